This design comes from an exercise in tuning for small area on the open sky130 flow, not from production work.
In this exercise RTL edits were held to simulation tests only and were not proved equivalent to the original.
Order is by start time. A run may have started before the one above it ended, and the first run may already hold edits.
Some runs may be left out. An edit can pass the tests and still lose a function that they never use.
The clock port is modelled as an ideal driver; clocking choices that lean on that would not hold on a real chip.
Power and IR drop assume default switching activity.

--- design/flow/run.sh ---
#!/bin/bash
# synth_recipe.tcl (not shown) runs the flow's synth.tcl, then flattens the netlist and writes it again
# the make line also repeats each setting of config.mk as NAME=value (left out here)
make -C /OpenROAD-flow-scripts/flow DESIGN_CONFIG=/design/flow/config.mk WORK_HOME=/design/flow/orfs CLKGATE_MAP_FILE= SYNTH_SCRIPT=/design/flow/synth_recipe.tcl finish
--- design/flow/config.mk ---
export PLATFORM = sky130hd
export DESIGN_NAME = conv2d_3x3_fifo_full
export DESIGN_NICKNAME = conv2d_3x3_fifo_full
export VERILOG_FILES = /design/flow/design.v
export SDC_FILE = /design/flow/constraint.sdc
export NUM_CORES = 4
export LEC_CHECK = 0
export CAP_MARGIN = 20
export CORE_MARGIN = 2
export CORE_UTILIZATION = 40
export SLEW_MARGIN = 20
--- design/flow/constraint.sdc ---
create_clock -name core_clock -period 10.0 [get_ports {clk}]
set_input_delay 2.0000 -clock core_clock [delete_from_list [all_inputs] [get_ports {clk}]]
set_output_delay 2.0000 -clock core_clock [all_outputs]
set_load 0.01 [all_outputs]
--- design/flow/design.v ---
`timescale 1ns/1ps
module fifo #(parameter DATA_WIDTH=8, parameter DEPTH=128)(
    input clk,
    input rst_n,
    input wr_en,
    input rd_en,
    input [DATA_WIDTH-1:0] din,
    output reg [DATA_WIDTH-1:0] dout,
    output full,
    output empty
);
    reg [DATA_WIDTH-1:0] mem [0:DEPTH-1];
    reg [$clog2(DEPTH)-1:0] wr_ptr;
    reg [$clog2(DEPTH)-1:0] rd_ptr;
    reg [$clog2(DEPTH+1)-1:0] count;
    wire do_rd = rd_en && !empty;
    wire do_wr = wr_en && (!full || do_rd);
    assign full = (count == DEPTH);
    assign empty = (count == 0);
    always @(posedge clk or negedge rst_n) begin
        if (!rst_n) begin
            wr_ptr <= 0; rd_ptr <= 0; count <= 0; dout <= 0;
        end else begin
            if (do_wr) begin
                wr_ptr <= (wr_ptr == DEPTH-1) ? 0 : wr_ptr + 1;
            end
            if (do_rd) begin
                dout <= mem[rd_ptr];
                rd_ptr <= (rd_ptr == DEPTH-1) ? 0 : rd_ptr + 1;
            end
            if (do_wr && !do_rd)
                count <= count + 1;
            else if (do_rd && !do_wr)
                count <= count - 1;
        end
    end
    always @(posedge clk) begin
        if (do_wr)
            mem[wr_ptr] <= din;
    end
endmodule
module conv2d_3x3_fifo_full #(
    parameter IMG_W = 128,
    parameter PIXEL_BITS = 8,
    parameter K00=1, K01=0, K02=-1,
    parameter K10=2, K11=0, K12=-2,
    parameter K20=1, K21=0, K22=-1
)(
    input clk,
    input rst_n,
    input [PIXEL_BITS-1:0] pixel_in,
    input pixel_valid,
    output reg [PIXEL_BITS-1:0] out_pixel,
    output reg out_valid
);
    wire [PIXEL_BITS-1:0] fifo_out1, fifo_out2;
    wire full1, full2;
    fifo #(PIXEL_BITS, IMG_W-1) linebuf1 (
        .clk(clk), .rst_n(rst_n),
        .wr_en(pixel_valid), .rd_en(pixel_valid && full1),
        .din(pixel_in), .dout(fifo_out1),
        .full(full1), .empty()
    );
    fifo #(PIXEL_BITS, IMG_W-1) linebuf2 (
        .clk(clk), .rst_n(rst_n),
        .wr_en(pixel_valid), .rd_en(pixel_valid && full2),
        .din(fifo_out1), .dout(fifo_out2),
        .full(full2), .empty()
    );
    reg [PIXEL_BITS-1:0] w00, w01, w02;
    reg [PIXEL_BITS-1:0] w10, w11, w12;
    reg [PIXEL_BITS-1:0] w20, w21, w22;
    always @(posedge clk or negedge rst_n) begin
        if (!rst_n) begin
            w00<=0; w01<=0; w02<=0;
            w10<=0; w11<=0; w12<=0;
            w20<=0; w21<=0; w22<=0;
            out_pixel<=0; out_valid<=0;
        end else if (pixel_valid) begin
            w00<=w01; w01<=w02; w02<=fifo_out2;
            w10<=w11; w11<=w12; w12<=fifo_out1;
            w20<=w21; w21<=w22; w22<=pixel_in;
            out_pixel <= (w00*K00 + w01*K01 + w02*K02
                        + w10*K10 + w11*K11 + w12*K12
                        + w20*K20 + w21*K21 + w22*K22) >>> 4;
            out_valid <= 1;
        end else begin
            out_valid <= 0;
        end
    end
endmodule
==> results of run 1 <==
critical path, cell delays in order, from the launching register on:
cell and delay, ns:
dfrtp_1 0.44, fa_1 0.46, fa_1 0.62, inv_1 0.13, fa_1 0.49, inv_1 0.05, fa_1 0.45, ha_1 0.33
xnor2_1 0.15, fa_1 0.48, inv_1 0.05, fa_1 0.52, fa_1 0.44, fa_1 0.51, fa_1 0.54, inv_1 0.05
fa_1 0.47, inv_1 0.05, fa_1 0.47, inv_1 0.04, ha_1 0.32, and4_1 0.17, a2111oi_0 0.77, o21bai_1 0.15
xor2_1 0.17, mux2_2 0.26
metrics by stage:
step | setup WS [ns] | std cells
after floorplan | 1.76 | 4556
after global placement | 1.24 | 7374
after detailed placement | 1.21 | 7374
after CTS | 1.21 | 7774
after global routing | 0.830 | 7776
final | 1.30 | 7778
flip-flops by register name (all words and copies together), names as in the netlist:
register	count
w11	8
linebuf1.dout	8
linebuf1.rd_ptr	7
out_pixel	8
w22	8
linebuf2.count	7
w21	8
linebuf2.wr_ptr	7
linebuf1.mem	1016
linebuf1.wr_ptr	7
out_valid	1
w20	8
w02	8
linebuf2.rd_ptr	7
w10	8
w12	8
w01	8
linebuf2.dout	8
w00	8
linebuf1.count	7
linebuf2.mem	1016
cells by family (layout without fill, tap and decap cells):
kind of cell / after synthesis / after routing / share of synthesized area, %
AOI/OAI and AO/OA: 453 / 453 / 3.47
xor gates and xnor gates: 46 / 46 / 0.455
adders and majority gates: 180 / 180 / 3.42
buffers and inverters: 390 / 651 / 2.16
DFF: 2171 / 2171 / 72.8
muxes: 685 / 685 / 14.6
other: 0 / 3 / 0
and+or+nand+nor: 631 / 631 / 3.08
synthesized netlist by cell type, types with 7 or more instances:
| library cell | count |
|---|---|
| a31oi_1 | 12 |
| inv_1 | 153 |
| nand4_1 | 11 |
| buf_6 | 21 |
| mux4_2 | 445 |
| nand3_1 | 33 |
| buf_2 | 65 |
| buf_4 | 27 |
| edfxtp_1 | 2032 |
| a22oi_1 | 54 |
| and3_1 | 9 |
| a221oi_1 | 27 |
| nor3_1 | 20 |
| clkbuf_1 | 96 |
| a21oi_1 | 75 |
| xor2_1 | 14 |
| ha_1 | 77 |
| nor2_1 | 323 |
| a22o_1 | 23 |
| xnor2_1 | 32 |
| o221ai_1 | 17 |
| nand2_1 | 147 |
| nor2b_1 | 39 |
| o211ai_1 | 7 |
| buf_8 | 7 |
| fa_1 | 103 |
| mux2i_1 | 124 |
| o31ai_1 | 11 |
| nand2b_1 | 15 |
| mux4_1 | 24 |
| buf_1 | 15 |
| o21ai_0 | 95 |
| mux2_2 | 92 |
| a211oi_1 | 43 |
| a21o_1 | 12 |
| a2111oi_0 | 13 |
| and2_1 | 11 |
| dfrtp_1 | 139 |
| o22ai_1 | 26 |
cell type report:
| class | instances | area [um2] | area share [%] |
|---|---|---|---|
| diodes | 3 | 7.51 | 0.00761 |
| flip-flops and latches | 2171 | 64500 | 65.4 |
| clock buffers | 287 | 5820 | 5.89 |
| clock inverters | 113 | 1040 | 1.05 |
| repair buffers | 94 | 796 | 0.806 |
| inverters | 157 | 589 | 0.597 |
| well taps | 2958 | 3700 | 3.75 |
| multi-input cells | 1995 | 22200 | 22.5 |
path summary, 6_finish.rpt:
path | start | to | slack [ns] | depth (start not counted)
worst max-delay path | w12[2] | out_pixel[6] | 1.30 | 25
worst min-delay path | w11[1] | w10[1] | 0.46 | 2
worst max register to register | w12[2] | out_pixel[6] | 1.30 | 25
worst min register to register | w11[1] | w10[1] | 0.46 | 2
max in group asynchronous | rst_n | w10[6] | 7.44 | 2
min in group asynchronous | rst_n | linebuf2.rd_ptr[2] | 1.26 | 1
where the power goes:
part           internal [W]  switching [W]  total (W)
sequential           0.0107       0.000460     0.0111
clock               0.00432        0.00350    0.00782
combinational       0.00787        0.00855     0.0164
total                0.0229         0.0125     0.0354
per-layer routing:
| metal | vias up | routed length (um) | global-route usage [%] |
|---|---|---|---|
| met5 | - | 109 | 0.324 |
| met4 | 4 | 7150 | 6.72 |
| met3 | 365 | 15100 | 3.93 |
| met2 | 1565 | 99000 | 29.1 |
| met1 | 23200 | 90000 | 26.3 |
| li1 | 18500 | - | - |
==> flow_summary_export.csv, run 1 <==
group,metric,value,unit
status,status,"no timing/DRC/antenna violations",
layout,drive_gt1_share,19.8,%
timing,fin_setup_tns,0,ns
clock_tree,cts_resized,0,
timing,min_period,8.70,ns
worst_hold_path,hp-class,"reg -> reg",
clock_tree,cts_buffer_depth,3,
clock_tree,cts-root-buf,"clkbuf_16",
power,ir_drop,1530,uV
synth,yosysTopAreaCell,"edfxtp_1",
floorplan,die_w,475,um
routing,vias,43600,
timing,finalCritPeriodShare,87.0,%
synth,syn_area_per_cell,19.4,um2
power,p_leak,32.1,nW
power,total_power,0.0354,W
place,io_buffers,19,
clock_tree,path_clk_slew,0.06,ns
clock_tree,numCtsBuffers,219,
timing,fin_skew,0.0711,ns
floorplan,start_util,40.3,%
clock_tree,cts.sinks,2171,
layout,mostFrequentLayoutCell,"edfxtp_1",
synth,ys.flop_type,"edfxtp_1",
layout,fin_util,44.9,%
global_route,grt_max_degree,111,
floorplan,io_pins,20,
synth,synth_warnings,2,
layout,area_growth,11.5,%
clock_tree,cts_tree,"done",
layout,mostFrequentLayoutCells,"2032 x edfxtp_1, 445 x mux4_2, 320 x nor2_1",
clock_tree,h-tree-depth,4,
synth,synth_nets,4747,
timing,tightestPinTransition,1.11,ns
routing,wl,211000,um
synth,netlist.area_leader.share,68.9,%
critical_path,worstSetupEndpointType,"flop",
floorplan,core_area,220000,um2
flow_run,timing.max_cap.violations,0,
global_route,grt_first_pass_wirelength,310000,um
critical_path,cp-start-kind,"flop",
timing,setup-violations-final,0,
global_route,antenna_found_initial,4,
synth,synth_edf_count,2032,
routing,antenna_left,0,
synth,netlist_instances,4556,
synth,syn_area,88600,um2
global_route,track_usage,18.8,%
clock_tree,ctsHoldBuffers,0,
synth,ys_top_cells_by_area,"edfxtp_1 69%, mux4_2 11%, dfrtp_1 3.9%",
layout,nFillCells,18800,
synth,async_flop_share,6.40,%
floorplan,die_height,475,um
timing,finalHoldViolCount,0,
floorplan,placementRows,172,
routing,drcViolationCount,0,
place,placed_cell_area,91800,um2
floorplan,dieArea,225000,um2
layout,final_nets,4829,
timing,holdWs,0.459,ns
synth,synth-seq-area-share,72.8,%
timing,drv_slew,0,
critical_path,crit_type,"reg -> reg",
place,dp_hpwl,128000,um
synth,ys_ff_latch,2171,
synth,ys_types,68,
global_route,overflow,0,
critical_path,cp_data_arrival_time,9.42,ns
layout,fin_area,98700,um2
critical_path,crit_required,10.73,ns
routing,drtIter0Drc,4544,
place,gp_congestion,0.802,
timing,fmax,115,MHz
clock_tree,clk_latency,0.89,ns
timing,rsz0062_at_grt,"false",
global_route,grt_pass1_vias,44500,
power,p_per_area,358,nW/um2
timing,maxSlewHeadroom,26.1,%
critical_path,crit_fanout,5,
routing,drtPass1Iterations,5,
clock_tree,cts_setup_buffers,0,
routing,viasPerCell,5.60,
routing,routedWlPerCell,27.2,um
==> run 2, diff against run 1 <==
==> design/flow/design.v (replaced) <==
`timescale 1ns/1ps
module conv2d_3x3_fifo_full #(
    parameter IMG_W = 128,
    parameter PIXEL_BITS = 8
)(
    input clk,
    input rst_n,
    input [PIXEL_BITS-1:0] pixel_in,
    input pixel_valid,
    output reg [PIXEL_BITS-1:0] out_pixel,
    output reg out_valid
);
    localparam N = 2*IMG_W + 3;
    reg [PIXEL_BITS-1:0] sr [1:N];
    integer k;
    always @(posedge clk) begin
        if (pixel_valid) begin
            sr[1] <= pixel_in;
            for (k = 2; k <= N; k = k + 1)
                sr[k] <= sr[k-1];
        end
    end
    reg [$clog2(N+1)-1:0] cnt;
    always @(posedge clk or negedge rst_n) begin
        if (!rst_n)
            cnt <= 0;
        else if (pixel_valid && cnt != N)
            cnt <= cnt + 1'b1;
    end
    wire [PIXEL_BITS-1:0] t1 = (cnt >= 1)         ? sr[1]         : 0;
    wire [PIXEL_BITS-1:0] t3 = (cnt >= 3)         ? sr[3]         : 0;
    wire [PIXEL_BITS-1:0] m1 = (cnt >= IMG_W+1)   ? sr[IMG_W+1]   : 0;
    wire [PIXEL_BITS-1:0] m3 = (cnt >= IMG_W+3)   ? sr[IMG_W+3]   : 0;
    wire [PIXEL_BITS-1:0] b1 = (cnt >= 2*IMG_W+1) ? sr[2*IMG_W+1] : 0;
    wire [PIXEL_BITS-1:0] b3 = (cnt >= 2*IMG_W+3) ? sr[2*IMG_W+3] : 0;
    wire [11:0] s = {4'd0, b3} - {4'd0, b1}
                  + {3'd0, m3, 1'b0} - {3'd0, m1, 1'b0}
                  + {4'd0, t3} - {4'd0, t1};
    always @(posedge clk or negedge rst_n) begin
        if (!rst_n) begin
            out_pixel <= 0;
            out_valid <= 0;
        end else begin
            out_valid <= pixel_valid;
            if (pixel_valid)
                out_pixel <= s[11:4];
        end
    end
endmodule
==> run 2 against run 1 <==
First-iteration DRC count decreased by 51%. Clock-buffer cell count decreased by 40. Core utilization increased by 0.94 points. Routed wire length decreased by 62%. Register-to-register slack improved by 3.5 ns. Via count decreased by 50%. Non-clock buffer count decreased by 55. Highest routed layer is now met4. Sequential share of layout area increased by 20 points. Hold slack got worse by 0.073 ns. Die area decreased by 27%. Synthesized area decreased by 27%.
==> flow_summary_export.csv, run 2 <==
group,metric,value,unit
synth,syn_area_per_cell,27.6,um2
synth,async_flop_share,0.861,%
layout,area_growth,13.8,%
synth,ys_top_cells_by_count,"2072 x edfxtp_1, 39 x inv_1, 35 x nand2_1",
critical_path,cp_data_arrival_time,5.87,ns
routing,dr_wl_met2,32000,um
power,pwr-share-comb,3.6,%
critical_path,setup.worst_path.start,"cnt[7]",
place,gp_congestion,0.769,
clock_tree,cts_setup_buffers,0,
floorplan,die_w,406,um
timing,maxSlewHeadroom,23.8,%
power,p_sw,0.00357,W
synth,syn_area,64700,um2
place,io_buffers,19,
synth,ys_ff_latch,2090,
synth,synth_edf_count,2072,
floorplan,placementRows,147,
clock_tree,cts_buffer_depth,3,
layout,largest-register,"sr",
power,p_leak,24.5,nW
global_route,grt_max_degree,217,
synth,ys_top_cells_by_area,"edfxtp_1 96%, fa_1 0.71%, dfrtp_1 0.70%",
layout,final_nets,2635,
global_route,overflow,0,
floorplan,dieArea,165000,um2
synth,netlist_instances,2345,
synth,ys.flop_type,"edfxtp_1",
power,p_per_area,241,nW/um2
synth,synth-seq-area-share,96.9,%
clock_tree,path_clk_slew,0.07,ns
critical_path,crit_type,"reg -> reg",
clock_tree,cts.sinks,2090,
critical_path,max_stage_delay,0.53,ns
power,ir_drop,179,uV
routing,drtIter0Drc,2224,
layout,top_regs,"sr x2072, cnt x9, out_pixel x8",
critical_path,worstSetupEndpointType,"flop",
global_route,antenna_found_initial,0,
routing,drcViolationCount,0,
critical_path,crit_chain,"nor3_2 -> a41oi_1 -> and2_1 -> ha_1 -> nor2b_1 -> o31a_1 -> o311ai_2 -> nand2b_1 -> a21oi_1 -> fa_1 -> ha_1 -> ha_1 -> o21a_1 -> nor2_1 -> or4_4 -> o211ai_2",
clock_tree,h-tree-depth,4,
floorplan,io_pins,20,
floorplan,die_height,406,um
power,internal_power,0.0141,W
clock_tree,cts_tree,"done",
synth,yosysMostFrequentCell,"edfxtp_1",
layout,drive_gt1_share,10.3,%
critical_path,slowest_stage,"or4_4",
timing,holdWs,0.387,ns
routing,antenna_left,0,
place,placed_cell_area,67800,um2
clock_tree,clk_latency,0.80,ns
synth,ys_types,44,
layout,mostFrequentLayoutCell,"edfxtp_1",
routing,top_layer_used,"met4",
global_route,grt_first_pass_wirelength,125000,um
routing,routedWlPerCell,16.3,um
timing,fmax,194,MHz
power,sw_frac_of_total,20.2,%
critical_path,crit_required,10.72,ns
critical_path,cp-start-kind,"flop",
global_route,track_usage,9.59,%
synth,synth_warnings,2,
power,p_seq_share,58.7,%
clock_tree,cts-root-buf,"clkbuf_16",
synth,netlist.area_leader.share,96.2,%
timing,fin_setup_tns,0,ns
routing,wl,79400,um
timing,fin_skew,0.0299,ns
critical_path,reg2reg_from,"cnt[7]",
clock_tree,ctsHoldBuffers,0,
layout,num_antenna_cells,0,
flow_run,timing.max_cap.violations,0,
routing,drtPass1Iterations,4,
layout,largest_reg_flops,2072,
worst_hold_path,min_from,"sr[28][1]",
critical_path,crit_fanout,8,
timing,drv_slew,0,
clock_tree,cts_resized,0,
global_route,grt_pass1_vias,21800,
synth,synth_nets,2405,
layout,fin_area,73600,um2
routing,route.met3.wl,3070,um
power,p_clk_share,37.8,%
place,dp_hpwl,34200,um
floorplan,core_area,161000,um2
clock_tree,numCtsBuffers,191,
status,status,"no timing/DRC/antenna violations",
timing,finalHoldViolCount,0,
routing,vias,21800,
layout,mostFrequentLayoutCells,"2072 x edfxtp_1, 195 x clkbuf_16, 52 x clkbuf_1",
timing,setup-violations-final,0,
routing,viasPerCell,4.46,
floorplan,start_util,40.3,%
timing,rsz0062_at_grt,"false",
worst_hold_path,hp-class,"reg -> reg",
critical_path,crit_top_cell,"ha_1",
synth,yosysTopAreaCell,"edfxtp_1",
timing,min_period,5.15,ns
routing,drt-met1-wl,41500,um
timing,tightestPinTransition,1.14,ns
timing,finalCritPeriodShare,51.5,%
-- run 2: cell count changes after synthesis, moves of 67 or more --
cell | previous run | this run
nand2_1 | 147 | 35
clkbuf_1 | 96 | 2
mux2i_1 | 124 | 0
a21oi_1 | 75 | 8
dfrtp_1 | 139 | 18
nor2_1 | 323 | 16
mux4_2 | 445 | 0
inv_1 | 153 | 39
fa_1 | 103 | 23
mux2_2 | 92 | 4
o21ai_0 | 95 | 7
-- run 2: final timing paths --
kind	endpoint	cells past startpoint	slack, ns
worst max register to register	out_pixel[7]	16	4.85
min in group asynchronous	out_pixel[7]	1	1.71
worst max-delay path	out_pixel[7]	16	4.85
max in group asynchronous	out_pixel[0]	1	7.73
worst min register to register	sr[29][1]	0	0.39
worst min-delay path	sr[29][1]	0	0.39
-- run 2: power groups by stage --
stage          clock network (W)  registers, W  logic (W)
2_1_floorplan                  0        0.0105   0.000339
3_3_place_gp                   0        0.0106   0.000623
3_5_place_dp                   0        0.0106   0.000646
4_1_cts                  0.00696        0.0104   0.000643
5_1_grt                  0.00731        0.0104   0.000716
6_report                 0.00669        0.0104   0.000629
-- run 2: stage by stage --
step | power, W | setup WS, ns | utilization, % | cells
global placement | 0.0112 | 5.03 | 42.2 | 4541
global route | 0.0185 | 4.43 | 45.8 | 4885
detailed placement | 0.0112 | 4.89 | 42.2 | 4541
finish | 0.0177 | 4.85 | 45.8 | 4885
floorplan | 0.0108 | 5.53 | - | 2345
CTS | 0.0180 | 4.87 | 45.8 | 4884
-- run 2: per-layer routing --
| layer | up-vias | GRT usage [%] |
|---|---|---|
| li1 | 9877 | - |
| met1 | 11400 | 15.2 |
| met2 | 352 | 12.1 |
| met3 | 181 | 2.26 |
| met4 | 0 | 5.09 |
| met5 | - | 0 |
-- run 2: cell families after synthesis --
| group | Yosys count | share of synthesized area, % |
|---|---|---|
| compound gates | 36 | 0.401 |
| fa+ha+maj | 49 | 1.22 |
| flops | 2090 | 96.9 |
| mux | 5 | 0.0929 |
| simple gates | 108 | 0.904 |
| xor+xnor | 16 | 0.217 |
| buf+inv | 41 | 0.238 |
-- run 2: worst max-delay path: cells and delay by family (launching register included) --
family | cells | cell delay (ns)
simple gates | 6 | 1.55
flops | 1 | 0.45
fa+ha+maj | 4 | 1.44
compound gates | 6 | 1.65
-- run 2: final cells by class --
| type | instances | area, um2 |
|---|---|---|
| clock buffer | 247 | 5070 |
| clock inverter | 96 | 674 |
| fill | 12900 | 87000 |
| inverter | 39 | 146 |
| multi-input combinational | 214 | 1830 |
| sequential | 2090 | 62700 |
| tap | 2160 | 2700 |
| timing repair buffer | 39 | 469 |
==> run 3, diff against run 2 <==
==> design/flow/design.v (replaced) <==
`timescale 1ns/1ps
module conv2d_3x3_fifo_full #(
    parameter IMG_W = 128,
    parameter PIXEL_BITS = 8
)(
    input clk,
    input rst_n,
    input [PIXEL_BITS-1:0] pixel_in,
    input pixel_valid,
    output reg [PIXEL_BITS-1:0] out_pixel,
    output reg out_valid
);
    localparam N = 2*IMG_W;
    reg [PIXEL_BITS-1:0] sr [1:N];
    integer k;
    always @(posedge clk) begin
        if (pixel_valid) begin
            sr[1] <= pixel_in;
            for (k = 2; k <= N; k = k + 1)
                sr[k] <= sr[k-1];
        end
    end
    reg [$clog2(N+1)-1:0] cnt;
    always @(posedge clk or negedge rst_n) begin
        if (!rst_n)
            cnt <= 0;
        else if (pixel_valid && cnt != N)
            cnt <= cnt + 1'b1;
    end
    wire [PIXEL_BITS-1:0] mid = (cnt >= IMG_W) ? sr[IMG_W] : 0;
    wire [PIXEL_BITS-1:0] bot = (cnt >= N)     ? sr[N]     : 0;
    wire [PIXEL_BITS+1:0] v0 = pixel_in + {mid, 1'b0} + bot;
    reg  [PIXEL_BITS+1:0] v1, v2;
    wire [PIXEL_BITS+3:0] s = {2'b00, v2} - {2'b00, v0};
    reg  [PIXEL_BITS-1:0] nxt;
    always @(posedge clk or negedge rst_n) begin
        if (!rst_n) begin
            v1 <= 0; v2 <= 0; nxt <= 0;
            out_pixel <= 0;
            out_valid <= 0;
        end else begin
            out_valid <= pixel_valid;
            if (pixel_valid) begin
                v1 <= v0;
                v2 <= v1;
                nxt <= s[PIXEL_BITS+3:4];
                out_pixel <= nxt;
            end
        end
    end
endmodule
--- a/design/flow/config.mk
+++ b/design/flow/config.mk
@@ -7,5 +7,8 @@
 export LEC_CHECK = 0
 export CAP_MARGIN = 20
 export CORE_MARGIN = 2
-export CORE_UTILIZATION = 40
+export CORE_UTILIZATION = 60
+export CTS_BUF_LIST = sky130_fd_sc_hd__clkbuf_8
+export CTS_CLUSTER_DIAMETER = 60
+export CTS_CLUSTER_SIZE = 22
 export SLEW_MARGIN = 20
==> run 3 against run 2 <==
Die area fell by 34%. Combinational power fell by 38%. Non-clock buffer count fell by 7. Sequential share of layout area rose by 5.3 points. Critical path depth fell by 1. Power fell by 15%. Critical endpoint is now nxt[4]. Clock skew fell by 0.0064 ns. Largest power group unchanged. Flip-flop and latch count rose by 2. Highest routed layer unchanged.
==> flow_summary_export.csv, run 3 <==
group,metric,value,unit
status,status,"no timing/DRC/antenna violations",
layout,largest-register,"sr",
synth,yosysTopAreaCell,"edfxtp_1",
layout,drive_gt1_share,10.4,%
clock_tree,path_clk_slew,0.12,ns
critical_path,crit_type,"in -> reg",
routing,drcViolationCount,0,
power,sw_frac_of_total,19.9,%
global_route,track_usage,13.2,%
timing,fmax,188,MHz
synth,synth_edf_count,2048,
place,io_buffers,19,
global_route,grt_pass1_vias,19900,
synth,synth-seq-area-share,97.7,%
critical_path,max_stage_delay,0.57,ns
synth,async_flop_share,2.10,%
power,pwr-share-comb,2.6,%
power,p_per_area,219,nW/um2
clock_tree,h-tree-depth,4,
place,dp_slack,3.82,ns
synth,ys_top_cells_by_area,"edfxtp_1 96%, dfrtp_1 1.7%, mux2_2 0.42%",
timing,fin_skew,0.0236,ns
routing,vias,20700,
layout,final_nets,2481,
routing,antenna_left,0,
clock_tree,cts-root-buf,"clkbuf_8",
layout,nFillCells,6613,
timing,maxSlewHeadroom,29.0,%
synth,syn_area,64100,um2
synth,netlist_instances,2278,
floorplan,die_height,331,um
synth,synth_nets,2315,
timing,fin_ws,4.67,ns
layout,area_growth,8.00,%
layout,top_regs,"sr x2048, v1 x10, v2 x10",
clock_tree,ctsHoldBuffers,0,
synth,ys.flop_type,"edfxtp_1",
critical_path,crit_chain,"clkdlybuf4s50_1 -> fa_1 -> ha_1 -> inv_1 -> fa_1 -> nor2b_1 -> o21ai_0 -> a21o_1 -> ha_1 -> and3_2 -> a221o_1 -> maj3_2 -> a21o_1 -> xor2_1 -> mux2_4",
timing,rsz0062_at_grt,"false",
layout,largest_reg_flops,2048,
floorplan,core_area,106000,um2
synth,syn_area_per_cell,28.1,um2
routing,drtPass1Iterations,5,
clock_tree,cts_buffer_depth,3,
clock_tree,cts.sinks,2092,
routing,drtIter0Drc,2158,
timing,finalHoldViolCount,0,
power,p_leak,23.0,nW
synth,yosysMostFrequentCell,"edfxtp_1",
synth,synth_top_family_by_area,"adder cells",
critical_path,crit_fanout,3,
floorplan,io_pins,20,
critical_path,cp_data_arrival_time,6.05,ns
layout,mostFrequentLayoutCells,"2048 x edfxtp_1, 146 x clkbuf_8, 44 x dfrtp_1",
synth,ys_types,43,
clock_tree,numCtsBuffers,139,
clock_tree,cts_setup_buffers,0,
clock_tree,cts_resized,0,
power,p_clk_share,28.7,%
synth,synth-simple-area-share,0.469,%
floorplan,die_w,331,um
place,gp_congestion,0.740,
flow_run,timing.max_cap.violations,0,
place,dp_hpwl,30400,um
critical_path,worstSetupEndpointType,"flop",
power,p_sw,0.00301,W
timing,drv_slew,0,
global_route,grt_max_degree,227,
global_route,overflow,0,
timing,finalCritPeriodShare,53.3,%
routing,viasPerCell,5.25,
floorplan,start_util,60.7,%
timing,fin_setup_tns,0,ns
synth,netlist.area_leader.share,96.0,%
floorplan,placementRows,119,
global_route,antenna_found_initial,3,
synth,synth_mux_area_share,0.461,%
synth,synth_xor_area_share,0.232,%
power,p_seq_share,68.7,%
synth,synth_warnings,2,
worst_hold_path,hp-class,"reg -> reg",
routing,routedWlPerCell,18.3,um
timing,setup-violations-final,0,
synth,ys_top_cells_by_count,"2048 x edfxtp_1, 44 x dfrtp_1, 24 x mux2_2",
critical_path,crit_required,10.73,ns
critical_path,cp-start-kind,"input pin",
synth,ys_ff_latch,2092,
global_route,grt_first_pass_wirelength,112000,um
synth,yosys.area_share.adder,0.619,%
power,ir_drop,173,uV
timing,min_period,5.33,ns
layout,mostFrequentLayoutCell,"edfxtp_1",
power,internal_power,0.0121,W
timing,tightestPinTransition,1.06,ns
floorplan,dieArea,109000,um2
synth,synth_compound_area_share,0.426,%
critical_path,slowest_stage,"fa_1",
clock_tree,cts_tree,"done",
clock_tree,clk_latency,0.83,ns
routing,wl,72300,um
## run 3: cell count changes in the layout (fill, tap and decap cells not counted), moves of 24 or more
cell,previous run,this run
dfrtp_1,18,44
clkbuf_8,0,146
clkbuf_1,52,0
edfxtp_1,2072,2048
clkinv_1,44,13
clkbuf_16,195,0
## run 3: routing by layer
metal | wire, um | track usage (%) | vias to the layer above
li1 | - | - | 9471
met1 | 40100 | 23.3 | 10800
met2 | 27900 | 15.8 | 245
met3 | 2340 | 2.77 | 139
met4 | 1900 | 5.10 | 0
met5 | 0 | 0 | -
## run 3: worst paths after layout
| kind | from | end | slack [ns] | depth (start not counted) |
|---|---|---|---|---|
| max in group asynchronous | rst_n | v2[2] | 8.43 | 1 |
| min | sr[130][5] | sr[131][5] | 0.40 | 0 |
| min reg2reg | sr[130][5] | sr[131][5] | 0.40 | 0 |
| min in group asynchronous | rst_n | nxt[5] | 1.16 | 1 |
| max reg2reg | cnt[8] | nxt[4] | 5.25 | 16 |
| max | pixel_in[1] | nxt[4] | 4.67 | 15 |
## run 3: logic make-up (layout without fill, tap and decap cells)
| family | Yosys count | count (layout) |
|---|---|---|
| buf+inv | 19 | 286 |
| flops | 2092 | 2092 |
| compound gates | 40 | 40 |
| mux | 26 | 26 |
| other cells | 0 | 4 |
| fa+ha+maj | 27 | 27 |
| xor+xnor | 17 | 17 |
| simple gates | 57 | 57 |
## run 3: final cells by class
cell class,count,area (um2),share of cell area (%)
multi-input combinational,167,1410,2.04
sequential,2092,62600,90.4
antenna,4,10.0,0.0145
clock buffer,146,2010,2.90
tap,1391,1740,2.51
clock inverter,96,948,1.37
timing repair buffer,32,448,0.647
inverter,12,45.0,0.0651
## run 3: through the flow
step / hold WS (ns) / power, W / std cells / instance area [um2] / util [%]
after floorplan: 0.400 / 0.0107 / 2278 / 64100 / -
after global placement: 0.400 / 0.0110 / 3693 / 66200 / 62.7
after detailed placement: 0.405 / 0.0110 / 3693 / 66200 / 62.7
after CTS: 0.399 / 0.0154 / 3935 / 69200 / 65.5
after global routing: 0.397 / 0.0158 / 3937 / 69200 / 65.6
final: 0.399 / 0.0151 / 3940 / 69200 / 65.6
## run 3: power groups by stage
stage / registers (W) / clock network, W / logic (W)
floorplan: 0.0105 / 0 / 0.000161
global placement: 0.0106 / 0 / 0.000380
detailed placement: 0.0106 / 0 / 0.000400
CTS: 0.0104 / 0.00457 / 0.000398
global route: 0.0105 / 0.00488 / 0.000439
finish: 0.0104 / 0.00434 / 0.000392
## run 3: critical path, delay by kind of cell
kind / cells / cell delay (ns)
AND/OR/NAND/NOR: 2 / 0.39
AO/OA/AOI/OAI: 4 / 0.85
XOR/XNOR: 1 / 0.14
buffers and inverters: 2 / 0.55
multiplexers: 1 / 0.25
adder cells (fa/ha/maj): 5 / 1.86
==> run 4, diff against run 3 <==
--- a/design/flow/config.mk
+++ b/design/flow/config.mk
@@ -8,7 +8,7 @@
 export CAP_MARGIN = 20
 export CORE_MARGIN = 2
 export CORE_UTILIZATION = 60
-export CTS_BUF_LIST = sky130_fd_sc_hd__clkbuf_8
-export CTS_CLUSTER_DIAMETER = 60
-export CTS_CLUSTER_SIZE = 22
+export CTS_BUF_LIST = sky130_fd_sc_hd__clkbuf_16
+export CTS_CLUSTER_DIAMETER = 70
+export CTS_CLUSTER_SIZE = 34
 export SLEW_MARGIN = 20
==> run 4 against run 3 <==
Die area did not move. Critical path type unchanged. Synthesized cell count did not move. Still clean. Global-route usage fell by 0.35 points. Critical endpoint unchanged. Final cell count fell by 2.0%.
==> flow_summary_export.csv, run 4 <==
group,metric,value,unit
status,status,"no timing/DRC/antenna violations",
routing,antenna_left,0,
clock_tree,cts_buffer_depth,3,
power,p_leak,23.0,nW
synth,ys_ff_latch,2092,
critical_path,crit_required,10.59,ns
synth,ys_types,43,
critical_path,reg2reg_from,"cnt[8]",
layout,multi_input_area,1410,um2
synth,synth_nets,2315,
floorplan,placementRows,119,
worst_hold_path,hold_depth,0,
clock_tree,clk_latency,0.69,ns
layout,top_regs,"sr x2048, v1 x10, v2 x10",
critical_path,max_stage_delay,0.57,ns
floorplan,die_height,331,um
floorplan,core_area,106000,um2
layout,nFillCells,6526,
global_route,grt_first_pass_wirelength,110000,um
routing,routedWlPerCell,18.3,um
timing,rsz0062_at_grt,"false",
worst_hold_path,hp-class,"reg -> reg",
synth,ys_top_cells_by_count,"2048 x edfxtp_1, 44 x dfrtp_1, 24 x mux2_2",
global_route,track_usage,12.8,%
timing,drv_slew,0,
layout,num_antenna_cells,0,
power,ir_drop,147,uV
timing,min_period,5.46,ns
routing,drcViolationCount,0,
place,io_buffers,19,
power,p_sw,0.00316,W
timing,fmax,183,MHz
global_route,grt_max_degree,227,
layout,register_area,62600,um2
place,placed_cell_area,66200,um2
worst_hold_path,min_from,"sr[81][5]",
power,p_clk_share,30.4,%
critical_path,crit_fanout,3,
timing,maxSlewHeadroom,21.6,%
worst_hold_path,hold_end,"sr[82][5]",
layout,area_growth,8.54,%
layout,largest_reg_flops,2048,
synth,yosysMostFrequentCell,"edfxtp_1",
critical_path,cp_data_arrival_time,6.05,ns
clock_tree,cts-root-buf,"clkbuf_16",
routing,drtPass1Iterations,4,
synth,syn_area_per_cell,28.1,um2
layout,mostFrequentLayoutCell,"edfxtp_1",
floorplan,dieArea,109000,um2
synth,netlist_instances,2278,
clock_tree,h-tree-depth,3,
routing,vias,20400,
global_route,antenna_found_initial,2,
critical_path,timing.reg2reg.setup_slack,5.22,ns
critical_path,setup.worst_path.start,"pixel_in[1]",
critical_path,timing.rr.end,"nxt[4]",
synth,synth_warnings,2,
clock_tree,cts_tree,"done",
timing,setup-violations-final,0,
power,pwr-share-comb,2.5,%
power,internal_power,0.0123,W
routing,drtIter0Drc,2223,
synth,ys_top_cells_by_area,"edfxtp_1 96%, dfrtp_1 1.7%, mux2_2 0.42%",
synth,synth_edf_count,2048,
clock_tree,numCtsBuffers,91,
floorplan,io_pins,20,
critical_path,worstSetupEndpointType,"flop",
global_route,overflow,0,
power,sw_frac_of_total,20.4,%
timing,holdWs,0.405,ns
synth,async_flop_share,2.10,%
critical_path,cp-start-kind,"input pin",
timing,fin_skew,0.0226,ns
power,p_seq_share,67.1,%
place,gp_congestion,0.740,
clock_tree,cts_setup_buffers,0,
synth,synth-seq-area-share,97.7,%
synth,syn_area,64100,um2
layout,drive_gt1_share,8.34,%
synth,netlist.area_leader.share,96.0,%
place,dp_hpwl,30400,um
timing,fin_setup_tns,0,ns
power,total_power,0.0155,W
critical_path,rr_worst_depth,16,
layout,largest-register,"sr",
power,p_per_area,223,nW/um2
critical_path,crit_type,"in -> reg",
synth,yosysTopAreaCell,"edfxtp_1",
synth,ys.flop_type,"edfxtp_1",
clock_tree,path_clk_slew,0.11,ns
clock_tree,cts_resized,0,
clock_tree,cts.sinks,2092,
layout,mostFrequentLayoutCells,"2048 x edfxtp_1, 93 x clkbuf_16, 44 x dfrtp_1",
layout,fin_util,65.9,%
timing,finalHoldViolCount,0,
global_route,grt_pass1_vias,19300,
routing,viasPerCell,5.28,
timing,tightestPinTransition,1.18,ns
layout,fin_area,69600,um2
timing,finalCritPeriodShare,54.6,%
critical_path,crit_chain,"clkdlybuf4s50_1 -> fa_1 -> ha_1 -> inv_1 -> fa_1 -> nor2b_1 -> o21ai_0 -> a21o_1 -> ha_1 -> and3_2 -> a221o_1 -> maj3_2 -> a21o_1 -> xor2_1 -> mux2_4",
layout,final_nets,2433,
floorplan,start_util,60.7,%
routing,wl,70600,um
critical_path,slowest_stage,"fa_1",
flow_run,timing.max_cap.violations,0,
floorplan,die_w,331,um
clock_tree,ctsHoldBuffers,0,
run 4: cell counts after synthesis:
Identical to the previous run, type by type.
run 4: routing by layer:
| layer | track usage, % | routed length, um | share of wire [%] | vias to the layer above |
|---|---|---|---|---|
| li1 | - | - | - | 9376 |
| met1 | 23.1 | 39300 | 56 | 10700 |
| met2 | 15.7 | 27600 | 39 | 204 |
| met3 | 2.58 | 2220 | 3.1 | 97 |
| met4 | 3.63 | 1600 | 2.3 | 0 |
| met5 | 0 | 0 | 0 | - |
run 4: worst max-delay path by stage:
stage	end	slack [ns]	cells after the start
2_1_floorplan	nxt[4]	4.57	14
3_3_place_gp	nxt[4]	3.87	15
3_5_place_dp	nxt[4]	3.82	15
4_1_cts	nxt[4]	4.59	15
5_1_grt	nxt[4]	4.43	15
6_report	nxt[4]	4.54	15
run 4: cell type report:
type                       count  area share [%]
sequential                  2092            90.0
clock buffer                  93            3.35
tap                         1391            2.50
multi-input combinational    167            2.03
clock inverter                73            1.42
timing repair buffer          32           0.644
inverter                      12          0.0648
run 4: logic make-up (layout without fill, tap and decap cells):
logic type                 after synthesis  after routing  share of synthesized area, %
adders and majority gates               27             27                         0.619
and+or+nand+nor                         57             57                         0.469
DFF                                   2092           2092                          97.7
xor gates and xnor gates                17             17                         0.232
muxes                                   26             26                         0.461
AOI/OAI and AO/OA                       40             40                         0.426
buffers and inverters                   19            210                         0.117
run 4: power groups by stage:
| stage | combinational (W) | sequential (W) | clock (W) |
|---|---|---|---|
| 2_1_floorplan | 0.000161 | 0.0105 | 0 |
| 3_3_place_gp | 0.000380 | 0.0106 | 0 |
| 3_5_place_dp | 0.000400 | 0.0106 | 0 |
| 4_1_cts | 0.000399 | 0.0104 | 0.00493 |
| 5_1_grt | 0.000438 | 0.0105 | 0.00524 |
| 6_report | 0.000392 | 0.0104 | 0.00471 |
run 4: critical path: cells and delay by family:
family                   cells  cell delay [ns]
adder cells (fa/ha/maj)      5             1.86
AO/OA/AOI/OAI                4             0.85
buffers and inverters        2             0.55
AND/OR/NAND/NOR              2             0.39
multiplexers                 1             0.25
XOR/XNOR                     1             0.14
run 4: per-stage QoR:
step                      setup slack [ns]  std cells
after floorplan                       4.57       2278
after global placement                3.87       3693
after detailed placement              3.82       3693
after CTS                             4.59       3859
after global routing                  4.43       3860
final                                 4.54       3860
==> run 5, diff against run 4 <==
--- a/design/flow/config.mk
+++ b/design/flow/config.mk
@@ -7,8 +7,8 @@
 export LEC_CHECK = 0
 export CAP_MARGIN = 20
 export CORE_MARGIN = 2
-export CORE_UTILIZATION = 60
+export CORE_UTILIZATION = 70
 export CTS_BUF_LIST = sky130_fd_sc_hd__clkbuf_16
-export CTS_CLUSTER_DIAMETER = 70
-export CTS_CLUSTER_SIZE = 34
+export CTS_CLUSTER_DIAMETER = 60
+export CTS_CLUSTER_SIZE = 30
 export SLEW_MARGIN = 20
==> run 5 against run 4 <==
Synthesized cell count unchanged. Register-to-register slack improved by 0.06 ns. Critical endpoint unchanged. Critical path type unchanged. Via count increased by 1.1%. Global-route usage increased by 2.4 points.
==> flow_summary_export.csv, run 5 <==
group,metric,value,unit
synth,async_flop_share,2.10,%
place,gp_congestion,0.750,
layout,area_growth,9.44,%
critical_path,rr_worst_depth,16,
timing,fin_setup_tns,0,ns
power,ir_drop,180,uV
synth,synth-seq-area-share,97.7,%
layout,top_regs,"sr x2048, v1 x10, v2 x10",
status,status,"no timing/DRC/antenna violations",
synth,netlist_instances,2278,
global_route,grt_pass1_vias,19600,
clock_tree,numCtsBuffers,112,
critical_path,crit_required,10.59,ns
critical_path,cp-start-kind,"input pin",
synth,syn_area,64100,um2
clock_tree,cts.sinks,2092,
clock_tree,cts_buffer_depth,3,
layout,num_antenna_cells,0,
critical_path,cp_data_arrival_time,6.10,ns
floorplan,placementRows,110,
floorplan,start_util,70.9,%
timing,rsz0062_at_grt,"false",
routing,drtPass1Iterations,5,
synth,yosysMostFrequentCell,"edfxtp_1",
synth,synth_warnings,2,
clock_tree,cts_resized,0,
floorplan,dieArea,94000,um2
layout,mostFrequentLayoutCells,"2048 x edfxtp_1, 117 x clkbuf_16, 44 x dfrtp_1",
power,p_leak,23.5,nW
critical_path,worstSetupEndpointType,"flop",
power,p_per_area,230,nW/um2
timing,fmax,182,MHz
floorplan,die_height,307,um
global_route,grt_max_degree,201,
critical_path,crit_type,"in -> reg",
worst_hold_path,hp-class,"reg -> reg",
timing,setup-violations-final,0,
clock_tree,cts-root-buf,"clkbuf_16",
global_route,antenna_found_initial,1,
timing,min_period,5.50,ns
layout,nFillCells,4399,
place,dp_slack,3.79,ns
layout,drive_gt1_share,10.1,%
global_route,grt_first_pass_wirelength,111000,um
synth,synth_edf_count,2048,
routing,drcViolationCount,0,
synth,yosysTopAreaCell,"edfxtp_1",
synth,ys_types,43,
critical_path,crit_fanout,3,
timing,fin_ws,4.50,ns
routing,vias,20600,
clock_tree,h-tree-depth,3,
clock_tree,ctsHoldBuffers,0,
place,io_buffers,19,
flow_run,timing.max_cap.violations,0,
timing,fin_skew,0.0336,ns
timing,maxSlewHeadroom,29.7,%
timing,drv_slew,0,
synth,netlist.area_leader.share,96.0,%
clock_tree,cts_tree,"done",
global_route,track_usage,15.2,%
floorplan,io_pins,20,
routing,drtIter0Drc,2115,
synth,syn_area_per_cell,28.1,um2
layout,largest-register,"sr",
routing,antenna_left,0,
synth,ys.flop_type,"edfxtp_1",
place,dp_hpwl,31000,um
timing,finalCritPeriodShare,55.0,%
synth,synth_nets,2315,
layout,final_nets,2457,
routing,viasPerCell,5.59,
floorplan,core_area,90400,um2
routing,wl,71200,um
worst_hold_path,hold_depth,0,
global_route,overflow,0,
synth,ys_top_cells_by_area,"edfxtp_1 96%, dfrtp_1 1.7%, mux2_2 0.42%",
clock_tree,cts_setup_buffers,0,
layout,largest_reg_flops,2048,
timing,finalHoldViolCount,0,
layout,mostFrequentLayoutCell,"edfxtp_1",
clock_tree,clk_latency,0.72,ns
timing,tightestPinTransition,1.06,ns
routing,routedWlPerCell,19.3,um
clock_tree,path_clk_slew,0.09,ns
synth,ys_ff_latch,2092,
floorplan,die_w,307,um
synth,ys_top_cells_by_count,"2048 x edfxtp_1, 44 x dfrtp_1, 24 x mux2_2",
==> run 5: cell counts after synthesis <==
No cell type changed its count.
==> run 5: routing by layer <==
| metal | GRT usage [%] | routed length, um | share of wire (%) |
|---|---|---|---|
| met5 | 0 | 0 | 0 |
| met4 | 4.66 | 1790 | 2.5 |
| met3 | 2.69 | 2470 | 3.5 |
| met2 | 19.9 | 29600 | 42 |
| met1 | 26.8 | 37300 | 52 |
==> run 5: cell type report <==
type                    instances  area [um2]  share of cell area (%)
flip-flops and latches       2092       62600                    89.3
well taps                    1176        1470                    2.10
inverters                      12        45.0                  0.0642
clock buffers                 117        2930                    4.17
clock inverters                92        1250                    1.78
multi-input cells             167        1410                    2.02
repair buffers                 35         429                   0.612
==> run 5: kinds of logic (layout without fill, tap and decap cells) <==
kind of cell,count (synthesis),count (layout),share of synthesized area (%)
compound gates,40,40,0.426
xor+xnor,17,17,0.232
fa+ha+maj,27,27,0.619
buf+inv,19,256,0.117
flops,2092,2092,97.7
mux,26,26,0.461
simple gates,57,57,0.469
==> run 5: power breakdown <==
group | internal, W | leakage (nW) | total (W) | switching (W)
clock | 0.00240 | 2.02 | 0.00535 | 0.00296
sequential | 0.0102 | 20.6 | 0.0104 | 0.000194
combinational | 0.000140 | 0.869 | 0.000396 | 0.000255
total | 0.0128 | 23.5 | 0.0162 | 0.00340
==> run 5: worst max-delay path: stages <==
cell and delay [ns]:
clkdlybuf4s50_1 0.48, fa_1 0.57, ha_1 0.21, inv_1 0.07, fa_1 0.41, nor2b_1 0.17, o21ai_0 0.11, a21o_1 0.18
ha_1 0.33, and3_2 0.22, a221o_1 0.37, maj3_2 0.36, a21o_1 0.19, xor2_1 0.15, mux2_4 0.26
==> run 5: stage by stage <==
stage          hold slack, ns  area [um2]  total power (W)  utilization (%)  cells
4_1_cts                 0.401       70100           0.0164             77.6   3691
5_1_grt                 0.405       70100           0.0167             77.6   3691
3_5_place_dp            0.405       66000           0.0110             72.9   3482
6_report                0.403       70100           0.0162             77.6   3691
3_3_place_gp            0.401       66000           0.0110             72.9   3482
2_1_floorplan           0.400       64100           0.0107                -   2278
==> run 5: worst paths after layout <==
kind,from,endpoint,slack [ns]
worst min-delay path,sr[54][6],sr[55][6],0.40
worst max register to register,cnt[8],nxt[4],5.28
worst min register to register,sr[54][6],sr[55][6],0.40
min in group asynchronous,rst_n,v2[1],1.29
max in group asynchronous,rst_n,v2[2],8.30
worst max-delay path,pixel_in[1],nxt[4],4.50
==> run 6, diff against run 5 <==
==> design/flow/flow/run.sh (new file) <==
#!/bin/bash
# The standard layout, with clock tree synthesis told to add no dummy loads
# and to cluster the flip-flops into larger groups per leaf buffer.
set -euo pipefail
export CTS_ARGS="-sink_clustering_enable -repair_clock_nets -dont_use_dummy_load -sink_clustering_size 28 -sink_clustering_max_diameter 100 -buf_list sky130_fd_sc_hd__clkbuf_16"
bash standard.sh > standard.log 2>&1
==> design/flow/standard.sh (new file) <==
#!/bin/bash
# synth_recipe.tcl (not shown) runs the flow's synth.tcl, then flattens the netlist and writes it again
# the make line also repeats each setting of config.mk as NAME=value (left out here)
make -C /OpenROAD-flow-scripts/flow DESIGN_CONFIG=/design/flow/config.mk WORK_HOME=/design/flow/orfs CLKGATE_MAP_FILE= SYNTH_SCRIPT=/design/flow/synth_recipe.tcl "${@:-finish}"
--- a/design/flow/config.mk
+++ b/design/flow/config.mk
@@ -7,8 +7,5 @@
 export LEC_CHECK = 0
 export CAP_MARGIN = 20
 export CORE_MARGIN = 2
-export CORE_UTILIZATION = 70
-export CTS_BUF_LIST = sky130_fd_sc_hd__clkbuf_16
-export CTS_CLUSTER_DIAMETER = 60
-export CTS_CLUSTER_SIZE = 30
+export CORE_UTILIZATION = 60
 export SLEW_MARGIN = 20
removed: design/flow/run.sh
==> run 6 against run 5 <==
Setup slack worse by 0.016 ns. Synthesized cell count unchanged. Largest power group unchanged. Combinational power is 1% lower. Maximum frequency down 0.28%. Routed wire length fell by 0.73%. Critical path depth did not move. Synthesized area stayed put. Highest routed layer unchanged. Critical path type unchanged. Core utilization shrank 13 points. Power down 9.8%.
==> flow_summary_export.csv, run 6 <==
group,metric,value,unit
layout,mostFrequentLayoutCell,"edfxtp_1",
synth,ys_ff_latch,2092,
clock_tree,ctsHoldBuffers,0,
critical_path,rr_worst_depth,16,
critical_path,crit_type,"in -> reg",
power,total_power,0.0146,W
timing,fin_skew,0.0288,ns
clock_tree,h-tree-depth,3,
routing,viasPerCell,5.39,
synth,ys_top_cells_by_count,"2048 x edfxtp_1, 44 x dfrtp_1, 24 x mux2_2",
clock_tree,clk_latency,0.67,ns
routing,drtIter0Drc,2103,
routing,wl,70600,um
clock_tree,cts.sinks,2092,
layout,largest-register,"sr",
synth,yosysTopAreaCell,"edfxtp_1",
layout,mostFrequentLayoutCells,"2048 x edfxtp_1, 84 x clkbuf_16, 44 x dfrtp_1",
routing,drtPass1Iterations,5,
timing,drv_slew,0,
synth,ys.flop_type,"edfxtp_1",
place,io_buffers,19,
routing,vias,20300,
clock_tree,cts-root-buf,"clkbuf_16",
routing,antenna_left,0,
global_route,overflow,0,
timing,rsz0062_at_grt,"false",
synth,netlist_instances,2278,
floorplan,core_area,106000,um2
power,p_per_area,213,nW/um2
floorplan,dieArea,109000,um2
critical_path,timing.rr.end,"nxt[4]",
global_route,grt_max_degree,227,
synth,syn_area_per_cell,28.1,um2
routing,routedWlPerCell,18.7,um
floorplan,placementRows,119,
floorplan,die_height,331,um
worst_hold_path,hold_end,"sr[103][0]",
clock_tree,numCtsBuffers,84,
global_route,antenna_found_initial,2,
routing,drt-met1-wl,39300,um
worst_hold_path,min_from,"sr[102][0]",
critical_path,cp-start-kind,"input pin",
layout,largest_reg_flops,2048,
layout,fin_area,68300,um2
global_route,track_usage,12.8,%
timing,finalCritPeriodShare,55.2,%
layout,num_antenna_cells,0,
clock_tree,cts_buffer_depth,3,
layout,final_nets,2426,
worst_hold_path,hold_depth,0,
synth,synth_edf_count,2048,
power,p_leak,22.5,nW
place,gp_congestion,0.740,
critical_path,cp_data_arrival_time,6.06,ns
timing,min_period,5.52,ns
synth,async_flop_share,2.10,%
worst_hold_path,hp-class,"reg -> reg",
status,status,"no timing/DRC/antenna violations",
synth,syn_area,64100,um2
routing,dr_wl_met2,27500,um
critical_path,crit_required,10.54,ns
floorplan,die_w,331,um
layout,drive_gt1_share,5.49,%
critical_path,worstSetupEndpointType,"flop",
routing,drcViolationCount,0,
layout,fin_util,64.7,%
floorplan,start_util,60.7,%
critical_path,crit_fanout,3,
timing,maxSlewHeadroom,28.8,%
clock_tree,cts_resized,0,
layout,top_regs,"sr x2048, v1 x10, v2 x10",
power,ir_drop,141,uV
place,dp_hpwl,30400,um
clock_tree,cts_setup_buffers,0,
flow_run,timing.max_cap.violations,0,
timing,tightestPinTransition,1.07,ns
synth,synth-seq-area-share,97.7,%
routing,top_layer_used,"met4",
timing,finalHoldViolCount,0,
timing,setup-violations-final,0,
synth,ys_types,43,
synth,yosysMostFrequentCell,"edfxtp_1",
critical_path,reg2reg_from,"cnt[8]",
synth,netlist.area_leader.share,96.0,%
synth,ys_top_cells_by_area,"edfxtp_1 96%, dfrtp_1 1.7%, mux2_2 0.42%",
synth,synth_warnings,2,
floorplan,io_pins,20,
layout,area_growth,6.65,%
critical_path,timing.reg2reg.setup_slack,5.22,ns
clock_tree,path_clk_slew,0.10,ns
global_route,grt_pass1_vias,19200,
routing,route.met3.wl,2000,um
timing,fin_setup_tns,0,ns
place,placed_cell_area,66200,um2
clock_tree,cts_tree,"done",
global_route,grt_first_pass_wirelength,110000,um
synth,synth_nets,2315,
timing,fmax,181,MHz
-- run 6: layout make-up --
type | instances | area (um2)
clock buffers | 84 | 2100
fillers | 6642 | 37200
inverters | 12 | 45.0
multi-input cells | 167 | 1410
flip-flops and latches | 2092 | 62600
well taps | 1391 | 1740
repair buffers | 32 | 448
-- run 6: cells by family (layout without fill, tap and decap cells) --
group	after synthesis	count (layout)	share of synthesized area, %
fa+ha+maj	27	27	0.619
xor+xnor	17	17	0.232
simple gates	57	57	0.469
compound gates	40	40	0.426
flops	2092	2092	97.7
mux	26	26	0.461
buf+inv	19	128	0.117
-- run 6: metrics by stage --
stage / instances / worst slack, ns / hold WS [ns]
detailed placement: 3693 / 3.82 / 0.405
finish: 3778 / 4.48 / 0.401
CTS: 3777 / 4.54 / 0.396
global placement: 3693 / 3.87 / 0.400
floorplan: 2278 / 4.57 / 0.400
global route: 3778 / 4.39 / 0.409
-- run 6: worst max-delay path, stage by stage --
cell and delay (ns):
clkdlybuf4s50_1 0.48, fa_1 0.57, ha_1 0.20, inv_1 0.07, fa_1 0.40, nor2b_1 0.18, o21ai_0 0.10, a21o_1 0.18
ha_1 0.33, and3_2 0.22, a221o_1 0.37, maj3_2 0.36, a21o_1 0.20, xor2_1 0.14, mux2_4 0.25
-- run 6: worst max path at each step --
stage                start     end  depth (start not counted)
3_3_place_gp   pixel_in[1]  nxt[4]                         15
4_1_cts        pixel_in[1]  nxt[4]                         15
6_report       pixel_in[1]  nxt[4]                         15
2_1_floorplan  pixel_in[1]  nxt[4]                         14
5_1_grt        pixel_in[1]  nxt[4]                         15
3_5_place_dp   pixel_in[1]  nxt[4]                         15
-- run 6: power by group --
group | total (W) | internal [W] | leakage (nW) | switching, W
clock network | 0.00378 | 0.00151 | 1.04 | 0.00226
logic | 0.000392 | 0.000141 | 0.870 | 0.000251
registers | 0.0104 | 0.0102 | 20.6 | 0.000189
total | 0.0146 | 0.0119 | 22.5 | 0.00270
-- run 6: per-layer routing --
metal,track usage [%],up-vias
li1,-,9262
met4,3.92,0
met1,23.2,10800
met2,15.7,213
met5,0,-
met3,2.28,109
==> run 7, diff against run 6 <==
==> design/flow/flow/run.sh (replaced) <==
#!/bin/bash
# The standard layout, with clock tree synthesis told to add no dummy loads
# and to cluster the flip-flops into larger groups per leaf buffer.
set -euo pipefail
export CTS_ARGS="-sink_clustering_enable -repair_clock_nets -dont_use_dummy_load -sink_clustering_size 36 -sink_clustering_max_diameter 100 -buf_list sky130_fd_sc_hd__clkbuf_16"
bash standard.sh > standard.log 2>&1
==> run 7 against run 6 <==
Largest cell class unchanged. Largest power group unchanged. Global-route usage decreased by 0.13 points. Power down 2.3%. Routed wire length down 0.91%. Critical path depth did not move. Still clean. Maximum frequency rose by 0.40%. Synthesized area stayed put.
==> flow_summary_export.csv, run 7 <==
group,metric,value,unit
critical_path,slowest_stage,"fa_1",
routing,antenna_left,0,
global_route,antenna_found_initial,2,
critical_path,reg2reg_from,"cnt[8]",
critical_path,cp-endpoint,"nxt[4]",
layout,largest_reg_flops,2048,
status,status,"no timing/DRC/antenna violations",
synth,ys_ff_latch,2092,
global_route,grt_max_degree,227,
synth,yosysTopAreaCell,"edfxtp_1",
critical_path,crit_type,"in -> reg",
floorplan,die_w,331,um
clock_tree,h-tree-depth,3,
floorplan,dieArea,109000,um2
routing,drtPass1Iterations,5,
layout,fin_cells,3762,
power,p_leak,22.3,nW
timing,fin_skew,0.0415,ns
clock_tree,cts-root-buf,"clkbuf_16",
place,dp_hpwl,30400,um
routing,wl,70000,um
layout,nFillCells,6693,
place,dp_slack,3.82,ns
synth,synth_nets,2315,
layout,register_area,62600,um2
clock_tree,clk_latency,0.66,ns
critical_path,setup.worst_path.start,"pixel_in[1]",
timing,min_period,5.50,ns
clock_tree,ctsHoldBuffers,0,
worst_hold_path,min_from,"sr[45][0]",
timing,fin_ws,4.50,ns
routing,drcViolationCount,0,
synth,ys.flop_type,"edfxtp_1",
layout,top_regs,"sr x2048, v1 x10, v2 x10",
layout,drive_gt1_share,4.85,%
timing,finalCritPeriodShare,55.0,%
critical_path,crit_chain,"clkdlybuf4s50_1 -> fa_1 -> ha_1 -> inv_1 -> fa_1 -> nor2b_1 -> o21ai_0 -> a21o_1 -> ha_1 -> and3_2 -> a221o_1 -> maj3_2 -> a21o_1 -> xor2_1 -> mux2_4",
routing,vias,20100,
clock_tree,path_clk_slew,0.12,ns
synth,ys_types,43,
timing,fin_setup_tns,0,ns
synth,yosys.area_share.adder,0.619,%
layout,multi_input_area,1410,um2
critical_path,worstSetupPathDepth,15,
timing,drv_slew,0,
critical_path,max_stage_delay,0.57,ns
synth,synth_xor_area_share,0.232,%
flow_run,timing.max_cap.violations,0,
critical_path,worstSetupEndpointType,"flop",
synth,synth_compound_area_share,0.426,%
synth,synth-seq-area-share,97.7,%
global_route,grt_first_pass_wirelength,109000,um
clock_tree,cts.sinks,2092,
synth,synth_top_family_by_area,"adder cells",
place,dp.cells,3693,
timing,tightestPinTransition,1.11,ns
clock_tree,numCtsBuffers,68,
synth,synth_mux_area_share,0.461,%
synth,syn_area,64100,um2
routing,drtIter0Drc,2201,
routing,routedWlPerCell,18.6,um
synth,synth_warnings,2,
clock_tree,cts_buffer_depth,3,
floorplan,start_util,60.7,%
timing,setup-violations-final,0,
floorplan,die_height,331,um
synth,synth-simple-area-share,0.469,%
synth,netlist.area_leader.share,96.0,%
layout,area_growth,6.02,%
critical_path,cp_data_arrival_time,6.05,ns
synth,syn_area_per_cell,28.1,um2
critical_path,path_delay_family,"adder cells",
synth,async_flop_share,2.10,%
power,p_per_area,210,nW/um2
layout,final_nets,2410,
timing,fmax,182,MHz
critical_path,rr_worst_depth,16,
critical_path,critPathBufInv,2,
timing,maxSlewHeadroom,26.3,%
clock_tree,cts_setup_buffers,0,
critical_path,crit_required,10.55,ns
clock_tree,cts_tree,"done",
clock_tree,cts_resized,0,
floorplan,core_area,106000,um2
place,io_buffers,19,
global_route,track_usage,12.6,%
place,gp_congestion,0.740,
critical_path,timing.reg2reg.setup_slack,5.23,ns
floorplan,placementRows,119,
power,ir_drop,156,uV
synth,ys_top_cells_by_count,"2048 x edfxtp_1, 44 x dfrtp_1, 24 x mux2_2",
synth,synth_edf_count,2048,
critical_path,crit_fanout,3,
global_route,overflow,0,
routing,viasPerCell,5.35,
synth,netlist_instances,2278,
synth,ys_top_cells_by_area,"edfxtp_1 96%, dfrtp_1 1.7%, mux2_2 0.42%",
critical_path,cp-start-kind,"input pin",
layout,mostFrequentLayoutCell,"edfxtp_1",
critical_path,timing.rr.end,"nxt[4]",
synth,yosysMostFrequentCell,"edfxtp_1",
layout,num_antenna_cells,0,
worst_hold_path,hp-class,"reg -> reg",
global_route,grt_pass1_vias,19000,
layout,largest-register,"sr",
timing,finalHoldViolCount,0,
layout,mostFrequentLayoutCells,"2048 x edfxtp_1, 68 x clkbuf_16, 44 x dfrtp_1",
timing,rsz0062_at_grt,"false",
floorplan,io_pins,20,
## run 7: cell counts after synthesis
No cell type changed its count.
## run 7: how the worst min path moves through the flow
stage | cells past startpoint | to | slack [ns]
6_report | 0 | sr[46][0] | 0.37
5_1_grt | 0 | sr[46][0] | 0.38
4_1_cts | 0 | sr[46][0] | 0.37
3_5_place_dp | 0 | sr[103][1] | 0.40
3_3_place_gp | 0 | sr[131][3] | 0.40
2_1_floorplan | 0 | sr[100][0] | 0.40
## run 7: metrics by stage
step | area (um2) | hold WS (ns) | utilization [%] | total power, W
floorplan | 64100 | 0.400 | - | 0.0107
CTS | 67900 | 0.373 | 64.3 | 0.0145
detailed placement | 66200 | 0.405 | 62.7 | 0.0110
global route | 67900 | 0.382 | 64.4 | 0.0148
global placement | 66200 | 0.400 | 62.7 | 0.0110
finish | 67900 | 0.373 | 64.4 | 0.0142
## run 7: report_power, final
| part | switching (W) | leakage (nW) | total [W] | internal (W) |
|---|---|---|---|---|
| logic | 0.000250 | 0.870 | 0.000391 | 0.000141 |
| registers | 0.000189 | 20.6 | 0.0104 | 0.0102 |
| clock network | 0.00220 | 0.838 | 0.00345 | 0.00125 |
## run 7: routing by layer
metal  vias to the layer above  share of wire (%)  global-route usage (%)  routed length (um)
met3                        97                2.9                    2.35                2000
met2                       171                 39                    15.6               27200
met4                         0                2.4                    3.57                1660
li1                       9221                  -                       -                   -
met5                         -                  0                       0                   0
met1                     10600                 56                    22.9               39100
## run 7: area by class of cell
class                      instances  area share, %
inverter                          12         0.0663
sequential                      2092           92.1
tap                             1391           2.56
timing repair buffer              32          0.659
multi-input combinational        167           2.08
clock buffer                      68           2.50
## run 7: cell families (layout without fill, tap and decap cells)
logic type | after synthesis | in the layout
AO/OA/AOI/OAI | 40 | 40
XOR/XNOR | 17 | 17
adder cells (fa/ha/maj) | 27 | 27
flip-flops | 2092 | 2092
AND/OR/NAND/NOR | 57 | 57
multiplexers | 26 | 26
buffers and inverters | 19 | 112
==> run 8, diff against run 7 <==
--- a/design/flow/design.v
+++ b/design/flow/design.v
@@ -24,11 +24,11 @@
     always @(posedge clk or negedge rst_n) begin
         if (!rst_n)
             cnt <= 0;
-        else if (pixel_valid && cnt != N)
+        else if (pixel_valid && !cnt[$clog2(N)])
             cnt <= cnt + 1'b1;
     end
-    wire [PIXEL_BITS-1:0] mid = (cnt >= IMG_W) ? sr[IMG_W] : 0;
-    wire [PIXEL_BITS-1:0] bot = (cnt >= N)     ? sr[N]     : 0;
+    wire [PIXEL_BITS-1:0] mid = (cnt[$clog2(N)] | cnt[$clog2(N)-1]) ? sr[IMG_W] : 0;
+    wire [PIXEL_BITS-1:0] bot = cnt[$clog2(N)] ? sr[N] : 0;
     wire [PIXEL_BITS+1:0] v0 = pixel_in + {mid, 1'b0} + bot;
     reg  [PIXEL_BITS+1:0] v1, v2;
     wire [PIXEL_BITS+3:0] s = {2'b00, v2} - {2'b00, v0};
==> design/flow/flow/run.sh (replaced) <==
#!/bin/bash
# The standard layout, with clock tree synthesis told to add no dummy loads
# and to cluster the flip-flops into larger groups per leaf buffer.
set -euo pipefail
export BUFFER_PORTS_ARGS="-buffer_cell sky130_fd_sc_hd__buf_1"
export CTS_ARGS="-sink_clustering_enable -repair_clock_nets -dont_use_dummy_load -sink_clustering_size 36 -sink_clustering_max_diameter 100 -buf_list sky130_fd_sc_hd__clkbuf_16"
bash standard.sh > standard.log 2>&1
==> run 8 against run 7 <==
Final cell count is essentially flat. Still clean. Critical path type unchanged. Synthesized cell count shrank 0.35%. Largest power group unchanged. Synthesized area is essentially flat. Critical endpoint unchanged.
==> flow_summary_export.csv, run 8 <==
group,metric,value,unit
status,status,"no timing/DRC/antenna violations",
synth,ys_types,44,
critical_path,crit_required,10.55,ns
global_route,grt_max_degree,211,
critical_path,path_delay_family,"adder cells",
critical_path,max_stage_delay,0.46,ns
global_route,grt_pass1_vias,19000,
layout,final_nets,2406,
clock_tree,ctsHoldBuffers,0,
floorplan,start_util,60.7,%
clock_tree,cts.sinks,2092,
power,p_leak,22.2,nW
critical_path,critPathBufInv,4,
clock_tree,clk_latency,0.67,ns
synth,async_flop_share,2.10,%
routing,drtPass1Iterations,5,
worst_hold_path,hp-class,"reg -> reg",
global_route,overflow,0,
routing,vias,20300,
place,gp_congestion,0.744,
place,io_buffers,19,
timing,finalHoldViolCount,0,
routing,wl,70200,um
synth,syn_area_per_cell,28.2,um2
layout,top_regs,"sr x2048, v1 x10, v2 x10",
synth,netlist.area_leader.share,96.0,%
routing,routedWlPerCell,18.7,um
critical_path,crit_chain,"buf_1 -> inv_1 -> fa_1 -> inv_1 -> ha_1 -> inv_1 -> fa_1 -> nor2b_1 -> o21ai_0 -> a21o_1 -> ha_1 -> and3_2 -> a221o_1 -> maj3_2 -> a21o_1 -> xor2_1 -> mux2_4",
synth,synth_warnings,2,
power,ir_drop,150,uV
synth,synth_edf_count,2048,
power,total_power,0.0141,W
layout,area_growth,5.85,%
synth,ys_ff_latch,2092,
critical_path,cp_data_arrival_time,5.71,ns
flow_run,timing.max_cap.violations,0,
synth,netlist_instances,2270,
critical_path,crit_top_cell,"inv_1",
synth,yosysTopAreaCell,"edfxtp_1",
floorplan,die_height,331,um
layout,mostFrequentLayoutCells,"2048 x edfxtp_1, 68 x clkbuf_16, 44 x dfrtp_1",
synth,ys.flop_type,"edfxtp_1",
worst_hold_path,min_from,"sr[129][3]",
timing,tightestPinTransition,1.08,ns
timing,fin_skew,0.0452,ns
layout,drive_gt1_share,4.94,%
critical_path,reg2reg_from,"cnt[8]",
global_route,track_usage,12.7,%
place,dp_hpwl,30800,um
layout,largest_reg_flops,2048,
floorplan,core_area,106000,um2
routing,drcViolationCount,0,
synth,yosysMostFrequentCell,"edfxtp_1",
clock_tree,cts_tree,"done",
critical_path,setup.worst_path.start,"pixel_in[1]",
timing,maxSlewHeadroom,28.2,%
timing,finalCritPeriodShare,51.7,%
critical_path,slowest_stage,"fa_1",
floorplan,io_pins,20,
routing,drtIter0Drc,2205,
global_route,antenna_found_initial,2,
timing,fmax,194,MHz
critical_path,crit_type,"in -> reg",
clock_tree,cts-root-buf,"clkbuf_16",
critical_path,cp-start-kind,"input pin",
floorplan,dieArea,109000,um2
critical_path,crit_fanout,3,
clock_tree,h-tree-depth,3,
routing,viasPerCell,5.39,
layout,nFillCells,6640,
synth,synth-seq-area-share,97.8,%
clock_tree,cts_buffer_depth,3,
synth,ys_top_cells_by_count,"2048 x edfxtp_1, 44 x dfrtp_1, 24 x mux2_2",
floorplan,placementRows,119,
layout,mostFrequentLayoutCell,"edfxtp_1",
synth,syn_area,64000,um2
clock_tree,path_clk_slew,0.12,ns
timing,min_period,5.17,ns
critical_path,worstSetupEndpointType,"flop",
synth,synth_nets,2306,
global_route,grt_first_pass_wirelength,109000,um
clock_tree,cts_resized,0,
timing,setup-violations-final,0,
clock_tree,cts_setup_buffers,0,
timing,rsz0062_at_grt,"false",
timing,drv_slew,0,
clock_tree,numCtsBuffers,68,
layout,largest-register,"sr",
timing,fin_setup_tns,0,ns
floorplan,die_w,331,um
synth,ys_top_cells_by_area,"edfxtp_1 96%, dfrtp_1 1.7%, mux2_2 0.42%",
routing,antenna_left,0,
power,p_per_area,208,nW/um2
-- run 8: cell families after synthesis --
family                     count (synthesis)  share of synthesized area (%)
AOI/OAI and AO/OA                         43                          0.453
xor gates and xnor gates                  16                          0.219
buffers and inverters                     17                          0.106
and+or+nand+nor                           50                          0.406
DFF                                     2092                           97.8
muxes                                     26                          0.461
adders and majority gates                 26                          0.600
-- run 8: cell type report --
type,instances,area [um2],share of cell area [%]
tap,1391,1740,2.57
multi-input combinational,161,1370,2.02
inverter,11,41.3,0.0609
timing repair buffer,36,329,0.485
sequential,2092,62600,92.4
antenna,1,2.50,0.00369
clock buffer,68,1700,2.51
-- run 8: through the flow --
step / setup slack [ns] / cells / cell area [um2] / util, % / hold slack (ns)
5_1_grt: 4.74 / 3759 / 67800 / 64.2 / 0.404
3_5_place_dp: 4.16 / 3690 / 66100 / 62.6 / 0.405
2_1_floorplan: 4.55 / 2270 / 64000 / - / 0.400
6_report: 4.83 / 3760 / 67800 / 64.2 / 0.389
4_1_cts: 4.90 / 3758 / 67800 / 64.2 / 0.389
3_3_place_gp: 4.20 / 3690 / 66100 / 62.6 / 0.400
-- run 8: final timing paths --
| path | to | slack [ns] | cells past startpoint |
|---|---|---|---|
| max in group asynchronous | v1[5] | 8.17 | 2 |
| max | nxt[4] | 4.83 | 17 |
| min | sr[130][3] | 0.39 | 0 |
| max reg2reg | nxt[4] | 5.41 | 15 |
| min reg2reg | sr[130][3] | 0.39 | 0 |
| min in group asynchronous | cnt[5] | 1.42 | 2 |
-- run 8: routing by layer --
layer	GRT usage, %	up-vias	wire length (um)
met1	23.0	10800	38600
li1	-	9208	-
met3	2.23	94	2080
met5	0	-	0
met4	3.59	0	1560
met2	15.8	202	28000
-- run 8: power breakdown --
group	leakage [nW]	switching, W	total, W	internal [W]
combinational	0.802	0.000207	0.000279	0.0000719
clock	0.838	0.00220	0.00344	0.00125
sequential	20.6	0.000178	0.0104	0.0102
==> run 9, diff against run 8 <==
==> design/flow/flow/run.sh (replaced) <==
#!/bin/bash
# The standard layout, with clock tree synthesis told to add no dummy loads
# and to cluster the flip-flops into larger groups per leaf buffer.
set -euo pipefail
export BUFFER_PORTS_ARGS="-buffer_cell sky130_fd_sc_hd__buf_1"
export CTS_ARGS="-sink_clustering_enable -repair_clock_nets -dont_use_dummy_load -sink_clustering_size 40 -sink_clustering_max_diameter 60 -buf_list sky130_fd_sc_hd__clkbuf_16"
bash standard.sh > standard.log 2>&1
--- a/design/flow/config.mk
+++ b/design/flow/config.mk
@@ -5,7 +5,7 @@
 export SDC_FILE = /design/flow/constraint.sdc
 export NUM_CORES = 4
 export LEC_CHECK = 0
-export CAP_MARGIN = 20
+export CAP_MARGIN = 0
 export CORE_MARGIN = 2
 export CORE_UTILIZATION = 60
-export SLEW_MARGIN = 20
+export SLEW_MARGIN = 0
==> run 9 against run 8 <==
Still clean. Register-to-register slack better by 0.04 ns. Core utilization up 1.4 points. Power up 9.2%. Maximum frequency up 1.6%. Clock skew down 0.0040 ns. Synthesized area unchanged. Non-clock buffer count down 1. Synthesized cell count unchanged. First-iteration DRC count down 0.45%. Critical path type unchanged.
==> flow_summary_export.csv, run 9 <==
group,metric,value,unit
critical_path,cp-start-kind,"input pin",
power,p_seq_share,67.4,%
power,p_leak,23.0,nW
synth,ys_top_cells_by_count,"2048 x edfxtp_1, 44 x dfrtp_1, 24 x mux2_2",
worst_hold_path,hp-class,"reg -> reg",
clock_tree,cts.sinks,2092,
critical_path,max_stage_delay,0.46,ns
synth,ys_top_cells_by_area,"edfxtp_1 96%, dfrtp_1 1.7%, mux2_2 0.42%",
clock_tree,path_clk_slew,0.09,ns
layout,drive_gt1_share,7.33,%
synth,ys_ff_latch,2092,
layout,top_regs,"sr x2048, v1 x10, v2 x10",
routing,vias,20600,
routing,wl,72100,um
floorplan,core_area,106000,um2
global_route,grtUsageMet2,16.0,%
timing,fin_skew,0.0412,ns
global_route,track_usage,13.2,%
synth,yosysMostFrequentCell,"edfxtp_1",
global_route,busiest_layer,"met1",
layout,largest_reg_flops,2048,
critical_path,crit_top_cell,"inv_1",
global_route,use_met3,2.53,%
synth,synth_warnings,2,
layout,area_growth,8.24,%
power,pwr-share-comb,1.8,%
clock_tree,cts-root-buf,"clkbuf_16",
critical_path,critPathBufInv,4,
power,p_clk_share,30.8,%
critical_path,crit_type,"in -> reg",
place,io_buffers,19,
timing,drv_slew,0,
synth,netlist_instances,2270,
clock_tree,cts_resized,0,
critical_path,crit_chain,"buf_1 -> inv_1 -> fa_1 -> inv_1 -> ha_1 -> inv_1 -> fa_1 -> nor2b_1 -> o21ai_0 -> a21o_1 -> ha_1 -> and3_2 -> a221o_1 -> maj3_2 -> a21o_1 -> xor2_1 -> mux2_4",
clock_tree,cts_buffer_depth,3,
layout,register_area,62600,um2
routing,antenna_left,0,
power,p_per_area,222,nW/um2
layout,mostFrequentLayoutCell,"edfxtp_1",
clock_tree,h-tree-depth,4,
synth,synth_nets,2306,
critical_path,slowest_stage,"fa_1",
clock_tree,cts_tree,"done",
place,dp_hpwl,30800,um
layout,final_nets,2467,
place,gp_congestion,0.744,
timing,finalHoldViolCount,0,
global_route,grt_pass1_vias,19700,
timing,tightestPinTransition,1.10,ns
synth,yosysTopAreaCell,"edfxtp_1",
status,status,"no timing/DRC/antenna violations",
routing,drtPass1Iterations,5,
synth,syn_area,64000,um2
timing,fin_setup_tns,0,ns
critical_path,worstSetupEndpointType,"flop",
floorplan,dieArea,109000,um2
clock_tree,cts_setup_buffers,0,
power,p_sw,0.00282,W
timing,rsz0062_at_grt,"false",
synth,async_flop_share,2.10,%
timing,finalCritPeriodShare,50.8,%
timing,setup-violations-final,0,
synth,syn_area_per_cell,28.2,um2
layout,mostFrequentLayoutCells,"2048 x edfxtp_1, 130 x clkbuf_16, 44 x dfrtp_1",
routing,routedWlPerCell,18.9,um
clock_tree,ctsHoldBuffers,0,
clock_tree,numCtsBuffers,130,
layout,largest-register,"sr",
global_route,antenna_found_initial,2,
clock_tree,clk_latency,0.73,ns
timing,min_period,5.08,ns
global_route,overflow,0,
floorplan,start_util,60.7,%
layout,multi_input_area,1370,um2
critical_path,crit_required,10.62,ns
synth,ys_types,44,
routing,drtIter0Drc,2195,
floorplan,die_height,331,um
flow_run,timing.max_cap.violations,0,
synth,netlist.area_leader.share,96.0,%
floorplan,io_pins,20,
power,total_power,0.0154,W
global_route,grt_first_pass_wirelength,112000,um
floorplan,placementRows,119,
global_route,grt_max_degree,211,
critical_path,path_delay_family,"adder cells",
layout,nFillCells,6502,
power,sw_frac_of_total,18.3,%
critical_path,crit_fanout,3,
critical_path,cp_data_arrival_time,5.70,ns
synth,synth_edf_count,2048,
layout,num_antenna_cells,0,
routing,viasPerCell,5.39,
timing,fmax,197,MHz
power,internal_power,0.0126,W
synth,ys.flop_type,"edfxtp_1",
synth,synth-seq-area-share,97.8,%
power,ir_drop,150,uV
routing,drcViolationCount,0,
timing,maxSlewHeadroom,26.6,%
global_route,grtUsageMet1,23.4,%
floorplan,die_w,331,um
timing,holdWs,0.381,ns
-- run 9: cell counts after synthesis --
Identical to the previous run, type by type.
-- run 9: layer usage --
layer / vias to the layer above / wire, um
li1: 9359 / -
met3: 142 / 2600
met5: - / 0
met2: 270 / 28100
met1: 10800 / 39400
met4: 0 / 1980
-- run 9: final timing paths --
path                       slack, ns         from         to  cells past startpoint
max in group asynchronous       8.20        rst_n      v2[6]                      2
min in group asynchronous       1.36        rst_n     nxt[5]                      2
setup / recovery                4.92  pixel_in[1]     nxt[4]                     17
hold / removal                  0.38    sr[21][5]  sr[22][5]                      0
setup reg to reg                5.45       cnt[8]     nxt[4]                     15
hold reg to reg                 0.38    sr[21][5]  sr[22][5]                      0
-- run 9: cell families after synthesis --
| family | synth area share [%] |
|---|---|
| flip-flops | 97.8 |
| AND/OR/NAND/NOR | 0.406 |
| AO/OA/AOI/OAI | 0.453 |
| multiplexers | 0.461 |
| adder cells (fa/ha/maj) | 0.600 |
| buffers and inverters | 0.106 |
| XOR/XNOR | 0.219 |
-- run 9: metrics by stage --
stage               instance area [um2]  setup WS, ns  utilization (%)  instances
floorplan                         64000          4.55                -       2270
global placement                  66100          4.20             62.6       3690
detailed placement                66100          4.16             62.6       3690
CTS                               69300          4.97             65.7       3820
global route                      69300          4.81             65.7       3820
finish                            69300          4.92             65.7       3820
-- run 9: layout make-up --
type                            count  share of cell area (%)
Inverter                           11                  0.0596
Sequential cell                  2092                    90.3
Tap cell                         1391                    2.51
Clock buffer                      130                    4.69
Multi-Input combinational cell    161                    1.98
Timing Repair Buffer               35                   0.446
-- run 9: power groups by stage --
stage / logic, W / registers [W] / clock network [W]
2_1_floorplan: 0.0000862 / 0.0105 / 0
3_3_place_gp: 0.000272 / 0.0106 / 0
3_5_place_dp: 0.000289 / 0.0106 / 0
4_1_cts: 0.000286 / 0.0104 / 0.00497
5_1_grt: 0.000314 / 0.0104 / 0.00525
6_report: 0.000278 / 0.0104 / 0.00473
==> run 10, diff against run 9 <==
==> design/flow/flow/run.sh (replaced) <==
#!/bin/bash
# The standard layout, with clock tree synthesis told to add no dummy loads
# and to cluster the flip-flops into larger groups per leaf buffer.
set -euo pipefail
export BUFFER_PORTS_ARGS="-buffer_cell sky130_fd_sc_hd__buf_1"
export CTS_ARGS="-sink_clustering_enable -repair_clock_nets -dont_use_dummy_load -sink_clustering_size 44 -sink_clustering_max_diameter 45 -buf_list sky130_fd_sc_hd__clkbuf_16"
bash standard.sh > standard.log 2>&1
==> run 10 against run 9 <==
Still clean. Die area stayed put. Maximum frequency decreased by 0.45%. Hold slack improved by 0.0065 ns. Core utilization rose by 0.73 points. Design area up 1.1%. Largest power group unchanged.
==> flow_summary_export.csv, run 10 <==
group,metric,value,unit
status,status,"no timing/DRC/antenna violations",
timing,min_period,5.11,ns
critical_path,timing.rr.end,"nxt[4]",
global_route,grtUsageMet2,15.9,%
synth,syn_area_per_cell,28.2,um2
floorplan,start_util,60.7,%
routing,drtPass1Iterations,5,
timing,finalCritPeriodShare,51.1,%
floorplan,die_w,331,um
floorplan,placementRows,119,
global_route,antenna_found_initial,2,
synth,yosysTopAreaCell,"edfxtp_1",
routing,wl,72400,um
timing,fmax,196,MHz
global_route,busiest_layer,"met1",
layout,final_nets,2498,
synth,ys_top_cells_by_count,"2048 x edfxtp_1, 44 x dfrtp_1, 24 x mux2_2",
synth,synth_nets,2306,
routing,viasPerCell,5.37,
synth,syn_area,64000,um2
critical_path,timing.reg2reg.setup_slack,5.42,ns
synth,ys_ff_latch,2092,
clock_tree,cts_setup_buffers,0,
synth,yosys.area_share.adder,0.600,%
worst_hold_path,hp-class,"reg -> reg",
layout,top_regs,"sr x2048, v1 x10, v2 x10",
clock_tree,h-tree-depth,4,
layout,mostFrequentLayoutCells,"2048 x edfxtp_1, 161 x clkbuf_16, 44 x dfrtp_1",
synth,netlist_instances,2270,
clock_tree,cts.sinks,2092,
clock_tree,numCtsBuffers,161,
synth,yosysMostFrequentCell,"edfxtp_1",
critical_path,cp_data_arrival_time,5.70,ns
critical_path,cp-start-kind,"input pin",
synth,ys_top_cells_by_area,"edfxtp_1 96%, dfrtp_1 1.7%, mux2_2 0.42%",
critical_path,crit_fanout,3,
global_route,grt_first_pass_wirelength,113000,um
timing,fin_skew,0.0338,ns
clock_tree,cts_buffer_depth,3,
layout,drive_gt1_share,8.50,%
routing,drtIter0Drc,2144,
global_route,overflow,0,
place,io_buffers,19,
routing,vias,20700,
layout,num_antenna_cells,0,
synth,synth_mux_area_share,0.461,%
global_route,use_met3,3.26,%
synth,ys_types,44,
synth,synth_warnings,2,
synth,synth-seq-area-share,97.8,%
layout,nFillCells,6425,
timing,finalHoldViolCount,0,
critical_path,crit_type,"in -> reg",
synth,synth_top_family_by_area,"adder cells",
layout,largest_reg_flops,2048,
worst_hold_path,hold_depth,0,
layout,mostFrequentLayoutCell,"edfxtp_1",
global_route,track_usage,13.3,%
clock_tree,clk_latency,0.73,ns
floorplan,dieArea,109000,um2
timing,fin_setup_tns,0,ns
flow_run,timing.max_cap.violations,0,
global_route,grt_max_degree,211,
critical_path,worstSetupEndpointType,"flop",
clock_tree,ctsHoldBuffers,0,
critical_path,crit_required,10.60,ns
timing,fin_ws,4.89,ns
timing,rsz0062_at_grt,"false",
worst_hold_path,hold_end,"sr[200][6]",
routing,antenna_left,0,
global_route,grtUsageMet1,23.4,%
synth,synth-simple-area-share,0.406,%
clock_tree,cts-root-buf,"clkbuf_16",
synth,netlist.area_leader.share,96.0,%
routing,drcViolationCount,0,
floorplan,io_pins,20,
power,ir_drop,150,uV
timing,drv_slew,0,
synth,synth_xor_area_share,0.219,%
power,p_per_area,229,nW/um2
critical_path,rr_worst_depth,15,
timing,tightestPinTransition,1.10,ns
power,p_leak,23.4,nW
synth,synth_compound_area_share,0.453,%
synth,async_flop_share,2.10,%
place,dp_slack,4.16,ns
clock_tree,cts_resized,0,
timing,setup-violations-final,0,
worst_hold_path,min_from,"sr[199][6]",
place,dp_hpwl,30800,um
synth,ys.flop_type,"edfxtp_1",
clock_tree,cts_tree,"done",
layout,largest-register,"sr",
place,gp_congestion,0.744,
synth,synth_edf_count,2048,
critical_path,reg2reg_from,"cnt[8]",
floorplan,die_height,331,um
floorplan,core_area,106000,um2
layout,area_growth,9.45,%
timing,maxSlewHeadroom,26.6,%
clock_tree,path_clk_slew,0.07,ns
global_route,grt_pass1_vias,19900,
routing,routedWlPerCell,18.8,um
## run 10: cell families after synthesis
group | after synthesis
adder cells (fa/ha/maj) | 26
flip-flops | 2092
AND/OR/NAND/NOR | 50
multiplexers | 26
AO/OA/AOI/OAI | 43
XOR/XNOR | 16
buffers and inverters | 17
## run 10: layout make-up
class	count	area (um2)	area share [%]
multi-input combinational	161	1370	1.95
sequential	2092	62600	89.3
clock buffer	161	4030	5.75
inverter	11	41.3	0.0589
tap	1391	1740	2.48
timing repair buffer	35	309	0.441
## run 10: how the worst max path moves through the flow
stage	start	end	slack, ns	cells past startpoint
floorplan	pixel_in[1]	nxt[4]	4.55	16
global placement	pixel_in[1]	nxt[4]	4.20	17
detailed placement	pixel_in[1]	nxt[4]	4.16	17
CTS	pixel_in[1]	nxt[4]	4.96	17
global route	pixel_in[1]	nxt[4]	4.80	17
finish	pixel_in[1]	nxt[4]	4.89	17
## run 10: where the power goes
part	internal (W)	switching (W)
logic	0.0000711	0.000207
registers	0.0102	0.000179
clock network	0.00283	0.00254
## run 10: metal layers
metal  part of all wire, %  vias to the layer above
met5                     0                        -
li1                      -                     9408
met1                    55                    10800
met3                   3.9                      153
met2                    39                      281
met4                   2.6                        0
## run 10: critical path: stages
cell and delay [ns]:
buf_1 0.11, inv_1 0.07, fa_1 0.46, inv_1 0.07, ha_1 0.20, inv_1 0.07, fa_1 0.41, nor2b_1 0.17
o21ai_0 0.10, a21o_1 0.19, ha_1 0.33, and3_2 0.22, a221o_1 0.36, maj3_2 0.36, a21o_1 0.20, xor2_1 0.14
mux2_4 0.25
## run 10: through the flow
| step | area, um2 | utilization [%] | power (W) | cells | hold WS [ns] |
|---|---|---|---|---|---|
| after global placement | 66100 | 62.6 | 0.0108 | 3690 | 0.400 |
| after floorplan | 64000 | - | 0.0106 | 2270 | 0.400 |
| after detailed placement | 66100 | 62.6 | 0.0109 | 3690 | 0.405 |
| after CTS | 70100 | 66.4 | 0.0163 | 3851 | 0.385 |
| after global routing | 70100 | 66.4 | 0.0167 | 3851 | 0.394 |
| final | 70100 | 66.4 | 0.0160 | 3851 | 0.388 |
==> run 11, diff against run 10 <==
==> design/flow/flow/run.sh (replaced) <==
#!/bin/bash
# The standard layout, with clock tree synthesis told to add no dummy loads
# and to cluster the flip-flops into larger groups per leaf buffer.
set -euo pipefail
export BUFFER_PORTS_ARGS="-buffer_cell sky130_fd_sc_hd__buf_1"
export CTS_ARGS="-sink_clustering_enable -repair_clock_nets -dont_use_dummy_load -sink_clustering_size 36 -sink_clustering_max_diameter 100 -buf_list sky130_fd_sc_hd__clkbuf_16 -tree_buf sky130_fd_sc_hd__clkbuf_8"
bash standard.sh > standard.log 2>&1
==> run 11 against run 10 <==
Sequential power barely moved. Largest power group unchanged. Register-to-register slack barely moved. Design area fell by 3.3%. Critical endpoint unchanged. Still clean.
==> flow_summary_export.csv, run 11 <==
group,metric,value,unit
critical_path,reg2reg_from,"cnt[8]",
synth,ys_types,44,
clock_tree,cts_buffer_depth,3,
place,io_buffers,19,
routing,drcViolationCount,0,
routing,wl,70300,um
critical_path,path_delay_family,"adder cells",
worst_hold_path,hp-class,"reg -> reg",
critical_path,timing.rr.end,"nxt[4]",
synth,ys_ff_latch,2092,
status,status,"no timing/DRC/antenna violations",
synth,netlist.area_leader.share,96.0,%
clock_tree,cts-root-buf,"clkbuf_16",
global_route,overflow,0,
synth,ys.flop_type,"edfxtp_1",
routing,vias,20200,
clock_tree,cts_resized,0,
synth,synth_nets,2306,
power,p_leak,22.2,nW
routing,drtPass1Iterations,5,
place,gp_congestion,0.744,
layout,final_nets,2405,
clock_tree,cts_tree,"done",
critical_path,crit_type,"in -> reg",
floorplan,dieArea,109000,um2
timing,fmax,194,MHz
routing,drtIter0Drc,2257,
timing,fin_skew,0.0460,ns
critical_path,cp-start-kind,"input pin",
layout,mostFrequentLayoutCell,"edfxtp_1",
layout,largest-register,"sr",
clock_tree,cts.sinks,2092,
synth,ys_top_cells_by_area,"edfxtp_1 96%, dfrtp_1 1.7%, mux2_2 0.42%",
timing,rsz0062_at_grt,"false",
synth,yosysMostFrequentCell,"edfxtp_1",
critical_path,crit_fanout,3,
critical_path,max_stage_delay,0.46,ns
clock_tree,cts_setup_buffers,0,
global_route,track_usage,12.7,%
critical_path,worstSetupEndpointType,"flop",
critical_path,critPathBufInv,4,
critical_path,cp_data_arrival_time,5.71,ns
routing,routedWlPerCell,18.7,um
layout,largest_reg_flops,2048,
critical_path,rr_worst_depth,15,
clock_tree,path_clk_slew,0.12,ns
synth,syn_area,64000,um2
worst_hold_path,hold_end,"sr[130][3]",
flow_run,timing.max_cap.violations,0,
timing,finalCritPeriodShare,51.6,%
floorplan,core_area,106000,um2
critical_path,timing.reg2reg.setup_slack,5.42,ns
floorplan,die_w,331,um
floorplan,io_pins,20,
worst_hold_path,min_from,"sr[129][3]",
layout,mostFrequentLayoutCells,"2048 x edfxtp_1, 68 x clkbuf_16, 44 x dfrtp_1",
synth,async_flop_share,2.10,%
clock_tree,clk_latency,0.67,ns
synth,synth-seq-area-share,97.8,%
timing,drv_slew,0,
place,dp.cells,3690,
power,p_per_area,208,nW/um2
layout,top_regs,"sr x2048, v1 x10, v2 x10",
timing,fin_setup_tns,0,ns
timing,tightestPinTransition,1.09,ns
layout,fin_cells,3759,
global_route,antenna_found_initial,2,
power,ir_drop,150,uV
floorplan,placementRows,119,
layout,fin_util,64.2,%
synth,netlist_instances,2270,
timing,finalHoldViolCount,0,
clock_tree,ctsHoldBuffers,0,
timing,maxSlewHeadroom,27.2,%
clock_tree,h-tree-depth,3,
worst_hold_path,hold_depth,0,
global_route,grt_first_pass_wirelength,109000,um
routing,antenna_left,0,
global_route,grt_pass1_vias,19000,
layout,area_growth,5.82,%
synth,synth_edf_count,2048,
critical_path,crit_required,10.55,ns
synth,ys_top_cells_by_count,"2048 x edfxtp_1, 44 x dfrtp_1, 24 x mux2_2",
timing,setup-violations-final,0,
routing,viasPerCell,5.37,
place,dp_hpwl,30800,um
floorplan,die_height,331,um
synth,syn_area_per_cell,28.2,um2
global_route,grt_max_degree,211,
critical_path,crit_top_cell,"inv_1",
timing,fin_ws,4.84,ns
synth,yosysTopAreaCell,"edfxtp_1",
critical_path,crit_chain,"buf_1 -> inv_1 -> fa_1 -> inv_1 -> ha_1 -> inv_1 -> fa_1 -> nor2b_1 -> o21ai_0 -> a21o_1 -> ha_1 -> and3_2 -> a221o_1 -> maj3_2 -> a21o_1 -> xor2_1 -> mux2_4",
critical_path,slowest_stage,"fa_1",
timing,min_period,5.16,ns
clock_tree,numCtsBuffers,68,
floorplan,start_util,60.7,%
layout,drive_gt1_share,4.90,%
synth,synth_warnings,2,
place,dp_slack,4.16,ns
## run 11: cell counts after synthesis
No cell type changed its count.
## run 11: worst max-delay path by stage
| stage | endpoint | cells past startpoint | slack, ns | startpoint |
|---|---|---|---|---|
| 4_1_cts | nxt[4] | 17 | 4.90 | pixel_in[1] |
| 5_1_grt | nxt[4] | 17 | 4.74 | pixel_in[1] |
| 3_5_place_dp | nxt[4] | 17 | 4.16 | pixel_in[1] |
| 6_report | nxt[4] | 17 | 4.84 | pixel_in[1] |
| 2_1_floorplan | nxt[4] | 16 | 4.55 | pixel_in[1] |
| 3_3_place_gp | nxt[4] | 17 | 4.20 | pixel_in[1] |
## run 11: layer usage
metal | GRT usage, % | routed length, um | vias up
met5 | 0 | 0 | -
met4 | 3.59 | 1530 | 0
met3 | 2.23 | 1880 | 95
met2 | 15.8 | 27800 | 182
met1 | 23.0 | 39100 | 10700
li1 | - | - | 9206
## run 11: area by class of cell
class	count	area (um2)
Inverter	11	41.3
Sequential cell	2092	62600
Fill cell	6641	37800
Antenna cell	1	2.50
Clock buffer	68	1700
Timing Repair Buffer	35	309
Multi-Input combinational cell	161	1370
Tap cell	1391	1740
## run 11: logic make-up after synthesis
family / Yosys count / synth area share, %
flops: 2092 / 97.8
simple gates: 50 / 0.406
compound gates: 43 / 0.453
mux: 26 / 0.461
fa+ha+maj: 26 / 0.600
buf+inv: 17 / 0.106
xor+xnor: 16 / 0.219
## run 11: where the power goes
part,internal [W],switching (W),leakage (nW)
clock,0.00125,0.00220,0.838
sequential,0.0102,0.000178,20.6
combinational,0.0000711,0.000207,0.793
## run 11: stage by stage
step / hold WS, ns / area (um2) / power [W]
5_1_grt: 0.404 / 67800 / 0.0146
3_5_place_dp: 0.405 / 66100 / 0.0109
6_report: 0.386 / 67800 / 0.0141
4_1_cts: 0.389 / 67800 / 0.0143
2_1_floorplan: 0.400 / 64000 / 0.0106
3_3_place_gp: 0.400 / 66100 / 0.0108
==> run 12, diff against run 11 <==
==> design/flow/flow/run.sh (replaced) <==
#!/bin/bash
# The standard layout, with clock tree synthesis told to add no dummy loads
# and to cluster the flip-flops into larger groups per leaf buffer.
set -euo pipefail
export BUFFER_PORTS_ARGS="-buffer_cell sky130_fd_sc_hd__buf_1"
export CTS_ARGS="-sink_clustering_enable -repair_clock_nets -dont_use_dummy_load -sink_clustering_size 36 -sink_clustering_max_diameter 100 -buf_list sky130_fd_sc_hd__clkbuf_16"
bash standard.sh > standard.log 2>&1
==> run 12 against run 11 <==
Maximum frequency unchanged. Clock power is essentially flat. Flip-flop and latch count unchanged. Largest cell class unchanged. Setup slack unchanged. Final cell count unchanged. Clock-buffer cell count unchanged. Highest routed layer unchanged. Critical path type unchanged. Still clean on timing, DRC and antenna. Power did not move.
==> flow_summary_export.csv, run 12 <==
group,metric,value,unit
timing,tightestPinTransition,1.09,ns
clock_tree,numCtsBuffers,68,
layout,multi_input_area,1370,um2
critical_path,max_stage_delay,0.46,ns
timing,drv_slew,0,
routing,drtPass1Iterations,5,
clock_tree,cts_resized,0,
synth,ys_ff_latch,2092,
timing,finalCritPeriodShare,51.6,%
clock_tree,cts-root-buf,"clkbuf_16",
floorplan,die_w,331,um
critical_path,crit_fanout,3,
synth,syn_area_per_cell,28.2,um2
synth,netlist.area_leader.share,96.0,%
floorplan,io_pins,20,
synth,yosysMostFrequentCell,"edfxtp_1",
timing,setup-violations-final,0,
clock_tree,cts_tree,"done",
critical_path,critPathBufInv,4,
power,p_leak,22.2,nW
synth,ys.flop_type,"edfxtp_1",
synth,ys_types,44,
timing,fin_setup_tns,0,ns
global_route,grt_max_degree,211,
timing,maxSlewHeadroom,27.2,%
synth,netlist_instances,2270,
timing,fin_skew,0.0460,ns
layout,final_nets,2405,
critical_path,crit_top_cell,"inv_1",
layout,largest_reg_flops,2048,
synth,synth_nets,2306,
synth,synth-seq-area-share,97.8,%
power,p_per_area,208,nW/um2
critical_path,path_delay_family,"adder cells",
flow_run,timing.max_cap.violations,0,
layout,fin_cells,3759,
critical_path,crit_required,10.55,ns
place,dp_hpwl,30800,um
synth,syn_area,64000,um2
critical_path,crit_type,"in -> reg",
floorplan,placementRows,119,
clock_tree,clk_latency,0.67,ns
routing,drtIter0Drc,2257,
floorplan,die_height,331,um
synth,ys_top_cells_by_count,"2048 x edfxtp_1, 44 x dfrtp_1, 24 x mux2_2",
global_route,grt_pass1_vias,19000,
global_route,grt_first_pass_wirelength,109000,um
floorplan,start_util,60.7,%
critical_path,crit_chain,"buf_1 -> inv_1 -> fa_1 -> inv_1 -> ha_1 -> inv_1 -> fa_1 -> nor2b_1 -> o21ai_0 -> a21o_1 -> ha_1 -> and3_2 -> a221o_1 -> maj3_2 -> a21o_1 -> xor2_1 -> mux2_4",
place,io_buffers,19,
layout,area_growth,5.82,%
layout,drive_gt1_share,4.90,%
synth,yosysTopAreaCell,"edfxtp_1",
synth,async_flop_share,2.10,%
clock_tree,cts.sinks,2092,
timing,finalHoldViolCount,0,
floorplan,core_area,106000,um2
layout,register_area,62600,um2
clock_tree,h-tree-depth,3,
synth,synth_edf_count,2048,
worst_hold_path,hp-class,"reg -> reg",
routing,wl,70300,um
global_route,track_usage,12.7,%
clock_tree,ctsHoldBuffers,0,
place,dp.cells,3690,
layout,fin_util,64.2,%
timing,min_period,5.16,ns
critical_path,slowest_stage,"fa_1",
layout,top_regs,"sr x2048, v1 x10, v2 x10",
critical_path,worstSetupEndpointType,"flop",
routing,viasPerCell,5.37,
timing,fmax,194,MHz
critical_path,cp-start-kind,"input pin",
clock_tree,path_clk_slew,0.12,ns
synth,synth_warnings,2,
global_route,overflow,0,
routing,routedWlPerCell,18.7,um
clock_tree,cts_buffer_depth,3,
critical_path,cp_data_arrival_time,5.71,ns
synth,ys_top_cells_by_area,"edfxtp_1 96%, dfrtp_1 1.7%, mux2_2 0.42%",
timing,rsz0062_at_grt,"false",
routing,antenna_left,0,
routing,vias,20200,
clock_tree,cts_setup_buffers,0,
power,ir_drop,150,uV
layout,largest-register,"sr",
status,status,"no timing/DRC/antenna violations",
routing,drcViolationCount,0,
layout,mostFrequentLayoutCells,"2048 x edfxtp_1, 68 x clkbuf_16, 44 x dfrtp_1",
timing,fin_ws,4.84,ns
floorplan,dieArea,109000,um2
place,gp_congestion,0.744,
layout,mostFrequentLayoutCell,"edfxtp_1",
global_route,antenna_found_initial,2,
layout,nFillCells,6641,
place,dp_slack,4.16,ns
[run 12: cell counts after synthesis]
Identical to the previous run, type by type.
[run 12: logic make-up after synthesis]
family / after synthesis / synth area share, %
AND/OR/NAND/NOR: 50 / 0.406
multiplexers: 26 / 0.461
adder cells (fa/ha/maj): 26 / 0.600
buffers and inverters: 17 / 0.106
XOR/XNOR: 16 / 0.219
flip-flops: 2092 / 97.8
AO/OA/AOI/OAI: 43 / 0.453
[run 12: metrics by stage]
step	power (W)	cell area, um2	hold slack, ns
2_1_floorplan	0.0106	64000	0.400
3_3_place_gp	0.0108	66100	0.400
3_5_place_dp	0.0109	66100	0.405
4_1_cts	0.0143	67800	0.389
5_1_grt	0.0146	67800	0.404
6_report	0.0141	67800	0.386
[run 12: final timing paths]
kind | depth (start not counted) | start | end | slack [ns]
hold reg to reg | 0 | sr[129][3] | sr[130][3] | 0.39
setup reg to reg | 15 | cnt[8] | nxt[4] | 5.42
min in group asynchronous | 2 | rst_n | cnt[5] | 1.42
setup / recovery | 17 | pixel_in[1] | nxt[4] | 4.84
hold / removal | 0 | sr[129][3] | sr[130][3] | 0.39
max in group asynchronous | 2 | rst_n | v1[5] | 8.16
[run 12: worst register-to-register path, stage by stage, from the launching register on]
cell,delay [ns]
dfrtp_1,0.55
nor2_1,0.41
nor2b_1,0.12
fa_1,0.54
inv_1,0.06
fa_1,0.47
nor2b_1,0.17
o21ai_0,0.11
a21o_1,0.19
ha_1,0.33
and3_2,0.22
a221o_1,0.36
maj3_2,0.36
a21o_1,0.20
xor2_1,0.14
mux2_4,0.25
[run 12: layer usage]
metal  global-route usage, %  vias to the layer above  wire (um)
met2                    15.8                      182      27800
li1                        -                     9206          -
met3                    2.23                       95       1880
met1                    23.0                    10700      39100
met5                       0                        -          0
met4                    3.59                        0       1530
[run 12: area by class of cell]
class	count	area share, %
flip-flops and latches	2092	92.4
repair buffers	35	0.456
inverters	11	0.0609
multi-input cells	161	2.02
clock buffers	68	2.51
diodes	1	0.00369
well taps	1391	2.57
[run 12: power by group]
group	switching, W	leakage, nW	internal, W
clock network	0.00220	0.838	0.00125
registers	0.000178	20.6	0.0102
logic	0.000207	0.793	0.0000711
total	0.00259	22.2	0.0115
==> run 13, diff against run 12 <==
--- a/design/flow/config.mk
+++ b/design/flow/config.mk
@@ -7,5 +7,5 @@
 export LEC_CHECK = 0
 export CAP_MARGIN = 0
 export CORE_MARGIN = 2
-export CORE_UTILIZATION = 60
+export CORE_UTILIZATION = 80
 export SLEW_MARGIN = 0
==> run 13 against run 12 <==
The run now fails in 3_5_place_dp. Synthesized cell count stayed put. Synthesized area stayed put.
==> flow_summary_export.csv, run 13 <==
group,metric,value,unit
synth,netlist_instances,2270,
synth,async_flop_share,2.10,%
synth,yosysMostFrequentCell,"edfxtp_1",
synth,ys_top_cells_by_count,"2048 x edfxtp_1, 44 x dfrtp_1, 24 x mux2_2",
synth,synth_edf_count,2048,
status,error_line,"[ERROR DPL-0033] detailed placement checks failed during check placement.",
synth,netlist.area_leader.share,96.0,%
floorplan,start_util,80.9,%
floorplan,die_height,287,um
floorplan,io_pins,20,
synth,ys_ff_latch,2092,
synth,syn_area,64000,um2
synth,yosysTopAreaCell,"edfxtp_1",
synth,synth_nets,2306,
status,status,"stopped before the end",
place,dp_hpwl,57900,um
synth,ys_top_cells_by_area,"edfxtp_1 96%, dfrtp_1 1.7%, mux2_2 0.42%",
synth,syn_area_per_cell,28.2,um2
floorplan,die_w,287,um
synth,synth_warnings,2,
status,lastStage,"3_5_place_dp",
synth,synth-seq-area-share,97.8,%
place,io_buffers,19,
synth,ys_types,44,
floorplan,placementRows,103,
place,gp_congestion,0.801,
synth,ys.flop_type,"edfxtp_1",
## run 13: cell counts after synthesis
No cell type changed its count.
## run 13: power by group through the flow
stage	clock network [W]	registers, W	logic (W)
2_1_floorplan	0	0.0105	0.0000862
3_3_place_gp	0	0.0106	0.000268
## run 13: how the worst max path moves through the flow
stage          slack [ns]      to  cells past startpoint
2_1_floorplan        4.55  nxt[4]                     16
3_3_place_gp         4.23  nxt[4]                     17
## run 13: through the flow
stage / cell area [um2] / total power, W / worst slack, ns / std cells
global placement: 65600 / 0.0108 / 4.23 / 3347
floorplan: 64000 / 0.0106 / 4.55 / 2270
## run 13: cells by family after synthesis
family                   Yosys count  synth area share (%)
buffers and inverters             17                 0.106
AND/OR/NAND/NOR                   50                 0.406
adder cells (fa/ha/maj)           26                 0.600
flip-flops                      2092                  97.8
XOR/XNOR                          16                 0.219
multiplexers                      26                 0.461
AO/OA/AOI/OAI                     43                 0.453
==> run 14, diff against run 13 <==
==> design/flow/design.v (replaced) <==
`timescale 1ns/1ps
module conv2d_3x3_fifo_full #(
    parameter IMG_W = 128,
    parameter PIXEL_BITS = 8
)(
    input clk,
    input rst_n,
    input [PIXEL_BITS-1:0] pixel_in,
    input pixel_valid,
    output [PIXEL_BITS-1:0] out_pixel,
    output reg out_valid
);
    localparam N = 2*IMG_W;
    reg [PIXEL_BITS-1:0] sr [1:N];
    integer k;
    always @(posedge clk) begin
        if (pixel_valid) begin
            sr[1] <= pixel_in;
            for (k = 2; k <= N; k = k + 1)
                sr[k] <= sr[k-1];
        end
    end
    reg [$clog2(IMG_W)-1:0] cnt;
    reg full1, full2;
    always @(posedge clk or negedge rst_n) begin
        if (!rst_n) begin
            cnt <= 0; full1 <= 0; full2 <= 0;
        end else if (pixel_valid && !full2) begin
            cnt <= cnt + 1'b1;
            if (&cnt) begin
                full1 <= 1'b1;
                full2 <= full1;
            end
        end
    end
    wire [PIXEL_BITS-1:0] mid = full1 ? sr[IMG_W] : 0;
    wire [PIXEL_BITS-1:0] bot = full2 ? sr[N]     : 0;
    wire [PIXEL_BITS+1:0] v0 = pixel_in + {mid, 1'b0} + bot;
    reg  [PIXEL_BITS+1:0] v1, v2;
    wire [PIXEL_BITS+2:0] s = {1'b0, v2} - {1'b0, v0};
    reg  [PIXEL_BITS-2:0] nxt, out;
    always @(posedge clk or negedge rst_n) begin
        if (!rst_n) begin
            v1 <= 0; v2 <= 0; nxt <= 0;
            out <= 0;
            out_valid <= 0;
        end else begin
            out_valid <= pixel_valid;
            if (pixel_valid) begin
                v1 <= v0;
                v2 <= v1;
                nxt <= s[PIXEL_BITS+2:4];
                out <= nxt;
            end
        end
    end
    assign out_pixel = {out[PIXEL_BITS-2], out};
endmodule
==> design/flow/flow/run.sh (replaced) <==
#!/bin/bash
# The standard layout (standard.sh), with these changes:
#  - input and output ports are buffered with buf_1 cells;
#  - clock tree synthesis adds no dummy loads and puts as many flip-flops
#    on each leaf buffer as the clock-pin slew limit allows: the layout is
#    made with the largest cluster size first, and made again from clock
#    tree synthesis on with a smaller one while the worst flip-flop clock-pin
#    slew of the final layout (ORFS's own extraction) is over SLEW_LIMIT_PS.
# Each tool's output goes to a log of its own in this folder.
set -euo pipefail
SLEW_LIMIT_PS=121
SIZES="37 36 35 34 33 32 30 28 24 20"
res=orfs/results/sky130hd/conv2d_3x3_fifo_full/base
export BUFFER_PORTS_ARGS="-buffer_cell sky130_fd_sc_hd__buf_1"
last=""
for sz in $SIZES; do
  last=$sz
  export CTS_ARGS="-sink_clustering_enable -repair_clock_nets -dont_use_dummy_load -sink_clustering_size $sz -sink_clustering_max_diameter 100 -buf_list sky130_fd_sc_hd__clkbuf_16"
  if [[ -d $res ]]; then
    rm -f $res/4_* $res/5_* $res/6_* out/final.def
  fi
  bash standard.sh > standard_cts$sz.log 2>&1
  SLEW_ODB=$res/6_final.odb SLEW_SPEF=$res/6_final.spef SLEW_SDC=$res/6_final.sdc \
  SLEW_LIB=$FLOW_HOME/platforms/sky130hd/lib/sky130_fd_sc_hd__tt_025C_1v80.lib \
  PLATFORM_DIR=$FLOW_HOME/platforms/sky130hd \
    openroad -no_init -exit flow/clkslew.tcl > clkslew_cts$sz.log 2>&1 || true
  slew=$(sed -n 's/^CLKSLEW //p' clkslew_cts$sz.log)
  echo "cluster size $sz: worst clock-pin slew ${slew:-unknown} ps"
  if [[ -n $slew ]] && awk -v s="$slew" -v l="$SLEW_LIMIT_PS" 'BEGIN { exit !(s <= l) }'; then
    break
  fi
done
echo "kept cluster size $last"
==> design/flow/flow/clkslew.tcl (new file) <==
# Worst flip-flop clock-pin slew (ps) of the final layout, from ORFS's own extraction.
read_db $::env(SLEW_ODB)
read_liberty $::env(SLEW_LIB)
read_sdc $::env(SLEW_SDC)
source $::env(PLATFORM_DIR)/setRC.tcl
read_spef $::env(SLEW_SPEF)
set_propagated_clock [all_clocks]
set worst 0
foreach pin [all_registers -clock_pins -edge_triggered] {
  foreach edge {rise fall} {
    foreach analysis {min max} {
      set s [expr {[sta::time_ui_sta [get_property $pin slew_${analysis}_$edge]] * 1e12}]
      set worst [expr {max($worst, $s)}]
    }
  }
}
puts "CLKSLEW $worst"
--- a/design/flow/config.mk
+++ b/design/flow/config.mk
@@ -7,5 +7,5 @@
 export LEC_CHECK = 0
 export CAP_MARGIN = 0
 export CORE_MARGIN = 2
-export CORE_UTILIZATION = 80
+export CORE_UTILIZATION = 60
 export SLEW_MARGIN = 0
==> run 14 against run 13 <==
Synthesized area hardly changed. Synthesized cell count down 0.26%. Now clean on timing, DRC and antenna.
==> flow_summary_export.csv, run 14 <==
group,metric,value,unit
status,status,"no timing/DRC/antenna violations",
clock_tree,cts.sinks,2092,
routing,drtPass1Iterations,5,
floorplan,io_pins,20,
routing,antenna_left,0,
power,p_seq_share,73.3,%
synth,synth_edf_count,2048,
synth,async_flop_share,2.10,%
layout,mostFrequentLayoutCell,"edfxtp_1",
power,pwr-share-comb,1.9,%
layout,final_nets,2401,
synth,ys_ff_latch,2092,
synth,yosysMostFrequentCell,"edfxtp_1",
global_route,grt_max_degree,204,
worst_hold_path,hp-class,"reg -> reg",
timing,drv_slew,0,
timing,tightestPinTransition,1.12,ns
routing,wl,71000,um
flow_run,timing.max_cap.violations,0,
floorplan,placementRows,119,
critical_path,crit_fanout,4,
synth,ys_top_cells_by_count,"2048 x edfxtp_1, 44 x dfrtp_1, 24 x mux2_2",
routing,viasPerCell,5.36,
timing,maxSlewHeadroom,25.2,%
power,internal_power,0.0116,W
global_route,grt_first_pass_wirelength,109000,um
synth,netlist_instances,2264,
clock_tree,cts_resized,0,
clock_tree,ctsHoldBuffers,0,
synth,syn_area,64000,um2
floorplan,core_area,106000,um2
critical_path,crit_required,10.56,ns
synth,synth_top_family_by_area,"adder cells",
layout,area_growth,5.95,%
clock_tree,cts_buffer_depth,3,
floorplan,die_w,331,um
timing,rsz0062_at_grt,"false",
synth,synth-simple-area-share,0.407,%
place,dp_hpwl,31200,um
timing,setup-violations-final,0,
critical_path,cp-start-kind,"input pin",
critical_path,cp_data_arrival_time,5.83,ns
power,total_power,0.0142,W
layout,drive_gt1_share,5.04,%
timing,finalHoldViolCount,0,
layout,fin_area,67800,um2
synth,synth_warnings,2,
synth,netlist.area_leader.share,96.1,%
layout,register_area,62600,um2
layout,fin_util,64.2,%
clock_tree,cts_tree,"done",
synth,synth_mux_area_share,0.446,%
global_route,antenna_found_initial,2,
floorplan,start_util,60.6,%
timing,fin_setup_tns,0,ns
routing,routedWlPerCell,18.9,um
floorplan,die_height,331,um
synth,syn_area_per_cell,28.3,um2
floorplan,dieArea,109000,um2
place,placed_cell_area,66000,um2
global_route,track_usage,12.7,%
place,gp_congestion,0.718,
synth,yosysTopAreaCell,"edfxtp_1",
layout,largest_reg_flops,2048,
critical_path,worstSetupEndpointType,"flop",
clock_tree,cts_setup_buffers,0,
clock_tree,clk_latency,0.66,ns
synth,synth-seq-area-share,97.8,%
power,p_per_area,209,nW/um2
power,sw_frac_of_total,18.4,%
power,p_clk_share,24.8,%
clock_tree,path_clk_slew,0.11,ns
routing,vias,20100,
layout,top_regs,"sr x2048, v1 x10, v2 x10",
synth,synth_nets,2300,
synth,ys_top_cells_by_area,"edfxtp_1 96%, dfrtp_1 1.7%, mux2_2 0.42%",
layout,mostFrequentLayoutCells,"2048 x edfxtp_1, 71 x clkbuf_16, 44 x dfrtp_1",
synth,synth_compound_area_share,0.420,%
global_route,grt_pass1_vias,19000,
timing,fin_skew,0.0419,ns
timing,finalCritPeriodShare,52.7,%
timing,min_period,5.27,ns
layout,multi_input_area,1330,um2
critical_path,timing.reg2reg.setup_slack,5.61,ns
timing,fmax,190,MHz
synth,ys_types,43,
clock_tree,h-tree-depth,3,
synth,yosys.area_share.adder,0.618,%
routing,drtIter0Drc,2119,
power,p_leak,22.2,nW
global_route,overflow,0,
power,ir_drop,159,uV
layout,largest-register,"sr",
layout,nFillCells,6647,
clock_tree,cts-root-buf,"clkbuf_16",
critical_path,crit_type,"in -> reg",
synth,ys.flop_type,"edfxtp_1",
synth,synth_xor_area_share,0.192,%
place,io_buffers,19,
power,p_sw,0.00260,W
clock_tree,numCtsBuffers,71,
layout,num_antenna_cells,0,
routing,drcViolationCount,0,
==> run 14: changes by cell type after synthesis, sizes merged, moves of 2 or more <==
cell    previous run  this run
nor2b              8         3
xnor2             11         6
and4               0         2
nand2b             2         0
xor2               5         8
inv               11         9
nand3              1         3
nand2             16        14
and2               6        12
==> run 14: critical path, stage by stage <==
cell     delay (ns)
buf_1          0.11
inv_1          0.07
fa_1           0.54
inv_1          0.04
ha_1           0.23
inv_1          0.08
fa_1           0.25
nor2b_4        0.05
o31a_1         0.27
a21o_1         0.18
ha_1           0.34
and3_1         0.20
a221o_1        0.36
maj3_2         0.35
maj3_2         0.34
xor2_1         0.15
mux2_4         0.25
==> run 14: power groups by stage <==
stage               sequential (W)  combinational, W  clock (W)
floorplan                   0.0105         0.0000793          0
global placement            0.0106          0.000268          0
detailed placement          0.0106          0.000283          0
CTS                         0.0104          0.000280    0.00373
global route                0.0104          0.000306    0.00400
finish                      0.0104          0.000273    0.00351
==> run 14: cells by family after synthesis <==
family,count (synthesis)
flip-flops,2092
AND/OR/NAND/NOR,48
AO/OA/AOI/OAI,41
adder cells (fa/ha/maj),27
multiplexers,25
buffers and inverters,17
XOR/XNOR,14
==> run 14: worst paths after layout <==
check                      depth (start not counted)        start   endpoint
min in group asynchronous                          2        rst_n  out_valid
max reg2reg                                       16        full1     nxt[4]
max                                               17  pixel_in[1]     nxt[4]
max in group asynchronous                          2        rst_n      v1[2]
min                                                0     sr[1][0]   sr[2][0]
min reg2reg                                        0     sr[1][0]   sr[2][0]
==> run 14: metrics by stage <==
| stage | setup WS, ns | hold slack, ns | std cells |
|---|---|---|---|
| 3_3_place_gp | 4.07 | 0.401 | 3683 |
| 3_5_place_dp | 4.03 | 0.405 | 3683 |
| 6_report | 4.73 | 0.405 | 3754 |
| 2_1_floorplan | 4.40 | 0.400 | 2264 |
| 5_1_grt | 4.61 | 0.417 | 3754 |
| 4_1_cts | 4.77 | 0.406 | 3754 |
==> run 14: metal layers <==
layer  vias up  track usage (%)  part of all wire, %
li1       9194                -                    -
met1     10600             23.0                   55
met2       216             15.9                   40
met3        87             2.09                  3.4
met4         0             3.88                  1.9
met5         -                0                    0
==> run 14: area by class of cell <==
| type | count | area share [%] |
|---|---|---|
| flip-flops and latches | 2092 | 92.3 |
| inverters | 10 | 0.0554 |
| clock buffers | 71 | 2.62 |
| well taps | 1391 | 2.57 |
| multi-input cells | 155 | 1.97 |
| repair buffers | 35 | 0.474 |
==> run 15, diff against run 14 <==
==> design/flow/flow/run.sh (replaced) <==
#!/bin/bash
# The standard layout, with clock tree synthesis told to add no dummy loads
# and to cluster the flip-flops into larger groups per leaf buffer.
set -euo pipefail
export BUFFER_PORTS_ARGS="-buffer_cell sky130_fd_sc_hd__buf_1"
export CTS_ARGS="-sink_clustering_enable -repair_clock_nets -dont_use_dummy_load -sink_clustering_size 36 -sink_clustering_max_diameter 100 -buf_list sky130_fd_sc_hd__clkbuf_16"
bash standard.sh > standard.log 2>&1
--- a/design/flow/config.mk
+++ b/design/flow/config.mk
@@ -7,5 +7,5 @@
 export LEC_CHECK = 0
 export CAP_MARGIN = 0
 export CORE_MARGIN = 2
-export CORE_UTILIZATION = 60
+export CORE_UTILIZATION = 66
 export SLEW_MARGIN = 0
removed: design/flow/flow/clkslew.tcl
==> run 15 against run 14 <==
Largest power group unchanged. Sequential share of layout area is 0.32 points higher. Combinational power up 1%. Non-clock buffer count grew 1. Clock power is 3% lower. Critical endpoint unchanged. Critical path depth is the same. Power fell by 0.63%. Design area is 0.35% lower.
==> flow_summary_export.csv, run 15 <==
group,metric,value,unit
timing,drv_slew,0,
power,p_leak,22.2,nW
layout,drive_gt1_share,4.96,%
routing,top_layer_used,"met4",
routing,vias,20100,
global_route,grt_first_pass_wirelength,107000,um
layout,mostFrequentLayoutCell,"edfxtp_1",
synth,ys_ff_latch,2092,
layout,top_regs,"sr x2048, v1 x10, v2 x10",
clock_tree,cts_setup_buffers,0,
global_route,grt_max_degree,210,
global_route,overflow,0,
timing,min_period,5.29,ns
routing,antenna_left,0,
timing,fin_ws,4.71,ns
timing,maxSlewHeadroom,28.1,%
timing,setup-violations-final,0,
critical_path,timing.rr.end,"nxt[4]",
critical_path,setup.worst_path.start,"pixel_in[1]",
critical_path,reg2reg_from,"full2",
global_route,track_usage,14.0,%
floorplan,dieArea,99500,um2
synth,ys_top_cells_by_area,"edfxtp_1 96%, dfrtp_1 1.7%, mux2_2 0.42%",
synth,ys.flop_type,"edfxtp_1",
floorplan,start_util,66.4,%
clock_tree,ctsHoldBuffers,0,
layout,fin_area,67600,um2
synth,ys_top_cells_by_count,"2048 x edfxtp_1, 44 x dfrtp_1, 24 x mux2_2",
clock_tree,path_clk_slew,0.12,ns
floorplan,die_w,315,um
critical_path,crit_fanout,4,
synth,syn_area,64000,um2
timing,rsz0062_at_grt,"false",
floorplan,placementRows,114,
routing,route.met3.wl,2400,um
routing,dr_wl_met2,28400,um
layout,multi_input_area,1330,um2
layout,nFillCells,5619,
critical_path,worstSetupEndpointType,"flop",
place,dp_slack,4.03,ns
clock_tree,cts-root-buf,"clkbuf_16",
routing,routedWlPerCell,19.4,um
timing,holdWs,0.338,ns
synth,syn_area_per_cell,28.3,um2
critical_path,cp-start-kind,"input pin",
clock_tree,cts_resized,0,
clock_tree,numCtsBuffers,68,
timing,finalCritPeriodShare,52.9,%
worst_hold_path,hp-class,"reg -> reg",
timing,tightestPinTransition,1.08,ns
power,ir_drop,178,uV
status,status,"no timing/DRC/antenna violations",
timing,fmax,189,MHz
critical_path,crit_required,10.55,ns
critical_path,cp-endpoint,"nxt[4]",
floorplan,io_pins,20,
synth,yosysTopAreaCell,"edfxtp_1",
synth,synth_warnings,2,
synth,netlist_instances,2264,
global_route,grt_pass1_vias,18500,
clock_tree,cts.sinks,2092,
routing,drtIter0Drc,2458,
clock_tree,cts_tree,"done",
clock_tree,cts_buffer_depth,3,
synth,netlist.area_leader.share,96.1,%
critical_path,crit_type,"in -> reg",
synth,ys_types,43,
timing,finalHoldViolCount,0,
place,dp_hpwl,32600,um
layout,num_antenna_cells,0,
layout,mostFrequentLayoutCells,"2048 x edfxtp_1, 68 x clkbuf_16, 44 x dfrtp_1",
routing,drt-met1-wl,38500,um
place,io_buffers,19,
routing,drtPass1Iterations,7,
clock_tree,clk_latency,0.67,ns
floorplan,core_area,96400,um2
routing,viasPerCell,5.52,
flow_run,timing.max_cap.violations,0,
timing,fin_skew,0.0723,ns
layout,largest_reg_flops,2048,
floorplan,die_height,315,um
synth,yosysMostFrequentCell,"edfxtp_1",
routing,wl,70600,um
layout,area_growth,5.58,%
critical_path,timing.reg2reg.setup_slack,5.59,ns
place,gp_congestion,0.763,
layout,final_nets,2399,
synth,synth_nets,2300,
routing,drcViolationCount,0,
layout,register_area,62600,um2
critical_path,cp_data_arrival_time,5.84,ns
power,p_per_area,208,nW/um2
synth,synth_edf_count,2048,
critical_path,rr_worst_depth,16,
global_route,antenna_found_initial,6,
clock_tree,h-tree-depth,3,
synth,async_flop_share,2.10,%
synth,synth-seq-area-share,97.8,%
place,placed_cell_area,65900,um2
layout,largest-register,"sr",
timing,fin_setup_tns,0,ns
run 15: cell counts after synthesis:
No cell type changed its count.
run 15: worst min path at each step:
| stage | from | to | slack [ns] | cells past startpoint |
|---|---|---|---|---|
| 2_1_floorplan | sr[99][0] | sr[100][0] | 0.40 | 0 |
| 3_3_place_gp | sr[193][2] | sr[194][2] | 0.40 | 0 |
| 3_5_place_dp | sr[99][3] | sr[100][3] | 0.40 | 0 |
| 4_1_cts | sr[28][2] | sr[29][2] | 0.34 | 0 |
| 5_1_grt | sr[28][2] | sr[29][2] | 0.33 | 0 |
| 6_report | sr[28][2] | sr[29][2] | 0.34 | 0 |
run 15: stage by stage:
stage | cells | total power, W | utilization (%)
finish | 3637 | 0.0141 | 70.1
global route | 3637 | 0.0146 | 70.1
CTS | 3637 | 0.0143 | 70.1
detailed placement | 3569 | 0.0109 | 68.3
global placement | 3569 | 0.0108 | 68.3
floorplan | 2264 | 0.0106 | -
run 15: kinds of logic after synthesis:
family	count (synthesis)	share of synthesized area, %
simple gates	48	0.407
compound gates	41	0.420
xor+xnor	14	0.192
flops	2092	97.8
fa+ha+maj	27	0.618
buf+inv	17	0.108
mux	25	0.446
run 15: report_power, final:
group          leakage, nW  internal (W)  switching (W)
Combinational        0.785     0.0000665       0.000210
Sequential            20.6        0.0102       0.000179
Clock                0.838       0.00124        0.00217
Total                 22.2        0.0115        0.00256
run 15: final cells by class:
cell class | count | area share (%)
Timing Repair Buffer | 36 | 0.450
Sequential cell | 2092 | 92.6
Clock buffer | 68 | 2.52
Inverter | 10 | 0.0555
Tap cell | 1276 | 2.36
Multi-Input combinational cell | 155 | 1.97
run 15: routing by layer:
layer	vias up	track usage, %
li1	9186	-
met1	10600	25.6
met2	220	17.6
met3	81	2.24
met4	0	3.89
met5	-	0
run 15: critical path, stage by stage:
cell     delay, ns
buf_1         0.10
inv_1         0.07
fa_1          0.47
inv_1         0.07
ha_1          0.20
inv_1         0.08
fa_1          0.44
nor2b_4       0.15
o21ai_0       0.08
a21o_1        0.18
ha_1          0.34
and3_1        0.20
a221o_1       0.36
maj3_2        0.36
maj3_2        0.35
xor2_1        0.15
mux2_4        0.25
==> run 16, diff against run 15 <==
--- a/design/flow/config.mk
+++ b/design/flow/config.mk
@@ -7,5 +7,5 @@
 export LEC_CHECK = 0
 export CAP_MARGIN = 0
 export CORE_MARGIN = 2
-export CORE_UTILIZATION = 66
+export CORE_UTILIZATION = 55
 export SLEW_MARGIN = 0
==> run 16 against run 15 <==
Die area up 20%. First-iteration DRC count down 3.2%. Still clean on timing, DRC and antenna. Global-route usage down 2.1 points.
==> flow_summary_export.csv, run 16 <==
group,metric,value,unit
timing,setup-violations-final,0,
synth,ys.flop_type,"edfxtp_1",
timing,maxSlewHeadroom,23.8,%
routing,antenna_left,0,
clock_tree,cts_tree,"done",
global_route,grt_max_degree,215,
synth,synth_nets,2300,
critical_path,crit_fanout,4,
layout,mostFrequentLayoutCells,"2048 x edfxtp_1, 69 x clkbuf_16, 44 x dfrtp_1",
global_route,overflow,0,
worst_hold_path,hold_depth,0,
routing,routedWlPerCell,18.5,um
layout,mostFrequentLayoutCell,"edfxtp_1",
critical_path,crit_type,"in -> reg",
synth,netlist_instances,2264,
routing,drtPass1Iterations,4,
synth,syn_area_per_cell,28.3,um2
layout,register_area,62600,um2
worst_hold_path,min_from,"sr[194][6]",
critical_path,timing.rr.end,"nxt[4]",
floorplan,dieArea,119000,um2
layout,top_regs,"sr x2048, v1 x10, v2 x10",
routing,drcViolationCount,0,
layout,num_antenna_cells,0,
synth,synth_warnings,2,
synth,ys_top_cells_by_count,"2048 x edfxtp_1, 44 x dfrtp_1, 24 x mux2_2",
clock_tree,cts-root-buf,"clkbuf_16",
clock_tree,h-tree-depth,3,
critical_path,worstSetupEndpointType,"flop",
global_route,grt_pass1_vias,19200,
timing,finalCritPeriodShare,52.8,%
synth,ys_types,43,
critical_path,crit_required,10.54,ns
timing,min_period,5.28,ns
clock_tree,cts_setup_buffers,0,
routing,wl,71900,um
layout,largest_reg_flops,2048,
synth,syn_area,64000,um2
status,status,"no timing/DRC/antenna violations",
floorplan,io_pins,20,
clock_tree,path_clk_slew,0.12,ns
layout,drive_gt1_share,5.00,%
timing,holdWs,0.355,ns
place,gp_congestion,0.759,
floorplan,start_util,55.3,%
timing,drv_slew,0,
floorplan,die_w,345,um
synth,ys_top_cells_by_area,"edfxtp_1 96%, dfrtp_1 1.7%, mux2_2 0.42%",
timing,fin_skew,0.0757,ns
timing,tightestPinTransition,1.14,ns
floorplan,die_height,345,um
timing,rsz0062_at_grt,"false",
routing,drtIter0Drc,2379,
critical_path,timing.reg2reg.setup_slack,5.56,ns
clock_tree,numCtsBuffers,69,
synth,netlist.area_leader.share,96.1,%
global_route,track_usage,11.9,%
synth,yosysTopAreaCell,"edfxtp_1",
flow_run,timing.max_cap.violations,0,
routing,vias,20200,
global_route,grt_first_pass_wirelength,112000,um
synth,synth_edf_count,2048,
synth,ys_ff_latch,2092,
routing,viasPerCell,5.21,
layout,final_nets,2400,
clock_tree,cts.sinks,2092,
place,io_buffers,19,
worst_hold_path,hp-class,"reg -> reg",
synth,async_flop_share,2.10,%
critical_path,rr_worst_depth,16,
synth,yosysMostFrequentCell,"edfxtp_1",
timing,fin_setup_tns,0,ns
layout,multi_input_area,1330,um2
timing,finalHoldViolCount,0,
routing,drt-met1-wl,39000,um
routing,top_layer_used,"met4",
routing,dr_wl_met2,29300,um
global_route,antenna_found_initial,1,
floorplan,placementRows,125,
power,p_per_area,208,nW/um2
critical_path,reg2reg_from,"full1",
layout,area_growth,6.08,%
clock_tree,clk_latency,0.65,ns
clock_tree,cts_resized,0,
timing,fmax,189,MHz
place,dp_hpwl,33000,um
routing,route.met3.wl,2050,um
worst_hold_path,hold_end,"sr[195][6]",
synth,synth-seq-area-share,97.8,%
power,p_leak,22.2,nW
layout,largest-register,"sr",
layout,nFillCells,7965,
power,ir_drop,140,uV
floorplan,core_area,116000,um2
critical_path,cp_data_arrival_time,5.82,ns
critical_path,cp-start-kind,"input pin",
clock_tree,cts_buffer_depth,3,
clock_tree,ctsHoldBuffers,0,
[run 16: cell counts after synthesis]
Identical to the previous run, type by type.
[run 16: kinds of logic after synthesis]
group | Yosys count | share of synthesized area (%)
and+or+nand+nor | 48 | 0.407
DFF | 2092 | 97.8
AOI/OAI and AO/OA | 41 | 0.420
muxes | 25 | 0.446
buffers and inverters | 17 | 0.108
adders and majority gates | 27 | 0.618
xor gates and xnor gates | 14 | 0.192
[run 16: area by class of cell]
| cell class | instances | share of cell area, % |
|---|---|---|
| Clock buffer | 69 | 2.54 |
| Inverter | 10 | 0.0553 |
| Multi-Input combinational cell | 155 | 1.96 |
| Sequential cell | 2092 | 92.2 |
| Tap cell | 1524 | 2.81 |
| Timing Repair Buffer | 36 | 0.429 |
[run 16: how the worst max path moves through the flow]
stage / to / from / cells after the start
2_1_floorplan: nxt[4] / pixel_in[1] / 16
3_3_place_gp: nxt[4] / pixel_in[1] / 17
3_5_place_dp: nxt[4] / pixel_in[1] / 17
4_1_cts: nxt[4] / pixel_in[1] / 17
5_1_grt: nxt[4] / pixel_in[1] / 17
6_report: nxt[4] / pixel_in[1] / 17
[run 16: where the power goes]
group	internal (W)	total [W]	switching, W	leakage, nW
Sequential	0.0102	0.0104	0.000179	20.6
Combinational	0.0000659	0.000273	0.000207	0.780
Clock	0.00126	0.00347	0.00221	0.850
[run 16: worst max-delay path: stages]
cell	delay, ns
buf_1	0.09
inv_1	0.06
fa_1	0.48
inv_1	0.07
ha_1	0.22
inv_1	0.07
fa_1	0.44
nor2b_4	0.14
o21ai_0	0.08
a21o_1	0.18
ha_1	0.33
and3_1	0.20
a221o_1	0.36
maj3_2	0.35
maj3_2	0.33
xor2_1	0.15
mux2_4	0.25
[run 16: metrics by stage]
step	util, %	setup WS (ns)	instances	area (um2)	power [W]
2_1_floorplan	-	4.40	2264	64000	0.0106
3_3_place_gp	57.2	4.06	3817	66200	0.0108
3_5_place_dp	57.2	4.09	3817	66200	0.0109
4_1_cts	58.7	4.79	3886	67900	0.0144
5_1_grt	58.7	4.56	3886	67900	0.0147
6_report	58.7	4.72	3886	67900	0.0141
[run 16: metal layers]
metal / global-route usage, % / up-vias
li1: - / 9192
met1: 20.7 / 10800
met2: 15.3 / 180
met3: 2.18 / 83
met4: 3.17 / 0
met5: 0 / -
==> run 17, diff against run 16 <==
==> design/flow/flow/run.sh (replaced) <==
#!/bin/bash
# The standard layout, with clock tree synthesis told to add no dummy loads
# and to cluster the flip-flops into larger groups per leaf buffer; its
# upper levels then use clkbuf_8 (post_cts.tcl).
set -euo pipefail
export BUFFER_PORTS_ARGS="-buffer_cell sky130_fd_sc_hd__buf_1"
export POST_CTS_TCL=$PWD/flow/post_cts.tcl
export CTS_ARGS="-sink_clustering_enable -repair_clock_nets -dont_use_dummy_load -sink_clustering_size 36 -sink_clustering_max_diameter 100 -buf_list sky130_fd_sc_hd__clkbuf_16"
bash standard.sh > standard.log 2>&1
==> design/flow/flow/post_cts.tcl (new file) <==
# The clock tree's upper levels drive only a few leaf buffers each: use
# clkbuf_8 for them in place of clkbuf_16. The leaf buffers stay clkbuf_16.
set n 0
foreach inst [[ord::get_db_block] getInsts] {
  set name [$inst getName]
  if {[$inst getMaster] ne "" && [[$inst getMaster] getName] eq "sky130_fd_sc_hd__clkbuf_16"
      && [string match "clkbuf_*" $name] && ![string match "clkbuf_leaf_*" $name]} {
    replace_cell $name sky130_fd_sc_hd__clkbuf_8
    incr n
  }
}
puts "post_cts: $n upper clock buffers now clkbuf_8"
estimate_parasitics -placement
==> run 17 against run 16 <==
Still clean. Maximum frequency up 1.9%. Critical path depth is the same. First-iteration DRC count down 1.6%. Via count fell by 0.16%. Combinational power hardly changed. Largest power group unchanged. Highest routed layer unchanged.
==> flow_summary_export.csv, run 17 <==
group,metric,value,unit
status,status,"no timing/DRC/antenna violations",
timing,drv_slew,0,
global_route,track_usage,11.9,%
synth,async_flop_share,2.10,%
timing,maxSlewHeadroom,24.7,%
floorplan,core_area,116000,um2
floorplan,start_util,55.3,%
place,dp_slack,4.09,ns
timing,fin_ws,4.81,ns
layout,area_growth,5.93,%
critical_path,crit_required,10.63,ns
clock_tree,clk_latency,0.74,ns
power,ir_drop,133,uV
routing,viasPerCell,5.20,
synth,synth_nets,2300,
layout,final_nets,2400,
floorplan,dieArea,119000,um2
power,p_clk_share,24.1,%
timing,fin_setup_tns,0,ns
synth,yosysMostFrequentCell,"edfxtp_1",
routing,routedWlPerCell,18.5,um
timing,fin_skew,0.0762,ns
synth,syn_area_per_cell,28.3,um2
timing,setup-violations-final,0,
global_route,grt_pass1_vias,19200,
timing,finalCritPeriodShare,51.9,%
synth,syn_area,64000,um2
layout,register_area,62600,um2
critical_path,crit_type,"in -> reg",
synth,synth_compound_area_share,0.420,%
power,sw_frac_of_total,18.5,%
layout,largest-register,"sr",
clock_tree,path_clk_slew,0.12,ns
routing,drtPass1Iterations,5,
routing,antenna_left,0,
global_route,grt_first_pass_wirelength,112000,um
power,internal_power,0.0114,W
floorplan,die_w,345,um
layout,mostFrequentLayoutCell,"edfxtp_1",
timing,finalHoldViolCount,0,
synth,ys_top_cells_by_area,"edfxtp_1 96%, dfrtp_1 1.7%, mux2_2 0.42%",
synth,yosys.area_share.adder,0.618,%
synth,ys_types,43,
global_route,grt_max_degree,215,
routing,drcViolationCount,0,
timing,min_period,5.19,ns
power,pwr-share-comb,1.9,%
synth,synth_top_family_by_area,"adder cells",
synth,ys_top_cells_by_count,"2048 x edfxtp_1, 44 x dfrtp_1, 24 x mux2_2",
synth,synth-simple-area-share,0.407,%
clock_tree,cts.sinks,2092,
synth,synth_warnings,2,
layout,top_regs,"sr x2048, v1 x10, v2 x10",
worst_hold_path,hp-class,"reg -> reg",
floorplan,io_pins,20,
critical_path,cp_data_arrival_time,5.82,ns
power,p_per_area,207,nW/um2
synth,ys_ff_latch,2092,
synth,netlist.area_leader.share,96.1,%
critical_path,crit_fanout,4,
layout,drive_gt1_share,5.00,%
synth,ys.flop_type,"edfxtp_1",
layout,mostFrequentLayoutCells,"2048 x edfxtp_1, 60 x clkbuf_16, 44 x dfrtp_1",
routing,vias,20200,
synth,synth-seq-area-share,97.8,%
synth,yosysTopAreaCell,"edfxtp_1",
routing,drtIter0Drc,2341,
flow_run,timing.max_cap.violations,0,
critical_path,worstSetupEndpointType,"flop",
layout,largest_reg_flops,2048,
timing,tightestPinTransition,1.13,ns
power,p_seq_share,74.0,%
place,dp_hpwl,33000,um
synth,synth_xor_area_share,0.192,%
floorplan,placementRows,125,
timing,fmax,193,MHz
place,gp_congestion,0.759,
layout,nFillCells,7974,
global_route,overflow,0,
global_route,antenna_found_initial,3,
synth,synth_edf_count,2048,
place,io_buffers,19,
power,p_leak,22.2,nW
power,p_sw,0.00259,W
synth,synth_mux_area_share,0.446,%
synth,netlist_instances,2264,
layout,multi_input_area,1330,um2
clock_tree,cts_tree,"done",
floorplan,die_height,345,um
timing,rsz0062_at_grt,"false",
critical_path,cp-start-kind,"input pin",
routing,wl,71900,um
-- run 17: changes by cell type in the layout (fill, tap and decap cells not counted), sizes merged --
cell,delta
diode,+2
-- run 17: area by class of cell --
cell class / instances / area share (%)
multi-input combinational: 155 / 1.97
tap: 1524 / 2.81
sequential: 2092 / 92.3
inverter: 10 / 0.0554
antenna: 2 / 0.00738
timing repair buffer: 36 / 0.430
clock buffer: 69 / 2.40
-- run 17: path summary, 6_finish.rpt --
| kind | from | endpoint | slack, ns | cells after the start |
|---|---|---|---|---|
| worst max register to register | full1 | nxt[4] | 5.56 | 16 |
| worst min-delay path | sr[194][6] | sr[195][6] | 0.36 | 0 |
| worst max-delay path | pixel_in[1] | nxt[4] | 4.81 | 17 |
| worst min register to register | sr[194][6] | sr[195][6] | 0.36 | 0 |
| min in group asynchronous | rst_n | out_valid | 1.41 | 1 |
| max in group asynchronous | rst_n | v1[4] | 7.83 | 1 |
-- run 17: cell families (layout without fill, tap and decap cells) --
family                     Yosys count  after routing
buffers and inverters               17            115
xor gates and xnor gates            14             14
adders and majority gates           27             27
AOI/OAI and AO/OA                   41             41
other                                0              2
and+or+nand+nor                     48             48
muxes                               25             25
DFF                               2092           2092
-- run 17: layer usage --
| metal | global-route usage [%] | part of all wire [%] | wire length (um) | vias up |
|---|---|---|---|---|
| met5 | 0 | 0 | 0 | - |
| met4 | 3.22 | 2.3 | 1660 | 0 |
| met3 | 2.12 | 2.9 | 2090 | 92 |
| met2 | 15.3 | 41 | 29200 | 170 |
| met1 | 20.7 | 54 | 39000 | 10800 |
| li1 | - | - | - | 9191 |
-- run 17: power by group through the flow --
stage                     clock (W)  combinational [W]  sequential, W
final                       0.00338           0.000273         0.0104
after global routing        0.00383           0.000308         0.0104
after detailed placement          0           0.000283         0.0106
after global placement            0           0.000269         0.0106
after floorplan                   0          0.0000793         0.0105
-- run 17: stage by stage --
stage / util [%] / total power [W] / hold slack [ns] / instances / instance area [um2]
6_report: 58.6 / 0.0140 / 0.357 / 3888 / 67800
5_1_grt: 58.6 / 0.0146 / 0.360 / 3888 / 67800
3_5_place_dp: 57.2 / 0.0109 / 0.405 / 3817 / 66200
3_3_place_gp: 57.2 / 0.0108 / 0.400 / 3817 / 66200
2_1_floorplan: - / 0.0106 / 0.400 / 2264 / 64000
-- run 17: critical path, stage by stage --
cell and delay, ns:
buf_1 0.09, inv_1 0.06, fa_1 0.48, inv_1 0.07
ha_1 0.22, inv_1 0.07, fa_1 0.44, nor2b_4 0.14
o21ai_0 0.08, a21o_1 0.18, ha_1 0.33, and3_1 0.20
a221o_1 0.36, maj3_2 0.35, maj3_2 0.33, xor2_1 0.15
mux2_4 0.25
==> run 18, diff against run 17 <==
--- a/design/flow/flow/run.sh
+++ b/design/flow/flow/run.sh
@@ -1,7 +1,7 @@
 #!/bin/bash
 # The standard layout, with clock tree synthesis told to add no dummy loads
 # and to cluster the flip-flops into larger groups per leaf buffer; its
-# upper levels then use clkbuf_8 (post_cts.tcl).
+# upper levels then use clkbuf_4 (post_cts.tcl).
 set -euo pipefail
 export BUFFER_PORTS_ARGS="-buffer_cell sky130_fd_sc_hd__buf_1"
 export POST_CTS_TCL=$PWD/flow/post_cts.tcl
==> design/flow/flow/post_cts.tcl (replaced) <==
# The clock tree's upper levels drive only a few leaf buffers each: use
# clkbuf_4 for them in place of clkbuf_16. The leaf buffers stay clkbuf_16.
set n 0
foreach inst [[ord::get_db_block] getInsts] {
  set name [$inst getName]
  if {[$inst getMaster] ne "" && [[$inst getMaster] getName] eq "sky130_fd_sc_hd__clkbuf_16"
      && [string match "clkbuf_*" $name] && ![string match "clkbuf_leaf_*" $name]} {
    replace_cell $name sky130_fd_sc_hd__clkbuf_4
    incr n
  }
}
puts "post_cts: $n upper clock buffers now clkbuf_4"
estimate_parasitics -placement
==> run 18 against run 17 <==
Sequential power is essentially flat. Die area is the same. Power shrank 0.45%. Via count grew 0.26%. Clock-buffer cell count is the same. Flip-flop and latch count is the same. Routed wire length grew 0.29%. Non-clock buffer count is the same. Critical path depth is the same. Setup slack gained 0.22 ns. Sequential share of layout area grew 0.063 points. Synthesized area is the same.
==> flow_summary_export.csv, run 18 <==
group,metric,value,unit
status,status,"no timing/DRC/antenna violations",
clock_tree,path_clk_slew,0.12,ns
synth,yosysMostFrequentCell,"edfxtp_1",
power,p_leak,22.1,nW
global_route,grt_pass1_vias,19200,
synth,netlist_instances,2264,
place,io_buffers,19,
synth,ys_top_cells_by_count,"2048 x edfxtp_1, 44 x dfrtp_1, 24 x mux2_2",
global_route,grt_first_pass_wirelength,112000,um
layout,top_regs,"sr x2048, v1 x10, v2 x10",
synth,yosys.area_share.adder,0.618,%
worst_hold_path,min_from,"sr[132][3]",
critical_path,max_stage_delay,0.48,ns
floorplan,core_area,116000,um2
critical_path,cp_data_arrival_time,5.82,ns
critical_path,crit_chain,"buf_1 -> inv_1 -> fa_1 -> inv_1 -> ha_1 -> inv_1 -> fa_1 -> nor2b_4 -> o21ai_0 -> a21o_1 -> ha_1 -> and3_1 -> a221o_1 -> maj3_2 -> maj3_2 -> xor2_1 -> mux2_4",
floorplan,die_w,345,um
routing,vias,20300,
timing,setup-violations-final,0,
layout,nFillCells,7983,
timing,rsz0062_at_grt,"false",
layout,area_growth,5.86,%
floorplan,die_height,345,um
synth,ys_types,43,
timing,maxSlewHeadroom,24.5,%
layout,drive_gt1_share,5.00,%
routing,wl,72100,um
routing,antenna_left,0,
global_route,grtUsageMet1,20.7,%
critical_path,slowest_stage,"fa_1",
clock_tree,cts.sinks,2092,
synth,synth_xor_area_share,0.192,%
timing,drv_slew,0,
synth,async_flop_share,2.10,%
synth,synth_edf_count,2048,
power,p_clk_share,23.7,%
synth,ys.flop_type,"edfxtp_1",
routing,drcViolationCount,0,
global_route,antenna_found_initial,3,
layout,mostFrequentLayoutCell,"edfxtp_1",
power,p_sw,0.00259,W
place,dp_hpwl,33000,um
synth,synth_mux_area_share,0.446,%
synth,synth_top_family_by_area,"adder cells",
synth,ys_ff_latch,2092,
power,p_per_area,206,nW/um2
critical_path,crit_fanout,4,
synth,synth_nets,2300,
routing,drtIter0Drc,2368,
timing,finalHoldViolCount,0,
synth,syn_area,64000,um2
timing,fmax,201,MHz
routing,viasPerCell,5.21,
synth,yosysTopAreaCell,"edfxtp_1",
power,total_power,0.0140,W
power,sw_frac_of_total,18.5,%
global_route,busiest_layer,"met1",
critical_path,cp-start-kind,"input pin",
routing,drtPass1Iterations,5,
flow_run,timing.max_cap.violations,0,
floorplan,io_pins,20,
timing,tightestPinTransition,1.13,ns
floorplan,start_util,55.3,%
layout,largest-register,"sr",
synth,synth-seq-area-share,97.8,%
synth,netlist.area_leader.share,96.1,%
critical_path,crit_required,10.86,ns
critical_path,critPathBufInv,4,
routing,routedWlPerCell,18.5,um
synth,synth_warnings,2,
synth,ys_top_cells_by_area,"edfxtp_1 96%, dfrtp_1 1.7%, mux2_2 0.42%",
layout,fin_area,67800,um2
global_route,grt_max_degree,215,
synth,synth_compound_area_share,0.420,%
critical_path,crit_type,"in -> reg",
layout,final_nets,2400,
critical_path,worstSetupEndpointType,"flop",
critical_path,crit_top_cell,"inv_1",
clock_tree,cts_tree,"done",
global_route,use_met3,2.11,%
layout,fin_cells,3892,
place,dp.cells,3817,
global_route,overflow,0,
place,gp_congestion,0.759,
layout,mostFrequentLayoutCells,"2048 x edfxtp_1, 60 x clkbuf_16, 44 x dfrtp_1",
clock_tree,clk_latency,1.07,ns
timing,finalCritPeriodShare,49.7,%
layout,fin_util,58.5,%
floorplan,placementRows,125,
power,internal_power,0.0114,W
floorplan,dieArea,119000,um2
layout,largest_reg_flops,2048,
synth,syn_area_per_cell,28.3,um2
timing,fin_setup_tns,0,ns
global_route,grtUsageMet2,15.3,%
critical_path,path_delay_family,"adder cells",
place,placed_cell_area,66200,um2
power,pwr-share-comb,2.0,%
worst_hold_path,hp-class,"reg -> reg",
global_route,track_usage,11.9,%
power,ir_drop,133,uV
synth,synth-simple-area-share,0.407,%
timing,min_period,4.97,ns
power,p_seq_share,74.3,%
critical_path,reg2reg_from,"full1",
critical_path,setup.worst_path.start,"pixel_in[1]",
timing,fin_skew,0.119,ns
-- run 18: final timing paths --
kind                            slack (ns)    endpoint  cells after the start
worst max-delay path                  5.03      nxt[4]                     17
worst min-delay path                  0.36  sr[133][3]                      0
worst max register to register        5.56      nxt[4]                     16
worst min register to register        0.36  sr[133][3]                      0
max in group asynchronous             8.05       v1[2]                      1
min in group asynchronous             1.17   out_valid                      1
-- run 18: layer usage --
metal	share of wire, %	up-vias
li1	-	9194
met1	54	10800
met2	40	194
met3	2.9	89
met4	2.3	0
met5	0	-
-- run 18: cell type report --
class                   instances  area (um2)  share of cell area, %
diodes                          6        15.0                 0.0222
clock buffers                  69        1570                   2.32
inverters                      10        37.5                 0.0554
multi-input cells             155        1330                   1.97
flip-flops and latches       2092       62600                   92.4
well taps                    1524        1910                   2.81
repair buffers                 36         292                  0.430
-- run 18: cell families (layout without fill, tap and decap cells) --
| group | count (synthesis) | after routing |
|---|---|---|
| flops | 2092 | 2092 |
| simple gates | 48 | 48 |
| compound gates | 41 | 41 |
| fa+ha+maj | 27 | 27 |
| mux | 25 | 25 |
| buf+inv | 17 | 115 |
| xor+xnor | 14 | 14 |
| other cells | 0 | 6 |
-- run 18: worst register-to-register path: cells and delay by family (launching register included) --
kind	cells	cell delay [ns]
mux	1	0.25
compound gates	3	0.62
fa+ha+maj	6	2.15
flops	1	0.55
buf+inv	2	0.14
xor+xnor	1	0.15
simple gates	3	0.47
-- run 18: through the flow --
stage	setup WS (ns)	hold slack (ns)
final	5.03	0.358
after global routing	4.97	0.360
after detailed placement	4.09	0.405
after global placement	4.06	0.400
after floorplan	4.40	0.400
-- run 18: power by group through the flow --
stage	combinational [W]	clock, W	sequential [W]
6_report	0.000273	0.00331	0.0104
5_1_grt	0.000308	0.00377	0.0104
3_5_place_dp	0.000283	0	0.0106
3_3_place_gp	0.000269	0	0.0106
2_1_floorplan	0.0000793	0	0.0105

-- what the ideal ports hide --
How much do the figures lean on ideal ports? The routed layouts below were timed once more, with nothing changed but the port constraints.
Step 1 (the two cells are an assumption about what drives the block):
set clk [get_ports {clk}]
set_driving_cell -lib_cell sky130_fd_sc_hd__clkbuf_16 $clk
set_driving_cell -lib_cell sky130_fd_sc_hd__buf_2 [delete_from_list [all_inputs] $clk]
Step 2 adds t to the input delays and takes it off the output delays; t is the mean of the earliest and latest rising clock arrival at the registers after step 1. Input paths then give back, and output paths get back, about the clock's delay inside the block.
Slacks: ideal / step 1 / step 2; pairs: ideal / step 1.
| run | shift t [ns] | slack for setup (ns) | latest minus earliest clock arrival (ns) |
|---|---|---|---|
| run 1 | 0.930 | 1.304 / 1.304 / 1.304 | 0.072 / 0.073 |
| run 2 | 0.854 | 4.851 / 4.851 / 4.851 | 0.032 / 0.032 |
| run 3 | 0.881 | 4.673 / 4.717 / 3.836 | 0.032 / 0.031 |
| run 4 | 0.756 | 4.537 / 4.585 / 3.828 | 0.034 / 0.035 |
| run 5 | 0.762 | 4.497 / 4.538 / 3.775 | 0.040 / 0.039 |
| run 6 | 0.722 | 4.481 / 4.529 / 3.808 | 0.036 / 0.035 |
| run 7 | 0.712 | 4.504 / 4.550 / 3.838 | 0.052 / 0.052 |
| run 8 | 0.716 | 4.834 / 4.874 / 4.158 | 0.047 / 0.047 |
| run 9 | 0.774 | 4.917 / 4.958 / 4.183 | 0.048 / 0.047 |
| run 10 | 0.780 | 4.894 / 4.935 / 4.155 | 0.055 / 0.055 |
| run 11 | 0.714 | 4.837 / 4.878 / 4.163 | 0.047 / 0.047 |
| run 12 | 0.714 | 4.837 / 4.878 / 4.163 | 0.047 / 0.047 |
| run 14 | 0.708 | 4.729 / 4.770 / 4.063 | 0.050 / 0.051 |
| run 15 | 0.697 | 4.708 / 4.750 / 4.053 | 0.073 / 0.074 |
| run 16 | 0.695 | 4.715 / 4.761 / 4.066 | 0.114 / 0.115 |
| run 17 | 0.799 | 4.812 / 4.854 / 4.055 | 0.137 / 0.136 |
| run 18 | 1.043 | 5.033 / 5.073 / 4.029 | 0.175 / 0.175 |
After both steps setup and hold are still met in every run listed. The setup slack of run 18, which loses most, moves by +0.040 ns with the drivers and by -1.004 ns with both steps.
